What follows belongs to an exercise in optimizing a design on an open flow for small area; a production flow would make more cautious choices. At most, simulation tests tie the RTL to the original design; equivalence was not proved. Runs are listed by start time; runs that overlapped did not see each other's results, and the first one shown may already differ from the original design. Some runs may be left out. An edit can pass the tests and still lose a function that they never use. Function not checked in run 9: the RTL went through the layout flow alone. The clock port is modelled as an ideal driver; clocking choices that lean on that would not hold on a real chip. Power and IR drop assume default switching activity.

`design/flow/run.sh`:
```
#!/bin/bash
# synth_recipe.tcl (not shown) runs the flow's synth.tcl, then flattens the netlist and writes it again
# the make line also repeats each setting of config.mk as NAME=value (left out here)
make -C /OpenROAD-flow-scripts/flow DESIGN_CONFIG=/design/flow/config.mk WORK_HOME=/design/flow/orfs CLKGATE_MAP_FILE= SYNTH_SCRIPT=/design/flow/synth_recipe.tcl finish
```
`design/flow/config.mk`:
```
export PLATFORM = sky130hd
export DESIGN_NAME = pong_core
export DESIGN_NICKNAME = pong_core
export VERILOG_FILES = /design/flow/design.v
export SDC_FILE = /design/flow/constraint.sdc
export NUM_CORES = 4
export LEC_CHECK = 0
export CAP_MARGIN = 20
export CORE_MARGIN = 2
export CORE_UTILIZATION = 40
export SLEW_MARGIN = 20
```
`design/flow/constraint.sdc`:
```
create_clock -name core_clock -period 10.0 [get_ports {clk}]
set_input_delay 2.0000 -clock core_clock [delete_from_list [all_inputs] [get_ports {clk}]]
set_output_delay 2.0000 -clock core_clock [all_outputs]
set_load 0.01 [all_outputs]
```
`design/flow/design.v`:
```
module debounce(
    input PB,   
	 input clk,	
	 input Reset,
    output reg PB_state,   
    output PB_down,   
    output PB_up    
);
reg PB_sync_0;  always @(posedge clk) if(Reset) PB_sync_0 <= 1'b0; else PB_sync_0 <= ~PB;   
reg PB_sync_1;  always @(posedge clk) if(Reset) PB_sync_1 <= 1'b0; else PB_sync_1 <= PB_sync_0;
reg [14:0] PB_cnt;
wire PB_idle = (PB_state==PB_sync_1);
wire PB_cnt_max = &PB_cnt;	 
always @(posedge clk)
if(Reset)
begin
    PB_cnt <= 0;
    PB_state <= 0;
end
else if(PB_idle)
    PB_cnt <= 0;   
else
begin
    PB_cnt <= PB_cnt + 15'd1;   
    if(PB_cnt_max) PB_state <= ~PB_state;   
end
assign PB_down = ~PB_idle & PB_cnt_max & ~PB_state;
assign PB_up   = ~PB_idle & PB_cnt_max &  PB_state;
endmodule
module pong_core(clk,BTN_EAST, BTN_WEST, Reset, CounterX, CounterY, inDisplayArea, vga_R, vga_G, vga_B, oLed);
input clk;
input wire BTN_EAST, BTN_WEST;
input Reset;
input wire [9:0] CounterX;
input wire [8:0] CounterY;
input wire inDisplayArea;
output vga_R, vga_G, vga_B;
output wire [7:0] oLed;
reg [7:0] oLedCount;
reg [8:0] PaddlePosition;
reg [9:0] ballX;
reg [8:0] ballY;
reg ball_inX, ball_inY;
reg ball_dirX, ball_dirY;
wire left, right;
debounce deboright(.PB(BTN_EAST), .clk(clk), .Reset(Reset), .PB_state(),.PB_down(right),.PB_up());
debounce deboleft (.PB(BTN_WEST), .clk(clk), .Reset(Reset), .PB_state(),.PB_down(left),.PB_up());
always @(posedge clk)
if(Reset)
	PaddlePosition <= 9'd192;
else if(left ^ right)
begin
	if(right)
	begin
		if(~&PaddlePosition)         
			PaddlePosition <= PaddlePosition + 64;
	end
	else
	begin
		if(|PaddlePosition)         
			PaddlePosition <= PaddlePosition - 64;
	end
end
always @(posedge clk)
if(Reset)
	ball_inX <= 0;
else if(ball_inX==0) 
	ball_inX <= (CounterX==ballX) & ball_inY; 
	else
		ball_inX <= !(CounterX==ballX+16);
always @(posedge clk)
if(Reset)
	ball_inY <= 0;
else if(ball_inY==0) 
	ball_inY <= (CounterY==ballY); 
	else 
		ball_inY <= !(CounterY==ballY+16);
wire ball = ball_inX & ball_inY;
wire border = (CounterX[9:3]==0) || (CounterX[9:3]==79) || (CounterY[8:3]==0) || (CounterY[8:3]==59);
wire paddle = (CounterX>=PaddlePosition+8) && (CounterX<=PaddlePosition+120) && (CounterY[8:4]==27);
wire borderDown = (CounterY[8:3]==59);
wire BouncingObject = border | paddle;  
reg ResetCollision;
always @(posedge clk) if(Reset) ResetCollision <= 0; else ResetCollision <= (CounterY==500) & (CounterX==0);   
reg CollisionX1, CollisionX2, CollisionY1, CollisionY2, collisionPaddle, collisionDown;
always @(posedge clk) if(ResetCollision | Reset) CollisionX1<=0; else if(BouncingObject & (CounterX==ballX   ) & (CounterY==ballY+ 8)) CollisionX1<=1;
always @(posedge clk) if(ResetCollision | Reset) CollisionX2<=0; else if(BouncingObject & (CounterX==ballX+16) & (CounterY==ballY+ 8)) CollisionX2<=1;
always @(posedge clk) if(ResetCollision | Reset) CollisionY1<=0; else if(BouncingObject & (CounterX==ballX+ 8) & (CounterY==ballY   )) CollisionY1<=1;
always @(posedge clk) if(ResetCollision | Reset) CollisionY2<=0; else if(BouncingObject & (CounterX==ballX+ 8) & (CounterY==ballY+16)) CollisionY2<=1;
always @(posedge clk) if(ResetCollision | Reset) collisionPaddle<=0; else if(paddle & (CounterX==ballX+ 8) & (CounterY==ballY+16)) collisionPaddle<=1;
always @(posedge clk) if(ResetCollision | Reset) collisionDown<=0; else if(borderDown & (CounterX==ballX+ 8) & (CounterY==ballY+16)) collisionDown<=1;
wire UpdateBallPosition = ResetCollision;   
reg [3:0] velocity;
reg newGame;
always @(posedge clk)
begin
if (Reset | collisionDown)
		newGame<=0;
	else 
		newGame<=1;
end 
always @(posedge clk)
if(Reset)
begin
	oLedCount <= 0;
	velocity <= 1;
	ballX <= 10'd312;
	ballY <= 9'd200;
	ball_dirX <= 0;
	ball_dirY <= 0;
end
else if(UpdateBallPosition && newGame)
begin
	if(collisionPaddle)
	begin
		oLedCount <= oLedCount + 1;
	end	
	if (oLedCount <9)
		velocity <= 1;
	if (oLedCount > 9 && oLedCount < 19)
		velocity <= 2;
	if (oLedCount > 19 && oLedCount < 25)
		velocity <= 3;
	if (oLedCount > 25 && oLedCount < 31)
		velocity <= 4;
	if(~(CollisionX1 & CollisionX2))         
	begin
		ballX <= ballX + (ball_dirX ? -velocity : velocity);
		if(CollisionX2)
			ball_dirX <= 1; 
			else if(CollisionX1)
				ball_dirX <= 0;
	end
	if(~(CollisionY1 & CollisionY2))         
	begin
		ballY <= ballY + (ball_dirY ? -velocity : velocity);
		if(CollisionY2) 
			begin
			ball_dirY <= 1; 
			end
			else if(CollisionY1) 
				ball_dirY <= 0;
	end
end
assign oLed = oLedCount;
wire R = BouncingObject | ball;
wire G = BouncingObject ;
wire B = BouncingObject | ball;
reg vga_R, vga_G, vga_B;
always @(posedge clk)
if(Reset)
begin
  vga_R <= 0;
  vga_G <= 0;
  vga_B <= 0;
end
else
begin
  vga_R <= R & inDisplayArea;
  vga_G <= G & inDisplayArea;
  vga_B <= B & inDisplayArea;
end
endmodule 
```
==> results.yml, run 1 <==
outcome:
  run_status: "timing/DRC/antenna clean"
timing:
  timing.final.crit_share_pct: 38.9
  minimum_clock_period_ps: 3890
  final.setup.tns_ps: 0
  post_route_skew_ps: 4.59
  finalSetupViolations: 0
  hold_vio_cnt_final: 0
  finalMaxSlewViolations: 0
  rsz0062_at_grt: "no"
  fmax_mhz: 257
  maxSlewHeadroom_pct: 57.0
  timing_worst_slew_pin_value_ps: 639
detailed_routing:
  route.final.wire_length_mm: 11.4
  drt_pass1_iterations: 4
  drt-initial-drc-count: 232
  antenna_left: 0
  vias_per_cell: 5.27
  routed_wire_length_per_instance_um: 13.6
  remaining_drc_errors: 0
  via_count: 4415
clocking:
  holdBufCountCts: 0
  cts.root.buffer_cell: "sky130_fd_sc_hd__clkbuf_16"
  worst_skew_pair.late_latency_ps: 340
  tritoncts: "built"
  tritoncts.num_buffers: 9
  h-tree-depth: 3
  clock_tree.buffer_depth: 2
  clock-sinks: 83
  cts-resized-gates: 0
  postCtsSetupBuffers: 0
  clkSlewWorstSetupHoldPaths_ps: 60
critical_path:
  timing.rr.end: "ballY[8]"
  crit_path_end: "CollisionY2"
  worst_setup_path_startpoint: "CounterX[7]"
  crit_path_max_fanout: 5
  worstSetupPathType: "in2reg"
  timing.reg2reg.worst_path_depth: 12
  crit-reg2reg-launch: "velocity[0]"
  worstSetupEndpointType: "register"
  critical_path_start_type: "input port"
  reg2reg_setup_slack_ps: 7020
  cp_data_arrival_time_ps: 4130
  worst_ep_required_time_ps: 10240
cells_and_area:
  ratio_of_cells_with_drive_above_1_in_the_final_layout_pct: 4.36
  layout_nets: 726
  syn2layout_area_growth_pct: 14.5
  num_antenna_cells: 0
  postLayoutCoreUtil_pct: 47.2
grt:
  grt_pass1_vias: 4248
  grt_start_max_net_pins: 54
  global_route.usage.total_pct: 17.1
  grt_antenna_before_repair: 0
  overflow: 0
  grt_pass1_wl_mm: 19.7
die:
  design.die.area_um2: 14000
  core.rowCount: 41
  top_level_ports: 35
  initial_standard_cell_utilization_of_the_core_pct: 41.2
  die_width_um: 118
  coreArea_um2: 12700
  die_height_um: 118
logic_synthesis:
  share_of_synthesized_area_spent_on_multiplexers_pct: 2.13
  synth_simple_gate_area_share_pct: 26.2
  yosys.cell_types.count: 63
  synthFlopType: "sky130_fd_sc_hd__dfxtp_1"
  synth-warning-count: 2
  dominant_combinational_cell_family_by_area_after_synthesis: "simple AND/OR/NAND/NOR gates"
  seq_area_frac_synth_pct: 31.8
  postSynthNetCount: 704
  syn-cell-area_um2: 5230
  number_of_enable_type_register_cells_in_the_synthesized_netlist: 0
  synth-compound-area-share_pct: 13.5
  synth_xor_xnor_area_share_pct: 12.1
  ys_seq_elements: 83
  synth-adder-area-share_pct: 10.5
  netlist_instances: 638
  async_flop_share_pct: 0
  syn_avg_cell_area_um2: 8.19
power:
  seq_power_share_pct: 47.1
  power_switching_uw: 163
  clock_power_share_pct: 47.8
  pwr_density_cell_nw_per_um2: 118
  switching_share_pct: 23.1
  worst_ir_drop_vdd_v: 0.0000714
  power_report.internal_total_uw: 543
  static-leakage-power_nw: 2.31
  share_of_total_power_in_combinational_logic_pct: 5.1
placed_design:
  globalplace.congestion: 0.814
  post-dp-hpwl_mm: 8.49
  numPortBuffers: 34
min_path:
  hp-start: "collisionDown"
  worstHoldPathCells: 1
  worst_hold_path_type: "reg2reg"
run:
  maxCapViolations: 0
stage by stage:
step	cell area (µm²)	power (mW)	setup slack, ps	std cells	hold slack (ps)
floorplan	5230	0.359	6430	638	393
CTS	5980	0.721	6130	837	429
global placement	5680	0.376	5830	821	423
detailed placement	5680	0.376	5750	821	407
global route	5980	0.736	5970	837	444
finish	5980	0.707	6110	837	432
final cells by class:
| type | instances | area (µm²) |
|---|---|---|
| flip-flops and latches | 83 | 1660 |
| inverters | 26 | 97.6 |
| clock buffers | 9 | 225 |
| well taps | 172 | 215 |
| fillers | 1272 | 6690 |
| repair buffers | 35 | 343 |
| multi-input cells | 505 | 3360 |
| clock inverters | 7 | 77.6 |
cells in the final DEF, fill, tap and decap left out, drive strengths merged, types with 5 or more instances in the layout:
cell	Yosys	final
nand2	58	58
nor4	6	6
and3	11	11
ha	39	39
nand3b	6	6
mux2i	10	10
nand3	29	29
a22o	5	5
nand4	11	11
a21o	7	7
dfxtp	83	83
clkdlybuf4s50	0	33
nand2b	13	13
nor3	20	20
a21oi	28	28
nor2	80	80
nor2b	8	8
xnor2	33	33
o21bai	6	6
clkbuf	19	9
and4	5	5
o21ai	23	23
xor2	39	39
inv	26	27
state kept, by name, indices dropped and copies added, names as in the netlist, 3 cells and up:
signal / cells
deboleft.PB_cnt: 15
deboright.PB_cnt: 15
ballX: 10
ballY: 9
oLedCount: 8
PaddlePosition: 3
velocity: 3
layer usage:
metal	vias up	share of wire, %	global-route usage, %
li1	2284	-	-
met4	0	0.93	5.27
met1	2075	48	21.4
met3	8	2.8	3.86
met2	48	48	29.0
met5	-	0	0
worst max-delay path: stages:
cell,delay [ps]
sky130_fd_sc_hd__clkdlybuf4s50_1,500
sky130_fd_sc_hd__ha_1,360
sky130_fd_sc_hd__a2111o_1,410
sky130_fd_sc_hd__a31oi_1,150
sky130_fd_sc_hd__or4_1,150
sky130_fd_sc_hd__a21oi_2,50
sky130_fd_sc_hd__or2_2,300
sky130_fd_sc_hd__a22o_1,190
power groups by stage:
stage | registers, mW | clock network (mW) | logic (mW)
after global routing | 0.333 | 0.363 | 0.0399
final | 0.333 | 0.338 | 0.0363
after CTS | 0.332 | 0.352 | 0.0367
after global placement | 0.340 | 0 | 0.0361
after floorplan | 0.340 | 0 | 0.0190
after detailed placement | 0.340 | 0 | 0.0364
synthesized netlist by cell type (all sizes together) (5+ instances only):
library cell / instances / share of area (%)
a21o: 7 / 1.0
a21oi: 28 / 2.8
a22o: 5 / 0.84
and3: 11 / 1.3
and4: 5 / 0.84
buf: 5 / 0.60
clkbuf: 19 / 1.4
dfxtp: 83 / 32
ha: 39 / 9.3
inv: 26 / 1.9
mux2i: 10 / 1.9
nand2: 58 / 4.2
nand2b: 13 / 1.6
nand3: 29 / 2.8
nand3b: 6 / 0.86
nand4: 11 / 1.3
nor2: 80 / 5.8
nor2b: 8 / 0.96
nor3: 20 / 1.9
nor4: 6 / 0.84
o21ai: 23 / 2.2
o21bai: 6 / 0.86
xnor2: 33 / 5.5
xor2: 39 / 6.5
kinds of logic (layout without fill, tap and decap cells):
group	Yosys count	after routing
xor gates and xnor gates	72	72
AOI/OAI and AO/OA	107	107
adders and majority gates	42	42
buffers and inverters	50	77
DFF	83	83
and+or+nand+nor	273	273
muxes	11	11
worst min path at each step:
stage | endpoint | slack (ps)
after floorplan | newGame | 390
after global placement | deboleft.PB_sync_1 | 420
after detailed placement | newGame | 410
after CTS | newGame | 430
after global routing | newGame | 440
final | newGame | 430
==> run 2: changes to the inputs <==
==> design/flow/design.v (replaced) <==
module debounce(
    input PB,
    input clk,
    input Reset,
    output reg PB_state,
    output PB_down,
    output PB_up
);
reg PB_sync_0;  always @(posedge clk) if(Reset) PB_sync_0 <= 1'b0; else PB_sync_0 <= ~PB;
reg PB_sync_1;  always @(posedge clk) if(Reset) PB_sync_1 <= 1'b0; else PB_sync_1 <= PB_sync_0;
localparam [14:0] POL = 15'b010101010101010;
reg [14:0] PB_cnt_q;
wire [14:0] PB_cnt = PB_cnt_q ^ POL;
wire PB_idle = (PB_state==PB_sync_1);
wire low_zero = ~|PB_cnt[13:0];
wire PB_cnt_max = PB_cnt[14] & low_zero;    
wire fb = PB_cnt[14] ^ PB_cnt[13] ^ low_zero;
always @(posedge clk)
if(Reset | PB_idle)
    PB_cnt_q <= POL;
else
    PB_cnt_q <= {PB_cnt[13:0], fb} ^ POL;
always @(posedge clk)
if(Reset)
    PB_state <= 0;
else if(~PB_idle & PB_cnt_max)
    PB_state <= ~PB_state;
assign PB_down = ~PB_idle & PB_cnt_max & ~PB_state;
assign PB_up   = ~PB_idle & PB_cnt_max &  PB_state;
endmodule
module pong_core(clk,BTN_EAST, BTN_WEST, Reset, CounterX, CounterY, inDisplayArea, vga_R, vga_G, vga_B, oLed);
input clk;
input wire BTN_EAST, BTN_WEST;
input Reset;
input wire [9:0] CounterX;
input wire [8:0] CounterY;
input wire inDisplayArea;
output vga_R, vga_G, vga_B;
output wire [7:0] oLed;
reg [7:0] oLedCount;
reg [2:0] PaddleBlock;       
reg [9:0] ballX;
reg [8:0] ballY;
reg ball_inX, ball_inY;
reg ball_dirX, ball_dirY;
wire left, right;
debounce deboright(.PB(BTN_EAST), .clk(clk), .Reset(Reset), .PB_state(),.PB_down(right),.PB_up());
debounce deboleft (.PB(BTN_WEST), .clk(clk), .Reset(Reset), .PB_state(),.PB_down(left),.PB_up());
always @(posedge clk)
if(Reset)
	PaddleBlock <= 3'd3;
else if(right & ~left)
	PaddleBlock <= PaddleBlock + 3'd1;
else if(left & ~right & (|PaddleBlock))
	PaddleBlock <= PaddleBlock - 3'd1;
function plus1_7; input [6:0] a; input [6:0] b;
  integer i; reg ok; reg [7:0] xx; begin
  xx = {1'b0, a ^ b}; ok = xx[0];
  for (i=0;i<7;i=i+1)
    if (xx[i]) ok = ok & (xx[i+1] ? (~a[i] & b[i]) : a[i]);
    else ok = ok & ~xx[i+1];
  plus1_7 = ok; end endfunction
wire [9:0] ex = CounterX ^ ballX;
wire [8:0] ey = CounterY ^ ballY;
wire x0  = ~|ex;
wire x8  = ~|ex[2:0] & plus1_7(CounterX[9:3], ballX[9:3]);
wire x16 = ~|ex[3:0] & plus1_7({1'b0, CounterX[9:4]}, {1'b0, ballX[9:4]});
wire y0  = ~|ey;
wire y8  = ~|ey[2:0] & plus1_7({1'b0, CounterY[8:3]}, {1'b0, ballY[8:3]});
wire y16 = ~|ey[3:0] & plus1_7({2'b0, CounterY[8:4]}, {2'b0, ballY[8:4]});
always @(posedge clk)
if(Reset)
	ball_inX <= 0;
else if(ball_inX==0)
	ball_inX <= x0 & ball_inY;
else
	ball_inX <= !x16;
always @(posedge clk)
if(Reset)
	ball_inY <= 0;
else if(ball_inY==0)
	ball_inY <= y0;
else
	ball_inY <= !y16;
wire ball = ball_inX & ball_inY;
wire border = (CounterX[9:3]==0) || (CounterX[9:3]==79) || (CounterY[8:3]==0) || (CounterY[8:3]==59);
wire [3:0] pb1 = {1'b0, PaddleBlock} + 4'd1;
wire padA = (CounterX[9:6] == {1'b0, PaddleBlock}) && (CounterX[5:3] != 3'd0);
wire padB = (CounterX[9:6] == pb1) && !((CounterX[5:3] == 3'd7) && (CounterX[2:0] != 3'd0));
wire paddle = (padA | padB) && (CounterY[8:4]==27);
wire BouncingObject = border | paddle;
reg ResetCollision;
always @(posedge clk) if(Reset) ResetCollision <= 0; else ResetCollision <= (CounterY==500) & (CounterX==0);
reg CollisionX1, CollisionX2, CollisionY1, hitBottom, collisionPaddle;
always @(posedge clk) if(ResetCollision | Reset) CollisionX1<=0; else if(BouncingObject & x0  & y8 ) CollisionX1<=1;
always @(posedge clk) if(ResetCollision | Reset) CollisionX2<=0; else if(BouncingObject & x16 & y8 ) CollisionX2<=1;
always @(posedge clk) if(ResetCollision | Reset) CollisionY1<=0; else if(BouncingObject & x8  & y0 ) CollisionY1<=1;
always @(posedge clk) if(ResetCollision | Reset) hitBottom<=0;   else if(x8 & y16) hitBottom<=1;
always @(posedge clk) if(ResetCollision | Reset) collisionPaddle<=0; else if(paddle & x8 & y16) collisionPaddle<=1;
wire bottomOnDown   = (ballY[8:3] == 6'd57);
wire bottomOnBorder = bottomOnDown | (ballX[9:3] == 7'd78);
wire collisionDown = hitBottom & bottomOnDown;
wire CollisionY2   = (hitBottom & bottomOnBorder) | collisionPaddle;
wire UpdateBallPosition = ResetCollision;
reg newGame;
always @(posedge clk)
	if (Reset | collisionDown) newGame<=0; else newGame<=1;
wire en = UpdateBallPosition & newGame;
reg fresh;
wire [7:0] c = oLedCount;
wire hi = |c[7:5];
wire [4:0] l = c[4:0];
wire v1 = ~hi & (fresh ? (l >= 1 && l <= 10) : (l <= 9));
wire v2 = ~hi & (fresh ? (l >= 11 && l <= 20) : (l >= 10 && l <= 19));
wire v3 = ~hi & (fresh ? (l >= 21 && l <= 26) : (l >= 20 && l <= 25));
wire [1:0] velm1 = v1 ? 2'd0 : v2 ? 2'd1 : v3 ? 2'd2 : 2'd3;    
wire enx = en & ~(CollisionX1 & CollisionX2);
wire eny = en & ~(CollisionY1 & CollisionY2);
wire [2:0] lx = ball_dirX ? {1'b0, ballX[1:0]} - {1'b0, velm1} - 3'd1 : {1'b0, ballX[1:0]} + {1'b0, velm1} + 3'd1;
wire [2:0] ly = ball_dirY ? {1'b0, ballY[1:0]} - {1'b0, velm1} - 3'd1 : {1'b0, ballY[1:0]} + {1'b0, velm1} + 3'd1;
wire [10:0] tx;
wire [9:0] ty;
wire [8:0] tl;
assign tx[2] = enx & lx[2];
assign ty[2] = eny & ly[2];
assign tl[0] = en & collisionPaddle;
genvar i;
generate for (i=2;i<10;i=i+1) begin: gx assign tx[i+1] = tx[i] & (ballX[i] ^ ball_dirX); end endgenerate
generate for (i=2;i<9;i=i+1) begin: gy assign ty[i+1] = ty[i] & (ballY[i] ^ ball_dirY); end endgenerate
generate for (i=0;i<8;i=i+1) begin: gl assign tl[i+1] = tl[i] & c[i]; end endgenerate
always @(posedge clk)
if(Reset)
begin
	oLedCount <= 0;
	fresh <= 0;
	ballX <= 10'd312;
	ballY <= 9'd200;
	ball_dirX <= 0;
	ball_dirY <= 0;
end
else
begin
	oLedCount <= oLedCount ^ tl[7:0];
	if (en) fresh <= collisionPaddle;
	ballX <= {ballX[9:2] ^ tx[9:2], enx ? lx[1:0] : ballX[1:0]};
	ballY <= {ballY[8:2] ^ ty[8:2], eny ? ly[1:0] : ballY[1:0]};
	if (enx & CollisionX2) ball_dirX <= 1; else if (enx & CollisionX1) ball_dirX <= 0;
	if (eny & CollisionY2) ball_dirY <= 1; else if (eny & CollisionY1) ball_dirY <= 0;
end
assign oLed = oLedCount;
reg vga_RB, vga_G;
always @(posedge clk)
if(Reset)
begin
  vga_RB <= 0;
  vga_G <= 0;
end
else
begin
  vga_RB <= (BouncingObject | ball) & inDisplayArea;
  vga_G <= BouncingObject & inDisplayArea;
end
assign vga_R = vga_RB;
assign vga_B = vga_RB;
endmodule
==> results.yml, run 2 <==
timing:
  final.setup.tns_ps: 0
  finalMaxSlewViolations: 0
  timing_worst_slew_pin_value_ps: 684
  timing.final.crit_share_pct: 44.5
  minimum_clock_period_ps: 4450
  fmax_mhz: 225
  rsz0062_at_grt: "no"
  worst_slack_ps: 5550
  finalSetupViolations: 0
  post_route_skew_ps: 13.6
  hold_vio_cnt_final: 0
  maxSlewHeadroom_pct: 54.0
logic_synthesis:
  netlist.top_cell.by_area: "sky130_fd_sc_hd__dfxtp_1"
  async_flop_share_pct: 0
  yosys-top-cells-area: "sky130_fd_sc_hd__dfxtp_1 (38%), sky130_fd_sc_hd__ha_1 (7.2%), sky130_fd_sc_hd__nor2_1 (4.2%), sky130_fd_sc_hd__xnor2_1 (3.8%), sky130_fd_sc_hd__nand2_1 (3.0%)"
  yosysMostFrequentCell: "sky130_fd_sc_hd__dfxtp_1"
  postSynthNetCount: 522
  netlist_instances: 469
  ys_seq_elements: 80
  syn_avg_cell_area_um2: 8.91
  syn-cell-area_um2: 4180
  yosys.area.top_type_share_pct: 38.3
  post_synth_most_frequent_cells: "sky130_fd_sc_hd__dfxtp_1 (80), sky130_fd_sc_hd__nor2_1 (47), sky130_fd_sc_hd__nand2_1 (33)"
  seq_area_frac_synth_pct: 38.3
  synth-warning-count: 2
  number_of_enable_type_register_cells_in_the_synthesized_netlist: 0
  synthFlopType: "sky130_fd_sc_hd__dfxtp_1"
  yosys.cell_types.count: 66
critical_path:
  reg2reg_setup_slack_ps: 6780
  crit_path_end: "collisionPaddle"
  series_of_cell_instances_along_the_critical_path: "clkdlybuf4s50_1, inv_1, ha_1, or3b_1, a32o_1, or4_4, or4b_4, o21ai_1"
  worstSetupPathType: "in2reg"
  crit-reg2reg-launch: "oLedCount[2]"
  timing.rr.end: "ballX[5]"
  timing.reg2reg.worst_path_depth: 11
  crit_path_max_incr_delay_ps: 580
  worst_setup_path_startpoint: "CounterX[7]"
  critical_path_depth: 8
  crit_path_max_fanout: 6
  cpMaxStageDelayCell: "sky130_fd_sc_hd__clkdlybuf4s50_1"
  critical_path_start_type: "input port"
  cp_data_arrival_time_ps: 4750
  crit_buf_inv: 2
  worstSetupEndpointType: "register"
  worst_ep_required_time_ps: 10300
  largest_delay_contributor_family_on_the_critical_path: "simple AND/OR/NAND/NOR gates"
detailed_routing:
  via_count: 3317
  vias_per_cell: 5.15
  drt-initial-drc-count: 143
  remaining_drc_errors: 0
  drt_pass1_iterations: 4
  antenna_left: 0
  route.final.wire_length_mm: 8.79
  routed_wire_length_per_instance_um: 13.6
cells_and_area:
  most_common_cell_after_layout_fill_and_taps_aside: "sky130_fd_sc_hd__dfxtp_1"
  layout_nets: 556
  postLayoutCoreUtil_pct: 47.2
  largestRegisters: "deboleft.PB_cnt_q x15, deboright.PB_cnt_q x15, ballX x10"
  mostFrequentLayoutCells: "sky130_fd_sc_hd__dfxtp_1 (80), sky130_fd_sc_hd__nor2_1 (47), sky130_fd_sc_hd__nand2_1 (33), sky130_fd_sc_hd__clkdlybuf4s50_1 (33), sky130_fd_sc_hd__inv_1 (27)"
  ratio_of_cells_with_drive_above_1_in_the_final_layout_pct: 6.50
  num_antenna_cells: 0
  fill_cell_count: 983
  syn2layout_area_growth_pct: 15.5
die:
  die_height_um: 106
  top_level_ports: 35
  design.die.area_um2: 11300
  coreArea_um2: 10200
  initial_standard_cell_utilization_of_the_core_pct: 40.8
  die_width_um: 106
  core.rowCount: 37
clocking:
  clkSlewWorstSetupHoldPaths_ps: 90
  tritoncts.num_buffers: 9
  h-tree-depth: 3
  holdBufCountCts: 0
  postCtsSetupBuffers: 0
  tritoncts: "built"
  cts.root.buffer_cell: "sky130_fd_sc_hd__clkbuf_8"
  worst_skew_pair.late_latency_ps: 370
  cts-resized-gates: 0
  clock_tree.buffer_depth: 2
  clock-sinks: 80
outcome:
  run_status: "timing/DRC/antenna clean"
grt:
  grt_start_max_net_pins: 53
  overflow: 0
  global_route.usage.total_pct: 17.1
  grt_pass1_wl_mm: 15.1
  grt_pass1_vias: 3221
  grt_antenna_before_repair: 0
power:
  pwr_density_cell_nw_per_um2: 122
  design_power_total_uw: 589
  worst_ir_drop_vdd_v: 0.0000994
  static-leakage-power_nw: 1.82
placed_design:
  dpl_worst_slack_ps: 5160
  post-dp-hpwl_mm: 6.53
  globalplace.congestion: 0.804
  numPortBuffers: 34
run:
  maxCapViolations: 0
min_path:
  worst_hold_path_type: "reg2reg"
## run 2: layout make-up
cell class / count / area [µm²] / share of cell area (%)
flip-flops and latches: 80 / 1600 / 33.2
well taps: 136 / 170 / 3.52
repair buffers: 35 / 343 / 7.10
multi-input cells: 350 / 2430 / 50.3
clock inverters: 7 / 61.3 / 1.27
clock buffers: 9 / 124 / 2.57
inverters: 27 / 101 / 2.10
## run 2: power by group
group	switching (mW)	internal (mW)
Sequential	0.00211	0.320
Combinational	0.0208	0.0200
Clock	0.131	0.0947
Total	0.154	0.435
## run 2: logic make-up after synthesis
family                     synth area share [%]
and+or+nand+nor                            27.3
DFF                                        38.3
AOI/OAI and AO/OA                          11.4
buffers and inverters                      3.59
xor gates and xnor gates                   6.71
adders and majority gates                  9.58
muxes                                      3.02
## run 2: worst min-delay path by stage
stage | startpoint | end | slack [ps] | depth (start not counted)
final | deboleft.PB_cnt_q[10] | deboleft.PB_cnt_q[11] | 370 | 1
after global routing | deboleft.PB_cnt_q[2] | deboleft.PB_cnt_q[3] | 400 | 1
after CTS | deboleft.PB_cnt_q[10] | deboleft.PB_cnt_q[11] | 380 | 1
after detailed placement | deboleft.PB_cnt_q[2] | deboleft.PB_cnt_q[3] | 360 | 1
after global placement | deboleft.PB_cnt_q[2] | deboleft.PB_cnt_q[3] | 360 | 1
after floorplan | deboleft.PB_cnt_q[10] | deboleft.PB_cnt_q[11] | 350 | 1
## run 2: through the flow
stage | hold slack [ps] | instance area (µm²) | std cells
floorplan | 352 | 4180 | 469
global placement | 363 | 4640 | 628
detailed placement | 364 | 4640 | 628
CTS | 378 | 4830 | 644
global route | 396 | 4830 | 644
finish | 372 | 4830 | 644
## run 2: layer usage
layer	GRT usage (%)	share of wire [%]	vias to the layer above
li1	-	-	1730
met1	22.0	50	1510
met2	26.2	43	62
met3	5.58	4.2	15
met4	7.52	2.4	0
met5	0	0	-
==> run 3: changes to the inputs <==
--- a/design/flow/config.mk
+++ b/design/flow/config.mk
@@ -9,3 +9,3 @@
 export CORE_MARGIN = 2
-export CORE_UTILIZATION = 40
+export CORE_UTILIZATION = 75
 export SLEW_MARGIN = 20
==> results.yml, run 3 <==
logic_synthesis:
  number_of_enable_type_register_cells_in_the_synthesized_netlist: 0
  yosys-top-cells-area: "sky130_fd_sc_hd__dfxtp_1 (38%), sky130_fd_sc_hd__ha_1 (7.2%), sky130_fd_sc_hd__nor2_1 (4.2%), sky130_fd_sc_hd__xnor2_1 (3.8%), sky130_fd_sc_hd__nand2_1 (3.0%)"
  synth_simple_gate_area_share_pct: 27.3
  syn-cell-area_um2: 4180
  seq_area_frac_synth_pct: 38.3
  share_of_synthesized_area_spent_on_multiplexers_pct: 3.02
  ys_seq_elements: 80
  synth-adder-area-share_pct: 9.58
  yosys.cell_types.count: 66
  synth_xor_xnor_area_share_pct: 6.71
  yosysMostFrequentCell: "sky130_fd_sc_hd__dfxtp_1"
  synthFlopType: "sky130_fd_sc_hd__dfxtp_1"
  synth-warning-count: 2
  netlist_instances: 469
  synth-compound-area-share_pct: 11.4
  postSynthNetCount: 522
  post_synth_most_frequent_cells: "sky130_fd_sc_hd__dfxtp_1 (80), sky130_fd_sc_hd__nor2_1 (47), sky130_fd_sc_hd__nand2_1 (33)"
  yosys.area.top_type_share_pct: 38.3
  dominant_combinational_cell_family_by_area_after_synthesis: "simple AND/OR/NAND/NOR gates"
  async_flop_share_pct: 0
  netlist.top_cell.by_area: "sky130_fd_sc_hd__dfxtp_1"
  syn_avg_cell_area_um2: 8.91
die:
  design.die.area_um2: 6190
  top_level_ports: 35
  die_height_um: 78.6
  initial_standard_cell_utilization_of_the_core_pct: 76.8
  coreArea_um2: 5440
  die_width_um: 78.6
  core.rowCount: 27
critical_path:
  cpMaxStageDelayCell: "sky130_fd_sc_hd__clkdlybuf4s50_1"
  largest_delay_contributor_family_on_the_critical_path: "simple AND/OR/NAND/NOR gates"
  crit_path_max_incr_delay_ps: 590
  worstSetupEndpointType: "register"
  worst_setup_path_startpoint: "CounterX[7]"
  crit_buf_inv: 2
  critical_path_start_type: "input port"
  crit_path_max_fanout: 6
  timing.reg2reg.worst_path_depth: 9
  reg2reg_setup_slack_ps: 6630
  series_of_cell_instances_along_the_critical_path: "clkdlybuf4s50_1, inv_1, ha_1, or3b_1, a32o_1, or4_4, or4b_4, o21ai_1"
  worstSetupPathType: "in2reg"
  timing.rr.end: "ballX[5]"
  crit-reg2reg-launch: "oLedCount[0]"
  worst_ep_required_time_ps: 10290
  cp_data_arrival_time_ps: 4760
power:
  static-leakage-power_nw: 1.81
  pwr_density_cell_nw_per_um2: 123
  worst_ir_drop_vdd_v: 0.000118
  design_power_total_uw: 582
cells_and_area:
  instances_no_fill: 579
  layout_nets: 555
  register_area_um2: 1600
  ratio_of_cells_with_drive_above_1_in_the_final_layout_pct: 6.31
  area_of_combinational_cells_with_multiple_inputs_um2: 2430
  fill_cell_count: 291
  most_common_cell_after_layout_fill_and_taps_aside: "sky130_fd_sc_hd__dfxtp_1"
  num_antenna_cells: 0
  largestRegisters: "deboleft.PB_cnt_q x15, deboright.PB_cnt_q x15, ballX x10"
  mostFrequentLayoutCells: "sky130_fd_sc_hd__dfxtp_1 (80), sky130_fd_sc_hd__nor2_1 (47), sky130_fd_sc_hd__nand2_1 (33), sky130_fd_sc_hd__clkdlybuf4s50_1 (33), sky130_fd_sc_hd__inv_1 (27)"
  syn2layout_area_growth_pct: 13.4
min_path:
  min_to: "deboleft.PB_cnt_q[7]"
  worst_hold_path_type: "reg2reg"
  worstHoldPathCells: 1
  hp-start: "deboleft.PB_cnt_q[6]"
detailed_routing:
  drt_pass1_iterations: 4
  antenna_left: 0
  via_count: 3527
  remaining_drc_errors: 0
  drt-initial-drc-count: 187
  routed_wire_length_per_instance_um: 16.4
  route.final.wire_length_mm: 9.50
  vias_per_cell: 6.09
timing:
  minimum_clock_period_ps: 4480
  timing.final.crit_share_pct: 44.8
  finalSetupViolations: 0
  rsz0062_at_grt: "no"
  final.hold.worst_slack_ps: 382
  finalMaxSlewViolations: 0
  timing_worst_slew_pin_value_ps: 894
  worst_slack_ps: 5520
  final.setup.tns_ps: 0
  post_route_skew_ps: 8.13
  fmax_mhz: 223
  hold_vio_cnt_final: 0
  maxSlewHeadroom_pct: 40.4
clocking:
  cts-resized-gates: 0
  worst_skew_pair.late_latency_ps: 360
  tritoncts: "built"
  clkSlewWorstSetupHoldPaths_ps: 80
  clock-sinks: 80
  postCtsSetupBuffers: 0
  tritoncts.num_buffers: 9
  clock_tree.buffer_depth: 2
  cts.root.buffer_cell: "sky130_fd_sc_hd__clkbuf_8"
  h-tree-depth: 3
  holdBufCountCts: 0
placed_design:
  post-dp-hpwl_mm: 6.59
  placed_cells_incl_taps: 563
  numPortBuffers: 34
  globalplace.congestion: 0.914
  dpl_worst_slack_ps: 5180
grt:
  grt_util_met1_pct: 40.1
  met2_usage_pct: 57.4
  overflow: 0
  grt_start_max_net_pins: 53
  grt_pass1_vias: 3477
  grt_antenna_before_repair: 0
  grt_pass1_wl_mm: 15.9
  top_usage_layer: "met2"
  grt.met3_usage_pct: 7.70
  global_route.usage.total_pct: 32.9
outcome:
  run_status: "timing/DRC/antenna clean"
run:
  maxCapViolations: 0
## run 3: cell counts after synthesis
Identical to the previous run, type by type.
## run 3: layer usage
layer	share of wire (%)	vias to the layer above
met5	0	-
met4	1.7	0
met3	5.5	14
met2	50	123
met1	42	1665
li1	-	1725
## run 3: area by class of cell
cell class | count | area share [%]
multi-input combinational | 350 | 51.2
sequential | 80 | 33.8
timing repair buffer | 34 | 7.08
clock buffer | 10 | 2.91
inverter | 27 | 2.14
tap | 72 | 1.90
clock inverter | 6 | 0.924
## run 3: where the power goes
part / internal [mW] / switching [mW]
Clock: 0.0972 / 0.122
Sequential: 0.320 / 0.00232
Combinational: 0.0199 / 0.0209
## run 3: stage by stage
step | utilization [%] | cell area, µm²
3_3_place_gp | 83.8 | 4560
5_1_grt | 87.1 | 4740
4_1_cts | 87.1 | 4740
6_report | 87.1 | 4740
2_1_floorplan | - | 4180
3_5_place_dp | 83.8 | 4560
## run 3: cell families after synthesis
| logic type | after synthesis |
|---|---|
| adders and majority gates | 29 |
| xor gates and xnor gates | 32 |
| AOI/OAI and AO/OA | 74 |
| DFF | 80 |
| buffers and inverters | 39 |
| muxes | 12 |
| and+or+nand+nor | 203 |
## run 3: worst max-delay path by stage
stage                                  to  slack, ps  depth (start not counted)
after floorplan                 hitBottom       5910                          7
after global placement          hitBottom       5230                          8
after detailed placement  collisionPaddle       5180                          8
after CTS                 collisionPaddle       5540                          8
after global routing            hitBottom       5450                          8
final                     collisionPaddle       5520                          8
==> run 4: changes to the inputs <==
==> design/flow/flow/run.sh (new file) <==
#!/bin/bash
# The standard layout, with the smallest buffer on each input and output port.
set -euo pipefail
bash standard.sh BUFFER_PORTS_ARGS="-buffer_cell sky130_fd_sc_hd__buf_1" finish > standard.log 2>&1
==> design/flow/standard.sh (new file) <==
#!/bin/bash
# synth_recipe.tcl (not shown) runs the flow's synth.tcl, then flattens the netlist and writes it again
# the make line also repeats each setting of config.mk as NAME=value (left out here)
make -C /OpenROAD-flow-scripts/flow DESIGN_CONFIG=/design/flow/config.mk WORK_HOME=/design/flow/orfs CLKGATE_MAP_FILE= SYNTH_SCRIPT=/design/flow/synth_recipe.tcl "${@:-finish}"
removed: design/flow/run.sh
==> results.yml, run 4 <==
logic_synthesis:
  netlist_instances: 469
  number_of_enable_type_register_cells_in_the_synthesized_netlist: 0
  seq_area_frac_synth_pct: 38.3
  post_synth_most_frequent_cells: "sky130_fd_sc_hd__dfxtp_1 (80), sky130_fd_sc_hd__nor2_1 (47), sky130_fd_sc_hd__nand2_1 (33)"
  syn_avg_cell_area_um2: 8.91
  netlist.top_cell.by_area: "sky130_fd_sc_hd__dfxtp_1"
  yosysMostFrequentCell: "sky130_fd_sc_hd__dfxtp_1"
  async_flop_share_pct: 0
  postSynthNetCount: 522
  yosys-top-cells-area: "sky130_fd_sc_hd__dfxtp_1 (38%), sky130_fd_sc_hd__ha_1 (7.2%), sky130_fd_sc_hd__nor2_1 (4.2%), sky130_fd_sc_hd__xnor2_1 (3.8%), sky130_fd_sc_hd__nand2_1 (3.0%)"
  yosys.cell_types.count: 66
  ys_seq_elements: 80
  synth-warning-count: 2
  syn-cell-area_um2: 4180
  yosys.area.top_type_share_pct: 38.3
  synthFlopType: "sky130_fd_sc_hd__dfxtp_1"
die:
  core.rowCount: 27
  initial_standard_cell_utilization_of_the_core_pct: 76.8
  design.die.area_um2: 6190
  coreArea_um2: 5440
  die_height_um: 78.6
  top_level_ports: 35
  die_width_um: 78.6
critical_path:
  critical_path_start_type: "input port"
  timing.reg2reg.worst_path_depth: 11
  series_of_cell_instances_along_the_critical_path: "buf_1, inv_1, ha_1, or3b_1, a32o_1, or4_4, or4b_4, o21ai_1"
  cp_data_arrival_time_ps: 4400
  crit_buf_inv: 2
  critical_path_depth: 8
  worstSetupPathType: "in2reg"
  crit-reg2reg-launch: "oLedCount[2]"
  worstSetupEndpointType: "register"
  crit_path_max_fanout: 6
  cpMaxStageDelayCell: "sky130_fd_sc_hd__or4b_4"
  largest_delay_contributor_family_on_the_critical_path: "simple AND/OR/NAND/NOR gates"
  crit_path_max_incr_delay_ps: 560
  worst_setup_path_startpoint: "CounterX[7]"
  worst_ep_required_time_ps: 10270
  timing.rr.end: "ballX[5]"
  reg2reg_setup_slack_ps: 6700
  crit_path_end: "collisionPaddle"
detailed_routing:
  drt_pass1_iterations: 4
  route.final.wire_length_mm: 8.99
  via_count: 3461
  vias_per_cell: 5.97
  remaining_drc_errors: 0
  antenna_left: 0
  routed_wire_length_per_instance_um: 15.5
  drt-initial-drc-count: 143
clocking:
  postCtsSetupBuffers: 0
  holdBufCountCts: 0
  clock-sinks: 80
  tritoncts.num_buffers: 9
  clock_tree.buffer_depth: 2
  h-tree-depth: 3
  cts.root.buffer_cell: "sky130_fd_sc_hd__clkbuf_8"
  cts-resized-gates: 0
  tritoncts: "built"
  worst_skew_pair.late_latency_ps: 350
  clkSlewWorstSetupHoldPaths_ps: 70
timing:
  hold_vio_cnt_final: 0
  post_route_skew_ps: 7.75
  finalMaxSlewViolations: 0
  timing_worst_slew_pin_value_ps: 697
  finalSetupViolations: 0
  timing.final.crit_share_pct: 41.2
  fmax_mhz: 242
  minimum_clock_period_ps: 4120
  final.setup.tns_ps: 0
  maxSlewHeadroom_pct: 53.6
  rsz0062_at_grt: "no"
min_path:
  hp-start: "deboright.PB_cnt_q[8]"
  worst_hold_path_type: "reg2reg"
cells_and_area:
  area_of_combinational_cells_with_multiple_inputs_um2: 2430
  mostFrequentLayoutCells: "sky130_fd_sc_hd__dfxtp_1 (80), sky130_fd_sc_hd__nor2_1 (47), sky130_fd_sc_hd__nand2_1 (33), sky130_fd_sc_hd__buf_1 (33), sky130_fd_sc_hd__inv_1 (27)"
  syn2layout_area_growth_pct: 9.01
  ratio_of_cells_with_drive_above_1_in_the_final_layout_pct: 6.10
  register_area_um2: 1600
  layout_nets: 556
  fill_cell_count: 315
  largestRegisters: "deboleft.PB_cnt_q x15, deboright.PB_cnt_q x15, ballX x10"
  most_common_cell_after_layout_fill_and_taps_aside: "sky130_fd_sc_hd__dfxtp_1"
  final_area_um2: 4560
  instances_no_fill: 580
  num_antenna_cells: 0
grt:
  grt_pass1_vias: 3317
  grt_start_max_net_pins: 53
  overflow: 0
  grt_pass1_wl_mm: 14.9
  grt_antenna_before_repair: 0
  global_route.usage.total_pct: 30.5
placed_design:
  globalplace.congestion: 0.929
  numPortBuffers: 34
  post_dp_cell_area_um2: 4360
  post-dp-hpwl_mm: 6.33
  placed_cells_incl_taps: 564
power:
  pwr_density_cell_nw_per_um2: 130
  design_power_total_uw: 593
  worst_ir_drop_vdd_v: 0.000105
  static-leakage-power_nw: 1.74
outcome:
  run_status: "timing/DRC/antenna clean"
run:
  maxCapViolations: 0
run 4: cell counts after synthesis:
No cell type changed its count.
run 4: logic make-up after synthesis:
group,count (synthesis),share of synthesized area [%]
and+or+nand+nor,203,27.3
DFF,80,38.3
adders and majority gates,29,9.58
muxes,12,3.02
xor gates and xnor gates,32,6.71
AOI/OAI and AO/OA,74,11.4
buffers and inverters,39,3.59
run 4: how the worst min path moves through the flow:
stage | slack, ps | cells after the start | to
after floorplan | 350 | 1 | deboleft.PB_cnt_q[11]
after global placement | 360 | 1 | deboleft.PB_cnt_q[9]
after detailed placement | 370 | 1 | deboleft.PB_cnt_q[3]
after CTS | 390 | 1 | deboright.PB_cnt_q[11]
after global routing | 400 | 1 | deboleft.PB_cnt_q[3]
final | 380 | 1 | deboright.PB_cnt_q[9]
run 4: layout make-up:
| type | count | area share [%] |
|---|---|---|
| multi-input cells | 350 | 53.3 |
| flip-flops and latches | 80 | 35.2 |
| clock buffers | 12 | 3.19 |
| repair buffers | 35 | 2.99 |
| inverters | 27 | 2.22 |
| well taps | 72 | 1.98 |
| clock inverters | 4 | 1.18 |
run 4: worst register-to-register path, delay by kind of cell (launching register included):
| kind | cells | cell delay (ps) |
|---|---|---|
| compound gates | 4 | 1270 |
| fa+ha+maj | 2 | 630 |
| buf+inv | 1 | 50 |
| flops | 1 | 460 |
| simple gates | 4 | 770 |
run 4: metrics by stage:
stage	util, %	setup WS [ps]	hold slack [ps]
finish	83.8	5880	384
detailed placement	80.1	5540	368
global route	83.8	5770	402
floorplan	-	5910	352
CTS	83.8	5890	387
global placement	80.1	5600	359
run 4: routing by layer:
layer	GRT usage [%]	vias to the layer above	wire length, µm
met4	8.77	0	139
li1	-	1726	-
met2	54.0	81	4540
met3	7.01	16	370
met1	36.8	1638	3940
met5	0	-	0
run 4: power by group:
| group | switching, mW | internal [mW] | leakage [nW] | total [mW] |
|---|---|---|---|---|
| Combinational | 0.0209 | 0.0142 | 0.999 | 0.0352 |
| Sequential | 0.00230 | 0.320 | 0.647 | 0.322 |
| Clock | 0.113 | 0.123 | 0.0928 | 0.236 |
| Total | 0.136 | 0.457 | 1.74 | 0.593 |
==> run 5: changes to the inputs <==
==> design/flow/flow/run.sh (replaced) <==
#!/bin/bash
# The standard layout, with the smallest buffer on each input and output port
# and the clock tree collapsed into one root buffer (flow/collapse_cts.tcl).
set -euo pipefail
here=$(pwd)
bash standard.sh \
  BUFFER_PORTS_ARGS="-buffer_cell sky130_fd_sc_hd__buf_1" \
  CTS_ARGS="-sink_clustering_enable -repair_clock_nets -dont_use_dummy_load -buf_list sky130_fd_sc_hd__clkbuf_16" \
  POST_CTS_TCL="$here/flow/collapse_cts.tcl" \
  finish > standard.log 2>&1
==> design/flow/flow/collapse_cts.tcl (new file) <==
# Runs at the end of the CTS step (POST_CTS_TCL): the clock tree that CTS
# built for this small design is collapsed into its root buffer, which is
# made large enough to drive every clock sink itself. The clock port still
# drives only that buffer.
set block [ord::get_db_block]
set db [ord::get_db]
set clk_port [$block findBTerm clk]
set clk_net [$clk_port getNet]
set root ""
foreach it [$clk_net getITerms] {
  if { [string match "sky130_fd_sc_hd__clkbuf_*" [[$it getInst] getMaster] ] } { }
  set inst [$it getInst]
  if { [string match "sky130_fd_sc_hd__clkbuf_*" [[$inst getMaster] getName]] } { set root $inst }
}
if { $root eq "" } { error "no clock root buffer found" }
set root_net [[$root findITerm X] getNet]
set sinks {}
set dead_insts {}
set dead_nets {}
proc walk { net } {
  global sinks dead_insts dead_nets
  foreach it [$net getITerms] {
    if { [$it isOutputSignal] } { continue }
    set inst [$it getInst]
    set m [[$inst getMaster] getName]
    if { [string match "sky130_fd_sc_hd__clkbuf_*" $m] || [string match "sky130_fd_sc_hd__clkinv*" $m] || [string match "sky130_fd_sc_hd__bufinv*" $m] } {
      lappend dead_insts $inst
      set out [$inst findITerm X]
      if { $out eq "NULL" || $out eq "" } { set out [$inst findITerm Y] }
      set onet [$out getNet]
      if { $onet ne "NULL" && $onet ne "" } { lappend dead_nets $onet; walk $onet }
    } else {
      lappend sinks $it
    }
  }
}
walk $root_net
puts "collapse_cts: [llength $sinks] sinks, removing [llength $dead_insts] buffers"
foreach it $sinks { $it disconnect; $it connect $root_net }
foreach inst $dead_insts { odb::dbInst_destroy $inst }
foreach net $dead_nets { odb::dbNet_destroy $net }
$root swapMaster [$db findMaster sky130_fd_sc_hd__clkbuf_16]
detailed_placement
check_placement -verbose
estimate_parasitics -placement
report_clock_skew
--- a/design/flow/config.mk
+++ b/design/flow/config.mk
@@ -9,3 +9,3 @@
 export CORE_MARGIN = 2
-export CORE_UTILIZATION = 75
+export CORE_UTILIZATION = 60
 export SLEW_MARGIN = 20
==> results.yml, run 5 <==
logic_synthesis:
  seq_area_frac_synth_pct: 38.3
  netlist.top_cell.by_area: "sky130_fd_sc_hd__dfxtp_1"
  yosys.area.top_type_share_pct: 38.3
  number_of_enable_type_register_cells_in_the_synthesized_netlist: 0
  netlist_instances: 469
  post_synth_most_frequent_cells: "sky130_fd_sc_hd__dfxtp_1 (80), sky130_fd_sc_hd__nor2_1 (47), sky130_fd_sc_hd__nand2_1 (33)"
  syn-cell-area_um2: 4180
  postSynthNetCount: 522
  synthFlopType: "sky130_fd_sc_hd__dfxtp_1"
  syn_avg_cell_area_um2: 8.91
  yosys-top-cells-area: "sky130_fd_sc_hd__dfxtp_1 (38%), sky130_fd_sc_hd__ha_1 (7.2%), sky130_fd_sc_hd__nor2_1 (4.2%), sky130_fd_sc_hd__xnor2_1 (3.8%), sky130_fd_sc_hd__nand2_1 (3.0%)"
  ys_seq_elements: 80
  synth-warning-count: 2
  yosys.cell_types.count: 66
  async_flop_share_pct: 0
  yosysMostFrequentCell: "sky130_fd_sc_hd__dfxtp_1"
detailed_routing:
  routed_wire_length_per_instance_um: 14.3
  vias_per_cell: 5.82
  drt_pass1_iterations: 4
  remaining_drc_errors: 0
  via_count: 3384
  route.final.wire_length_mm: 8.30
  antenna_left: 0
  drt-initial-drc-count: 167
grt:
  grt_pass1_vias: 3078
  grt_start_max_net_pins: 53
  global_route.usage.total_pct: 23.3
  grt_antenna_before_repair: 0
  grt_pass1_wl_mm: 14.1
  overflow: 0
cells_and_area:
  ratio_of_cells_with_drive_above_1_in_the_final_layout_pct: 5.19
  postLayoutCoreUtil_pct: 68.0
  fill_cell_count: 594
  mostFrequentLayoutCells: "sky130_fd_sc_hd__dfxtp_1 (80), sky130_fd_sc_hd__nor2_1 (47), sky130_fd_sc_hd__nand2_1 (33), sky130_fd_sc_hd__buf_1 (33), sky130_fd_sc_hd__inv_1 (27)"
  most_common_cell_after_layout_fill_and_taps_aside: "sky130_fd_sc_hd__dfxtp_1"
  largestRegisters: "deboleft.PB_cnt_q x15, deboright.PB_cnt_q x15, ballX x10"
  layout_nets: 556
  num_antenna_cells: 0
  syn2layout_area_growth_pct: 9.88
timing:
  hold_vio_cnt_final: 0
  minimum_clock_period_ps: 4160
  fmax_mhz: 240
  maxSlewHeadroom_pct: 58.2
  worst_slack_ps: 5840
  post_route_skew_ps: 14.3
  finalMaxSlewViolations: 0
  timing.final.crit_share_pct: 41.6
  timing_worst_slew_pin_value_ps: 623
  final.setup.tns_ps: 0
  finalSetupViolations: 0
  rsz0062_at_grt: "no"
placed_design:
  globalplace.congestion: 0.804
  post-dp-hpwl_mm: 6.22
  dpl_worst_slack_ps: 5520
  numPortBuffers: 34
min_path:
  worst_hold_path_type: "reg2reg"
  hp-start: "deboleft.PB_cnt_q[12]"
  min_to: "deboleft.PB_cnt_q[13]"
  worstHoldPathCells: 1
critical_path:
  worstSetupEndpointType: "register"
  crit-reg2reg-launch: "fresh"
  timing.rr.end: "ballX[5]"
  reg2reg_setup_slack_ps: 6790
  worst_ep_required_time_ps: 10250
  worstSetupPathType: "in2reg"
  cp_data_arrival_time_ps: 4410
  crit_path_max_fanout: 6
  critical_path_start_type: "input port"
  timing.reg2reg.worst_path_depth: 9
die:
  die_height_um: 87.5
  core.rowCount: 30
  top_level_ports: 35
  initial_standard_cell_utilization_of_the_core_pct: 61.9
  die_width_um: 87.5
  design.die.area_um2: 7650
  coreArea_um2: 6760
clocking:
  clock-sinks: 80
  clkSlewWorstSetupHoldPaths_ps: 60
  worst_skew_pair.late_latency_ps: 330
  tritoncts: "built"
run:
  maxCapViolations: 0
outcome:
  run_status: "timing/DRC/antenna clean"
power:
  pwr_density_cell_nw_per_um2: 135
  worst_ir_drop_vdd_v: 0.0000952
  static-leakage-power_nw: 1.76
## run 5: cell types whose count changed in the layout (fill, tap and decap cells not counted), sizes merged
cell | previous run | this run
clkinv | 1 | 0
clkbuf | 13 | 10
clkinvlp | 2 | 0
bufinv | 1 | 0
## run 5: cell type report
type | count | area, µm² | share of cell area (%)
multi-input combinational | 350 | 2430 | 52.9
clock buffer | 9 | 225 | 4.90
sequential | 80 | 1600 | 34.9
timing repair buffer | 35 | 136 | 2.97
inverter | 27 | 101 | 2.21
tap | 80 | 100 | 2.18
## run 5: where the power goes
part	leakage (nW)	total [mW]	switching (mW)	internal (mW)
sequential	0.647	0.323	0.00214	0.321
clock	0.111	0.264	0.106	0.158
combinational	0.999	0.0349	0.0207	0.0142
total	1.76	0.622	0.129	0.493
## run 5: cell families (layout without fill, tap and decap cells)
kind of cell,count (synthesis),count (layout),synth area share [%]
adders and majority gates,29,29,9.58
buffers and inverters,39,71,3.59
muxes,12,12,3.02
DFF,80,80,38.3
xor gates and xnor gates,32,32,6.71
AOI/OAI and AO/OA,74,74,11.4
and+or+nand+nor,203,203,27.3
## run 5: metal layers
layer / up-vias / global-route usage [%] / part of all wire, %
met5: - / 0 / 0
met4: 0 / 8.39 / 2.0
met3: 17 / 4.83 / 3.9
met2: 70 / 38.4 / 48
met1: 1573 / 30.1 / 46
li1: 1724 / - / -
## run 5: how the worst max path moves through the flow
| stage | start | end | slack (ps) |
|---|---|---|---|
| 6_report | CounterX[7] | collisionPaddle | 5840 |
| 5_1_grt | CounterX[7] | hitBottom | 5720 |
| 3_5_place_dp | CounterX[7] | collisionPaddle | 5520 |
| 3_3_place_gp | CounterX[7] | hitBottom | 5610 |
| 2_1_floorplan | CounterX[7] | hitBottom | 5910 |
## run 5: critical path, stage by stage
cell,delay (ps)
sky130_fd_sc_hd__buf_1,220
sky130_fd_sc_hd__inv_1,80
sky130_fd_sc_hd__ha_1,350
sky130_fd_sc_hd__or3b_1,400
sky130_fd_sc_hd__a32o_1,220
sky130_fd_sc_hd__or4_4,430
sky130_fd_sc_hd__or4b_4,560
sky130_fd_sc_hd__o21ai_1,150
## run 5: per-stage QoR
stage	hold WS, ps	cells	area, µm²	power, mW
after floorplan	352	469	4180	0.352
after global placement	359	572	4370	0.363
after detailed placement	368	572	4370	0.364
after global routing	384	581	4590	0.645
final	376	581	4590	0.622
==> run 6: changes to the inputs <==
--- a/design/flow/design.v
+++ b/design/flow/design.v
@@ -41,4 +41,6 @@
 reg [2:0] PaddleBlock;       
-reg [9:0] ballX;
-reg [8:0] ballY;
+reg [9:0] ballXn;            
+reg [8:0] ballYn;
+wire [9:0] ballX = ~ballXn;
+wire [8:0] ballY = ~ballYn;
 reg ball_inX, ball_inY;
@@ -55,17 +57,5 @@
 	PaddleBlock <= PaddleBlock - 3'd1;
-function plus1_7; input [6:0] a; input [6:0] b;
-  integer i; reg ok; reg [7:0] xx; begin
-  xx = {1'b0, a ^ b}; ok = xx[0];
-  for (i=0;i<7;i=i+1)
-    if (xx[i]) ok = ok & (xx[i+1] ? (~a[i] & b[i]) : a[i]);
-    else ok = ok & ~xx[i+1];
-  plus1_7 = ok; end endfunction
-wire [9:0] ex = CounterX ^ ballX;
-wire [8:0] ey = CounterY ^ ballY;
-wire x0  = ~|ex;
-wire x8  = ~|ex[2:0] & plus1_7(CounterX[9:3], ballX[9:3]);
-wire x16 = ~|ex[3:0] & plus1_7({1'b0, CounterX[9:4]}, {1'b0, ballX[9:4]});
-wire y0  = ~|ey;
-wire y8  = ~|ey[2:0] & plus1_7({1'b0, CounterY[8:3]}, {1'b0, ballY[8:3]});
-wire y16 = ~|ey[3:0] & plus1_7({2'b0, CounterY[8:4]}, {2'b0, ballY[8:4]});
+wire x0, x8, x16, y0, y8, y16;
+edge_cmp #(.N(10)) cmpx (.a(CounterX), .bn(ballXn), .e0(x0), .e8(x8), .e16(x16));
+edge_cmp #(.N(9))  cmpy (.a(CounterY), .bn(ballYn), .e0(y0), .e8(y8), .e16(y16));
 always @(posedge clk)
@@ -110,2 +100,115 @@
 wire [7:0] c = oLedCount;
+wire [1:0] velm1;    
+vel_table vt (.c(c), .fresh(fresh), .velm1(velm1));
+wire enx = en & ~(CollisionX1 & CollisionX2);
+wire eny = en & ~(CollisionY1 & CollisionY2);
+wire [9:0] ballXn_d;
+wire [8:0] ballYn_d;
+wire [10:2] tx;    
+wire [9:2] ty;
+ball_low #(.K(2'b11)) lowx (.q(ballXn[1:0]), .vm1(velm1), .dir(ball_dirX), .en(enx), .rst(Reset), .d(ballXn_d[1:0]), .t(tx[2]));
+ball_low #(.K(2'b11)) lowy (.q(ballYn[1:0]), .vm1(velm1), .dir(ball_dirY), .en(eny), .rst(Reset), .d(ballYn_d[1:0]), .t(ty[2]));
+genvar i;
+generate for (i=2;i<10;i=i+1) begin: gx
+	ball_bit #(.K((~10'd312 >> i) & 1), .P(i & 1)) u (.q(ballXn[i]), .t(tx[i]), .dir(ball_dirX), .rst(Reset), .rst_n(~Reset), .d(ballXn_d[i]), .to(tx[i+1]));
+end endgenerate
+generate for (i=2;i<9;i=i+1) begin: gy
+	ball_bit #(.K((~9'd200 >> i) & 1), .P(i & 1)) u (.q(ballYn[i]), .t(ty[i]), .dir(ball_dirY), .rst(Reset), .rst_n(~Reset), .d(ballYn_d[i]), .to(ty[i+1]));
+end endgenerate
+wire [8:0] tl;
+assign tl[0] = en & collisionPaddle;
+generate for (i=0;i<8;i=i+1) begin: gl assign tl[i+1] = tl[i] & c[i]; end endgenerate
+always @(posedge clk)
+begin
+	ballXn <= ballXn_d;
+	ballYn <= ballYn_d;
+end
+always @(posedge clk)
+if(Reset)
+begin
+	oLedCount <= 0;
+	fresh <= 0;
+	ball_dirX <= 0;
+	ball_dirY <= 0;
+end
+else
+begin
+	oLedCount <= oLedCount ^ tl[7:0];
+	if (en) fresh <= collisionPaddle;
+	if (enx & CollisionX2) ball_dirX <= 1; else if (enx & CollisionX1) ball_dirX <= 0;
+	if (eny & CollisionY2) ball_dirY <= 1; else if (eny & CollisionY1) ball_dirY <= 0;
+end
+assign oLed = oLedCount;
+reg vga_RB, vga_G;
+always @(posedge clk)
+if(Reset)
+begin
+  vga_RB <= 0;
+  vga_G <= 0;
+end
+else
+begin
+  vga_RB <= (BouncingObject | ball) & inDisplayArea;
+  vga_G <= BouncingObject & inDisplayArea;
+end
+assign vga_R = vga_RB;
+assign vga_B = vga_RB;
+endmodule
+module ball_low #(parameter [1:0] K = 2'b11) (
+	input [1:0] q, input [1:0] vm1, input dir, input en, input rst,
+	output [1:0] d, output t);
+wire p0, p1, h, y0, y1;
+xnor2m x_p0 (.a(q[0]), .b(dir), .y(p0));
+xnor2m x_p1 (.a(q[1]), .b(dir), .y(p1));
+wire c1 = p0 | vm1[0];
+xor2m x_h  (.a(vm1[1]), .b(c1), .y(h));
+xor2m x_y1 (.a(q[1]), .b(en & h), .y(y1));
+xor2m x_y0 (.a(q[0]), .b(en & ~vm1[0]), .y(y0));
+assign d = rst ? K : {y1, y0};
+assign t = en & ((p1 & vm1[1]) | (p1 & c1) | (vm1[1] & c1));
+endmodule
+module ball_bit #(parameter K = 0, parameter P = 0) (
+	input q, input t, input dir, input rst, input rst_n,
+	output d, output to);
+wire p, yn;    
+generate if (P == 0) begin: ph
+	xnor2m x_p (.a(q), .b(dir), .y(p));
+	xnor2m x_y (.a(q), .b(t), .y(yn));
+	assign to = ~(t & p);
+end else begin: pl
+	xor2m  x_p (.a(q), .b(dir), .y(p));
+	xor2m  x_y (.a(q), .b(t), .y(yn));
+	assign to = ~(t | p);
+end endgenerate
+generate if (K[0]) begin: k1
+	assign d = ~(rst_n & yn);
+end else begin: k0
+	assign d = ~(rst | yn);
+end endgenerate
+endmodule
+module xor2m(input a, input b, output y);
+assign y = a ^ b;
+endmodule
+module xnor2m(input a, input b, output y);
+assign y = ~(a ^ b);
+endmodule
+module edge_cmp #(parameter N = 10) (input [N-1:0] a, input [N-1:0] bn, output e0, output e8, output e16);
+wire [N:1] c;
+wire [N-1:0] s;
+assign s[0] = ~(a[0] ^ bn[0]);
+assign c[1] = a[0] | bn[0];
+genvar i;
+generate for (i=1;i<N;i=i+1) begin: g
+	fa_m u (.a(a[i]), .b(bn[i]), .ci(c[i]), .s(s[i]), .co(c[i+1]));
+end endgenerate
+wire hz = c[N] & ~|s[N-1:5] & ~|s[2:0];
+assign e0  = hz & ~s[4] & ~s[3];
+assign e8  = hz & ~s[4] &  s[3];
+assign e16 = hz &  s[4] & ~s[3];
+endmodule
+module fa_m(input a, input b, input ci, output s, output co);
+assign s = a ^ b ^ ci;
+assign co = (a & b) | (a & ci) | (b & ci);
+endmodule
+module vel_table(input [7:0] c, input fresh, output [1:0] velm1);
 wire hi = |c[7:5];
@@ -115,51 +218,3 @@
 wire v3 = ~hi & (fresh ? (l >= 21 && l <= 26) : (l >= 20 && l <= 25));
-wire [1:0] velm1 = v1 ? 2'd0 : v2 ? 2'd1 : v3 ? 2'd2 : 2'd3;    
-wire enx = en & ~(CollisionX1 & CollisionX2);
-wire eny = en & ~(CollisionY1 & CollisionY2);
-wire [2:0] lx = ball_dirX ? {1'b0, ballX[1:0]} - {1'b0, velm1} - 3'd1 : {1'b0, ballX[1:0]} + {1'b0, velm1} + 3'd1;
-wire [2:0] ly = ball_dirY ? {1'b0, ballY[1:0]} - {1'b0, velm1} - 3'd1 : {1'b0, ballY[1:0]} + {1'b0, velm1} + 3'd1;
-wire [10:0] tx;
-wire [9:0] ty;
-wire [8:0] tl;
-assign tx[2] = enx & lx[2];
-assign ty[2] = eny & ly[2];
-assign tl[0] = en & collisionPaddle;
-genvar i;
-generate for (i=2;i<10;i=i+1) begin: gx assign tx[i+1] = tx[i] & (ballX[i] ^ ball_dirX); end endgenerate
-generate for (i=2;i<9;i=i+1) begin: gy assign ty[i+1] = ty[i] & (ballY[i] ^ ball_dirY); end endgenerate
-generate for (i=0;i<8;i=i+1) begin: gl assign tl[i+1] = tl[i] & c[i]; end endgenerate
-always @(posedge clk)
-if(Reset)
-begin
-	oLedCount <= 0;
-	fresh <= 0;
-	ballX <= 10'd312;
-	ballY <= 9'd200;
-	ball_dirX <= 0;
-	ball_dirY <= 0;
-end
-else
-begin
-	oLedCount <= oLedCount ^ tl[7:0];
-	if (en) fresh <= collisionPaddle;
-	ballX <= {ballX[9:2] ^ tx[9:2], enx ? lx[1:0] : ballX[1:0]};
-	ballY <= {ballY[8:2] ^ ty[8:2], eny ? ly[1:0] : ballY[1:0]};
-	if (enx & CollisionX2) ball_dirX <= 1; else if (enx & CollisionX1) ball_dirX <= 0;
-	if (eny & CollisionY2) ball_dirY <= 1; else if (eny & CollisionY1) ball_dirY <= 0;
-end
-assign oLed = oLedCount;
-reg vga_RB, vga_G;
-always @(posedge clk)
-if(Reset)
-begin
-  vga_RB <= 0;
-  vga_G <= 0;
-end
-else
-begin
-  vga_RB <= (BouncingObject | ball) & inDisplayArea;
-  vga_G <= BouncingObject & inDisplayArea;
-end
-assign vga_R = vga_RB;
-assign vga_B = vga_RB;
-endmodule
+assign velm1 = v1 ? 2'd0 : v2 ? 2'd1 : v3 ? 2'd2 : 2'd3;
+endmodule
==> design/flow/run.sh (new file) <==
#!/bin/bash
# synth_recipe.tcl (not shown) runs the flow's synth.tcl, then flattens the netlist and writes it again
# the make line also repeats each setting of config.mk as NAME=value (left out here)
make -C /OpenROAD-flow-scripts/flow DESIGN_CONFIG=/design/flow/config.mk WORK_HOME=/design/flow/orfs CLKGATE_MAP_FILE= SYNTH_SCRIPT=/design/flow/synth_recipe.tcl finish
--- a/design/flow/config.mk
+++ b/design/flow/config.mk
@@ -9,3 +9,4 @@
 export CORE_MARGIN = 2
-export CORE_UTILIZATION = 60
+export CORE_UTILIZATION = 40
 export SLEW_MARGIN = 20
+export SYNTH_HIERARCHICAL = 1
removed: design/flow/flow/run.sh
removed: design/flow/flow/collapse_cts.tcl
removed: design/flow/standard.sh
==> results.yml, run 6 <==
die:
  initial_standard_cell_utilization_of_the_core_pct: 41.5
  design.die.area_um2: 10500
  core.rowCount: 35
  die_height_um: 102
  die_width_um: 102
  coreArea_um2: 9330
  top_level_ports: 35
critical_path:
  worstSetupEndpointType: "register"
  cp_data_arrival_time_ps: 7440
  crit_path_max_fanout: 3
  critical_path_start_type: "input port"
  worst_ep_required_time_ps: 10280
  worstSetupPathType: "in2reg"
detailed_routing:
  route.final.wire_length_mm: 7.28
  drt-initial-drc-count: 62
  via_count: 2760
  antenna_left: 0
  routed_wire_length_per_instance_um: 12.9
  remaining_drc_errors: 0
  drt_pass1_iterations: 4
  vias_per_cell: 4.88
clocking:
  holdBufCountCts: 0
  cts.root.buffer_cell: "sky130_fd_sc_hd__clkbuf_8"
  worst_skew_pair.late_latency_ps: 350
  tritoncts: "built"
  h-tree-depth: 3
  clock-sinks: 80
  clock_tree.buffer_depth: 2
  tritoncts.num_buffers: 9
  cts-resized-gates: 0
  clkSlewWorstSetupHoldPaths_ps: 90
  postCtsSetupBuffers: 0
cells_and_area:
  largestRegisters: "deboleft.PB_cnt_q x15, deboright.PB_cnt_q x15, ballXn x10"
  mostFrequentLayoutCells: "sky130_fd_sc_hd__dfxtp_1 (80), sky130_fd_sc_hd__nor2_1 (44), sky130_fd_sc_hd__nand2_1 (43), sky130_fd_sc_hd__clkdlybuf4s50_1 (34), sky130_fd_sc_hd__xnor2_1 (27)"
  syn2layout_area_growth_pct: 19.0
  layout_nets: 484
  num_antenna_cells: 0
  instances_no_fill: 565
  final_area_um2: 4610
  most_common_cell_after_layout_fill_and_taps_aside: "sky130_fd_sc_hd__dfxtp_1"
  ratio_of_cells_with_drive_above_1_in_the_final_layout_pct: 8.03
outcome:
  run_status: "timing/DRC/antenna clean"
placed_design:
  post-dp-hpwl_mm: 5.56
  numPortBuffers: 34
  post_dp_cell_area_um2: 4360
  placed_cells_incl_taps: 549
  globalplace.congestion: 0.735
timing:
  maxSlewHeadroom_pct: 56.9
  post_route_skew_ps: 6.09
  finalSetupViolations: 0
  hold_vio_cnt_final: 0
  final.hold.worst_slack_ps: 385
  timing_worst_slew_pin_value_ps: 643
  finalMaxSlewViolations: 0
  fmax_mhz: 140
  minimum_clock_period_ps: 7160
  rsz0062_at_grt: "no"
  timing.final.crit_share_pct: 71.6
  final.setup.tns_ps: 0
power:
  static-leakage-power_nw: 1.78
  design_power_total_uw: 653
  worst_ir_drop_vdd_v: 0.0000945
  pwr_density_cell_nw_per_um2: 142
logic_synthesis:
  netlist_instances: 390
  synth-warning-count: 8
  syn-cell-area_um2: 3870
  syn_avg_cell_area_um2: 9.93
  postSynthNetCount: 443
run:
  maxCapViolations: 0
grt:
  global_route.usage.total_pct: 15.1
  met2_usage_pct: 26.3
  grt_start_max_net_pins: 41
  grt_pass1_vias: 2611
  top_usage_layer: "met2"
  grt_antenna_before_repair: 0
  overflow: 0
  grt_pass1_wl_mm: 12.2
  grt.met3_usage_pct: 4.17
  grt_util_met1_pct: 18.1
min_path:
  worst_hold_path_type: "reg2reg"
-- run 6: layout make-up --
cell class	instances	area (µm²)
Inverter	16	60.1
Sequential cell	80	1600
Fill cell	909	4720
Clock buffer	9	124
Timing Repair Buffer	35	348
Tap cell	129	161
Multi-Input combinational cell	289	2190
Clock inverter	7	125
-- run 6: metrics by stage --
stage	utilization (%)	setup WS, ps
2_1_floorplan	-	3220
3_3_place_gp	46.7	2610
3_5_place_dp	46.7	2510
4_1_cts	49.4	2850
5_1_grt	49.4	2560
6_report	49.4	2840
-- run 6: layer usage --
layer | share of wire (%) | vias up
met5 | 0 | -
met4 | 1.3 | 0
met3 | 3.1 | 9
met2 | 50 | 31
met1 | 45 | 1310
li1 | - | 1410
-- run 6: final timing paths --
check,to,startpoint,depth (start not counted),slack (ps)
setup / recovery,collisionPaddle,CounterX[0],17,2840
hold / removal,deboright.PB_cnt_q[11],deboright.PB_cnt_q[10],1,380
setup reg to reg,collisionPaddle,ballXn[0],16,4560
hold reg to reg,deboright.PB_cnt_q[11],deboright.PB_cnt_q[10],1,380
-- run 6: where the power goes --
part	switching, mW	leakage [nW]	internal (mW)	total [mW]
clock network	0.123	0.124	0.168	0.292
logic	0.0192	1.01	0.0200	0.0392
registers	0.00226	0.647	0.320	0.322
total	0.145	1.78	0.508	0.653
-- run 6: critical path, cell delays in order --
cell	delay [ps]
sky130_fd_sc_hd__clkdlybuf4s50_1	410
sky130_fd_sc_hd__inv_1	60
sky130_fd_sc_hd__ha_1	140
sky130_fd_sc_hd__inv_1	50
sky130_fd_sc_hd__fa_1	370
sky130_fd_sc_hd__fa_1	390
sky130_fd_sc_hd__fa_1	390
sky130_fd_sc_hd__fa_1	380
sky130_fd_sc_hd__fa_1	390
sky130_fd_sc_hd__fa_1	390
sky130_fd_sc_hd__fa_1	400
sky130_fd_sc_hd__fa_1	400
sky130_fd_sc_hd__fa_1	450
sky130_fd_sc_hd__or4b_1	470
sky130_fd_sc_hd__nor4_1	380
sky130_fd_sc_hd__o211ai_1	180
sky130_fd_sc_hd__a21boi_1	190
==> run 7: changes to the inputs <==
==> design/flow/flow/run.sh (new file) <==
#!/bin/bash
# The standard layout (standard.sh, unchanged synthesis), with two changes:
# the smallest buffer (buf_1) on each input and output port, and a clock tree
# of clkbuf_8 without the dummy loads CTS adds to balance it.
set -euo pipefail
bash standard.sh \
  BUFFER_PORTS_ARGS="-buffer_cell sky130_fd_sc_hd__buf_1" \
  CTS_ARGS="-sink_clustering_enable -repair_clock_nets -dont_use_dummy_load -buf_list sky130_fd_sc_hd__clkbuf_8" \
  finish > standard.log 2>&1
==> design/flow/standard.sh (new file) <==
#!/bin/bash
# synth_recipe.tcl (not shown) runs the flow's synth.tcl, then flattens the netlist and writes it again
# the make line also repeats each setting of config.mk as NAME=value (left out here)
make -C /OpenROAD-flow-scripts/flow DESIGN_CONFIG=/design/flow/config.mk WORK_HOME=/design/flow/orfs CLKGATE_MAP_FILE= SYNTH_SCRIPT=/design/flow/synth_recipe.tcl "${@:-finish}"
removed: design/flow/run.sh
==> results.yml, run 7 <==
critical_path:
  worst_ep_required_time_ps: 10270
  largest_delay_contributor_family_on_the_critical_path: "adder cells"
  critical_path_start_type: "input port"
  crit_buf_inv: 3
  crit_path_max_incr_delay_ps: 470
  cpMaxStageDelayCell: "sky130_fd_sc_hd__or4b_1"
  worstSetupPathType: "in2reg"
  series_of_cell_instances_along_the_critical_path: "buf_1, inv_1, ha_1, inv_1, fa_1, fa_1, fa_1, fa_1, fa_1, fa_1, fa_1, fa_1, fa_1, or4b_1, nor4_1, o211ai_1, a21boi_1"
  worstSetupEndpointType: "register"
  reg2reg_setup_slack_ps: 4610
  crit_path_max_fanout: 3
  most_common_cell_type_on_the_critical_path: "sky130_fd_sc_hd__fa_1"
  cp_data_arrival_time_ps: 7040
cells_and_area:
  ratio_of_cells_with_drive_above_1_in_the_final_layout_pct: 6.54
  layout_nets: 483
  instances_no_fill: 557
  syn2layout_area_growth_pct: 10.1
  most_common_cell_after_layout_fill_and_taps_aside: "sky130_fd_sc_hd__dfxtp_1"
  num_antenna_cells: 0
  mostFrequentLayoutCells: "sky130_fd_sc_hd__dfxtp_1 (80), sky130_fd_sc_hd__nor2_1 (44), sky130_fd_sc_hd__nand2_1 (43), sky130_fd_sc_hd__buf_1 (33), sky130_fd_sc_hd__xnor2_1 (27)"
  largestRegisters: "deboleft.PB_cnt_q x15, deboright.PB_cnt_q x15, ballXn x10"
  postLayoutCoreUtil_pct: 45.7
  fill_cell_count: 919
power:
  pwr_density_cell_nw_per_um2: 125
  power_switching_uw: 119
  worst_ir_drop_vdd_v: 0.000110
  seq_power_share_pct: 60.5
  clock_power_share_pct: 33.3
  static-leakage-power_nw: 1.63
  switching_share_pct: 22.3
  design_power_total_uw: 533
  share_of_total_power_in_combinational_logic_pct: 6.2
  power_report.internal_total_uw: 414
detailed_routing:
  antenna_left: 0
  vias_per_cell: 4.86
  route.final.wire_length_mm: 7.19
  drt_pass1_iterations: 4
  via_count: 2708
  drt-initial-drc-count: 69
  routed_wire_length_per_instance_um: 12.9
  remaining_drc_errors: 0
timing:
  final.hold.worst_slack_ps: 375
  rsz0062_at_grt: "no"
  minimum_clock_period_ps: 6780
  maxSlewHeadroom_pct: 42.7
  finalSetupViolations: 0
  timing.final.crit_share_pct: 67.8
  fmax_mhz: 148
  finalMaxSlewViolations: 0
  hold_vio_cnt_final: 0
  final.setup.tns_ps: 0
  post_route_skew_ps: 18.9
  timing_worst_slew_pin_value_ps: 859
clocking:
  clock_tree.buffer_depth: 2
  tritoncts.num_buffers: 9
  clock-sinks: 80
  clkSlewWorstSetupHoldPaths_ps: 80
  tritoncts: "built"
  postCtsSetupBuffers: 0
  h-tree-depth: 3
  cts.root.buffer_cell: "sky130_fd_sc_hd__clkbuf_8"
  cts-resized-gates: 0
  worst_skew_pair.late_latency_ps: 350
  holdBufCountCts: 0
die:
  initial_standard_cell_utilization_of_the_core_pct: 41.5
  coreArea_um2: 9330
  design.die.area_um2: 10500
  die_height_um: 102
  core.rowCount: 35
  top_level_ports: 35
  die_width_um: 102
logic_synthesis:
  synth-warning-count: 8
  syn_avg_cell_area_um2: 9.93
  syn-cell-area_um2: 3870
  postSynthNetCount: 443
  netlist_instances: 390
grt:
  grt_antenna_before_repair: 0
  overflow: 0
  grt_pass1_vias: 2757
  grt_start_max_net_pins: 41
  global_route.usage.total_pct: 15.6
  grt_pass1_wl_mm: 12.6
run:
  maxCapViolations: 0
placed_design:
  globalplace.congestion: 0.780
  placed_cells_incl_taps: 548
  post-dp-hpwl_mm: 5.46
  numPortBuffers: 34
min_path:
  worst_hold_path_type: "reg2reg"
outcome:
  run_status: "timing/DRC/antenna clean"
run 7: routing by layer:
layer | track usage, % | part of all wire (%) | up-vias
li1 | - | - | 1400
met1 | 18.3 | 45 | 1254
met2 | 27.1 | 49 | 41
met3 | 5.20 | 3.9 | 13
met4 | 4.41 | 1.6 | 0
met5 | 0 | 0 | -
run 7: power groups by stage:
stage / clock network [mW] / logic [mW] / registers, mW
after global placement: 0 / 0.0326 / 0.330
after CTS: 0.186 / 0.0339 / 0.322
after detailed placement: 0 / 0.0337 / 0.330
after global routing: 0.197 / 0.0381 / 0.323
after floorplan: 0 / 0.0200 / 0.329
final: 0.177 / 0.0333 / 0.322
run 7: cell type report:
type	count	area, µm²	share of cell area (%)
clock buffers	9	124	2.90
inverters	16	60.1	1.41
multi-input cells	289	2190	51.3
flip-flops and latches	80	1600	37.6
well taps	129	161	3.79
repair buffers	34	129	3.02
run 7: worst reg2reg max path: cells and delay by family (launching register included):
kind / cells / cell delay [ps]
fa+ha+maj: 10 / 3680
flops: 1 / 340
buf+inv: 2 / 110
compound gates: 2 / 340
simple gates: 2 / 860
run 7: worst paths after layout:
path,depth (start not counted),end,startpoint
worst min register to register,1,deboright.PB_cnt_q[13],deboright.PB_cnt_q[12]
worst max-delay path,17,collisionPaddle,CounterX[0]
worst min-delay path,1,deboright.PB_cnt_q[13],deboright.PB_cnt_q[12]
worst max register to register,16,collisionPaddle,ballXn[0]
run 7: through the flow:
step                area, µm²  worst slack [ps]
floorplan                3870              3220
global placement         4140              2960
detailed placement       4140              2900
CTS                      4260              3250
global route             4260              3060
finish                   4260              3220
==> run 8: changes to the inputs <==
--- a/design/flow/flow/run.sh
+++ b/design/flow/flow/run.sh
@@ -8,2 +8,3 @@
   CTS_ARGS="-sink_clustering_enable -repair_clock_nets -dont_use_dummy_load -buf_list sky130_fd_sc_hd__clkbuf_8" \
+  RECOVER_POWER=100 \
   finish > standard.log 2>&1
==> results.yml, run 8 <==
critical_path:
  worstSetupPathType: "in2reg"
  cp_data_arrival_time_ps: 7030
  crit_path_max_fanout: 3
  crit-reg2reg-launch: "ballXn[0]"
  most_common_cell_type_on_the_critical_path: "sky130_fd_sc_hd__fa_1"
  series_of_cell_instances_along_the_critical_path: "buf_1, inv_1, ha_1, inv_1, fa_1, fa_1, fa_1, fa_1, fa_1, fa_1, fa_1, fa_1, fa_1, or4b_1, nor4_1, o211ai_1, a21boi_0"
  crit_buf_inv: 3
  worstSetupEndpointType: "register"
  largest_delay_contributor_family_on_the_critical_path: "adder cells"
  worst_ep_required_time_ps: 10260
  crit_path_max_incr_delay_ps: 470
  cpMaxStageDelayCell: "sky130_fd_sc_hd__or4b_1"
  critical_path_start_type: "input port"
  timing.reg2reg.worst_path_depth: 16
  critical_path_depth: 17
  worst_setup_path_startpoint: "CounterX[0]"
clocking:
  holdBufCountCts: 0
  h-tree-depth: 3
  tritoncts.num_buffers: 9
  clock-sinks: 80
  worst_skew_pair.late_latency_ps: 350
  clkSlewWorstSetupHoldPaths_ps: 80
  cts-resized-gates: 0
  tritoncts: "built"
  clock_tree.buffer_depth: 2
  postCtsSetupBuffers: 0
  cts.root.buffer_cell: "sky130_fd_sc_hd__clkbuf_8"
die:
  initial_standard_cell_utilization_of_the_core_pct: 41.5
  coreArea_um2: 9330
  core.rowCount: 35
  top_level_ports: 35
  die_height_um: 102
  design.die.area_um2: 10500
  die_width_um: 102
placed_design:
  post_dp_cell_area_um2: 4140
  placed_cells_incl_taps: 548
  globalplace.congestion: 0.780
  numPortBuffers: 34
  post-dp-hpwl_mm: 5.46
  dpl_worst_slack_ps: 2900
timing:
  finalMaxSlewViolations: 41
  maxSlewHeadroom_pct: -23.3
  worst_slack_ps: 3230
  post_route_skew_ps: 18.8
  fmax_mhz: 148
  finalSetupViolations: 0
  final.hold.worst_slack_ps: 375
  minimum_clock_period_ps: 6770
  rsz0062_at_grt: "no"
  final.setup.tns_ps: 0
  timing.final.crit_share_pct: 67.7
  hold_vio_cnt_final: 0
  timing_worst_slew_pin_value_ps: 1850
detailed_routing:
  antenna_left: 0
  drt_pass1_iterations: 6
  via_count: 2694
  routed_wire_length_per_instance_um: 12.9
  remaining_drc_errors: 0
  vias_per_cell: 4.84
  drt-initial-drc-count: 62
  route.final.wire_length_mm: 7.20
cells_and_area:
  ratio_of_cells_with_drive_above_1_in_the_final_layout_pct: 6.07
  layout_nets: 483
  postLayoutCoreUtil_pct: 45.7
  num_antenna_cells: 0
  syn2layout_area_growth_pct: 9.98
  final_area_um2: 4260
  most_common_cell_after_layout_fill_and_taps_aside: "sky130_fd_sc_hd__dfxtp_1"
  mostFrequentLayoutCells: "sky130_fd_sc_hd__dfxtp_1 (80), sky130_fd_sc_hd__nor2_1 (44), sky130_fd_sc_hd__nand2_1 (43), sky130_fd_sc_hd__buf_1 (33), sky130_fd_sc_hd__xnor2_1 (27)"
  instances_no_fill: 557
  largestRegisters: "deboleft.PB_cnt_q x15, deboright.PB_cnt_q x15, ballXn x10"
power:
  static-leakage-power_nw: 1.63
  design_power_total_uw: 533
  pwr_density_cell_nw_per_um2: 125
  worst_ir_drop_vdd_v: 0.000110
min_path:
  worst_hold_path_type: "reg2reg"
  hp-start: "deboright.PB_cnt_q[12]"
  worstHoldPathCells: 1
outcome:
  run_status: "finished with violations"
  failed_layout_checks: "max-capacitance violations, max-slew violations"
logic_synthesis:
  netlist_instances: 390
  syn_avg_cell_area_um2: 9.93
  postSynthNetCount: 443
  syn-cell-area_um2: 3870
  synth-warning-count: 8
grt:
  overflow: 0
  grt_start_max_net_pins: 41
  grt_pass1_vias: 2757
  grt_pass1_wl_mm: 12.6
  global_route.usage.total_pct: 15.6
  grt_antenna_before_repair: 0
run:
  maxCapViolations: 1
==> run 8: cell types whose count changed in the layout (fill, tap and decap cells not counted) <==
cell,change
sky130_fd_sc_hd__clkbuf_1,+1
sky130_fd_sc_hd__a21boi_0,+1
sky130_fd_sc_hd__a21boi_1,-1
sky130_fd_sc_hd__o21ai_1,-3
sky130_fd_sc_hd__or4_1,+1
sky130_fd_sc_hd__o21ai_0,+3
sky130_fd_sc_hd__clkbuf_2,-1
sky130_fd_sc_hd__or4_4,-1
==> run 8: path summary, 6_finish.rpt <==
| path | end | slack, ps |
|---|---|---|
| max reg2reg | collisionPaddle | 4620 |
| min reg2reg | deboright.PB_cnt_q[13] | 380 |
| min | deboright.PB_cnt_q[13] | 380 |
| max | collisionPaddle | 3230 |
==> run 8: layer usage <==
metal	GRT usage (%)	vias up	routed length [µm]
met5	0	-	0
met4	4.41	0	116
met3	5.20	13	262
li1	-	1400	-
met2	27.1	33	3530
met1	18.3	1248	3290
==> run 8: cell type report <==
class / count / area [µm²]
Fill cell: 921 / 5070
Multi-Input combinational cell: 289 / 2180
Sequential cell: 80 / 1600
Tap cell: 129 / 161
Timing Repair Buffer: 34 / 128
Clock buffer: 9 / 124
Inverter: 16 / 60.1
==> run 8: power breakdown <==
| part | switching (mW) | leakage (nW) | internal [mW] |
|---|---|---|---|
| Combinational | 0.0194 | 0.914 | 0.0135 |
| Clock | 0.0973 | 0.0647 | 0.0803 |
| Sequential | 0.00232 | 0.647 | 0.320 |
| Total | 0.119 | 1.63 | 0.414 |
==> run 9: changes to the inputs <==
--- a/design/flow/design.v
+++ b/design/flow/design.v
@@ -4,2 +4,3 @@
     input Reset,
+    input Reset_n,       
     output reg PB_state,
@@ -8,23 +9,59 @@
 );
-reg PB_sync_0;  always @(posedge clk) if(Reset) PB_sync_0 <= 1'b0; else PB_sync_0 <= ~PB;
-reg PB_sync_1;  always @(posedge clk) if(Reset) PB_sync_1 <= 1'b0; else PB_sync_1 <= PB_sync_0;
-localparam [14:0] POL = 15'b010101010101010;
+reg PB_sync_0;      
+reg PB_sync_1_n;    
 reg [14:0] PB_cnt_q;
-wire [14:0] PB_cnt = PB_cnt_q ^ POL;
-wire PB_idle = (PB_state==PB_sync_1);
-wire low_zero = ~|PB_cnt[13:0];
-wire PB_cnt_max = PB_cnt[14] & low_zero;    
-wire fb = PB_cnt[14] ^ PB_cnt[13] ^ low_zero;
-always @(posedge clk)
-if(Reset | PB_idle)
-    PB_cnt_q <= POL;
-else
-    PB_cnt_q <= {PB_cnt[13:0], fb} ^ POL;
-always @(posedge clk)
-if(Reset)
-    PB_state <= 0;
-else if(~PB_idle & PB_cnt_max)
-    PB_state <= ~PB_state;
-assign PB_down = ~PB_idle & PB_cnt_max & ~PB_state;
-assign PB_up   = ~PB_idle & PB_cnt_max &  PB_state;
+wire s0_d, s1n_d, state_d, clr, clr_n, lz, fb_n, max;
+wire [14:0] cnt_d;
+db_sync sy (.pb(PB), .s0(PB_sync_0), .rst(Reset), .rst_n(Reset_n), .s0_d(s0_d), .s1n_d(s1n_d));
+db_lowzero lzd (.q(PB_cnt_q[13:0]), .lz(lz));
+db_fb fbd (.q14(PB_cnt_q[14]), .q13(PB_cnt_q[13]), .lz(lz), .fb_n(fb_n));
+db_ctrl ct (.state(PB_state), .s1n(PB_sync_1_n), .q14(PB_cnt_q[14]), .lz(lz), .rst(Reset),
+            .clr(clr), .clr_n(clr_n), .state_d(state_d), .down(PB_down), .up(PB_up));
+db_nor2 c0 (.a(clr), .b(fb_n), .y(cnt_d[0]));
+genvar i;
+generate for (i=1;i<15;i=i+1) begin: st
+	if (i & 1) begin: odd
+		db_nand2 g (.a(clr_n), .b(PB_cnt_q[i-1]), .y(cnt_d[i]));
+	end else begin: even
+		db_nor2 g (.a(clr), .b(PB_cnt_q[i-1]), .y(cnt_d[i]));
+	end
+end endgenerate
+always @(posedge clk)
+begin
+	PB_sync_0 <= s0_d;
+	PB_sync_1_n <= s1n_d;
+	PB_cnt_q <= cnt_d;
+	PB_state <= state_d;
+end
+endmodule
+module db_sync(input pb, input s0, input rst, input rst_n, output s0_d, output s1n_d);
+assign s0_d = ~(rst | pb);
+assign s1n_d = ~(rst_n & s0);
+endmodule
+module db_lowzero(input [13:0] q, output lz);
+assign lz = ~|{q[12], q[10], q[8], q[6], q[4], q[2], q[0]} & (&{q[13], q[11], q[9], q[7], q[5], q[3], q[1]});
+endmodule
+module db_fb(input q14, input q13, input lz, output fb_n);
+wire a;
+db_xnor2 x1 (.a(q14), .b(q13), .y(a));
+db_xnor2 x2 (.a(a), .b(lz), .y(fb_n));
+endmodule
+module db_ctrl(input state, input s1n, input q14, input lz, input rst,
+               output clr, output clr_n, output state_d, output down, output up);
+wire idle = state ^ s1n;         
+wire flip = ~idle & q14 & lz;    
+assign clr = rst | idle;
+assign clr_n = ~clr;
+assign state_d = ~rst & (state ^ flip);
+assign down = flip & ~state;
+assign up = flip & state;
+endmodule
+module db_nor2(input a, input b, output y);
+assign y = ~(a | b);
+endmodule
+module db_nand2(input a, input b, output y);
+assign y = ~(a & b);
+endmodule
+module db_xnor2(input a, input b, output y);
+assign y = ~(a ^ b);
 endmodule
@@ -48,11 +85,7 @@
 wire left, right;
-debounce deboright(.PB(BTN_EAST), .clk(clk), .Reset(Reset), .PB_state(),.PB_down(right),.PB_up());
-debounce deboleft (.PB(BTN_WEST), .clk(clk), .Reset(Reset), .PB_state(),.PB_down(left),.PB_up());
-always @(posedge clk)
-if(Reset)
-	PaddleBlock <= 3'd3;
-else if(right & ~left)
-	PaddleBlock <= PaddleBlock + 3'd1;
-else if(left & ~right & (|PaddleBlock))
-	PaddleBlock <= PaddleBlock - 3'd1;
+debounce deboright(.PB(BTN_EAST), .clk(clk), .Reset(Reset), .Reset_n(~Reset), .PB_state(),.PB_down(right),.PB_up());
+debounce deboleft (.PB(BTN_WEST), .clk(clk), .Reset(Reset), .Reset_n(~Reset), .PB_state(),.PB_down(left),.PB_up());
+wire [2:0] PaddleBlock_d;
+paddle_next pn (.p(PaddleBlock), .left(left), .right(right), .rst(Reset), .rst_n(~Reset), .d(PaddleBlock_d));
+always @(posedge clk) PaddleBlock <= PaddleBlock_d;
 wire x0, x8, x16, y0, y8, y16;
@@ -220 +253,17 @@
 endmodule
+module paddle_next(input [2:0] p, input left, input right, input rst, input rst_n, output [2:0] d);
+wire nz = p[0] | p[1] | p[2];
+wire one, c1n, c2, yn0, y1, yn2;
+xor2m x_m (.a(right), .b(left), .y(one));           
+wire t0n = ~(one & (right | nz));                     
+xor2m x_c1 (.a(p[0]), .b(right), .y(c1n));          
+xnor2m x_c2 (.a(p[1]), .b(right), .y(c2));          
+wire t1 = ~(t0n | c1n);
+wire t2n = ~(t1 & c2);
+xor2m x_y0 (.a(p[0]), .b(t0n), .y(yn0));            
+xnor2m x_y1 (.a(p[1]), .b(t1), .y(y1));             
+xor2m x_y2 (.a(p[2]), .b(t2n), .y(yn2));            
+assign d[0] = ~(rst_n & yn0);
+assign d[1] = ~(rst_n & y1);
+assign d[2] = ~(rst | yn2);
+endmodule
==> design/flow/flow/run.sh (replaced) <==
#!/bin/bash
# The standard layout (standard.sh, with its synthesis unchanged), with three
# changes to the physical steps:
#  - after the floorplan, combinational cells that synthesis sized up are
#    sized down to the smallest cell of their footprint (flow/downsize.tcl);
#    the placement repair steps then fix any slew or capacitance limit;
#  - the smallest buffer (buf_1) on each input and output port;
#  - a clock tree of clkbuf_8 without the dummy loads CTS adds to balance it.
# make's output goes to standard.log; each ORFS step logs to orfs/logs/.
set -euo pipefail
here=$(pwd)
bash standard.sh \
  POST_FLOORPLAN_TCL="$here/flow/downsize.tcl" \
  BUFFER_PORTS_ARGS="-buffer_cell sky130_fd_sc_hd__buf_1" \
  CTS_ARGS="-sink_clustering_enable -repair_clock_nets -dont_use_dummy_load -buf_list sky130_fd_sc_hd__clkbuf_8" \
  finish > standard.log 2>&1
==> design/flow/flow/downsize.tcl (new file) <==
# Downsize every combinational cell that synthesis sized up (drive > 1) to
# the smallest cell of the same footprint; buffers, inverters, clock cells
# and registers are left alone. Timing has a large margin at this period;
# the later repair steps fix any slew or capacitance limit this breaks.
set ::downsize_count 0
set ::downsize_saved 0.0
foreach inst [[ord::get_db_block] getInsts] {
  set master [$inst getMaster]
  set name [$master getName]
  if { ![regexp {^(sky130_fd_sc_hd__[a-z0-9]+)_([0-9]+)$} $name -> base size] } { continue }
  if { $size <= 1 } { continue }
  if { [regexp {__(buf|inv|clk|dly|df|edf|sdf|dl|conb|tap|fill|decap|bufinv|probe|lpflow|mux2)} $base] } {
    if { ![string match "*__mux2*" $base] } { continue }
  }
  set best ""
  set best_area 1e9
  foreach s {0 1 2} {
    set m [[ord::get_db] findMaster ${base}_$s]
    if { $m eq "NULL" || $m eq "" } { continue }
    if { $s >= $size } { continue }
    set a [expr {[$m getWidth] * [$m getHeight]}]
    if { $a < $best_area } { set best $m; set best_area $a }
  }
  if { $best eq "" } { continue }
  set old_area [expr {[$master getWidth] * [$master getHeight]}]
  if { [$inst swapMaster $best] } {
    incr ::downsize_count
    set ::downsize_saved [expr {$::downsize_saved + ($old_area - $best_area) / 1e6}]
  }
}
puts "downsize: $::downsize_count cells, [format %.1f $::downsize_saved] um2"
==> results.yml, run 9 <==
critical_path:
  worstSetupPathType: "in2reg"
  cp_data_arrival_time_ps: 7060
  worstSetupEndpointType: "register"
  critical_path_start_type: "input port"
  crit_path_max_fanout: 3
  worst_ep_required_time_ps: 10270
grt:
  global_route.usage.total_pct: 15.6
  grt_pass1_vias: 2727
  grt_start_max_net_pins: 39
  met2_usage_pct: 27.3
  grt_antenna_before_repair: 0
  grt_util_met1_pct: 17.8
  grt_pass1_wl_mm: 12.4
  grt.met3_usage_pct: 5.87
  top_usage_layer: "met2"
  overflow: 0
cells_and_area:
  fill_cell_count: 908
  mostFrequentLayoutCells: "sky130_fd_sc_hd__dfxtp_1 (80), sky130_fd_sc_hd__nor2_1 (47), sky130_fd_sc_hd__nand2_1 (43), sky130_fd_sc_hd__buf_1 (34), sky130_fd_sc_hd__xnor2_1 (30)"
  syn2layout_area_growth_pct: 9.41
  num_antenna_cells: 0
  ratio_of_cells_with_drive_above_1_in_the_final_layout_pct: 2.36
  postLayoutCoreUtil_pct: 45.0
  most_common_cell_after_layout_fill_and_taps_aside: "sky130_fd_sc_hd__dfxtp_1"
  layout_nets: 479
  largestRegisters: "deboleft.PB_cnt_q x15, deboright.PB_cnt_q x15, ballXn x10"
  area_of_combinational_cells_with_multiple_inputs_um2: 2090
  register_area_um2: 1600
timing:
  rsz0062_at_grt: "no"
  timing.final.crit_share_pct: 68.0
  worst_slack_ps: 3200
  finalSetupViolations: 0
  minimum_clock_period_ps: 6800
  hold_vio_cnt_final: 0
  timing_worst_slew_pin_value_ps: 642
  final.setup.tns_ps: 0
  post_route_skew_ps: 27.6
  maxSlewHeadroom_pct: 57.0
  finalMaxSlewViolations: 0
  fmax_mhz: 147
outcome:
  run_status: "timing/DRC/antenna clean"
min_path:
  worst_hold_path_type: "reg2reg"
die:
  coreArea_um2: 9240
  top_level_ports: 35
  design.die.area_um2: 10300
  die_width_um: 102
  die_height_um: 102
  core.rowCount: 35
  initial_standard_cell_utilization_of_the_core_pct: 41.2
clocking:
  clkSlewWorstSetupHoldPaths_ps: 80
  cts.root.buffer_cell: "sky130_fd_sc_hd__clkbuf_8"
  cts-resized-gates: 0
  worst_skew_pair.late_latency_ps: 360
  tritoncts.num_buffers: 9
  holdBufCountCts: 0
  postCtsSetupBuffers: 0
  clock_tree.buffer_depth: 2
  h-tree-depth: 3
  clock-sinks: 80
  tritoncts: "built"
power:
  static-leakage-power_nw: 1.56
  worst_ir_drop_vdd_v: 0.0000818
  design_power_total_uw: 533
  pwr_density_cell_nw_per_um2: 128
run:
  maxCapViolations: 0
detailed_routing:
  remaining_drc_errors: 0
  drt-initial-drc-count: 67
  routed_wire_length_per_instance_um: 12.9
  vias_per_cell: 4.87
  drt_pass1_iterations: 4
  antenna_left: 0
  via_count: 2695
  route.final.wire_length_mm: 7.15
logic_synthesis:
  netlist_instances: 383
  syn-cell-area_um2: 3800
  syn_avg_cell_area_um2: 9.93
  postSynthNetCount: 436
  synth-warning-count: 8
placed_design:
  globalplace.congestion: 0.810
  post-dp-hpwl_mm: 5.49
  numPortBuffers: 34
  dpl_worst_slack_ps: 2830
-- run 9: cell count changes in the layout (fill, tap and decap cells not counted), moves of 3 or more --
cell,before,now
sky130_fd_sc_hd__or2_0,0,6
sky130_fd_sc_hd__o21ai_0,9,4
sky130_fd_sc_hd__nor2_1,44,47
sky130_fd_sc_hd__nor2b_1,12,9
sky130_fd_sc_hd__or2_2,6,0
sky130_fd_sc_hd__xnor2_1,27,30
sky130_fd_sc_hd__o21ai_1,0,3
-- run 9: path summary, 6_finish.rpt --
path / startpoint / end / slack [ps] / cells past startpoint
max: CounterX[0] / collisionPaddle / 3200 / 17
min: deboleft.PB_sync_0 / deboleft.PB_sync_1_n / 370 / 1
max reg2reg: ballXn[0] / collisionPaddle / 4590 / 16
min reg2reg: deboleft.PB_sync_0 / deboleft.PB_sync_1_n / 370 / 1
-- run 9: routing by layer --
metal	wire length (µm)	vias up	part of all wire, %
met4	93	0	1.3
met2	3540	43	50
met5	0	-	0
met1	3150	1271	44
met3	355	9	5.0
li1	-	1372	-
-- run 9: cell type report --
cell class	instances	area share (%)
Sequential cell	80	38.5
Inverter	14	1.26
Clock buffer	9	2.98
Timing Repair Buffer	35	3.25
Multi-Input combinational cell	286	50.2
Tap cell	129	3.88
-- run 9: through the flow --
| stage | hold slack, ps | cells | area, µm² |
|---|---|---|---|
| final | 367 | 553 | 4160 |
| after floorplan | 343 | 383 | 3800 |
| after CTS | 370 | 553 | 4160 |
| after global placement | 347 | 544 | 4040 |
| after global routing | 389 | 553 | 4160 |
| after detailed placement | 349 | 544 | 4040 |
-- run 9: where the power goes --
group	internal (mW)	total, mW	switching, mW
logic	0.0129	0.0321	0.0192
clock network	0.0804	0.178	0.0980
registers	0.320	0.322	0.00223
-- run 9: critical path, stage by stage --
cell                       delay [ps]
sky130_fd_sc_hd__buf_1             80
sky130_fd_sc_hd__inv_1             50
sky130_fd_sc_hd__ha_1             140
sky130_fd_sc_hd__inv_1             50
sky130_fd_sc_hd__fa_1             370
sky130_fd_sc_hd__fa_1             380
sky130_fd_sc_hd__fa_1             390
sky130_fd_sc_hd__fa_1             390
sky130_fd_sc_hd__fa_1             390
sky130_fd_sc_hd__fa_1             380
sky130_fd_sc_hd__fa_1             390
sky130_fd_sc_hd__fa_1             400
sky130_fd_sc_hd__fa_1             440
sky130_fd_sc_hd__or4b_1           470
sky130_fd_sc_hd__nor4_1           410
sky130_fd_sc_hd__o211ai_1         180
sky130_fd_sc_hd__a21boi_1         160
==> run 10: changes to the inputs <==
--- a/design/flow/design.v
+++ b/design/flow/design.v
@@ -228,18 +228,22 @@
 module edge_cmp #(parameter N = 10) (input [N-1:0] a, input [N-1:0] bn, output e0, output e8, output e16);
-wire [N:1] c;
-wire [N-1:0] s;
-assign s[0] = ~(a[0] ^ bn[0]);
-assign c[1] = a[0] | bn[0];
+wire [N-1:0] xx;
 genvar i;
-generate for (i=1;i<N;i=i+1) begin: g
-	fa_m u (.a(a[i]), .b(bn[i]), .ci(c[i]), .s(s[i]), .co(c[i+1]));
-end endgenerate
-wire hz = c[N] & ~|s[N-1:5] & ~|s[2:0];
-assign e0  = hz & ~s[4] & ~s[3];
-assign e8  = hz & ~s[4] &  s[3];
-assign e16 = hz &  s[4] & ~s[3];
-endmodule
-module fa_m(input a, input b, input ci, output s, output co);
-assign s = a ^ b ^ ci;
-assign co = (a & b) | (a & ci) | (b & ci);
+generate for (i=0;i<N;i=i+1) begin: gx
+	xnor2m u (.a(a[i]), .b(bn[i]), .y(xx[i]));
+end endgenerate
+wire [N:4] m;       
+assign m[4] = 1'b1;
+generate for (i=4;i<N;i=i+1) begin: gm
+	assign m[i+1] = m[i] & ~bn[i];
+end endgenerate
+wire [N-1:5] ok;    
+generate for (i=5;i<N;i=i+1) begin: go
+	xnor2m u (.a(xx[i]), .b(m[i]), .y(ok[i]));
+end endgenerate
+wire low3eq = ~|xx[2:0];
+wire z_hi = ~|xx[N-1:4];
+wire e_hi = xx[4] & (&ok) & ~m[N];
+assign e0  = low3eq & ~xx[3] & z_hi;
+assign e16 = low3eq & ~xx[3] & e_hi;
+assign e8  = low3eq &  xx[3] & (bn[3] ? z_hi : e_hi);
 endmodule
==> results.yml, run 10 <==
outcome:
  run_status: "timing/DRC/antenna clean"
cells_and_area:
  area_of_combinational_cells_with_multiple_inputs_um2: 2060
  largestRegisters: "deboleft.PB_cnt_q x15, deboright.PB_cnt_q x15, ballXn x10"
  instances_no_fill: 559
  mostFrequentLayoutCells: "sky130_fd_sc_hd__dfxtp_1 (80), sky130_fd_sc_hd__xnor2_1 (58), sky130_fd_sc_hd__nor2_1 (51), sky130_fd_sc_hd__nand2_1 (44), sky130_fd_sc_hd__buf_1 (34)"
  ratio_of_cells_with_drive_above_1_in_the_final_layout_pct: 2.23
  most_common_cell_after_layout_fill_and_taps_aside: "sky130_fd_sc_hd__dfxtp_1"
  num_antenna_cells: 0
  syn2layout_area_growth_pct: 8.95
  register_area_um2: 1600
  layout_nets: 484
  postLayoutCoreUtil_pct: 44.5
  fill_cell_count: 909
power:
  design_power_total_uw: 532
  worst_ir_drop_vdd_v: 0.0000587
  pwr_density_cell_nw_per_um2: 130
  static-leakage-power_nw: 1.50
grt:
  overflow: 0
  grt_pass1_vias: 2606
  global_route.usage.total_pct: 15.4
  grt_pass1_wl_mm: 12.2
  grt_start_max_net_pins: 39
  grt_antenna_before_repair: 0
die:
  core.rowCount: 35
  coreArea_um2: 9200
  top_level_ports: 35
  die_width_um: 101
  initial_standard_cell_utilization_of_the_core_pct: 40.9
  die_height_um: 101
  design.die.area_um2: 10200
critical_path:
  worst_ep_required_time_ps: 10260
  crit_path_max_fanout: 4
  worst_setup_path_startpoint: "CounterX[7]"
  crit-reg2reg-launch: "oLedCount[1]"
  worstSetupPathType: "in2reg"
  reg2reg_setup_slack_ps: 7060
  timing.rr.end: "ballXn[9]"
  crit_path_end: "collisionPaddle"
  cp_data_arrival_time_ps: 3910
  worstSetupEndpointType: "register"
  critical_path_start_type: "input port"
  timing.reg2reg.worst_path_depth: 14
logic_synthesis:
  synth-warning-count: 8
  postSynthNetCount: 441
  syn-cell-area_um2: 3760
  netlist_instances: 407
  syn_avg_cell_area_um2: 9.23
min_path:
  worst_hold_path_type: "reg2reg"
  worstHoldPathCells: 1
detailed_routing:
  drt-initial-drc-count: 83
  via_count: 2782
  routed_wire_length_per_instance_um: 12.9
  remaining_drc_errors: 0
  route.final.wire_length_mm: 7.23
  antenna_left: 0
  drt_pass1_iterations: 6
  vias_per_cell: 4.98
placed_design:
  post-dp-hpwl_mm: 5.38
  dpl_worst_slack_ps: 6000
  numPortBuffers: 34
  placed_cells_incl_taps: 550
  globalplace.congestion: 0.782
clocking:
  cts.root.buffer_cell: "sky130_fd_sc_hd__clkbuf_8"
  clock-sinks: 80
  worst_skew_pair.late_latency_ps: 350
  h-tree-depth: 3
  clock_tree.buffer_depth: 2
  clkSlewWorstSetupHoldPaths_ps: 70
  cts-resized-gates: 0
  tritoncts: "built"
  tritoncts.num_buffers: 9
  holdBufCountCts: 0
  postCtsSetupBuffers: 0
timing:
  post_route_skew_ps: 22.4
  minimum_clock_period_ps: 3650
  maxSlewHeadroom_pct: 53.5
  rsz0062_at_grt: "no"
  timing_worst_slew_pin_value_ps: 680
  hold_vio_cnt_final: 0
  fmax_mhz: 274
  timing.final.crit_share_pct: 36.5
  finalSetupViolations: 0
  finalMaxSlewViolations: 0
  final.setup.tns_ps: 0
  worst_slack_ps: 6350
run:
  maxCapViolations: 0
run 10: changes by cell type in the layout (fill, tap and decap cells not counted), moves of 3 or more:
cell,previous run,this run
sky130_fd_sc_hd__fa_1,17,0
sky130_fd_sc_hd__nor4_1,9,6
sky130_fd_sc_hd__nor2_1,47,51
sky130_fd_sc_hd__nor3_1,4,11
sky130_fd_sc_hd__inv_1,14,10
sky130_fd_sc_hd__xnor2_1,30,58
run 10: metrics by stage:
| step | hold slack (ps) | area, µm² |
|---|---|---|
| 2_1_floorplan | 343 | 3760 |
| 3_3_place_gp | 348 | 3970 |
| 3_5_place_dp | 352 | 3970 |
| 4_1_cts | 368 | 4100 |
| 5_1_grt | 373 | 4100 |
| 6_report | 368 | 4100 |
run 10: critical path, stage by stage:
cell,delay [ps]
sky130_fd_sc_hd__buf_1,190
sky130_fd_sc_hd__xnor2_1,130
sky130_fd_sc_hd__or4_1,500
sky130_fd_sc_hd__or4b_1,510
sky130_fd_sc_hd__o31ai_1,70
sky130_fd_sc_hd__and3_1,240
sky130_fd_sc_hd__o211ai_1,100
sky130_fd_sc_hd__a21boi_1,160
run 10: routing by layer:
metal,wire length (µm),track usage (%)
met3,331,4.58
met2,3390,24.1
met1,3460,20.1
met4,46,5.93
met5,0,0
run 10: power by group:
group          switching, mW  total (mW)  internal [mW]
clock                  0.101       0.181         0.0805
combinational         0.0165      0.0289         0.0124
sequential           0.00224       0.322          0.320
total                  0.119       0.532          0.413
run 10: final cells by class:
type | instances | area share (%)
Clock buffer | 9 | 3.02
Inverter | 10 | 0.917
Sequential cell | 80 | 39.1
Tap cell | 111 | 3.39
Timing Repair Buffer | 35 | 3.30
Multi-Input combinational cell | 314 | 50.3
run 10: worst min path at each step:
stage | end | start | slack, ps
final | deboleft.PB_sync_1_n | deboleft.PB_sync_0 | 370
after global routing | deboleft.PB_sync_1_n | deboleft.PB_sync_0 | 370
after CTS | deboleft.PB_sync_1_n | deboleft.PB_sync_0 | 370
after detailed placement | deboleft.PB_sync_1_n | deboleft.PB_sync_0 | 350
after global placement | deboleft.PB_sync_1_n | deboleft.PB_sync_0 | 350
after floorplan | deboleft.PB_sync_1_n | deboleft.PB_sync_0 | 340
==> run 11: changes to the inputs <==
--- a/design/flow/design.v
+++ b/design/flow/design.v
@@ -116,3 +116,3 @@
 always @(posedge clk) if(Reset) ResetCollision <= 0; else ResetCollision <= (CounterY==500) & (CounterX==0);
-reg CollisionX1, CollisionX2, CollisionY1, hitBottom, collisionPaddle;
+reg CollisionX1, CollisionX2, CollisionY1, CollisionY2;
 always @(posedge clk) if(ResetCollision | Reset) CollisionX1<=0; else if(BouncingObject & x0  & y8 ) CollisionX1<=1;
@@ -120,8 +120,7 @@
 always @(posedge clk) if(ResetCollision | Reset) CollisionY1<=0; else if(BouncingObject & x8  & y0 ) CollisionY1<=1;
-always @(posedge clk) if(ResetCollision | Reset) hitBottom<=0;   else if(x8 & y16) hitBottom<=1;
-always @(posedge clk) if(ResetCollision | Reset) collisionPaddle<=0; else if(paddle & x8 & y16) collisionPaddle<=1;
+always @(posedge clk) if(ResetCollision | Reset) CollisionY2<=0; else if(BouncingObject & x8  & y16) CollisionY2<=1;
 wire bottomOnDown   = (ballY[8:3] == 6'd57);
 wire bottomOnBorder = bottomOnDown | (ballX[9:3] == 7'd78);
-wire collisionDown = hitBottom & bottomOnDown;
-wire CollisionY2   = (hitBottom & bottomOnBorder) | collisionPaddle;
+wire collisionDown   = CollisionY2 & bottomOnDown;
+wire collisionPaddle = CollisionY2 & ~bottomOnBorder;
 wire UpdateBallPosition = ResetCollision;
==> results.yml, run 11 <==
outcome:
  run_status: "timing/DRC/antenna clean"
timing:
  timing_worst_slew_pin_value_ps: 753
  worst_slack_ps: 6380
  rsz0062_at_grt: "no"
  fmax_mhz: 276
  final.setup.tns_ps: 0
  timing.final.crit_share_pct: 36.2
  finalSetupViolations: 0
  finalMaxSlewViolations: 0
  maxSlewHeadroom_pct: 49.4
  post_route_skew_ps: 28.2
  hold_vio_cnt_final: 0
  minimum_clock_period_ps: 3620
critical_path:
  crit_buf_inv: 1
  largest_delay_contributor_family_on_the_critical_path: "simple AND/OR/NAND/NOR gates"
  reg2reg_setup_slack_ps: 7010
  timing.reg2reg.worst_path_depth: 14
  timing.rr.end: "ballXn[9]"
  worst_ep_required_time_ps: 10280
  crit-reg2reg-launch: "oLedCount[0]"
  cp_data_arrival_time_ps: 3900
  worstSetupPathType: "in2reg"
  crit_path_max_fanout: 4
  cpMaxStageDelayCell: "sky130_fd_sc_hd__or4b_1"
  worstSetupEndpointType: "register"
  crit_path_max_incr_delay_ps: 530
  series_of_cell_instances_along_the_critical_path: "buf_1, xnor2_1, or4_1, or4b_1, o31ai_1, and3_1, nand3_1, o21ai_1"
  critical_path_start_type: "input port"
grt:
  grt_start_max_net_pins: 38
  grt_antenna_before_repair: 0
  global_route.usage.total_pct: 15.9
  grt_pass1_vias: 2642
  overflow: 0
  grt_pass1_wl_mm: 12.6
detailed_routing:
  remaining_drc_errors: 0
  drt_pass1_iterations: 4
  route.final.wire_length_mm: 7.44
  antenna_left: 0
  drt-initial-drc-count: 85
  via_count: 2799
  routed_wire_length_per_instance_um: 13.4
  vias_per_cell: 5.03
min_path:
  worst_hold_path_type: "reg2reg"
  min_to: "deboleft.PB_sync_1_n"
  worstHoldPathCells: 1
  hp-start: "deboleft.PB_sync_0"
clocking:
  holdBufCountCts: 0
  tritoncts.num_buffers: 9
  tritoncts: "built"
  clkSlewWorstSetupHoldPaths_ps: 70
  h-tree-depth: 3
  postCtsSetupBuffers: 0
  cts-resized-gates: 0
  clock-sinks: 79
  cts.root.buffer_cell: "sky130_fd_sc_hd__clkbuf_8"
  worst_skew_pair.late_latency_ps: 350
  clock_tree.buffer_depth: 2
die:
  core.rowCount: 35
  design.die.area_um2: 10100
  top_level_ports: 35
  coreArea_um2: 9150
  die_height_um: 101
  initial_standard_cell_utilization_of_the_core_pct: 40.7
  die_width_um: 101
cells_and_area:
  syn2layout_area_growth_pct: 9.00
  most_common_cell_after_layout_fill_and_taps_aside: "sky130_fd_sc_hd__dfxtp_1"
  register_area_um2: 1580
  instances_no_fill: 556
  final_area_um2: 4060
  num_antenna_cells: 0
  mostFrequentLayoutCells: "sky130_fd_sc_hd__dfxtp_1 (79), sky130_fd_sc_hd__xnor2_1 (57), sky130_fd_sc_hd__nor2_1 (48), sky130_fd_sc_hd__nand2_1 (44), sky130_fd_sc_hd__buf_1 (34)"
  ratio_of_cells_with_drive_above_1_in_the_final_layout_pct: 2.25
  layout_nets: 481
  fill_cell_count: 923
  area_of_combinational_cells_with_multiple_inputs_um2: 2050
  largestRegisters: "deboleft.PB_cnt_q x15, deboright.PB_cnt_q x15, ballXn x10"
logic_synthesis:
  synth-warning-count: 8
  netlist_instances: 403
  postSynthNetCount: 437
  syn-cell-area_um2: 3720
  syn_avg_cell_area_um2: 9.24
placed_design:
  post-dp-hpwl_mm: 5.46
  placed_cells_incl_taps: 547
  numPortBuffers: 34
  globalplace.congestion: 0.835
  post_dp_cell_area_um2: 3940
  dpl_worst_slack_ps: 6040
power:
  pwr_density_cell_nw_per_um2: 131
  worst_ir_drop_vdd_v: 0.0000507
  static-leakage-power_nw: 1.47
run:
  maxCapViolations: 0
-- run 11: worst max-delay path by stage --
stage	startpoint	end	slack, ps	cells after the start
finish	CounterX[7]	CollisionY2	6380	8
floorplan	CounterX[5]	CollisionY1	6350	7
global route	CounterX[5]	CollisionY2	6240	8
CTS	CounterX[5]	CollisionY2	6400	8
global placement	CounterX[5]	CollisionY2	6120	8
detailed placement	CounterX[5]	CollisionY2	6040	8
-- run 11: layout make-up --
class	instances	share of cell area, %
multi-input cells	313	50.4
clock buffers	9	3.05
flip-flops and latches	79	39.0
inverters	9	0.832
repair buffers	35	3.33
well taps	111	3.42
-- run 11: worst reg2reg max path, stage by stage (launching register included) --
cell,delay [ps]
sky130_fd_sc_hd__dfxtp_1,340
sky130_fd_sc_hd__nor3b_1,400
sky130_fd_sc_hd__a21oi_1,140
sky130_fd_sc_hd__o211ai_1,420
sky130_fd_sc_hd__or2_1,200
sky130_fd_sc_hd__a31o_1,190
sky130_fd_sc_hd__nand2_1,100
sky130_fd_sc_hd__nor2_1,180
sky130_fd_sc_hd__nand2_1,120
sky130_fd_sc_hd__nor2_1,170
sky130_fd_sc_hd__nand2_1,110
sky130_fd_sc_hd__nor2_1,170
sky130_fd_sc_hd__nand2_1,90
sky130_fd_sc_hd__xor2_1,160
sky130_fd_sc_hd__nand2_1,60
-- run 11: power by group --
part | total (mW) | switching [mW] | internal [mW]
logic | 0.0335 | 0.0190 | 0.0145
clock network | 0.180 | 0.0994 | 0.0804
registers | 0.320 | 0.00369 | 0.317
total | 0.534 | 0.122 | 0.412
-- run 11: stage by stage --
step	hold slack [ps]	util (%)	power [mW]
2_1_floorplan	343	-	0.348
3_3_place_gp	348	43.0	0.360
3_5_place_dp	352	43.0	0.361
4_1_cts	368	44.4	0.540
5_1_grt	371	44.4	0.558
6_report	363	44.4	0.534
-- run 11: per-layer routing --
layer / vias to the layer above / global-route usage, % / routed length (µm)
li1: 1448 / - / -
met2: 46 / 24.8 / 3310
met1: 1295 / 21.6 / 3740
met5: - / 0 / 0
met4: 0 / 6.95 / 125
met3: 10 / 2.91 / 264
==> run 12: changes to the inputs <==
==> design/flow/flow/run.sh (replaced) <==
#!/bin/bash
# The standard layout (standard.sh, with its synthesis unchanged), with these
# changes to the physical steps:
#  - after the floorplan, combinational cells that synthesis sized up are
#    sized down to the smallest cell of their footprint (flow/downsize.tcl);
#    the placement repair steps then fix any slew or capacitance limit;
#  - the smallest buffer (buf_1) on each input and output port;
#  - a clock tree of clkbuf_4 without the dummy loads CTS adds to balance it,
#    with its root and its slowest leaves made clkbuf_8 (flow/resize_ct.tcl).
# make's output goes to standard.log; each ORFS step logs to orfs/logs/.
set -euo pipefail
here=$(pwd)
bash standard.sh \
  POST_FLOORPLAN_TCL="$here/flow/downsize.tcl" \
  BUFFER_PORTS_ARGS="-buffer_cell sky130_fd_sc_hd__buf_1" \
  CTS_ARGS="-sink_clustering_enable -repair_clock_nets -dont_use_dummy_load -buf_list sky130_fd_sc_hd__clkbuf_4" \
  POST_CTS_TCL="$here/flow/resize_ct.tcl" \
  finish > standard.log 2>&1
==> design/flow/flow/resize_ct.tcl (new file) <==
set db [ord::get_db]
set block [ord::get_db_block]
set big [$db findMaster sky130_fd_sc_hd__clkbuf_8]
set clk_net [[$block findBTerm clk] getNet]
foreach it [$clk_net getITerms] {
  set inst [$it getInst]
  if { [string match "sky130_fd_sc_hd__clkbuf_*" [[$inst getMaster] getName]] } { $inst swapMaster $big }
}
estimate_parasitics -placement
set n_up 0
foreach inst [$block getInsts] {
  if { [[$inst getMaster] getName] ne "sky130_fd_sc_hd__clkbuf_4" } { continue }
  set net [[$inst findITerm X] getNet]
  set worst 0.0
  foreach it [$net getITerms] {
    if { ![$it isInputSignal] } { continue }
    set s [get_property [get_pins [$it getName /]] slew_max]
    if { $s > $worst } { set worst $s }
  }
  if { $worst > 0.100 } { $inst swapMaster $big; incr n_up }
}
puts "resize_ct: $n_up leaf buffers made clkbuf_8"
detailed_placement
estimate_parasitics -placement
--- a/design/flow/config.mk
+++ b/design/flow/config.mk
@@ -9,3 +9,3 @@
 export CORE_MARGIN = 2
-export CORE_UTILIZATION = 40
+export CORE_UTILIZATION = 70
 export SLEW_MARGIN = 20
==> results.yml, run 12 <==
cells_and_area:
  largestRegisters: "deboleft.PB_cnt_q x15, deboright.PB_cnt_q x15, ballXn x10"
  num_antenna_cells: 0
  syn2layout_area_growth_pct: 6.79
  postLayoutCoreUtil_pct: 77.9
  instances_no_fill: 515
  mostFrequentLayoutCells: "sky130_fd_sc_hd__dfxtp_1 (79), sky130_fd_sc_hd__xnor2_1 (57), sky130_fd_sc_hd__nor2_1 (48), sky130_fd_sc_hd__nand2_1 (44), sky130_fd_sc_hd__buf_1 (34)"
  most_common_cell_after_layout_fill_and_taps_aside: "sky130_fd_sc_hd__dfxtp_1"
  fill_cell_count: 376
  layout_nets: 481
  ratio_of_cells_with_drive_above_1_in_the_final_layout_pct: 2.25
detailed_routing:
  drt_pass1_iterations: 4
  antenna_left: 0
  via_count: 2828
  remaining_drc_errors: 0
  routed_wire_length_per_instance_um: 13.8
  drt-initial-drc-count: 163
  route.final.wire_length_mm: 7.11
  vias_per_cell: 5.49
timing:
  timing_worst_slew_pin_value_ps: 786
  fmax_mhz: 274
  rsz0062_at_grt: "no"
  finalMaxSlewViolations: 0
  hold_vio_cnt_final: 0
  finalSetupViolations: 0
  timing.final.crit_share_pct: 36.5
  minimum_clock_period_ps: 3650
  post_route_skew_ps: 25.2
  final.setup.tns_ps: 0
  maxSlewHeadroom_pct: 47.2
run:
  maxCapViolations: 0
placed_design:
  globalplace.congestion: 0.928
  numPortBuffers: 34
  post-dp-hpwl_mm: 5.32
  placed_cells_incl_taps: 506
critical_path:
  worstSetupPathType: "in2reg"
  worstSetupEndpointType: "register"
  reg2reg_setup_slack_ps: 7070
  critical_path_start_type: "input port"
  worst_ep_required_time_ps: 10250
  timing.reg2reg.worst_path_depth: 12
  crit-reg2reg-launch: "ballXn[4]"
  crit_path_max_fanout: 5
  cp_data_arrival_time_ps: 3900
  timing.rr.end: "oLedCount[7]"
clocking:
  clkSlewWorstSetupHoldPaths_ps: 90
  worst_skew_pair.late_latency_ps: 340
  clock-sinks: 79
  tritoncts: "built"
die:
  core.rowCount: 26
  initial_standard_cell_utilization_of_the_core_pct: 72.9
  die_width_um: 76.9
  design.die.area_um2: 5920
  top_level_ports: 35
  die_height_um: 76.9
  coreArea_um2: 5110
grt:
  grt_pass1_wl_mm: 12.4
  grt_antenna_before_repair: 0
  grt_start_max_net_pins: 26
  overflow: 0
  global_route.usage.total_pct: 26.2
  grt_pass1_vias: 2759
logic_synthesis:
  synth-warning-count: 8
  netlist_instances: 403
  syn-cell-area_um2: 3720
  postSynthNetCount: 437
  syn_avg_cell_area_um2: 9.24
power:
  pwr_density_cell_nw_per_um2: 127
  worst_ir_drop_vdd_v: 0.0000974
  static-leakage-power_nw: 1.46
outcome:
  run_status: "timing/DRC/antenna clean"
min_path:
  hp-start: "deboright.PB_cnt_q[4]"
  min_to: "deboright.PB_cnt_q[5]"
  worst_hold_path_type: "reg2reg"
  worstHoldPathCells: 1
## run 12: how the worst max path moves through the flow
stage / from / to / slack, ps / depth (start not counted)
floorplan: CounterX[5] / CollisionY1 / 6350 / 7
global placement: CounterX[5] / CollisionY2 / 6130 / 8
detailed placement: CounterX[5] / CollisionY1 / 6050 / 8
global route: CounterX[5] / CollisionY1 / 6250 / 8
finish: CounterX[5] / CollisionY1 / 6350 / 8
## run 12: per-stage QoR
step                      setup slack, ps  hold WS [ps]  total power, mW  area [µm²]
after floorplan                      6350           343            0.348        3720
after global placement               6130           347            0.360        3880
after global routing                 6250           372            0.526        3980
final                                6350           362            0.503        3980
after detailed placement             6050           359            0.361        3880
## run 12: area by class of cell
cell class                      count  area [µm²]  area share (%)
Inverter                            9        33.8           0.849
Timing Repair Buffer               35         135            3.40
Clock buffer                        9        92.6            2.33
Tap cell                           70        87.6            2.20
Multi-Input combinational cell    313        2050            51.5
Sequential cell                    79        1580            39.8
## run 12: critical path, stage by stage
cell and delay (ps):
sky130_fd_sc_hd__buf_1 180, sky130_fd_sc_hd__xnor2_1 130, sky130_fd_sc_hd__or4_1 580, sky130_fd_sc_hd__or4b_1 510, sky130_fd_sc_hd__o31ai_1 80, sky130_fd_sc_hd__and3_1 220
sky130_fd_sc_hd__nand3_1 70, sky130_fd_sc_hd__o21ai_1 130
## run 12: report_power, final
group	leakage [nW]	internal (mW)	switching, mW	total (mW)
registers	0.639	0.316	0.00374	0.320
logic	0.765	0.0145	0.0194	0.0339
clock network	0.0518	0.0594	0.0898	0.149
total	1.46	0.390	0.113	0.503
## run 12: layer usage
layer | GRT usage [%] | vias up | wire, µm
met4 | 8.36 | 0 | 80
met3 | 6.47 | 10 | 316
met1 | 33.2 | 1308 | 3270
li1 | - | 1458 | -
met5 | 0 | - | 0
met2 | 44.0 | 52 | 3440
==> run 13: changes to the inputs <==
--- a/design/flow/config.mk
+++ b/design/flow/config.mk
@@ -9,3 +9,3 @@
 export CORE_MARGIN = 2
-export CORE_UTILIZATION = 70
+export CORE_UTILIZATION = 40
 export SLEW_MARGIN = 20
==> results.yml, run 13 <==
outcome:
  run_status: "timing/DRC/antenna clean"
power:
  design_power_total_uw: 517
  static-leakage-power_nw: 1.46
  pwr_density_cell_nw_per_um2: 128
  worst_ir_drop_vdd_v: 0.0000502
placed_design:
  numPortBuffers: 34
  globalplace.congestion: 0.835
  post-dp-hpwl_mm: 5.46
  post_dp_cell_area_um2: 3940
grt:
  grt_antenna_before_repair: 0
  overflow: 0
  grt_pass1_vias: 2645
  grt_pass1_wl_mm: 12.6
  grt_start_max_net_pins: 38
  global_route.usage.total_pct: 15.8
critical_path:
  worstSetupEndpointType: "register"
  timing.rr.end: "ballXn[9]"
  reg2reg_setup_slack_ps: 6950
  cp_data_arrival_time_ps: 3900
  crit-reg2reg-launch: "oLedCount[1]"
  critical_path_start_type: "input port"
  crit_path_max_fanout: 4
  timing.reg2reg.worst_path_depth: 14
  worst_ep_required_time_ps: 10260
  worstSetupPathType: "in2reg"
min_path:
  worst_hold_path_type: "reg2reg"
  worstHoldPathCells: 1
  hp-start: "deboleft.PB_sync_0"
  min_to: "deboleft.PB_sync_1_n"
die:
  design.die.area_um2: 10100
  die_width_um: 101
  die_height_um: 101
  coreArea_um2: 9150
  top_level_ports: 35
  core.rowCount: 35
  initial_standard_cell_utilization_of_the_core_pct: 40.7
cells_and_area:
  largestRegisters: "deboleft.PB_cnt_q x15, deboright.PB_cnt_q x15, ballXn x10"
  ratio_of_cells_with_drive_above_1_in_the_final_layout_pct: 2.25
  register_area_um2: 1580
  num_antenna_cells: 0
  final_area_um2: 4040
  most_common_cell_after_layout_fill_and_taps_aside: "sky130_fd_sc_hd__dfxtp_1"
  mostFrequentLayoutCells: "sky130_fd_sc_hd__dfxtp_1 (79), sky130_fd_sc_hd__xnor2_1 (57), sky130_fd_sc_hd__nor2_1 (48), sky130_fd_sc_hd__nand2_1 (44), sky130_fd_sc_hd__buf_1 (34)"
  layout_nets: 481
  syn2layout_area_growth_pct: 8.50
  area_of_combinational_cells_with_multiple_inputs_um2: 2050
  fill_cell_count: 930
logic_synthesis:
  syn-cell-area_um2: 3720
  netlist_instances: 403
  synth-warning-count: 8
  syn_avg_cell_area_um2: 9.24
  postSynthNetCount: 437
timing:
  finalMaxSlewViolations: 0
  timing.final.crit_share_pct: 36.4
  fmax_mhz: 275
  finalSetupViolations: 0
  maxSlewHeadroom_pct: 51.0
  hold_vio_cnt_final: 0
  final.setup.tns_ps: 0
  minimum_clock_period_ps: 3640
  post_route_skew_ps: 24.9
  rsz0062_at_grt: "no"
  final.hold.worst_slack_ps: 362
  timing_worst_slew_pin_value_ps: 730
detailed_routing:
  routed_wire_length_per_instance_um: 13.3
  route.final.wire_length_mm: 7.42
  via_count: 2800
  drt-initial-drc-count: 87
  vias_per_cell: 5.04
  antenna_left: 0
  drt_pass1_iterations: 4
  remaining_drc_errors: 0
clocking:
  tritoncts: "built"
  clkSlewWorstSetupHoldPaths_ps: 70
  clock-sinks: 79
  worst_skew_pair.late_latency_ps: 350
run:
  maxCapViolations: 0
[run 13: per-layer routing]
layer | GRT usage [%] | routed length [µm]
met5 | 0 | 0
met4 | 6.64 | 111
met3 | 2.91 | 255
met2 | 24.7 | 3270
met1 | 21.5 | 3780
[run 13: per-stage QoR]
stage,setup WS [ps],std cells,utilization (%)
2_1_floorplan,6350,403,-
3_3_place_gp,6120,547,43.0
3_5_place_dp,6040,547,43.0
5_1_grt,6220,556,44.2
6_report,6360,556,44.2
[run 13: how the worst max path moves through the flow]
| stage | from | to | slack [ps] | cells past startpoint |
|---|---|---|---|---|
| after floorplan | CounterX[5] | CollisionY1 | 6350 | 7 |
| after global placement | CounterX[5] | CollisionY2 | 6120 | 8 |
| after detailed placement | CounterX[5] | CollisionY2 | 6040 | 8 |
| after global routing | CounterX[5] | CollisionY2 | 6220 | 8 |
| final | CounterX[7] | CollisionY2 | 6360 | 8 |
[run 13: final cells by class]
cell class,count,area share (%)
Clock buffer,9,2.60
Inverter,9,0.836
Multi-Input combinational cell,313,50.7
Sequential cell,79,39.1
Tap cell,111,3.44
Timing Repair Buffer,35,3.34
[run 13: critical path, stage by stage]
cell                      delay (ps)
sky130_fd_sc_hd__buf_1           210
sky130_fd_sc_hd__xnor2_1         140
sky130_fd_sc_hd__or4_1           520
sky130_fd_sc_hd__or4b_1          520
sky130_fd_sc_hd__o31ai_1          80
sky130_fd_sc_hd__and3_1          210
sky130_fd_sc_hd__nand3_1          80
sky130_fd_sc_hd__o21ai_1         130
[run 13: power by group]
| group | leakage [nW] | switching [mW] | internal, mW | total [mW] |
|---|---|---|---|---|
| Clock | 0.0569 | 0.0956 | 0.0679 | 0.164 |
| Sequential | 0.639 | 0.00367 | 0.316 | 0.320 |
| Combinational | 0.765 | 0.0191 | 0.0145 | 0.0336 |
| Total | 1.46 | 0.118 | 0.399 | 0.517 |
==> run 14: changes to the inputs <==
--- a/design/flow/design.v
+++ b/design/flow/design.v
@@ -108,10 +108,7 @@
 wire ball = ball_inX & ball_inY;
-wire border = (CounterX[9:3]==0) || (CounterX[9:3]==79) || (CounterY[8:3]==0) || (CounterY[8:3]==59);
-wire [3:0] pb1 = {1'b0, PaddleBlock} + 4'd1;
-wire padA = (CounterX[9:6] == {1'b0, PaddleBlock}) && (CounterX[5:3] != 3'd0);
-wire padB = (CounterX[9:6] == pb1) && !((CounterX[5:3] == 3'd7) && (CounterX[2:0] != 3'd0));
-wire paddle = (padA | padB) && (CounterY[8:4]==27);
+wire border, paddle, rc_d;
+raster_dec rd (.cx(CounterX), .cy(CounterY), .p(PaddleBlock), .rst(Reset), .border(border), .paddle(paddle), .rc_d(rc_d));
 wire BouncingObject = border | paddle;
 reg ResetCollision;
-always @(posedge clk) if(Reset) ResetCollision <= 0; else ResetCollision <= (CounterY==500) & (CounterX==0);
+always @(posedge clk) ResetCollision <= rc_d;
 reg CollisionX1, CollisionX2, CollisionY1, CollisionY2;
@@ -149,5 +146,9 @@
 end endgenerate
+wire [7:0] led_d;
 wire [8:0] tl;
 assign tl[0] = en & collisionPaddle;
-generate for (i=0;i<8;i=i+1) begin: gl assign tl[i+1] = tl[i] & c[i]; end endgenerate
+generate for (i=0;i<8;i=i+1) begin: gl
+	cnt_bit #(.P(i & 1)) u (.c(oLedCount[i]), .t(tl[i]), .rst(Reset), .d(led_d[i]), .to(tl[i+1]));
+end endgenerate
+always @(posedge clk) oLedCount <= led_d;
 always @(posedge clk)
@@ -160,3 +161,2 @@
 begin
-	oLedCount <= 0;
 	fresh <= 0;
@@ -167,3 +167,2 @@
 begin
-	oLedCount <= oLedCount ^ tl[7:0];
 	if (en) fresh <= collisionPaddle;
@@ -272 +271,20 @@
 endmodule
+module cnt_bit #(parameter P = 0) (input c, input t, input rst, output d, output to);
+wire yn;    
+generate if (P == 0) begin: ph
+	xnor2m x (.a(c), .b(t), .y(yn));
+	assign to = ~(t & c);
+end else begin: pl
+	xor2m x (.a(c), .b(t), .y(yn));
+	assign to = ~t & c;
+end endgenerate
+assign d = ~(rst | yn);
+endmodule
+module raster_dec(input [9:0] cx, input [8:0] cy, input [2:0] p, input rst, output border, output paddle, output rc_d);
+assign border = (cx[9:3]==0) || (cx[9:3]==79) || (cy[8:3]==0) || (cy[8:3]==59);
+wire [3:0] pb1 = {1'b0, p} + 4'd1;
+wire padA = (cx[9:6] == {1'b0, p}) && (cx[5:3] != 3'd0);
+wire padB = (cx[9:6] == pb1) && !((cx[5:3] == 3'd7) && (cx[2:0] != 3'd0));
+assign paddle = (padA | padB) && (cy[8:4]==27);
+assign rc_d = ~rst & (cy == 9'd500) & (cx == 10'd0);
+endmodule
--- a/design/flow/config.mk
+++ b/design/flow/config.mk
@@ -9,3 +9,3 @@
 export CORE_MARGIN = 2
-export CORE_UTILIZATION = 40
+export CORE_UTILIZATION = 70
 export SLEW_MARGIN = 20
==> results.yml, run 14 <==
die:
  core.rowCount: 26
  top_level_ports: 35
  coreArea_um2: 5140
  die_width_um: 77.1
  design.die.area_um2: 5950
  die_height_um: 77.1
  initial_standard_cell_utilization_of_the_core_pct: 72.8
min_path:
  worst_hold_path_type: "reg2reg"
placed_design:
  numPortBuffers: 34
  post-dp-hpwl_mm: 5.29
  globalplace.congestion: 0.792
critical_path:
  worst_ep_required_time_ps: 10240
  crit_path_max_incr_delay_ps: 510
  cp_data_arrival_time_ps: 3880
  critical_path_start_type: "input port"
  worstSetupEndpointType: "register"
  crit_path_max_fanout: 5
  worstSetupPathType: "in2reg"
  series_of_cell_instances_along_the_critical_path: "buf_1, xnor2_1, or4_1, or4b_1, o31ai_1, and3_1, a31oi_1, nor3_1"
  cpMaxStageDelayCell: "sky130_fd_sc_hd__or4_1"
outcome:
  run_status: "timing/DRC/antenna clean"
logic_synthesis:
  postSynthNetCount: 431
  netlist_instances: 404
  syn-cell-area_um2: 3740
  syn_avg_cell_area_um2: 9.26
  synth-warning-count: 8
timing:
  timing.final.crit_share_pct: 36.4
  hold_vio_cnt_final: 0
  finalMaxSlewViolations: 0
  timing_worst_slew_pin_value_ps: 817
  finalSetupViolations: 0
  fmax_mhz: 275
  minimum_clock_period_ps: 3640
  post_route_skew_ps: 29.2
  final.hold.worst_slack_ps: 365
  maxSlewHeadroom_pct: 45.5
  rsz0062_at_grt: "no"
  final.setup.tns_ps: 0
power:
  seq_power_share_pct: 62.5
  clock_power_share_pct: 31.1
  worst_ir_drop_vdd_v: 0.000127
  static-leakage-power_nw: 1.40
  power_report.internal_total_uw: 394
  switching_share_pct: 23.0
  power_switching_uw: 118
  pwr_density_cell_nw_per_um2: 129
  share_of_total_power_in_combinational_logic_pct: 6.4
clocking:
  clkSlewWorstSetupHoldPaths_ps: 90
  worst_skew_pair.late_latency_ps: 350
  tritoncts: "built"
  clock-sinks: 79
grt:
  grt_pass1_vias: 2783
  grt_pass1_wl_mm: 12.4
  grt_antenna_before_repair: 0
  grt_start_max_net_pins: 42
  overflow: 0
  global_route.usage.total_pct: 26.2
detailed_routing:
  drt_pass1_iterations: 4
  route.final.wire_length_mm: 7.26
  antenna_left: 0
  via_count: 2890
  remaining_drc_errors: 0
  routed_wire_length_per_instance_um: 14.1
  drt-initial-drc-count: 128
  vias_per_cell: 5.62
cells_and_area:
  ratio_of_cells_with_drive_above_1_in_the_final_layout_pct: 2.25
  num_antenna_cells: 0
  layout_nets: 473
  largestRegisters: "deboleft.PB_cnt_q x15, deboright.PB_cnt_q x15, ballXn x10"
  most_common_cell_after_layout_fill_and_taps_aside: "sky130_fd_sc_hd__dfxtp_1"
  syn2layout_area_growth_pct: 5.78
  mostFrequentLayoutCells: "sky130_fd_sc_hd__dfxtp_1 (79), sky130_fd_sc_hd__xnor2_1 (61), sky130_fd_sc_hd__nor2_1 (54), sky130_fd_sc_hd__nand2_1 (42), sky130_fd_sc_hd__buf_1 (33)"
run:
  maxCapViolations: 0
## run 14: layout make-up
class	instances	area, µm²
Timing Repair Buffer	34	129
Tap cell	70	87.6
Sequential cell	79	1580
Multi-Input combinational cell	313	2030
Fill cell	399	1180
Clock buffer	9	98.8
Inverter	9	33.8
## run 14: metal layers
metal | GRT usage [%] | share of wire [%]
met1 | 32.6 | 44
met2 | 45.0 | 49
met3 | 5.41 | 4.7
met4 | 9.82 | 2.2
met5 | 0 | 0
## run 14: worst paths after layout
kind                            start                     to  slack (ps)  cells past startpoint
setup / recovery          CounterX[7]            CollisionY1        6360                      8
hold / removal    deboright.PB_sync_0  deboright.PB_sync_1_n         370                      1
setup reg to reg         oLedCount[1]              ballXn[9]        7060                     14
hold reg to reg   deboright.PB_sync_0  deboright.PB_sync_1_n         370                      1
## run 14: power groups by stage
stage	combinational, mW	clock, mW	sequential (mW)
floorplan	0.0213	0	0.327
global placement	0.0313	0	0.327
detailed placement	0.0323	0	0.328
global route	0.0366	0.174	0.321
finish	0.0326	0.159	0.320
## run 14: through the flow
| stage | instance area, µm² | setup WS (ps) | power (mW) | cells | utilization, % |
|---|---|---|---|---|---|
| finish | 3960 | 6360 | 0.512 | 514 | 77.0 |
| global route | 3960 | 6240 | 0.531 | 514 | 77.0 |
| detailed placement | 3860 | 6020 | 0.360 | 505 | 75.1 |
| global placement | 3860 | 6080 | 0.359 | 505 | 75.1 |
| floorplan | 3740 | 6340 | 0.348 | 404 | - |
## run 14: worst max-delay path: cells and delay by family
family	cells	cell delay (ps)
simple gates	4	1350
buf+inv	1	250
xor+xnor	1	140
compound gates	2	140
==> run 15: changes to the inputs <==
--- a/design/flow/config.mk
+++ b/design/flow/config.mk
@@ -9,3 +9,3 @@
 export CORE_MARGIN = 2
-export CORE_UTILIZATION = 70
+export CORE_UTILIZATION = 85
 export SLEW_MARGIN = 20
==> results.yml, run 15 <==
outcome:
  run_status: "timing/DRC/antenna clean"
clocking:
  worst_skew_pair.late_latency_ps: 360
  clkSlewWorstSetupHoldPaths_ps: 90
  clock-sinks: 79
  tritoncts: "built"
critical_path:
  worstSetupEndpointType: "register"
  worst_ep_required_time_ps: 10280
  cp_data_arrival_time_ps: 4020
  reg2reg_setup_slack_ps: 7010
  timing.rr.end: "ballXn[9]"
  crit-reg2reg-launch: "fresh"
  cpMaxStageDelayCell: "sky130_fd_sc_hd__or4_1"
  crit_path_max_fanout: 5
  crit_path_max_incr_delay_ps: 570
  worstSetupPathType: "in2reg"
  critical_path_depth: 8
  series_of_cell_instances_along_the_critical_path: "buf_1, xnor2_1, or4_1, or4b_1, o31ai_1, and3_1, a31oi_1, nor3_1"
  timing.reg2reg.worst_path_depth: 14
  critical_path_start_type: "input port"
  largest_delay_contributor_family_on_the_critical_path: "simple AND/OR/NAND/NOR gates"
  crit_buf_inv: 1
cells_and_area:
  ratio_of_cells_with_drive_above_1_in_the_final_layout_pct: 2.25
  final_area_um2: 3940
  num_antenna_cells: 0
  mostFrequentLayoutCells: "sky130_fd_sc_hd__dfxtp_1 (79), sky130_fd_sc_hd__xnor2_1 (61), sky130_fd_sc_hd__nor2_1 (54), sky130_fd_sc_hd__nand2_1 (42), sky130_fd_sc_hd__buf_1 (34)"
  most_common_cell_after_layout_fill_and_taps_aside: "sky130_fd_sc_hd__dfxtp_1"
  fill_cell_count: 162
  instances_no_fill: 497
  layout_nets: 474
  largestRegisters: "deboleft.PB_cnt_q x15, deboright.PB_cnt_q x15, ballXn x10"
  syn2layout_area_growth_pct: 5.35
detailed_routing:
  drt_pass1_iterations: 5
  vias_per_cell: 6.31
  route.final.wire_length_mm: 9.05
  routed_wire_length_per_instance_um: 18.2
  via_count: 3138
  remaining_drc_errors: 0
  antenna_left: 0
  drt-initial-drc-count: 263
power:
  worst_ir_drop_vdd_v: 0.000151
  pwr_density_cell_nw_per_um2: 131
  static-leakage-power_nw: 1.40
timing:
  timing.final.crit_share_pct: 37.4
  minimum_clock_period_ps: 3740
  post_route_skew_ps: 28.1
  fmax_mhz: 267
  final.setup.tns_ps: 0
  finalSetupViolations: 0
  hold_vio_cnt_final: 0
  maxSlewHeadroom_pct: 59.4
  timing_worst_slew_pin_value_ps: 604
  final.hold.worst_slack_ps: 396
  rsz0062_at_grt: "no"
  finalMaxSlewViolations: 0
placed_design:
  post-dp-hpwl_mm: 5.99
  placed_cells_incl_taps: 488
  post_dp_cell_area_um2: 3840
  numPortBuffers: 34
  globalplace.congestion: 0.856
logic_synthesis:
  syn_avg_cell_area_um2: 9.26
  syn-cell-area_um2: 3740
  synth-warning-count: 8
  postSynthNetCount: 431
  netlist_instances: 404
grt:
  grt_start_max_net_pins: 42
  grt_pass1_wl_mm: 15.0
  grt_pass1_vias: 3133
  overflow: 0
  global_route.usage.total_pct: 39.3
  grt_antenna_before_repair: 0
min_path:
  worstHoldPathCells: 1
  min_to: "deboright.PB_cnt_q[1]"
  worst_hold_path_type: "reg2reg"
  hp-start: "deboright.PB_cnt_q[0]"
die:
  coreArea_um2: 4290
  top_level_ports: 35
  design.die.area_um2: 4950
  die_height_um: 70.4
  initial_standard_cell_utilization_of_the_core_pct: 87.2
  die_width_um: 70.4
  core.rowCount: 24
run:
  maxCapViolations: 0
run 15: stage by stage:
| step | utilization (%) | total power [mW] | worst slack, ps |
|---|---|---|---|
| final | 91.8 | 0.515 | 6260 |
| after global routing | 91.8 | 0.528 | 6120 |
| after detailed placement | 89.5 | 0.361 | 5980 |
| after global placement | 89.5 | 0.359 | 6120 |
| after floorplan | - | 0.348 | 6340 |
run 15: worst max path at each step:
| stage | from | to |
|---|---|---|
| global placement | CounterX[7] | CollisionY2 |
| floorplan | CounterX[5] | CollisionY2 |
| finish | CounterX[7] | CollisionY2 |
| global route | CounterX[7] | CollisionY1 |
| detailed placement | CounterX[7] | CollisionY2 |
run 15: worst reg2reg max path: stages (launching register included):
cell                       delay [ps]
sky130_fd_sc_hd__dfxtp_1          360
sky130_fd_sc_hd__nor3b_1          370
sky130_fd_sc_hd__a21oi_1          130
sky130_fd_sc_hd__o211ai_1         420
sky130_fd_sc_hd__or2_1            230
sky130_fd_sc_hd__a31o_1           200
sky130_fd_sc_hd__nand2_1           90
sky130_fd_sc_hd__nor2_1           180
sky130_fd_sc_hd__nand2_1          120
sky130_fd_sc_hd__nor2_1           180
sky130_fd_sc_hd__nand2_1          120
sky130_fd_sc_hd__nor2_1           170
sky130_fd_sc_hd__nand2_1           90
sky130_fd_sc_hd__xor2_1           150
sky130_fd_sc_hd__nand2_1           70
run 15: where the power goes:
part | internal, mW | switching [mW] | leakage [nW]
logic | 0.0146 | 0.0204 | 0.707
registers | 0.316 | 0.00420 | 0.639
clock network | 0.0636 | 0.0955 | 0.0544
run 15: layer usage:
layer / wire, µm / GRT usage [%] / up-vias
li1: - / - / 1453
met1: 3500 / 45.8 / 1498
met2: 4650 / 67.5 / 145
met3: 574 / 7.94 / 42
met4: 332 / 20.9 / 0
met5: 0 / 0 / -
run 15: cell type report:
class	count	area [µm²]	area share, %
Clock buffer	9	98.8	2.51
Inverter	9	33.8	0.857
Multi-Input combinational cell	313	2030	51.4
Sequential cell	79	1580	40.1
Tap cell	52	65.1	1.65
Timing Repair Buffer	35	135	3.43
==> run 16: changes to the inputs <==
--- a/design/flow/design.v
+++ b/design/flow/design.v
@@ -190,9 +190,8 @@
 	output [1:0] d, output t);
-wire p0, p1, h, y0, y1;
-xnor2m x_p0 (.a(q[0]), .b(dir), .y(p0));
-xnor2m x_p1 (.a(q[1]), .b(dir), .y(p1));
+wire p0 = ~(q[0] ^ dir);
+wire p1 = ~(q[1] ^ dir);
 wire c1 = p0 | vm1[0];
-xor2m x_h  (.a(vm1[1]), .b(c1), .y(h));
-xor2m x_y1 (.a(q[1]), .b(en & h), .y(y1));
-xor2m x_y0 (.a(q[0]), .b(en & ~vm1[0]), .y(y0));
+wire h = vm1[1] ^ c1;
+wire y1 = q[1] ^ (en & h);
+wire y0 = q[0] ^ (en & ~vm1[0]);
 assign d = rst ? K : {y1, y0};
@@ -237,5 +236,3 @@
 wire [N-1:5] ok;    
-generate for (i=5;i<N;i=i+1) begin: go
-	xnor2m u (.a(xx[i]), .b(m[i]), .y(ok[i]));
-end endgenerate
+assign ok = ~(xx[N-1:5] ^ m[N-1:5]);
 wire low3eq = ~|xx[2:0];
--- a/design/flow/config.mk
+++ b/design/flow/config.mk
@@ -9,3 +9,3 @@
 export CORE_MARGIN = 2
-export CORE_UTILIZATION = 85
+export CORE_UTILIZATION = 70
 export SLEW_MARGIN = 20
==> results.yml, run 16 <==
cells_and_area:
  fill_cell_count: 393
  instances_no_fill: 518
  syn2layout_area_growth_pct: 5.25
  largestRegisters: "deboleft.PB_cnt_q x15, deboright.PB_cnt_q x15, ballXn x10"
  register_area_um2: 1580
  layout_nets: 479
  ratio_of_cells_with_drive_above_1_in_the_final_layout_pct: 2.23
  most_common_cell_after_layout_fill_and_taps_aside: "sky130_fd_sc_hd__dfxtp_1"
  final_area_um2: 3940
  mostFrequentLayoutCells: "sky130_fd_sc_hd__dfxtp_1 (79), sky130_fd_sc_hd__nor2_1 (58), sky130_fd_sc_hd__xnor2_1 (52), sky130_fd_sc_hd__nand2_1 (45), sky130_fd_sc_hd__buf_1 (33)"
  area_of_combinational_cells_with_multiple_inputs_um2: 2020
  num_antenna_cells: 0
die:
  core.rowCount: 26
  die_width_um: 77.1
  top_level_ports: 35
  initial_standard_cell_utilization_of_the_core_pct: 72.8
  coreArea_um2: 5140
  die_height_um: 77.1
  design.die.area_um2: 5950
timing:
  finalMaxSlewViolations: 0
  finalSetupViolations: 0
  hold_vio_cnt_final: 0
  timing.final.crit_share_pct: 34.8
  final.hold.worst_slack_ps: 368
  fmax_mhz: 287
  minimum_clock_period_ps: 3480
  worst_slack_ps: 6520
  timing_worst_slew_pin_value_ps: 804
  post_route_skew_ps: 31.8
  rsz0062_at_grt: "no"
  maxSlewHeadroom_pct: 46.4
  final.setup.tns_ps: 0
critical_path:
  crit_buf_inv: 1
  worstSetupEndpointType: "register"
  cpMaxStageDelayCell: "sky130_fd_sc_hd__or3_1"
  largest_delay_contributor_family_on_the_critical_path: "simple AND/OR/NAND/NOR gates"
  crit_path_max_fanout: 6
  cp_data_arrival_time_ps: 3760
  worstSetupPathType: "in2reg"
  worst_ep_required_time_ps: 10280
  crit_path_max_incr_delay_ps: 430
  series_of_cell_instances_along_the_critical_path: "buf_1, or3_1, a211o_1, a31o_1, a211oi_1, or2_0, a31oi_1, nor3_1"
  critical_path_start_type: "input port"
grt:
  grt_start_max_net_pins: 42
  overflow: 0
  grt_antenna_before_repair: 0
  global_route.usage.total_pct: 25.4
  grt_pass1_wl_mm: 12.0
  grt_pass1_vias: 2752
detailed_routing:
  drt-initial-drc-count: 151
  route.final.wire_length_mm: 7.13
  remaining_drc_errors: 0
  vias_per_cell: 5.70
  via_count: 2954
  antenna_left: 0
  routed_wire_length_per_instance_um: 13.8
  drt_pass1_iterations: 5
power:
  switching_share_pct: 22.3
  seq_power_share_pct: 63.8
  power_report.internal_total_uw: 390
  power_switching_uw: 112
  static-leakage-power_nw: 1.41
  share_of_total_power_in_combinational_logic_pct: 6.5
  clock_power_share_pct: 29.7
  worst_ir_drop_vdd_v: 0.000141
  pwr_density_cell_nw_per_um2: 127
placed_design:
  placed_cells_incl_taps: 509
  post-dp-hpwl_mm: 5.36
  dpl_worst_slack_ps: 6130
  globalplace.congestion: 0.874
  numPortBuffers: 34
  post_dp_cell_area_um2: 3850
logic_synthesis:
  postSynthNetCount: 437
  syn-cell-area_um2: 3740
  syn_avg_cell_area_um2: 9.17
  netlist_instances: 408
  synth-warning-count: 8
clocking:
  clock-sinks: 79
  clkSlewWorstSetupHoldPaths_ps: 100
  worst_skew_pair.late_latency_ps: 360
  tritoncts: "built"
min_path:
  worst_hold_path_type: "reg2reg"
run:
  maxCapViolations: 0
outcome:
  run_status: "timing/DRC/antenna clean"
-- run 16: routing by layer --
| metal | up-vias | global-route usage [%] | share of wire (%) |
|---|---|---|---|
| li1 | 1473 | - | - |
| met1 | 1389 | 30.5 | 45 |
| met2 | 77 | 43.3 | 48 |
| met3 | 15 | 7.06 | 4.2 |
| met4 | 0 | 9.29 | 2.0 |
| met5 | - | 0 | 0 |
-- run 16: power by group through the flow --
stage | registers, mW | logic [mW] | clock network, mW
3_5_place_dp | 0.327 | 0.0322 | 0
3_3_place_gp | 0.327 | 0.0312 | 0
2_1_floorplan | 0.327 | 0.0215 | 0
5_1_grt | 0.320 | 0.0361 | 0.165
6_report | 0.320 | 0.0326 | 0.149
-- run 16: final timing paths --
path                                           from                    end  slack, ps  cells after the start
worst max-delay path                    CounterX[1]            CollisionX2       6520                      8
worst max register to register                fresh              ballXn[9]       6950                     15
worst min-delay path            deboright.PB_sync_0  deboright.PB_sync_1_n        370                      1
worst min register to register  deboright.PB_sync_0  deboright.PB_sync_1_n        370                      1
-- run 16: layout make-up --
cell class	count	area share [%]
multi-input combinational	319	51.3
clock buffer	9	2.35
timing repair buffer	34	3.27
tap	70	2.22
inverter	7	0.667
sequential	79	40.2
-- run 16: metrics by stage --
stage	total power, mW	utilization, %
floorplan	0.348	-
global placement	0.359	74.8
detailed placement	0.360	74.8
global route	0.522	76.6
finish	0.502	76.6
-- run 16: worst register-to-register path, stage by stage (launching register included) --
cell	delay, ps
sky130_fd_sc_hd__dfxtp_1	360
sky130_fd_sc_hd__nor3b_1	380
sky130_fd_sc_hd__a21oi_1	120
sky130_fd_sc_hd__o211ai_1	450
sky130_fd_sc_hd__nand2b_1	180
sky130_fd_sc_hd__ha_1	140
sky130_fd_sc_hd__o21a_1	180
sky130_fd_sc_hd__nand2_1	90
sky130_fd_sc_hd__nor2_1	160
sky130_fd_sc_hd__nand2_1	120
sky130_fd_sc_hd__nor2_1	170
sky130_fd_sc_hd__nand2_1	100
sky130_fd_sc_hd__nor2_1	180
sky130_fd_sc_hd__nand2_1	90
sky130_fd_sc_hd__xor2_1	150
sky130_fd_sc_hd__nand2_1	60
==> run 17: changes to the inputs <==
--- a/design/flow/flow/resize_ct.tcl
+++ b/design/flow/flow/resize_ct.tcl
@@ -19,3 +19,3 @@
   }
-  if { $worst > 0.100 } { $inst swapMaster $big; incr n_up }
+  if { $worst > 0.115 } { $inst swapMaster $big; incr n_up }
 }
==> results.yml, run 17 <==
critical_path:
  worst_ep_required_time_ps: 10270
  reg2reg_setup_slack_ps: 6930
  critical_path_start_type: "input port"
  crit_path_max_fanout: 6
  cpMaxStageDelayCell: "sky130_fd_sc_hd__or3_1"
  crit_path_max_incr_delay_ps: 420
  series_of_cell_instances_along_the_critical_path: "buf_1, or3_1, a211o_1, a31o_1, a211oi_1, or2_0, a31oi_1, nor3_1"
  timing.reg2reg.worst_path_depth: 15
  cp_data_arrival_time_ps: 3760
  worstSetupEndpointType: "register"
  worstSetupPathType: "in2reg"
  timing.rr.end: "ballXn[9]"
  crit-reg2reg-launch: "oLedCount[1]"
power:
  power_switching_uw: 111
  seq_power_share_pct: 64.5
  design_power_total_uw: 496
  pwr_density_cell_nw_per_um2: 126
  switching_share_pct: 22.3
  static-leakage-power_nw: 1.41
  worst_ir_drop_vdd_v: 0.000141
  share_of_total_power_in_combinational_logic_pct: 6.6
  power_report.internal_total_uw: 385
  clock_power_share_pct: 28.9
grt:
  grt_start_max_net_pins: 42
  overflow: 0
  grt_antenna_before_repair: 0
  global_route.usage.total_pct: 25.2
  grt_pass1_vias: 2758
  grt_pass1_wl_mm: 12.0
cells_and_area:
  largestRegisters: "deboleft.PB_cnt_q x15, deboright.PB_cnt_q x15, ballXn x10"
  ratio_of_cells_with_drive_above_1_in_the_final_layout_pct: 2.23
  most_common_cell_after_layout_fill_and_taps_aside: "sky130_fd_sc_hd__dfxtp_1"
  num_antenna_cells: 0
  syn2layout_area_growth_pct: 5.08
  layout_nets: 479
  mostFrequentLayoutCells: "sky130_fd_sc_hd__dfxtp_1 (79), sky130_fd_sc_hd__nor2_1 (58), sky130_fd_sc_hd__xnor2_1 (52), sky130_fd_sc_hd__nand2_1 (45), sky130_fd_sc_hd__buf_1 (33)"
  instances_no_fill: 518
  final_area_um2: 3930
placed_design:
  numPortBuffers: 34
  post-dp-hpwl_mm: 5.36
  post_dp_cell_area_um2: 3850
  placed_cells_incl_taps: 509
  globalplace.congestion: 0.874
die:
  coreArea_um2: 5140
  die_height_um: 77.1
  core.rowCount: 26
  top_level_ports: 35
  design.die.area_um2: 5950
  die_width_um: 77.1
  initial_standard_cell_utilization_of_the_core_pct: 72.8
logic_synthesis:
  synth-warning-count: 8
  syn_avg_cell_area_um2: 9.17
  postSynthNetCount: 437
  syn-cell-area_um2: 3740
  netlist_instances: 408
detailed_routing:
  drt_pass1_iterations: 4
  route.final.wire_length_mm: 7.15
  vias_per_cell: 5.63
  via_count: 2915
  remaining_drc_errors: 0
  antenna_left: 0
  routed_wire_length_per_instance_um: 13.8
  drt-initial-drc-count: 153
timing:
  final.hold.worst_slack_ps: 368
  post_route_skew_ps: 23.3
  rsz0062_at_grt: "no"
  hold_vio_cnt_final: 0
  fmax_mhz: 287
  maxSlewHeadroom_pct: 44.9
  minimum_clock_period_ps: 3490
  final.setup.tns_ps: 0
  timing_worst_slew_pin_value_ps: 827
  finalSetupViolations: 0
  timing.final.crit_share_pct: 34.9
  finalMaxSlewViolations: 0
clocking:
  clkSlewWorstSetupHoldPaths_ps: 100
  clock-sinks: 79
  tritoncts: "built"
  worst_skew_pair.late_latency_ps: 350
min_path:
  min_to: "deboright.PB_sync_1_n"
  worstHoldPathCells: 1
  hp-start: "deboright.PB_sync_0"
  worst_hold_path_type: "reg2reg"
outcome:
  run_status: "timing/DRC/antenna clean"
run:
  maxCapViolations: 0
[run 17: final cells by class]
| type | instances | area, µm² |
|---|---|---|
| fill | 392 | 1210 |
| clock buffer | 9 | 86.3 |
| sequential | 79 | 1580 |
| inverter | 7 | 26.3 |
| timing repair buffer | 34 | 129 |
| multi-input combinational | 319 | 2020 |
| tap | 70 | 87.6 |
[run 17: worst max path at each step]
stage           startpoint     endpoint  slack (ps)  cells past startpoint
2_1_floorplan  CounterX[1]  CollisionX1        6440                      8
3_3_place_gp   CounterX[1]  CollisionX1        6210                      8
3_5_place_dp   CounterX[1]  CollisionX2        6130                      8
5_1_grt        CounterX[1]  CollisionX1        6330                      8
6_report       CounterX[1]  CollisionX2        6510                      8
[run 17: power groups by stage]
stage          clock [mW]  sequential [mW]  combinational, mW
5_1_grt             0.159            0.321             0.0361
6_report            0.144            0.320             0.0325
3_5_place_dp            0            0.327             0.0322
3_3_place_gp            0            0.327             0.0312
2_1_floorplan           0            0.327             0.0215
[run 17: worst max-delay path, delay by kind of cell]
kind	cells	cell delay (ps)
AND/OR/NAND/NOR	3	870
AO/OA/AOI/OAI	4	790
buffers and inverters	1	90
[run 17: metal layers]
metal | up-vias | global-route usage (%) | wire length, µm
met3 | 14 | 6.71 | 331
met4 | 0 | 8.75 | 123
met1 | 1366 | 30.6 | 3190
li1 | 1471 | - | -
met5 | - | 0 | 0
met2 | 64 | 43.3 | 3500
[run 17: metrics by stage]
| stage | util (%) | setup WS, ps |
|---|---|---|
| floorplan | - | 6440 |
| global placement | 74.8 | 6210 |
| detailed placement | 74.8 | 6130 |
| global route | 76.5 | 6330 |
| finish | 76.5 | 6510 |
==> run 18: changes to the inputs <==
--- a/design/flow/design.v
+++ b/design/flow/design.v
@@ -127,6 +127,6 @@
 wire en = UpdateBallPosition & newGame;
-reg fresh;
+reg [1:0] velm1;     
 wire [7:0] c = oLedCount;
-wire [1:0] velm1;    
-vel_table vt (.c(c), .fresh(fresh), .velm1(velm1));
+wire [1:0] velm1_new;
+vel_of vt (.c(c), .velm1(velm1_new));
 wire enx = en & ~(CollisionX1 & CollisionX2);
@@ -161,3 +161,3 @@
 begin
-	fresh <= 0;
+	velm1 <= 0;
 	ball_dirX <= 0;
@@ -167,3 +167,3 @@
 begin
-	if (en) fresh <= collisionPaddle;
+	if (en) velm1 <= velm1_new;
 	if (enx & CollisionX2) ball_dirX <= 1; else if (enx & CollisionX1) ball_dirX <= 0;
@@ -244,9 +244,4 @@
 endmodule
-module vel_table(input [7:0] c, input fresh, output [1:0] velm1);
-wire hi = |c[7:5];
-wire [4:0] l = c[4:0];
-wire v1 = ~hi & (fresh ? (l >= 1 && l <= 10) : (l <= 9));
-wire v2 = ~hi & (fresh ? (l >= 11 && l <= 20) : (l >= 10 && l <= 19));
-wire v3 = ~hi & (fresh ? (l >= 21 && l <= 26) : (l >= 20 && l <= 25));
-assign velm1 = v1 ? 2'd0 : v2 ? 2'd1 : v3 ? 2'd2 : 2'd3;
+module vel_of(input [7:0] c, output [1:0] velm1);
+assign velm1 = (c <= 8'd9) ? 2'd0 : (c <= 8'd19) ? 2'd1 : (c <= 8'd25) ? 2'd2 : 2'd3;
 endmodule
--- a/design/flow/flow/resize_ct.tcl
+++ b/design/flow/flow/resize_ct.tcl
@@ -19,3 +19,3 @@
   }
-  if { $worst > 0.115 } { $inst swapMaster $big; incr n_up }
+  if { $worst > 0.125 } { $inst swapMaster $big; incr n_up }
 }
==> results.yml, run 18 <==
timing:
  hold_vio_cnt_final: 0
  rsz0062_at_grt: "no"
  worst_slack_ps: 6390
  post_route_skew_ps: 26.0
  timing.final.crit_share_pct: 36.1
  final.hold.worst_slack_ps: 349
  final.setup.tns_ps: 0
  finalSetupViolations: 0
  maxSlewHeadroom_pct: 44.7
  timing_worst_slew_pin_value_ps: 830
  minimum_clock_period_ps: 3610
  fmax_mhz: 277
  finalMaxSlewViolations: 0
logic_synthesis:
  netlist_instances: 406
  postSynthNetCount: 435
  syn-cell-area_um2: 3740
  synth-warning-count: 8
  syn_avg_cell_area_um2: 9.21
critical_path:
  crit_buf_inv: 1
  worstSetupPathType: "in2reg"
  crit_path_max_fanout: 5
  cp_data_arrival_time_ps: 3870
  worst_ep_required_time_ps: 10260
  series_of_cell_instances_along_the_critical_path: "buf_1, xnor2_1, nor4b_1, a41o_1, a31oi_1, o41ai_1, and3_1, a31oi_1, nor3_1"
  worstSetupEndpointType: "register"
  crit_path_max_incr_delay_ps: 490
  cpMaxStageDelayCell: "sky130_fd_sc_hd__o41ai_1"
  largest_delay_contributor_family_on_the_critical_path: "compound AO/OA/AOI/OAI gates"
  critical_path_start_type: "input port"
  most_common_cell_type_on_the_critical_path: "sky130_fd_sc_hd__a31oi_1"
detailed_routing:
  routed_wire_length_per_instance_um: 13.9
  via_count: 2867
  antenna_left: 0
  remaining_drc_errors: 0
  drt-initial-drc-count: 140
  route.final.wire_length_mm: 7.18
  vias_per_cell: 5.56
  drt_pass1_iterations: 4
cells_and_area:
  largestRegisters: "deboleft.PB_cnt_q x15, deboright.PB_cnt_q x15, ballXn x10"
  layout_nets: 477
  mostFrequentLayoutCells: "sky130_fd_sc_hd__dfxtp_1 (80), sky130_fd_sc_hd__nor2_1 (56), sky130_fd_sc_hd__xnor2_1 (52), sky130_fd_sc_hd__nand2_1 (50), sky130_fd_sc_hd__buf_1 (33)"
  register_area_um2: 1600
  ratio_of_cells_with_drive_above_1_in_the_final_layout_pct: 2.24
  postLayoutCoreUtil_pct: 76.2
  num_antenna_cells: 0
  final_area_um2: 3920
  syn2layout_area_growth_pct: 4.72
  fill_cell_count: 435
  area_of_combinational_cells_with_multiple_inputs_um2: 1990
  most_common_cell_after_layout_fill_and_taps_aside: "sky130_fd_sc_hd__dfxtp_1"
  instances_no_fill: 516
placed_design:
  numPortBuffers: 34
  dpl_worst_slack_ps: 6260
  post_dp_cell_area_um2: 3830
  globalplace.congestion: 0.825
  placed_cells_incl_taps: 507
  post-dp-hpwl_mm: 5.29
power:
  power_switching_uw: 114
  static-leakage-power_nw: 1.41
  design_power_total_uw: 498
  worst_ir_drop_vdd_v: 0.0000999
  seq_power_share_pct: 65.0
  pwr_density_cell_nw_per_um2: 127
  switching_share_pct: 22.8
  share_of_total_power_in_combinational_logic_pct: 6.4
  power_report.internal_total_uw: 384
  clock_power_share_pct: 28.7
grt:
  grt.met3_usage_pct: 7.29
  grt_util_met1_pct: 31.6
  met2_usage_pct: 44.6
  grt_antenna_before_repair: 0
  top_usage_layer: "met2"
  grt_pass1_wl_mm: 12.3
  grt_pass1_vias: 2766
  global_route.usage.total_pct: 26.3
  overflow: 0
  grt_start_max_net_pins: 43
min_path:
  worst_hold_path_type: "reg2reg"
clocking:
  worst_skew_pair.late_latency_ps: 350
  clkSlewWorstSetupHoldPaths_ps: 110
  clock-sinks: 80
  tritoncts: "built"
die:
  coreArea_um2: 5140
  die_height_um: 77.1
  top_level_ports: 35
  die_width_um: 77.1
  design.die.area_um2: 5940
  core.rowCount: 26
  initial_standard_cell_utilization_of_the_core_pct: 72.7
run:
  maxCapViolations: 0
outcome:
  run_status: "timing/DRC/antenna clean"
run 18: cell type report:
class	count	area share (%)
timing repair buffer	34	3.29
multi-input combinational	316	50.8
clock buffer	9	2.05
sequential	80	40.9
tap	70	2.24
inverter	7	0.671
run 18: final timing paths:
path	startpoint	endpoint	slack (ps)	depth (start not counted)
worst min register to register	deboleft.PB_sync_0	deboleft.PB_sync_1_n	350	1
worst min-delay path	deboleft.PB_sync_0	deboleft.PB_sync_1_n	350	1
worst max-delay path	CounterX[7]	CollisionY2	6390	9
worst max register to register	deboright.PB_cnt_q[2]	PaddleBlock[2]	7250	9
run 18: power groups by stage:
stage	combinational (mW)	sequential, mW	clock (mW)
2_1_floorplan	0.0207	0.330	0
6_report	0.0316	0.323	0.143
3_5_place_dp	0.0312	0.331	0
3_3_place_gp	0.0304	0.331	0
5_1_grt	0.0353	0.324	0.160
run 18: worst reg2reg max path: cells and delay by family, from the launching register on:
kind / cells / cell delay (ps)
AOI/OAI and AO/OA: 1 / 130
xor gates and xnor gates: 2 / 320
adders and majority gates: 1 / 240
DFF: 1 / 330
and+or+nand+nor: 5 / 1610
run 18: per-layer routing:
metal  wire (µm)  share of wire, %
met1        3220                45
met2        3480                48
met3         302               4.2
met4         181               2.5
met5           0                 0
==> run 19: changes to the inputs <==
--- a/design/flow/flow/resize_ct.tcl
+++ b/design/flow/flow/resize_ct.tcl
@@ -19,3 +19,3 @@
   }
-  if { $worst > 0.125 } { $inst swapMaster $big; incr n_up }
+  if { $worst > 0.115 } { $inst swapMaster $big; incr n_up }
 }
==> results.yml, run 19 <==
grt:
  grt.met3_usage_pct: 8.00
  grt_pass1_vias: 2762
  grt_antenna_before_repair: 0
  global_route.usage.total_pct: 26.4
  grt_util_met1_pct: 31.7
  grt_start_max_net_pins: 43
  overflow: 0
  met2_usage_pct: 44.6
  grt_pass1_wl_mm: 12.3
  top_usage_layer: "met2"
cells_and_area:
  ratio_of_cells_with_drive_above_1_in_the_final_layout_pct: 2.24
  largestRegisters: "deboleft.PB_cnt_q x15, deboright.PB_cnt_q x15, ballXn x10"
  mostFrequentLayoutCells: "sky130_fd_sc_hd__dfxtp_1 (80), sky130_fd_sc_hd__nor2_1 (56), sky130_fd_sc_hd__xnor2_1 (52), sky130_fd_sc_hd__nand2_1 (50), sky130_fd_sc_hd__buf_1 (33)"
  layout_nets: 477
  most_common_cell_after_layout_fill_and_taps_aside: "sky130_fd_sc_hd__dfxtp_1"
  fill_cell_count: 434
  num_antenna_cells: 0
  final_area_um2: 3920
  syn2layout_area_growth_pct: 4.89
detailed_routing:
  vias_per_cell: 5.58
  drt-initial-drc-count: 129
  via_count: 2879
  antenna_left: 0
  route.final.wire_length_mm: 7.19
  remaining_drc_errors: 0
  drt_pass1_iterations: 4
  routed_wire_length_per_instance_um: 13.9
power:
  worst_ir_drop_vdd_v: 0.0000959
  pwr_density_cell_nw_per_um2: 128
  static-leakage-power_nw: 1.41
die:
  design.die.area_um2: 5940
  top_level_ports: 35
  coreArea_um2: 5140
  die_width_um: 77.1
  initial_standard_cell_utilization_of_the_core_pct: 72.7
  die_height_um: 77.1
  core.rowCount: 26
critical_path:
  worst_ep_required_time_ps: 10260
  cp_data_arrival_time_ps: 3870
  timing.reg2reg.worst_path_depth: 9
  worstSetupEndpointType: "register"
  critical_path_start_type: "input port"
  crit_path_max_fanout: 5
  worstSetupPathType: "in2reg"
  reg2reg_setup_slack_ps: 7240
timing:
  finalSetupViolations: 0
  minimum_clock_period_ps: 3620
  timing.final.crit_share_pct: 36.2
  timing_worst_slew_pin_value_ps: 840
  finalMaxSlewViolations: 0
  post_route_skew_ps: 26.9
  hold_vio_cnt_final: 0
  rsz0062_at_grt: "no"
  fmax_mhz: 277
  maxSlewHeadroom_pct: 44.0
  worst_slack_ps: 6380
  final.setup.tns_ps: 0
logic_synthesis:
  synth-warning-count: 8
  syn_avg_cell_area_um2: 9.21
  netlist_instances: 406
  syn-cell-area_um2: 3740
  postSynthNetCount: 435
outcome:
  run_status: "timing/DRC/antenna clean"
clocking:
  tritoncts: "built"
  clkSlewWorstSetupHoldPaths_ps: 100
  clock-sinks: 80
  worst_skew_pair.late_latency_ps: 350
placed_design:
  post-dp-hpwl_mm: 5.29
  dpl_worst_slack_ps: 6260
  numPortBuffers: 34
  post_dp_cell_area_um2: 3830
  globalplace.congestion: 0.825
run:
  maxCapViolations: 0
min_path:
  worst_hold_path_type: "reg2reg"
  worstHoldPathCells: 1
==> run 19: changes by cell type in the layout (fill, tap and decap cells not counted) <==
cell                       before  now
sky130_fd_sc_hd__clkbuf_4       7    6
sky130_fd_sc_hd__clkbuf_8       2    3
==> run 19: report_power, final <==
group / switching (mW) / internal (mW)
clock network: 0.0928 / 0.0552
logic: 0.0187 / 0.0130
registers: 0.00318 / 0.320
total: 0.115 / 0.388
==> run 19: through the flow <==
step / util, % / hold slack, ps / total power, mW / instances
2_1_floorplan: - / 343 / 0.351 / 406
3_3_place_gp: 74.6 / 346 / 0.361 / 507
3_5_place_dp: 74.6 / 353 / 0.362 / 507
5_1_grt: 76.3 / 361 / 0.526 / 516
6_report: 76.3 / 358 / 0.503 / 516
==> run 19: worst max-delay path: stages <==
cell and delay [ps]:
sky130_fd_sc_hd__buf_1 220, sky130_fd_sc_hd__xnor2_1 160, sky130_fd_sc_hd__nor4b_1 310, sky130_fd_sc_hd__a41o_1 140
sky130_fd_sc_hd__a31oi_1 60, sky130_fd_sc_hd__o41ai_1 490, sky130_fd_sc_hd__and3_1 280, sky130_fd_sc_hd__a31oi_1 90
sky130_fd_sc_hd__nor3_1 120
==> run 19: routing by layer <==
metal,up-vias,routed length (µm)
met2,70,3480
met3,18,340
li1,1467,-
met1,1324,3200
met5,-,0
met4,0,170
==> run 19: final cells by class <==
class / count / area, µm² / area share (%)
well taps: 70 / 87.6 / 2.23
flip-flops and latches: 80 / 1600 / 40.8
multi-input cells: 316 / 1990 / 50.8
inverters: 7 / 26.3 / 0.670
repair buffers: 34 / 129 / 3.29
clock buffers: 9 / 86.3 / 2.20
==> run 19: path summary, 6_finish.rpt <==
check,startpoint,endpoint
worst max-delay path,CounterX[7],CollisionY2
worst min-delay path,deboright.PB_cnt_q[12],deboright.PB_cnt_q[13]
worst max register to register,deboright.PB_cnt_q[2],PaddleBlock[2]
worst min register to register,deboright.PB_cnt_q[12],deboright.PB_cnt_q[13]
==> run 20: changes to the inputs <==
--- a/design/flow/design.v
+++ b/design/flow/design.v
@@ -78,6 +78,4 @@
 reg [2:0] PaddleBlock;       
-reg [9:0] ballXn;            
-reg [8:0] ballYn;
-wire [9:0] ballX = ~ballXn;
-wire [8:0] ballY = ~ballYn;
+reg [9:0] ballX;
+reg [8:0] ballY;
 reg ball_inX, ball_inY;
@@ -91,4 +89,4 @@
 wire x0, x8, x16, y0, y8, y16;
-edge_cmp #(.N(10)) cmpx (.a(CounterX), .bn(ballXn), .e0(x0), .e8(x8), .e16(x16));
-edge_cmp #(.N(9))  cmpy (.a(CounterY), .bn(ballYn), .e0(y0), .e8(y8), .e16(y16));
+edge_cmp #(.N(10)) cmpx (.a(CounterX), .b(ballX), .e0(x0), .e8(x8), .e16(x16));
+edge_cmp #(.N(9))  cmpy (.a(CounterY), .b(ballY), .e0(y0), .e8(y8), .e16(y16));
 always @(posedge clk)
@@ -133,14 +131,14 @@
 wire eny = en & ~(CollisionY1 & CollisionY2);
-wire [9:0] ballXn_d;
-wire [8:0] ballYn_d;
+wire [9:0] ballX_d;
+wire [8:0] ballY_d;
 wire [10:2] tx;    
 wire [9:2] ty;
-ball_low #(.K(2'b11)) lowx (.q(ballXn[1:0]), .vm1(velm1), .dir(ball_dirX), .en(enx), .rst(Reset), .d(ballXn_d[1:0]), .t(tx[2]));
-ball_low #(.K(2'b11)) lowy (.q(ballYn[1:0]), .vm1(velm1), .dir(ball_dirY), .en(eny), .rst(Reset), .d(ballYn_d[1:0]), .t(ty[2]));
+ball_low #(.K(2'b00)) lowx (.b(ballX[1:0]), .vm1(velm1), .dir(ball_dirX), .en(enx), .rst(Reset), .d(ballX_d[1:0]), .t(tx[2]));
+ball_low #(.K(2'b00)) lowy (.b(ballY[1:0]), .vm1(velm1), .dir(ball_dirY), .en(eny), .rst(Reset), .d(ballY_d[1:0]), .t(ty[2]));
 genvar i;
 generate for (i=2;i<10;i=i+1) begin: gx
-	ball_bit #(.K((~10'd312 >> i) & 1), .P(i & 1)) u (.q(ballXn[i]), .t(tx[i]), .dir(ball_dirX), .rst(Reset), .rst_n(~Reset), .d(ballXn_d[i]), .to(tx[i+1]));
+	ball_bit #(.K((10'd312 >> i) & 1), .P(i & 1)) u (.b(ballX[i]), .t(tx[i]), .dir(ball_dirX), .rst(Reset), .rst_n(~Reset), .d(ballX_d[i]), .to(tx[i+1]));
 end endgenerate
 generate for (i=2;i<9;i=i+1) begin: gy
-	ball_bit #(.K((~9'd200 >> i) & 1), .P(i & 1)) u (.q(ballYn[i]), .t(ty[i]), .dir(ball_dirY), .rst(Reset), .rst_n(~Reset), .d(ballYn_d[i]), .to(ty[i+1]));
+	ball_bit #(.K((9'd200 >> i) & 1), .P(i & 1)) u (.b(ballY[i]), .t(ty[i]), .dir(ball_dirY), .rst(Reset), .rst_n(~Reset), .d(ballY_d[i]), .to(ty[i+1]));
 end endgenerate
@@ -155,4 +153,4 @@
 begin
-	ballXn <= ballXn_d;
-	ballYn <= ballYn_d;
+	ballX <= ballX_d;
+	ballY <= ballY_d;
 end
@@ -187,11 +185,11 @@
 endmodule
-module ball_low #(parameter [1:0] K = 2'b11) (
-	input [1:0] q, input [1:0] vm1, input dir, input en, input rst,
+module ball_low #(parameter [1:0] K = 2'b00) (
+	input [1:0] b, input [1:0] vm1, input dir, input en, input rst,
 	output [1:0] d, output t);
-wire p0 = ~(q[0] ^ dir);
-wire p1 = ~(q[1] ^ dir);
+wire p0 = b[0] ^ dir;
+wire p1 = b[1] ^ dir;
 wire c1 = p0 | vm1[0];
 wire h = vm1[1] ^ c1;
-wire y1 = q[1] ^ (en & h);
-wire y0 = q[0] ^ (en & ~vm1[0]);
+wire y1 = b[1] ^ (en & h);
+wire y0 = b[0] ^ (en & ~vm1[0]);
 assign d = rst ? K : {y1, y0};
@@ -200,3 +198,3 @@
 module ball_bit #(parameter K = 0, parameter P = 0) (
-	input q, input t, input dir, input rst, input rst_n,
+	input b, input t, input dir, input rst, input rst_n,
 	output d, output to);
@@ -204,8 +202,8 @@
 generate if (P == 0) begin: ph
-	xnor2m x_p (.a(q), .b(dir), .y(p));
-	xnor2m x_y (.a(q), .b(t), .y(yn));
+	xor2m  x_p (.a(b), .b(dir), .y(p));
+	xnor2m x_y (.a(b), .b(t), .y(yn));
 	assign to = ~(t & p);
 end else begin: pl
-	xor2m  x_p (.a(q), .b(dir), .y(p));
-	xor2m  x_y (.a(q), .b(t), .y(yn));
+	xnor2m x_p (.a(b), .b(dir), .y(p));
+	xor2m  x_y (.a(b), .b(t), .y(yn));
 	assign to = ~(t | p);
@@ -224,3 +222,3 @@
 endmodule
-module edge_cmp #(parameter N = 10) (input [N-1:0] a, input [N-1:0] bn, output e0, output e8, output e16);
+module edge_cmp #(parameter N = 10) (input [N-1:0] a, input [N-1:0] b, output e0, output e8, output e16);
 wire [N-1:0] xx;
@@ -228,3 +226,3 @@
 generate for (i=0;i<N;i=i+1) begin: gx
-	xnor2m u (.a(a[i]), .b(bn[i]), .y(xx[i]));
+	xor2m u (.a(a[i]), .b(b[i]), .y(xx[i]));
 end endgenerate
@@ -233,6 +231,5 @@
 generate for (i=4;i<N;i=i+1) begin: gm
-	assign m[i+1] = m[i] & ~bn[i];
-end endgenerate
-wire [N-1:5] ok;    
-assign ok = ~(xx[N-1:5] ^ m[N-1:5]);
+	assign m[i+1] = m[i] & b[i];
+end endgenerate
+wire [N-1:5] ok = ~(xx[N-1:5] ^ m[N-1:5]);    
 wire low3eq = ~|xx[2:0];
@@ -242,3 +239,3 @@
 assign e16 = low3eq & ~xx[3] & e_hi;
-assign e8  = low3eq &  xx[3] & (bn[3] ? z_hi : e_hi);
+assign e8  = low3eq &  xx[3] & (b[3] ? e_hi : z_hi);
 endmodule
==> results.yml, run 20 <==
grt:
  grt_pass1_vias: 2770
  grt_antenna_before_repair: 0
  grt_start_max_net_pins: 44
  global_route.usage.total_pct: 25.4
  grt_pass1_wl_mm: 12.0
  overflow: 0
detailed_routing:
  routed_wire_length_per_instance_um: 13.4
  antenna_left: 0
  via_count: 2858
  route.final.wire_length_mm: 6.93
  vias_per_cell: 5.53
  drt_pass1_iterations: 4
  drt-initial-drc-count: 164
  remaining_drc_errors: 0
power:
  switching_share_pct: 22.5
  share_of_total_power_in_combinational_logic_pct: 6.1
  power_switching_uw: 113
  power_report.internal_total_uw: 388
  seq_power_share_pct: 64.6
  design_power_total_uw: 501
  clock_power_share_pct: 29.3
  pwr_density_cell_nw_per_um2: 128
  static-leakage-power_nw: 1.44
  worst_ir_drop_vdd_v: 0.000116
logic_synthesis:
  netlist_instances: 406
  postSynthNetCount: 435
  syn_avg_cell_area_um2: 9.11
  synth-warning-count: 8
  syn-cell-area_um2: 3700
timing:
  timing.final.crit_share_pct: 35.9
  timing_worst_slew_pin_value_ps: 607
  final.setup.tns_ps: 0
  rsz0062_at_grt: "no"
  finalMaxSlewViolations: 0
  minimum_clock_period_ps: 3590
  final.hold.worst_slack_ps: 363
  fmax_mhz: 278
  maxSlewHeadroom_pct: 59.0
  worst_slack_ps: 6410
  finalSetupViolations: 0
  post_route_skew_ps: 34.1
  hold_vio_cnt_final: 0
clocking:
  worst_skew_pair.late_latency_ps: 350
  clock-sinks: 80
  tritoncts: "built"
  clkSlewWorstSetupHoldPaths_ps: 90
placed_design:
  numPortBuffers: 34
  globalplace.congestion: 0.821
  dpl_worst_slack_ps: 6070
  post-dp-hpwl_mm: 5.08
  post_dp_cell_area_um2: 3820
outcome:
  run_status: "timing/DRC/antenna clean"
die:
  die_height_um: 76.7
  top_level_ports: 35
  initial_standard_cell_utilization_of_the_core_pct: 72.4
  core.rowCount: 26
  coreArea_um2: 5110
  die_width_um: 76.7
  design.die.area_um2: 5880
critical_path:
  reg2reg_setup_slack_ps: 6990
  crit_path_end: "ball_inX"
  worst_ep_required_time_ps: 10210
  cp_data_arrival_time_ps: 3800
  crit-reg2reg-launch: "deboright.PB_cnt_q[2]"
  crit_path_max_fanout: 5
  timing.rr.end: "PaddleBlock[2]"
  timing.reg2reg.worst_path_depth: 9
  worstSetupEndpointType: "register"
  worstSetupPathType: "in2reg"
  worst_setup_path_startpoint: "CounterX[7]"
  critical_path_start_type: "input port"
cells_and_area:
  largestRegisters: "deboleft.PB_cnt_q x15, deboright.PB_cnt_q x15, ballX x10"
  syn2layout_area_growth_pct: 5.65
  final_area_um2: 3910
  num_antenna_cells: 0
  most_common_cell_after_layout_fill_and_taps_aside: "sky130_fd_sc_hd__dfxtp_1"
  ratio_of_cells_with_drive_above_1_in_the_final_layout_pct: 2.46
  layout_nets: 478
  mostFrequentLayoutCells: "sky130_fd_sc_hd__dfxtp_1 (80), sky130_fd_sc_hd__nor2_1 (62), sky130_fd_sc_hd__nand2_1 (53), sky130_fd_sc_hd__xor2_1 (47), sky130_fd_sc_hd__xnor2_1 (35)"
  fill_cell_count: 413
min_path:
  worst_hold_path_type: "reg2reg"
  hp-start: "deboleft.PB_cnt_q[2]"
run:
  maxCapViolations: 0
-- run 20: final cells by class --
cell class / instances / area [µm²] / share of cell area (%)
clock buffers: 9 / 86.3 / 2.21
inverters: 6 / 22.5 / 0.576
multi-input cells: 317 / 1970 / 50.5
flip-flops and latches: 80 / 1600 / 41.0
well taps: 70 / 87.6 / 2.24
repair buffers: 35 / 136 / 3.49
-- run 20: critical path, stage by stage --
cell,delay [ps]
sky130_fd_sc_hd__buf_1,220
sky130_fd_sc_hd__xor2_1,160
sky130_fd_sc_hd__or4_1,520
sky130_fd_sc_hd__o21ai_1,90
sky130_fd_sc_hd__a21oi_1,70
sky130_fd_sc_hd__a2111oi_0,480
sky130_fd_sc_hd__mux2_1,220
sky130_fd_sc_hd__nor2_1,40
-- run 20: through the flow --
| stage | instances | util, % |
|---|---|---|
| after global routing | 517 | 76.5 |
| after detailed placement | 508 | 74.8 |
| after global placement | 508 | 74.8 |
| final | 517 | 76.5 |
| after floorplan | 406 | - |
-- run 20: worst min-delay path by stage --
stage          cells past startpoint                    to  slack [ps]
3_5_place_dp                       1  deboleft.PB_sync_1_n         350
2_1_floorplan                      1  deboleft.PB_sync_1_n         340
5_1_grt                            1  deboleft.PB_cnt_q[3]         380
6_report                           1  deboleft.PB_cnt_q[3]         360
3_3_place_gp                       1  deboleft.PB_sync_1_n         350
-- run 20: per-layer routing --
layer / vias up / wire length, µm / track usage, %
li1: 1452 / - / -
met4: 0 / 59 / 6.73
met1: 1351 / 3130 / 30.5
met2: 48 / 3480 / 45.4
met3: 7 / 256 / 6.12
met5: - / 0 / 0
-- run 20: power by group through the flow --
stage	logic (mW)	clock network [mW]	registers [mW]
after floorplan	0.0192	0	0.330
after global placement	0.0292	0	0.331
after detailed placement	0.0301	0	0.331
after global routing	0.0340	0.165	0.324
final	0.0305	0.147	0.323

==> separate check: timing with driven ports <==
No port has a modelled driver above. Below, the same layouts with a new extraction and two added sets of constraints.
Step 1 assumes that a clkbuf_16 drives the clock port and a buf_2 every other input.
Step 2 also shifts input and output timing later by t, the mid clock arrival at the registers, as if the neighbouring blocks saw the same clock.
a / b / c = ideal / step 1 / step 2; a / b = the first two.
run | t, ns | setup slack, ns | worst slew at a driven data input, ns
run 1 | 0.377 | 6.110 / 6.104 / 5.728 | 0.05
run 2 | 0.393 | 5.549 / 5.555 / 5.162 | 0.05
run 3 | 0.383 | 5.522 / 5.528 / 5.145 | 0.03
run 4 | 0.375 | 5.876 / 5.882 / 5.507 | 0.03
run 5 | 0.354 | 5.838 / 5.848 / 5.494 | 0.04
run 6 | 0.382 | 2.843 / 2.852 / 2.470 | 0.04
run 7 | 0.373 | 3.223 / 3.233 / 2.860 | 0.04
run 8 | 0.376 | 3.231 / 3.241 / 2.865 | 0.04
run 9 | 0.377 | 3.202 / 3.213 / 2.837 | 0.05
run 10 | 0.368 | 6.351 / 6.341 / 5.973 | 0.04
run 11 | 0.374 | 6.381 / 6.392 / 6.018 | 0.04
run 12 | 0.360 | 6.354 / 6.361 / 6.001 | 0.03
run 13 | 0.366 | 6.364 / 6.374 / 6.007 | 0.04
run 14 | 0.369 | 6.359 / 6.364 / 5.995 | 0.03
run 15 | 0.377 | 6.257 / 6.263 / 5.886 | 0.04
run 16 | 0.372 | 6.519 / 6.528 / 6.156 | 0.03
run 17 | 0.369 | 6.513 / 6.522 / 6.152 | 0.03
run 18 | 0.368 | 6.391 / 6.388 / 6.020 | 0.03
run 19 | 0.363 | 6.384 / 6.382 / 6.019 | 0.03
run 20 | 0.360 | 6.407 / 6.412 / 6.053 | 0.04
The setup slack of run 2, which loses most, moves by +0.006 ns with the drivers and by -0.387 ns with both steps.
